Source: an optimization exercise on an open RTL-to-GDS flow (aim: small area and a short achievable clock period). Production flows keep margins and buffers that such runs may drop. RTL that was checked went through simulation tests only; none was proved equivalent to the original. The runs stand in the order in which they began. Some may have run side by side, so a run need not build on the results above it, and the first need not be the original design. Some runs may be left out. An edit can pass the tests and still lose a function that they never use. No functional check of the RTL was part of runs 2 to 8, 10, 11 and 13 to 18.

## flow/run.sh

```bash
#!/bin/bash
# synth_recipe.tcl (not shown) runs the flow's synth.tcl, then flattens the netlist and writes it again
# the make line also repeats each setting of config.mk as NAME=value (left out here)
make -C /OpenROAD-flow-scripts/flow DESIGN_CONFIG=/design/flow/config.mk WORK_HOME=/design/flow/orfs CLKGATE_MAP_FILE= SYNTH_SCRIPT=/design/flow/synth_recipe.tcl finish
```

## flow/config.mk

```make
export PLATFORM = sky130hd
export DESIGN_NAME = top
export DESIGN_NICKNAME = top
export VERILOG_FILES = /design/flow/design.v
export SDC_FILE = /design/flow/constraint.sdc
export NUM_CORES = 4
export LEC_CHECK = 0
export CAP_MARGIN = 20
export CORE_MARGIN = 2
export CORE_UTILIZATION = 40
export SLEW_MARGIN = 20
```

## flow/constraint.sdc

```tcl
create_clock -name core_clock -period 3.1 [get_ports {clk}]
set_input_delay 0.6200 -clock core_clock [delete_from_list [all_inputs] [get_ports {clk}]]
set_output_delay 0.6200 -clock core_clock [all_outputs]
set_load 0.01 [all_outputs]
```

## flow/design.v

```verilog
module fifo
	#(
		parameter DATA_WIDTH = 64,  
		parameter ADDR_WIDTH = 5
	)
	(
		input logic								clk,
		input logic								rst,
		input logic		[DATA_WIDTH-1:0] 		data_input,
		input logic								read_enable_input,
		input logic								write_enable_input,
		output logic	[DATA_WIDTH-1:0]		data_output,
		output logic							empty,
		output logic							full
	);
	parameter FIFO_SIZE  = (1 << ADDR_WIDTH);
	reg [DATA_WIDTH-1:0] fifo_mem [0:FIFO_SIZE-1]; 
	reg	[ADDR_WIDTH-1:0] head_ptr;	 
	reg	[ADDR_WIDTH-1:0] tail_ptr;	 
	reg [ADDR_WIDTH:0]   fifo_cnt;	 
	wire read_enable, write_enable;
	assign read_enable = read_enable_input && !empty;
	assign write_enable = write_enable_input && !full;
	assign full = (fifo_cnt == (FIFO_SIZE));
	assign empty = (fifo_cnt == 0);
	always @(posedge clk, posedge rst)
	begin
		if (rst) begin
			fifo_cnt <= 0;
		end	else if (read_enable && !write_enable) begin
			fifo_cnt <= fifo_cnt - 1;
		end else if (!read_enable && write_enable) begin
			fifo_cnt <= fifo_cnt + 1;
		end else if (read_enable && write_enable) begin
			fifo_cnt <= fifo_cnt;
		end else begin
			fifo_cnt <= fifo_cnt;
		end 
	end
	always @(posedge clk, posedge rst) 
	begin
		if (rst) begin
			head_ptr <= 0;
		end else if (read_enable && !empty) begin
			head_ptr <= head_ptr + 1;
		end else begin
			head_ptr <= head_ptr;
		end  
	end
	always @(posedge clk, posedge rst) 
	begin
		if (rst) begin
			tail_ptr <= 0;
		end else if (write_enable && !full) begin
			tail_ptr <= tail_ptr + 1;
		end else begin
			tail_ptr <= tail_ptr;
		end  
	end
	always @(posedge clk) 
	begin
		if (!full && write_enable) begin
			fifo_mem[tail_ptr] <= data_input;
		end else begin
			fifo_mem[tail_ptr] <= fifo_mem[tail_ptr];
		end 
	end	
	always @(posedge clk) 
	begin
		if (!empty && read_enable) begin
			data_output <= fifo_mem[head_ptr];
		end else begin
			data_output <= data_output;
		end 
	end
endmodule  
module top(
	input clk,
	input rst,
	input [64-1:0] data_input,
	input read_enable,
	input write_enable,
	output [64-1:0] data_output,
	output empty,
	output full
);
fifo #(
	.DATA_WIDTH(64),  
	.ADDR_WIDTH(3))
	fifo(	clk,
			rst,
			data_input,
			read_enable,
			write_enable,
			data_output,
			empty,
			full
			);
endmodule
```

==> flow_summary.ini, run 1 <==
[job]
cap_violations = 0

[critical_path]
arrival_ns = 2.26
worstSetupPathType = reg2out
worstRegToRegCells = 6
cp_max_fo = 8
rr_startpoint = fifo.fifo_cnt[0]
end_kind = output port
worstPathRequired_ns = 2.48
rrSetupSlack_ns = 0.55
startpoint_type = flip-flop
startpoint = fifo.fifo_cnt[0]
endpoint = full
r2r_end = fifo.fifo_cnt[3]

[grt]
grt_max_degree = 66
grt_pass1_vias = 10200
grt_first_pass_wirelength_mm = 62.4
grt_antenna_before_repair = 6
grt_use_total = 0.148
grt_overflow = 0

[synth]
synth_top_area_share = 0.795
synth_edf_count = 576
async_flop_share = 0.0171
synthCells = 869
synth_warnings = 1
syn_nets = 942
synthFlopType = edfxtp_1
synth_cell_types = 33
syn-cell-area_mm2 = 0.0218
synth_common_cells = edfxtp_1, mux4_2, mux2_2
synth_area_leaders = edfxtp_1, mux4_2, mux2_2
synth-seq-area-share = 0.806
yosysTopAreaCell = edfxtp_1
ys_ff_latch = 586
synth.most_common_cell = edfxtp_1
syn_avg_cell_area_um2 = 25.0

[finish]
nFillCells = 4276
finalInstanceArea_mm2 = 0.0261
final_layout_size_suffix_gt1_frac = 0.291
n_antenna_cell = 0
finalNonFillerCells = 1792
syn_to_final_growth_pct = 19.9
nets = 1124

[timing]
slew_headroom = 0.316
period_share = 0.928
fmax_mhz = 348
hold_viol_final = 0
clock_skew_ns = 0.0202
worst_slew_pin_slew_ns = 1.03
period_needed_ns = 2.88
tns_ns = 0
timing.hold.ws_ns = 0.329
finalSetupViolCount = 0
grt_setup_unrepaired = false
maxSlewViolCount = 0

[placement]
dp_hpwl_mm = 22.5
gp_congestion = 0.694
placed_area_mm2 = 0.0243
portBuffers = 133
placed_cells_incl_taps = 1688

[clock_network]
cts_tree = done
cts-root-buf = clkbuf_16
numCtsBuffers = 57
htree_levels = 2
cts_num_sinks = 586
clk_path_buf_depth = 3
clock_latency_ns = 0.60
postCtsSetupBuffers = 0
cts_resized = 0
postCtsHoldBufs = 0
clk_pin_slew_ns = 0.06

[drt]
routedWlPerCell_um = 22.8
drt_pass1_iterations = 5
highest_layer = met5
drt-met1-wl_mm = 17.4
wl_mm = 40.8
met3_length_mm = 2.08
drtIter0Drc = 703
drc = 0
wl_met2_mm = 20.5
ant_nets = 0
vias = 9278
viasPerCell = 5.18

[floorplan]
core_mm2 = 0.0538
chipHeight_um = 237
die_w_um = 237
die_area_mm2 = 0.0563
rows = 85
start_util = 0.404
io_pins = 134

[worst_hold_path]
hold_path.class = in2async

[status]
status = timing/DRC/antenna clean
## critical path: stages, from the launching register on
cell	delay, ns
dfrtp_1	0.47
or4b_4	0.60
inv_1	0.07
clkdlybuf4s50_1	0.53
## state kept, by name (all words and copies together), names as in the netlist
register,flops
fifo.fifo_cnt,4
fifo.data_output,64
fifo.tail_ptr,3
fifo.fifo_mem,512
fifo.head_ptr,3
## cells in the final DEF (no fill, tap or decap), drive strengths merged, types with 4 or more instances in the layout
cell           synthesis  final
edfxtp               576    576
clkdlybuf4s50          0    133
mux4                 128    128
clkbuf                11     69
mux2                  66     66
buf                   27     28
clkinv                 0     26
dfrtp                 10     10
bufinv                 0      7
xnor2                  6      6
nand2                  6      6
inv                    5      6
ha                     5      5
nor3                   4      4
nor2                   4      4
## routing by layer
metal | up-vias | global-route usage
li1 | 4072 | -
met1 | 4922 | 0.190
met2 | 207 | 0.252
met3 | 65 | 0.0377
met4 | 12 | 0.0354
met5 | - | 0
## cell families after synthesis
kind of cell,after synthesis,synth area share
flip-flops,586,0.806
AO/OA/AOI/OAI,7,0.00253
buffers and inverters,43,0.0118
AND/OR/NAND/NOR,26,0.00684
XOR/XNOR,7,0.00282
adder cells (fa/ha/maj),5,0.00287
multiplexers,195,0.167
## worst min-delay path by stage
stage | startpoint | end | slack (ns) | cells past startpoint
after floorplan | rst | fifo.fifo_cnt[0] | 0.46 | 1
after global placement | fifo.fifo_cnt[2] | fifo.fifo_cnt[2] | 0.60 | 1
after detailed placement | fifo.fifo_cnt[2] | fifo.fifo_cnt[2] | 0.63 | 1
after CTS | rst | fifo.fifo_cnt[3] | 0.30 | 2
after global routing | rst | fifo.fifo_cnt[3] | 0.34 | 2
final | rst | fifo.fifo_cnt[3] | 0.33 | 2
## metrics by stage
step / util / worst slack [ns]
floorplan: - / -0.873
global placement: 0.451 / 0.333
detailed placement: 0.451 / 0.345
CTS: 0.485 / 0.176
global route: 0.485 / 0.137
finish: 0.485 / 0.223
## layout make-up
cell class | instances | area [um^2] | area share
clock buffers | 69 | 1490 | 0.0572
clock inverters | 35 | 354 | 0.0136
inverters | 5 | 21.3 | 0.000815
multi-input cells | 240 | 4050 | 0.155
flip-flops and latches | 586 | 17600 | 0.673
well taps | 696 | 871 | 0.0334
repair buffers | 161 | 1750 | 0.0672
Power of run 1 is not shown: the default activity estimate is doubtful for this run.
==> run 2: changes to the inputs <==
==> flow/design.v (replaced) <==
module fifo
	#(
		parameter DATA_WIDTH = 64,  
		parameter ADDR_WIDTH = 5
	)
	(
		input logic								clk,
		input logic								rst,
		input logic		[DATA_WIDTH-1:0] 		data_input,
		input logic								read_enable_input,
		input logic								write_enable_input,
		output logic	[DATA_WIDTH-1:0]		data_output,
		output logic							empty,
		output logic							full
	);
	localparam FIFO_SIZE = (1 << ADDR_WIDTH);
	reg [DATA_WIDTH-1:0] fifo_mem [0:FIFO_SIZE-1];
	reg [ADDR_WIDTH-1:0] head_ptr;	 
	reg [ADDR_WIDTH-1:0] tail_ptr;	 
	reg                  empty_r;
	reg                  full_r;
	wire read_enable  = read_enable_input  && !empty_r;
	wire write_enable = write_enable_input && !full_r;
	wire [ADDR_WIDTH-1:0] head_inc = head_ptr + 1'b1;
	wire [ADDR_WIDTH-1:0] tail_inc = tail_ptr + 1'b1;
	assign empty = empty_r;
	assign full  = full_r;
	always @(posedge clk, posedge rst) begin
		if (rst) begin
			head_ptr <= 0;
			tail_ptr <= 0;
			empty_r  <= 1'b1;
			full_r   <= 1'b0;
		end else begin
			if (read_enable)
				head_ptr <= head_inc;
			if (write_enable)
				tail_ptr <= tail_inc;
			if (read_enable && !write_enable) begin
				empty_r <= (head_inc == tail_ptr);
				full_r  <= 1'b0;
			end else if (write_enable && !read_enable) begin
				empty_r <= 1'b0;
				full_r  <= (tail_inc == head_ptr);
			end
		end
	end
	always @(posedge clk) begin
		if (write_enable)
			fifo_mem[tail_ptr] <= data_input;
	end
	always @(posedge clk) begin
		if (read_enable)
			data_output <= fifo_mem[head_ptr];
	end
endmodule  
module top(
	input clk,
	input rst,
	input [64-1:0] data_input,
	input read_enable,
	input write_enable,
	output [64-1:0] data_output,
	output empty,
	output full
);
fifo #(
	.DATA_WIDTH(64),  
	.ADDR_WIDTH(3))
	fifo(	clk,
			rst,
			data_input,
			read_enable,
			write_enable,
			data_output,
			empty,
			full
			);
endmodule
==> run 2 against run 1 <==
Still clean on timing, DRC and antenna. Global-route usage hardly changed. Sequential share of layout area up 0.41 points. Hold slack worse by 0.044 ns. Final cell count fell by 0.67%. Critical endpoint is now empty. Largest cell class unchanged.
==> flow_summary.ini, run 2 <==
[grt]
grt_antenna_before_repair = 5
grt_overflow = 0
grt_first_pass_wirelength_mm = 61.8
grt_pass1_vias = 9967
grt_max_degree = 65
grt_use_total = 0.148

[critical_path]
cpLargestDelayFamily = flip-flops
slowest_delay_ns = 0.57
cp_max_fo = 3
end_kind = output port
startpoint_type = flip-flop
arrival_ns = 1.70
cp_cell_sequence = clkdlybuf4s50_1
worstPathRequired_ns = 2.48
slowest_stage = dfstp_2
worstSetupPathType = reg2out
cp_num_buf_inv = 1

[drt]
ant_nets = 0
wl_mm = 40.7
vias = 9138
drc = 0
drt_pass1_iterations = 4
viasPerCell = 5.13
routedWlPerCell_um = 22.9
drtIter0Drc = 597

[clock_network]
postCtsSetupBuffers = 0
numCtsBuffers = 56
cts_num_sinks = 584
htree_levels = 2
clk_path_buf_depth = 3
postCtsHoldBufs = 0
cts_tree = done
cts-root-buf = clkbuf_16
cts_resized = 0
clock_latency_ns = 0.61
clk_pin_slew_ns = 0.06

[finish]
final_common_cell = edfxtp_1
reg_top3 = fifo.fifo_mem: 512 flops, fifo.data_output: 64 flops
finalNonFillerCells = 1780
final_layout_size_suffix_gt1_frac = 0.293
nets = 1105
finalInstanceArea_mm2 = 0.0259
top_register = fifo.fifo_mem
mostFrequentLayoutCells = edfxtp_1, clkdlybuf4s50_1, mux4_2
fin_util = 0.483
largest_register_ffs = 512
syn_to_final_growth_pct = 19.7

[floorplan]
core_mm2 = 0.0536
chipHeight_um = 236
rows = 85
die_w_um = 236
start_util = 0.403
die_area_mm2 = 0.0559
io_pins = 134

[placement]
placed_area_mm2 = 0.0241
portBuffers = 133
placed_cells_incl_taps = 1672
dp_hpwl_mm = 22.8
gp_congestion = 0.689

[synth]
ys_ff_latch = 584
synth_cell_types = 20
synthFlopType = edfxtp_1
synth_common_cells = edfxtp_1, mux4_2, mux2_2
synth-seq-area-share = 0.810
synth_warnings = 1
synth_area_leaders = edfxtp_1, mux4_2, mux2_2
syn-cell-area_mm2 = 0.0216
syn_avg_cell_area_um2 = 25.3
synth_edf_count = 576
synthAdderAreaFrac = 0.00174
synth_xor_area_frac = 0.00405
yosysTopAreaCell = edfxtp_1
synth_top_family_by_area = multiplexers
async_flop_share = 0.0137
synth_top_area_share = 0.800
synth.most_common_cell = edfxtp_1
syn_nets = 924
synth-compound-area-share = 0.000868
synthSimpleGateAreaFrac = 0.00434
synthCells = 853
synthMuxAreaShare = 0.168

[timing]
hold_viol_final = 0
fmax_mhz = 430
period_share = 0.749
worst_slew_pin_slew_ns = 0.556
clock_skew_ns = 0.0222
maxSlewViolCount = 0
period_needed_ns = 2.32
grt_setup_unrepaired = false
finalSetupViolCount = 0
timing.hold.ws_ns = 0.285
slew_headroom = 0.630

[status]
status = timing/DRC/antenna clean

[job]
cap_violations = 0

[worst_hold_path]
hold_path.class = in2async
-- run 2: final cells by class --
cell class                      instances  area, um^2
Multi-Input combinational cell        230        3940
Antenna cell                            2        5.00
Tap cell                              696         871
Clock buffer                           67        1440
Sequential cell                       584       17500
Fill cell                            4315       27700
Inverter                                2        7.51
Timing Repair Buffer                  160        1720
Clock inverter                         39         369
-- run 2: path summary, 6_finish.rpt --
kind | from | end | slack [ns] | cells after the start
max | fifo.empty_r | empty | 0.78 | 1
min | rst | fifo.full_r | 0.29 | 2
max reg2reg | fifo.head_ptr[1] | fifo.data_output[34] | 0.94 | 3
min reg2reg | fifo.empty_r | fifo.empty_r | 0.51 | 2
max in group asynchronous | rst | fifo.empty_r | 2.53 | 2
min in group core_clock | fifo.empty_r | fifo.empty_r | 0.51 | 2
-- run 2: metal layers --
layer	wire length, um	global-route usage
met1	17100	0.190
met3	1600	0.0290
met5	37	0
met4	790	0.0466
met2	21200	0.255
-- run 2: logic make-up after synthesis --
logic type / after synthesis
flip-flops: 584
AND/OR/NAND/NOR: 21
multiplexers: 194
AO/OA/AOI/OAI: 2
XOR/XNOR: 10
buffers and inverters: 39
adder cells (fa/ha/maj): 3
-- run 2: metrics by stage --
stage	TNS (ns)	worst slack (ns)
2_1_floorplan	-31.00	-0.0847
3_3_place_gp	0	0.378
3_5_place_dp	0	0.359
4_1_cts	0	0.739
5_1_grt	0	0.732
6_report	0	0.777
Power of run 2 is not shown: the default activity estimate is doubtful for this run.
==> run 3: changes to the inputs <==
--- a/flow/design.v
+++ b/flow/design.v
@@ -50,7 +50,13 @@
 			fifo_mem[tail_ptr] <= data_input;
 	end
+	reg [DATA_WIDTH-1:0] read_word;
+	integer i;
+	always @(*) begin
+		read_word = {DATA_WIDTH{!read_enable}} & data_output;
+		for (i = 0; i < FIFO_SIZE; i = i + 1)
+			read_word = read_word | ({DATA_WIDTH{read_enable && head_ptr == i}} & fifo_mem[i]);
+	end
 	always @(posedge clk) begin
-		if (read_enable)
-			data_output <= fifo_mem[head_ptr];
+		data_output <= read_word;
 	end
 endmodule  
==> run 3 against run 2 <==
Still clean on timing, DRC and antenna. Core utilization is 0.21 points higher. Design area shrank 1.5%. First-iteration DRC count up 75%. Flip-flop and latch count unchanged. Global-route usage up 2.0 points. Non-clock buffer count grew 4. Sequential share of layout area is 1.5 points lower. Count of clock-buffer cells in the layout rose by 16. Critical endpoint is now fifo.data_output[60].
==> flow_summary.ini, run 3 <==
[drt]
vias = 11000
drt_pass1_iterations = 5
drtIter0Drc = 1045
drc = 0
viasPerCell = 5.49
wl_mm = 46.0
ant_nets = 0
routedWlPerCell_um = 22.9

[grt]
grt_first_pass_wirelength_mm = 69.3
grt_use_total = 0.168
grt_max_degree = 100
grt_antenna_before_repair = 1
grt_pass1_vias = 11400
grt_overflow = 0

[job]
cap_violations = 0

[status]
status = timing/DRC/antenna clean

[clock_network]
htree_levels = 2
cts_resized = 0
clock_latency_ns = 0.62
postCtsSetupBuffers = 0
postCtsHoldBufs = 0
clk_path_buf_depth = 3
cts_num_sinks = 584
cts_tree = done
cts-root-buf = clkbuf_16
clk_pin_slew_ns = 0.06
numCtsBuffers = 57

[synth]
yosysTopAreaCell = edfxtp_1
async_flop_share = 0.0137
synthFlopType = edfxtp_1
syn-cell-area_mm2 = 0.0212
syn_nets = 1209
synth_area_leaders = edfxtp_1, dfxtp_1, mux2_4
synth-seq-area-share = 0.794
synth_warnings = 1
ys_ff_latch = 584
syn_avg_cell_area_um2 = 18.7
synth_cell_types = 35
synth_edf_count = 512
synth_top_area_share = 0.724
synth.most_common_cell = edfxtp_1
synthCells = 1133
synth_common_cells = edfxtp_1, nand2_1, dfxtp_1

[floorplan]
core_mm2 = 0.0526
start_util = 0.404
die_area_mm2 = 0.0549
die_w_um = 234
rows = 84
io_pins = 134
chipHeight_um = 234

[timing]
finalSetupViolCount = 0
period_needed_ns = 2.42
hold_viol_final = 0
fmax_mhz = 413
grt_setup_unrepaired = false
slew_headroom = 0.369
maxSlewViolCount = 0
period_share = 0.781
clock_skew_ns = 0.0271
worst_slew_pin_slew_ns = 0.947

[critical_path]
cp_max_fo = 48
end_kind = flip-flop
rrSetupSlack_ns = 0.68
worstRegToRegCells = 6
r2r_end = fifo.data_output[60]
arrival_ns = 2.92
startpoint_type = flip-flop
worstSetupPathType = reg2reg
rr_startpoint = fifo.head_ptr[0]
worstPathRequired_ns = 3.60

[placement]
gp_congestion = 0.745
portBuffers = 133
placed_area_mm2 = 0.0235
dp_hpwl_mm = 25.7

[finish]
top_register = fifo.fifo_mem
final_layout_size_suffix_gt1_frac = 0.144
largest_register_ffs = 512
reg_top3 = fifo.fifo_mem: 512 flops, fifo.data_output: 64 flops
syn_to_final_growth_pct = 20.0
final_common_cell = edfxtp_1
nets = 1353
finalInstanceArea_mm2 = 0.0255
mostFrequentLayoutCells = edfxtp_1, clkdlybuf4s50_1, nand2_1
n_antenna_cell = 0

[worst_hold_path]
hold_path.class = in2async
-- run 3: cell types whose count changed after synthesis, moves of 49 or more --
cell,delta
dfxtp_1,+64
edfxtp_1,-64
mux4_2,-128
mux2_2,-61
nand2_1,+65
a221o_1,+49
-- run 3: worst max path at each step --
stage                      from              endpoint  slack, ns  depth (start not counted)
2_1_floorplan      write_enable   fifo.fifo_mem[6][0]      -0.08                          3
3_3_place_gp        read_enable  fifo.data_output[31]       0.49                          6
3_5_place_dp        read_enable  fifo.data_output[19]       0.44                          6
4_1_cts        fifo.head_ptr[1]   fifo.data_output[5]       0.64                          6
5_1_grt        fifo.head_ptr[0]  fifo.data_output[43]       0.58                          7
6_report       fifo.head_ptr[0]  fifo.data_output[60]       0.68                          6
-- run 3: critical path: stages, from the launching register on --
cell and delay, ns:
dfrtp_1 0.44, ha_1 0.31, ha_4 0.39, buf_4 0.34
a222oi_1 0.37, o221ai_1 0.15, a221o_1 0.28
-- run 3: layout make-up --
| class | count | area [um^2] |
|---|---|---|
| clock buffers | 83 | 1650 |
| clock inverters | 24 | 251 |
| fillers | 4320 | 27100 |
| inverters | 6 | 22.5 |
| multi-input cells | 464 | 4070 |
| flip-flops and latches | 584 | 16900 |
| well taps | 688 | 861 |
| repair buffers | 164 | 1760 |
-- run 3: per-stage QoR --
step                setup WS (ns)  std cells  TNS (ns)  hold WS [ns]   util
finish                      0.680       2013         0         0.280  0.485
global route                0.578       2013         0         0.287  0.485
CTS                         0.644       2012         0         0.263  0.484
detailed placement          0.444       1905         0         0.455  0.448
global placement            0.489       1905         0         0.449  0.448
floorplan                 -0.0847       1133    -31.01         0.435      -
-- run 3: cell families after synthesis --
logic type	after synthesis	share of synthesized area
and+or+nand+nor	106	0.0212
adders and majority gates	8	0.00472
buffers and inverters	85	0.0198
DFF	584	0.794
xor gates and xnor gates	9	0.00371
AOI/OAI and AO/OA	242	0.0987
muxes	99	0.0578
-- run 3: per-layer routing --
metal / global-route usage / routed length [um] / vias up
met3: 0.0294 / 2680 / 53
li1: - / - / 5004
met5: 0 / 13 / -
met2: 0.277 / 22300 / 328
met1: 0.229 / 20300 / 5655
met4: 0.0470 / 755 / 2
Power of run 3 is not shown: the default activity estimate is doubtful for this run.
==> run 4: changes to the inputs <==
--- a/flow/design.v
+++ b/flow/design.v
@@ -50,13 +50,7 @@
 			fifo_mem[tail_ptr] <= data_input;
 	end
-	reg [DATA_WIDTH-1:0] read_word;
-	integer i;
-	always @(*) begin
-		read_word = {DATA_WIDTH{!read_enable}} & data_output;
-		for (i = 0; i < FIFO_SIZE; i = i + 1)
-			read_word = read_word | ({DATA_WIDTH{read_enable && head_ptr == i}} & fifo_mem[i]);
-	end
 	always @(posedge clk) begin
-		data_output <= read_word;
+		if (read_enable)
+			data_output <= fifo_mem[head_ptr];
 	end
 endmodule  
--- a/flow/config.mk
+++ b/flow/config.mk
@@ -9,3 +9,4 @@
 export CORE_MARGIN = 2
 export CORE_UTILIZATION = 40
+export SETUP_SLACK_MARGIN = 1.0
 export SLEW_MARGIN = 20
==> run 4 against run 3 <==
Still clean on timing, DRC and antenna. Count of clock-buffer cells in the layout decreased by 14. Sequential share of layout area is 1.2 points higher. Flip-flop and latch count unchanged. Routed wire length down 8.8%. Core utilization hardly changed. Area after synthesis is 1.8% higher. Fmax is 19% higher. Via count down 17%. Synthesized cell count shrank 25%. Critical endpoint is now empty. Highest routed layer unchanged.
==> flow_summary.ini, run 4 <==
[worst_hold_path]
hold_path.class = in2async

[floorplan]
io_pins = 134
start_util = 0.403
die_area_mm2 = 0.0559
chipHeight_um = 236
core_mm2 = 0.0536
die_w_um = 236
rows = 85

[timing]
period_share = 0.654
slew_headroom = 0.634
clock_skew_ns = 0.0172
period_needed_ns = 2.03
finalSetupViolCount = 0
worst_slew_pin_slew_ns = 0.549
hold_viol_final = 0
tns_ns = 0
maxSlewViolCount = 0
fmax_mhz = 493
grt_setup_unrepaired = false

[synth]
synth_edf_count = 576
synthAdderAreaFrac = 0.00174
synthSimpleGateAreaFrac = 0.00434
synth.most_common_cell = edfxtp_1
synth_common_cells = edfxtp_1, mux4_2, mux2_2
synth_cell_types = 20
synth_xor_area_frac = 0.00405
yosysTopAreaCell = edfxtp_1
async_flop_share = 0.0137
synthMuxAreaShare = 0.168
synth-seq-area-share = 0.810
synthCells = 853
synth_top_area_share = 0.800
syn_avg_cell_area_um2 = 25.3
synth_top_family_by_area = multiplexers
synth_area_leaders = edfxtp_1, mux4_2, mux2_2
ys_ff_latch = 584
synthFlopType = edfxtp_1
syn-cell-area_mm2 = 0.0216
synth-compound-area-share = 0.000868
syn_nets = 924
synth_warnings = 1

[clock_network]
cts-root-buf = clkbuf_16
numCtsBuffers = 56
htree_levels = 2
clock_latency_ns = 0.60
clk_path_buf_depth = 3
clk_pin_slew_ns = 0.06
cts_num_sinks = 584
cts_tree = done

[drt]
highest_layer = met5
drc = 0
ant_nets = 0
routedWlPerCell_um = 23.5
wl_mm = 42.0
vias = 9154
met3_length_mm = 2.18
drt-met1-wl_mm = 18.0
viasPerCell = 5.13
drtIter0Drc = 643
drt_pass1_iterations = 5
wl_met2_mm = 20.9

[grt]
grt_antenna_before_repair = 5
grt_overflow = 0
grt_pass1_vias = 9934
grt_max_degree = 65
grt_use_total = 0.153
grt_first_pass_wirelength_mm = 63.4

[critical_path]
cp_cell_sequence = clkdlybuf4s15_1
arrival_ns = 1.41
end_kind = output port
slowest_stage = dfstp_2
cpLargestDelayFamily = flip-flops
worstSetupPathType = reg2out
worstPathRequired_ns = 2.48
cp_num_buf_inv = 1
cp_max_fo = 3
startpoint_type = flip-flop
slowest_delay_ns = 0.57

[finish]
syn_to_final_growth_pct = 20.2
reg_top3 = fifo.fifo_mem: 512 flops, fifo.data_output: 64 flops
final_layout_size_suffix_gt1_frac = 0.297
top_register = fifo.fifo_mem
final_common_cell = edfxtp_1
fin_util = 0.485
largest_register_ffs = 512
nets = 1110
mostFrequentLayoutCells = edfxtp_1, mux4_2, clkdlybuf4s50_1

[job]
cap_violations = 0

[placement]
dp_hpwl_mm = 22.7
gp_congestion = 0.679
portBuffers = 133

[status]
status = timing/DRC/antenna clean
run 4: path summary, 6_finish.rpt:
path / startpoint / end / slack [ns] / cells after the start
worst max register to register: fifo.head_ptr[1] / fifo.data_output[31] / 1.10 / 3
worst min-delay path: rst / fifo.tail_ptr[1] / 0.42 / 2
max in group asynchronous: rst / fifo.head_ptr[1] / 2.36 / 2
min in group core_clock: fifo.empty_r / fifo.empty_r / 0.52 / 2
worst min register to register: fifo.empty_r / fifo.empty_r / 0.52 / 2
worst max-delay path: fifo.empty_r / empty / 1.07 / 1
run 4: what timing repair did:
item / in CTS / in global routing
gates resized for setup: 63 / 4
endpoints found under the hold margin: 0 / 0
hold buffers: 0 / 0
endpoints found under the setup margin: 120 / 9
setup buffers: 5 / 1
run 4: metal layers:
metal	up-vias	track usage
li1	4016	-
met1	4891	0.206
met2	182	0.253
met3	61	0.0317
met4	4	0.0435
met5	-	0
run 4: cell families (layout without fill, tap and decap cells):
group / count (synthesis) / after routing
buffers and inverters: 39 / 272
AOI/OAI and AO/OA: 2 / 2
other: 0 / 3
adders and majority gates: 3 / 3
xor gates and xnor gates: 10 / 10
DFF: 584 / 584
muxes: 194 / 194
and+or+nand+nor: 21 / 21
run 4: final cells by class:
class,count,area [um^2]
antenna,3,7.51
tap,696,871
clock buffer,69,1490
multi-input combinational,230,3990
inverter,2,7.51
sequential,584,17500
clock inverter,36,357
fill,4376,27600
timing repair buffer,165,1740
run 4: through the flow:
step	setup WS (ns)	cells	hold slack [ns]	area (um^2)
floorplan	0.0947	853	0.435	21700
CTS	0.994	1781	0.414	25900
finish	1.07	1785	0.418	26000
global placement	0.527	1671	0.512	24100
detailed placement	0.511	1671	0.511	24100
global route	1.02	1784	0.431	26000
Power of run 4 is not shown: the default activity estimate is doubtful for this run.
==> run 5: changes to the inputs <==
--- a/flow/design.v
+++ b/flow/design.v
@@ -15,5 +15,4 @@
 	);
 	localparam FIFO_SIZE = (1 << ADDR_WIDTH);
-	reg [DATA_WIDTH-1:0] fifo_mem [0:FIFO_SIZE-1];
 	reg [ADDR_WIDTH-1:0] head_ptr;	 
 	reg [ADDR_WIDTH-1:0] tail_ptr;	 
@@ -46,13 +45,77 @@
 		end
 	end
-	always @(posedge clk) begin
-		if (write_enable)
-			fifo_mem[tail_ptr] <= data_input;
-	end
-	always @(posedge clk) begin
-		if (read_enable)
-			data_output <= fifo_mem[head_ptr];
-	end
+	wire [FIFO_SIZE-1:0] wsel, wsel_n, rsel;
+	wire                 rhold = !read_enable;
+	genvar i;
+	generate
+		for (i = 0; i < FIFO_SIZE; i = i + 1) begin : dec
+			assign wsel[i]   = write_enable && (tail_ptr == i);
+			assign wsel_n[i] = !wsel[i];
+			assign rsel[i]   = read_enable && (head_ptr == i);
+		end
+	endgenerate
+	wire [DATA_WIDTH-1:0] mem_q [0:FIFO_SIZE-1];
+	generate
+		for (i = 0; i < FIFO_SIZE; i = i + 1) begin : entry
+			reg  [DATA_WIDTH-1:0] word;
+			wire [DATA_WIDTH-1:0] word_d;
+			fifo_ao22 #(.W(DATA_WIDTH)) hold_mux (
+				.a(data_input), .sa(wsel[i]),
+				.b(word),       .sb(wsel_n[i]),
+				.y(word_d));
+			always @(posedge clk)
+				word <= word_d;
+			assign mem_q[i] = word;
+		end
+	endgenerate
+	wire [DATA_WIDTH-1:0] rd_n0, rd_n1, rd_n2, rd_word;
+	fifo_aoi222 #(.W(DATA_WIDTH)) rd_g0 (
+		.a(mem_q[0]), .sa(rsel[0]),
+		.b(mem_q[1]), .sb(rsel[1]),
+		.c(mem_q[2]), .sc(rsel[2]),
+		.y(rd_n0));
+	fifo_aoi222 #(.W(DATA_WIDTH)) rd_g1 (
+		.a(mem_q[3]), .sa(rsel[3]),
+		.b(mem_q[4]), .sb(rsel[4]),
+		.c(mem_q[5]), .sc(rsel[5]),
+		.y(rd_n1));
+	fifo_aoi222 #(.W(DATA_WIDTH)) rd_g2 (
+		.a(mem_q[6]),    .sa(rsel[6]),
+		.b(mem_q[7]),    .sb(rsel[7]),
+		.c(data_output), .sc(rhold),
+		.y(rd_n2));
+	fifo_nand3 #(.W(DATA_WIDTH)) rd_g3 (
+		.a(rd_n0), .b(rd_n1), .c(rd_n2), .y(rd_word));
+	always @(posedge clk)
+		data_output <= rd_word;
 endmodule  
+module fifo_ao22 #(parameter W = 1) (
+	input  [W-1:0] a,
+	input          sa,
+	input  [W-1:0] b,
+	input          sb,
+	output [W-1:0] y
+);
+	assign y = ({W{sa}} & a) | ({W{sb}} & b);
+endmodule
+module fifo_aoi222 #(parameter W = 1) (
+	input  [W-1:0] a,
+	input          sa,
+	input  [W-1:0] b,
+	input          sb,
+	input  [W-1:0] c,
+	input          sc,
+	output [W-1:0] y
+);
+	assign y = ~(({W{sa}} & a) | ({W{sb}} & b) | ({W{sc}} & c));
+endmodule
+module fifo_nand3 #(parameter W = 1) (
+	input  [W-1:0] a,
+	input  [W-1:0] b,
+	input  [W-1:0] c,
+	output [W-1:0] y
+);
+	assign y = ~(a & b & c);
+endmodule
 module top(
 	input clk,
--- a/flow/config.mk
+++ b/flow/config.mk
@@ -9,4 +9,5 @@
 export CORE_MARGIN = 2
 export CORE_UTILIZATION = 40
-export SETUP_SLACK_MARGIN = 1.0
 export SLEW_MARGIN = 20
+export SYNTH_HIERARCHICAL = 1
+export SYNTH_MINIMUM_KEEP_SIZE = 0
==> run 5 against run 4 <==
Non-clock buffer count is 22 higher. Via count increased by 69%. Fmax shrank 17%. Hold slack worse by 0.17 ns. Critical path depth grew 5. Register-to-register slack worse by 0.44 ns. Largest cell class unchanged. Flip-flop and latch count did not move.
==> flow_summary.ini, run 5 <==
[synth]
async_flop_share = 0.0137
syn_nets = 1678
synth.most_common_cell = dfxtp_1
synth-compound-area-share = 0.310
syn_avg_cell_area_um2 = 13.0
yosysTopAreaCell = dfxtp_1
ys_ff_latch = 584
synth_edf_count = 0
synth_warnings = 7
synthSimpleGateAreaFrac = 0.0223
synth_area_leaders = dfxtp_1, a22o_1, a222oi_1
synthAdderAreaFrac = 0.00782
synth-seq-area-share = 0.564
synth_common_cells = dfxtp_1, a22o_1, a222oi_1
synthCells = 1597
synth_xor_area_frac = 0.00295
synth_top_family_by_area = compound AO/OA/AOI/OAI gates
synthFlopType = dfxtp_1
synth_top_area_share = 0.555
syn-cell-area_mm2 = 0.0208
synthMuxAreaShare = 0
synth_cell_types = 22

[drt]
wl_mm = 64.2
drtIter0Drc = 2186
viasPerCell = 6.46
ant_nets = 0
drt_pass1_iterations = 8
vias = 15500
drc = 0
routedWlPerCell_um = 26.8

[floorplan]
io_pins = 134
rows = 83
die_area_mm2 = 0.0538
die_w_um = 232
core_mm2 = 0.0513
chipHeight_um = 232
start_util = 0.405

[clock_network]
postCtsSetupBuffers = 0
numCtsBuffers = 58
clock_latency_ns = 0.62
cts_num_sinks = 584
clk_pin_slew_ns = 0.06
cts-root-buf = clkbuf_16
cts_resized = 0
htree_levels = 2
clk_path_buf_depth = 3
cts_tree = done
postCtsHoldBufs = 0

[finish]
final_layout_size_suffix_gt1_frac = 0.0976
syn_to_final_growth_pct = 13.9
nets = 1748
final_common_cell = dfxtp_1
top_register = fifo.entry.word
fin_util = 0.462
reg_top3 = fifo.entry.word: 512 flops, fifo.data_output: 64 flops
largest_register_ffs = 512
mostFrequentLayoutCells = dfxtp_1, a22o_1, a222oi_1

[grt]
grt_use_total = 0.230
grt_first_pass_wirelength_mm = 96.5
grt_pass1_vias = 15400
grt_antenna_before_repair = 4
grt_max_degree = 67
grt_overflow = 0

[timing]
hold_viol_final = 0
worst_slew_pin_slew_ns = 1.09
maxSlewViolCount = 0
tns_ns = 0
fmax_mhz = 409
grt_setup_unrepaired = false
period_needed_ns = 2.44
period_share = 0.788
fin_ws_ns = 0.656
finalSetupViolCount = 0
slew_headroom = 0.275
clock_skew_ns = 0.0214

[job]
cap_violations = 0

[critical_path]
worstPathRequired_ns = 3.56
worstSetupPathType = reg2reg
end_kind = flip-flop
rrSetupSlack_ns = 0.66
startpoint = fifo.empty_r
worstRegToRegCells = 6
cp_max_fo = 36
arrival_ns = 2.91
startpoint_type = flip-flop
rr_startpoint = fifo.empty_r

[status]
status = timing/DRC/antenna clean

[placement]
dp_hpwl_mm = 35.0
dp_slack_ns = 0.287
portBuffers = 133
gp_congestion = 0.773

[worst_hold_path]
hold_path.class = in2async
[run 5: critical path, cell delays in order (launching register included)]
cell      delay (ns)
dfstp_2         0.59
nand2b_4        0.17
inv_1           0.16
and3_2          0.42
buf_12          0.25
a222oi_1        0.54
nand3_1         0.13
[run 5: kinds of logic (layout without fill, tap and decap cells)]
| logic type | after synthesis | in the layout |
|---|---|---|
| AOI/OAI and AO/OA | 710 | 710 |
| DFF | 584 | 584 |
| buffers and inverters | 194 | 308 |
| and+or+nand+nor | 89 | 89 |
| adders and majority gates | 13 | 13 |
| xor gates and xnor gates | 7 | 7 |
| other | 0 | 2 |
[run 5: per-stage QoR]
| step | instance area [um^2] | hold slack (ns) | instances |
|---|---|---|---|
| 3_3_place_gp | 21800 | 0.451 | 2287 |
| 5_1_grt | 23700 | 0.275 | 2392 |
| 6_report | 23700 | 0.250 | 2393 |
| 3_5_place_dp | 21800 | 0.452 | 2287 |
| 4_1_cts | 23700 | 0.241 | 2391 |
| 2_1_floorplan | 20800 | 0.435 | 1597 |
[run 5: path summary, 6_finish.rpt]
kind	to
worst min-delay path	fifo.tail_ptr[0]
min in group core_clock	fifo.entry[2].word[11]
max in group asynchronous	fifo.empty_r
worst max-delay path	fifo.data_output[40]
worst max register to register	fifo.data_output[40]
worst min register to register	fifo.entry[2].word[11]
[run 5: metal layers]
| metal | up-vias | global-route usage | wire (um) |
|---|---|---|---|
| li1 | 6712 | - | - |
| met1 | 7849 | 0.316 | 28100 |
| met2 | 805 | 0.364 | 29000 |
| met3 | 100 | 0.0476 | 5700 |
| met4 | 4 | 0.0725 | 1370 |
| met5 | - | 0 | 29 |
[run 5: final cells by class]
type / instances / area, um^2
fillers: 4589 / 27600
flip-flops and latches: 584 / 11700
multi-input cells: 819 / 7160
repair buffers: 187 / 1990
clock buffers: 91 / 1760
well taps: 680 / 851
clock inverters: 13 / 125
inverters: 17 / 63.8
diodes: 2 / 5.00
Power of run 5 is not shown: the default activity estimate is doubtful for this run.
==> run 6: changes to the inputs <==
--- a/flow/config.mk
+++ b/flow/config.mk
@@ -9,4 +9,5 @@
 export CORE_MARGIN = 2
 export CORE_UTILIZATION = 40
+export SETUP_SLACK_MARGIN = 1.2
 export SLEW_MARGIN = 20
 export SYNTH_HIERARCHICAL = 1
==> run 6 against run 5 <==
Still clean. Global-route usage up 0.45 points. Core utilization up 0.90 points. Synthesized cell count unchanged. Largest cell class unchanged. Highest routed layer unchanged.
==> flow_summary.ini, run 6 <==
[clock_network]
clock_latency_ns = 0.62
postCtsHoldBufs = 0
clk_path_buf_depth = 3
clk_pin_slew_ns = 0.06
cts-root-buf = clkbuf_16
cts_num_sinks = 584
numCtsBuffers = 58
cts_tree = done
htree_levels = 2

[drt]
routedWlPerCell_um = 27.4
drtIter0Drc = 2345
drt_pass1_iterations = 9
vias = 15700
viasPerCell = 6.50
drc = 0
ant_nets = 0
wl_mm = 66.2

[finish]
final_layout_size_suffix_gt1_frac = 0.132
reg_top3 = fifo.entry.word: 512 flops, fifo.data_output: 64 flops
top_register = fifo.entry.word
finalNonFillerCells = 2414
mostFrequentLayoutCells = dfxtp_1, a22o_1, a222oi_1
nets = 1768
final_common_cell = dfxtp_1
largest_register_ffs = 512
syn_to_final_growth_pct = 16.2

[timing]
clock_skew_ns = 0.0233
period_needed_ns = 2.23
slew_headroom = 0.280
hold_viol_final = 0
fmax_mhz = 448
period_share = 0.720
worst_slew_pin_slew_ns = 1.08
tns_ns = 0
finalSetupViolCount = 0
grt_setup_unrepaired = true
maxSlewViolCount = 0

[status]
status = timing/DRC/antenna clean

[critical_path]
worstSetupPathType = reg2reg
worstPathRequired_ns = 3.56
rrSetupSlack_ns = 0.87
rr_startpoint = fifo.empty_r
slowest_stage = a222oi_1
startpoint_type = flip-flop
slowest_delay_ns = 0.60
r2r_end = fifo.data_output[37]
cp_cell_sequence = nand2b_4, clkinvlp_4, and3_4, buf_4, a222oi_1, nand3_1
arrival_ns = 2.69
end_kind = flip-flop
worstRegToRegCells = 6
cp_max_fo = 7

[floorplan]
die_area_mm2 = 0.0538
core_mm2 = 0.0513
die_w_um = 232
rows = 83
chipHeight_um = 232
start_util = 0.405
io_pins = 134

[grt]
grt_max_degree = 67
grt_use_total = 0.235
grt_overflow = 0
grt_first_pass_wirelength_mm = 97.9
grt_pass1_vias = 15500
grt_antenna_before_repair = 4

[synth]
synth_warnings = 7
synth_area_leaders = dfxtp_1, a22o_1, a222oi_1
synthCells = 1597
yosysTopAreaCell = dfxtp_1
synthFlopType = dfxtp_1
synth_edf_count = 0
async_flop_share = 0.0137
synth_cell_types = 22
synth_common_cells = dfxtp_1, a22o_1, a222oi_1
synth.most_common_cell = dfxtp_1
syn-cell-area_mm2 = 0.0208
ys_ff_latch = 584
synth_top_area_share = 0.555
syn_avg_cell_area_um2 = 13.0
syn_nets = 1678
synth-seq-area-share = 0.564

[placement]
dp_hpwl_mm = 35.0
gp_congestion = 0.773
portBuffers = 133
placed_cells_incl_taps = 2287

[job]
cap_violations = 0

[worst_hold_path]
hold_path.class = in2async
## run 6: cell counts after synthesis
Identical to the previous run, type by type.
## run 6: how the worst max path moves through the flow
stage	start	endpoint	cells past startpoint
after CTS	fifo.empty_r	fifo.data_output[40]	6
after global placement	read_enable	fifo.data_output[40]	7
after global routing	fifo.empty_r	fifo.data_output[40]	6
final	fifo.empty_r	fifo.data_output[37]	6
after detailed placement	read_enable	fifo.data_output[40]	7
after floorplan	fifo.empty_r	fifo.data_output[10]	8
## run 6: stage by stage
step	worst slack, ns	hold WS (ns)	area [um^2]	utilization
finish	0.869	0.252	24100	0.471
floorplan	1.29	0.435	20800	-
global placement	0.287	0.451	21800	0.425
global route	0.831	0.275	24100	0.471
detailed placement	0.287	0.452	21800	0.425
CTS	0.919	0.241	24000	0.468
## run 6: cell type report
| type | instances | area, um^2 |
|---|---|---|
| sequential | 584 | 11800 |
| inverter | 17 | 75.1 |
| clock inverter | 13 | 125 |
| multi-input combinational | 819 | 7200 |
| clock buffer | 91 | 1760 |
| fill | 4565 | 27200 |
| antenna | 3 | 7.51 |
| timing repair buffer | 207 | 2370 |
| tap | 680 | 851 |
## run 6: routing by layer
| layer | global-route usage | wire length (um) | vias to the layer above |
|---|---|---|---|
| li1 | - | - | 6760 |
| met1 | 0.321 | 28700 | 7966 |
| met2 | 0.367 | 29700 | 847 |
| met3 | 0.0516 | 6200 | 111 |
| met4 | 0.0795 | 1550 | 2 |
| met5 | 0 | 15 | - |
## run 6: what timing repair did
action                                  4_1_cts  5_1_grt
setup buffers                                10        3
resized for setup                           182       26
pin swaps                                    63       53
cloned                                        3        4
hold endpoints to repair                      0        0
endpoints found under the setup margin      272      168
## run 6: cell families (layout without fill, tap and decap cells)
family / count (synthesis) / count (layout) / share of synthesized area
adder cells (fa/ha/maj): 13 / 13 / 0.00782
buffers and inverters: 194 / 328 / 0.0926
AO/OA/AOI/OAI: 710 / 710 / 0.310
XOR/XNOR: 7 / 7 / 0.00295
other: 0 / 3 / 0
AND/OR/NAND/NOR: 89 / 89 / 0.0223
flip-flops: 584 / 584 / 0.564
## run 6: critical path: cells and delay by family (launching register included)
kind | cells | cell delay, ns
AO/OA/AOI/OAI | 1 | 0.60
buffers and inverters | 2 | 0.32
flip-flops | 1 | 0.59
AND/OR/NAND/NOR | 3 | 0.55
Power of run 6 is not shown: the default activity estimate is doubtful for this run.
==> run 7: changes to the inputs <==
--- a/flow/config.mk
+++ b/flow/config.mk
@@ -9,5 +9,5 @@
 export CORE_MARGIN = 2
 export CORE_UTILIZATION = 40
-export SETUP_SLACK_MARGIN = 1.2
+export CTS_BUF_LIST = sky130_fd_sc_hd__clkbuf_4 sky130_fd_sc_hd__clkbuf_8
 export SLEW_MARGIN = 20
 export SYNTH_HIERARCHICAL = 1
==> run 7 against run 6 <==
Still clean. Critical endpoint is now empty. Worst setup slack lost 0.21 ns. Register-to-register slack worse by 0.13 ns. Routed wire length fell by 2.3%. Flip-flop and latch count stayed put. Global-route usage fell by 0.17 points. Critical path depth shrank 5. Hold slack got worse by 0.046 ns.
==> flow_summary.ini, run 7 <==
[status]
status = timing/DRC/antenna clean

[timing]
fmax_mhz = 409
worst_slew_pin_slew_ns = 1.11
maxSlewViolCount = 0
slew_headroom = 0.261
finalSetupViolCount = 0
timing.hold.ws_ns = 0.206
period_needed_ns = 2.45
hold_viol_final = 0
tns_ns = 0
grt_setup_unrepaired = false
clock_skew_ns = 0.0173
period_share = 0.789

[drt]
highest_layer = met5
drc = 0
vias = 15600
met3_length_mm = 6.37
viasPerCell = 6.38
wl_met2_mm = 29.2
wl_mm = 64.7
drtIter0Drc = 2202
drt-met1-wl_mm = 27.9
drt_pass1_iterations = 9
routedWlPerCell_um = 26.4
ant_nets = 0

[clock_network]
cts_num_sinks = 584
cts-root-buf = clkbuf_8
clk_path_buf_depth = 3
cts_resized = 0
clk_pin_slew_ns = 0.06
postCtsHoldBufs = 0
cts_tree = done
numCtsBuffers = 92
postCtsSetupBuffers = 0
clock_latency_ns = 0.67
htree_levels = 3

[floorplan]
rows = 83
io_pins = 134
start_util = 0.405
core_mm2 = 0.0513
die_area_mm2 = 0.0538
chipHeight_um = 232
die_w_um = 232

[synth]
synth_xor_area_frac = 0.00295
synth_edf_count = 0
synth_cell_types = 22
synth.most_common_cell = dfxtp_1
synthFlopType = dfxtp_1
synth_area_leaders = dfxtp_1, a22o_1, a222oi_1
synth-seq-area-share = 0.564
synthMuxAreaShare = 0
synth_common_cells = dfxtp_1, a22o_1, a222oi_1
synth_top_family_by_area = compound AO/OA/AOI/OAI gates
syn_avg_cell_area_um2 = 13.0
synthSimpleGateAreaFrac = 0.0223
synthCells = 1597
syn-cell-area_mm2 = 0.0208
ys_ff_latch = 584
syn_nets = 1678
synthAdderAreaFrac = 0.00782
yosysTopAreaCell = dfxtp_1
synth_warnings = 7
synth_top_area_share = 0.555
async_flop_share = 0.0137
synth-compound-area-share = 0.310

[grt]
grt_first_pass_wirelength_mm = 97.4
grt_pass1_vias = 15700
grt_use_total = 0.233
grt_overflow = 0
grt_max_degree = 67
grt_antenna_before_repair = 4

[finish]
reg_top3 = fifo.entry.word: 512 flops, fifo.data_output: 64 flops
syn_to_final_growth_pct = 14.3
final_common_cell = dfxtp_1
final_layout_size_suffix_gt1_frac = 0.138
nets = 1782
largest_register_ffs = 512
top_register = fifo.entry.word
mostFrequentLayoutCells = dfxtp_1, a22o_1, a222oi_1

[critical_path]
cp_cell_sequence = clkdlybuf4s50_1
cp_max_fo = 3
cpLargestDelayFamily = flip-flops
slowest_delay_ns = 0.60
worstSetupPathType = reg2out
worstPathRequired_ns = 2.48
slowest_stage = dfstp_2
arrival_ns = 1.83
end_kind = output port
cp_num_buf_inv = 1
startpoint_type = flip-flop

[placement]
dp_hpwl_mm = 35.0
gp_congestion = 0.773
portBuffers = 133

[worst_hold_path]
hold_path.class = in2async

[job]
cap_violations = 0
run 7: cell counts after synthesis:
Identical to the previous run, type by type.
run 7: final timing paths:
path,start,to,slack (ns),depth (start not counted)
hold reg to reg,fifo.entry[5].word[57],fifo.entry[5].word[57],0.47,1
min in group core_clock,fifo.entry[5].word[57],fifo.entry[5].word[57],0.47,1
setup reg to reg,fifo.empty_r,fifo.data_output[9],0.74,6
setup / recovery,fifo.empty_r,empty,0.65,1
hold / removal,rst,fifo.tail_ptr[0],0.21,2
max in group asynchronous,rst,fifo.empty_r,2.60,2
run 7: final cells by class:
class	count	area (um^2)
fillers	4647	27600
multi-input cells	819	7160
inverters	17	63.8
diodes	2	5.00
clock buffers	143	1810
well taps	680	851
repair buffers	187	1990
flip-flops and latches	584	11700
clock inverters	20	144
run 7: metal layers:
layer	up-vias	global-route usage
met5	-	0
met4	4	0.0781
met3	93	0.0548
met2	847	0.366
met1	7895	0.315
li1	6802	-
run 7: kinds of logic (layout without fill, tap and decap cells):
group                    after synthesis  in the layout
buffers and inverters                194            367
XOR/XNOR                               7              7
other                                  0              2
flip-flops                           584            584
AO/OA/AOI/OAI                        710            710
AND/OR/NAND/NOR                       89             89
adder cells (fa/ha/maj)               13             13
run 7: through the flow:
stage | std cells | worst slack [ns] | utilization | cell area [um^2]
floorplan | 1597 | 1.29 | - | 20800
global placement | 2287 | 0.287 | 0.425 | 21800
detailed placement | 2287 | 0.287 | 0.425 | 21800
CTS | 2450 | 0.618 | 0.463 | 23700
global route | 2451 | 0.604 | 0.463 | 23700
finish | 2452 | 0.655 | 0.463 | 23800
Power of run 7 is not shown: the default activity estimate is doubtful for this run.
==> run 8: changes to the inputs <==
--- a/flow/design.v
+++ b/flow/design.v
@@ -17,11 +17,11 @@
 	reg [ADDR_WIDTH-1:0] head_ptr;	 
 	reg [ADDR_WIDTH-1:0] tail_ptr;	 
-	reg                  empty_r;
+	reg                  not_empty_r;	 
 	reg                  full_r;
-	wire read_enable  = read_enable_input  && !empty_r;
+	wire read_enable  = read_enable_input  && not_empty_r;
 	wire write_enable = write_enable_input && !full_r;
 	wire [ADDR_WIDTH-1:0] head_inc = head_ptr + 1'b1;
 	wire [ADDR_WIDTH-1:0] tail_inc = tail_ptr + 1'b1;
-	assign empty = empty_r;
+	assign empty = !not_empty_r;
 	assign full  = full_r;
 	always @(posedge clk, posedge rst) begin
@@ -29,5 +29,5 @@
 			head_ptr <= 0;
 			tail_ptr <= 0;
-			empty_r  <= 1'b1;
+			not_empty_r <= 1'b0;
 			full_r   <= 1'b0;
 		end else begin
@@ -37,14 +37,15 @@
 				tail_ptr <= tail_inc;
 			if (read_enable && !write_enable) begin
-				empty_r <= (head_inc == tail_ptr);
+				not_empty_r <= (head_inc != tail_ptr);
 				full_r  <= 1'b0;
 			end else if (write_enable && !read_enable) begin
-				empty_r <= 1'b0;
+				not_empty_r <= 1'b1;
 				full_r  <= (tail_inc == head_ptr);
 			end
 		end
 	end
-	wire [FIFO_SIZE-1:0] wsel, wsel_n, rsel;
-	wire                 rhold = !read_enable;
+	wire [FIFO_SIZE-1:0] wsel, wsel_n, hsel;
+	wire                 rd_take = read_enable;
+	wire                 rd_hold = !read_enable;
 	genvar i;
 	generate
@@ -52,5 +53,5 @@
 			assign wsel[i]   = write_enable && (tail_ptr == i);
 			assign wsel_n[i] = !wsel[i];
-			assign rsel[i]   = read_enable && (head_ptr == i);
+			assign hsel[i]   = (head_ptr == i);
 		end
 	endgenerate
@@ -69,22 +70,25 @@
 		end
 	endgenerate
-	wire [DATA_WIDTH-1:0] rd_n0, rd_n1, rd_n2, rd_word;
+	wire [DATA_WIDTH-1:0] rd_n0, rd_n1, rd_n2, head_word, rd_word;
 	fifo_aoi222 #(.W(DATA_WIDTH)) rd_g0 (
-		.a(mem_q[0]), .sa(rsel[0]),
-		.b(mem_q[1]), .sb(rsel[1]),
-		.c(mem_q[2]), .sc(rsel[2]),
+		.a(mem_q[0]), .sa(hsel[0]),
+		.b(mem_q[1]), .sb(hsel[1]),
+		.c(mem_q[2]), .sc(hsel[2]),
 		.y(rd_n0));
 	fifo_aoi222 #(.W(DATA_WIDTH)) rd_g1 (
-		.a(mem_q[3]), .sa(rsel[3]),
-		.b(mem_q[4]), .sb(rsel[4]),
-		.c(mem_q[5]), .sc(rsel[5]),
+		.a(mem_q[3]), .sa(hsel[3]),
+		.b(mem_q[4]), .sb(hsel[4]),
+		.c(mem_q[5]), .sc(hsel[5]),
 		.y(rd_n1));
-	fifo_aoi222 #(.W(DATA_WIDTH)) rd_g2 (
-		.a(mem_q[6]),    .sa(rsel[6]),
-		.b(mem_q[7]),    .sb(rsel[7]),
-		.c(data_output), .sc(rhold),
+	fifo_aoi22 #(.W(DATA_WIDTH)) rd_g2 (
+		.a(mem_q[6]), .sa(hsel[6]),
+		.b(mem_q[7]), .sb(hsel[7]),
 		.y(rd_n2));
 	fifo_nand3 #(.W(DATA_WIDTH)) rd_g3 (
-		.a(rd_n0), .b(rd_n1), .c(rd_n2), .y(rd_word));
+		.a(rd_n0), .b(rd_n1), .c(rd_n2), .y(head_word));
+	fifo_ao22 #(.W(DATA_WIDTH)) rd_g4 (
+		.a(head_word),   .sa(rd_take),
+		.b(data_output), .sb(rd_hold),
+		.y(rd_word));
 	always @(posedge clk)
 		data_output <= rd_word;
@@ -109,4 +113,13 @@
 );
 	assign y = ~(({W{sa}} & a) | ({W{sb}} & b) | ({W{sc}} & c));
+endmodule
+module fifo_aoi22 #(parameter W = 1) (
+	input  [W-1:0] a,
+	input          sa,
+	input  [W-1:0] b,
+	input          sb,
+	output [W-1:0] y
+);
+	assign y = ~(({W{sa}} & a) | ({W{sb}} & b));
 endmodule
 module fifo_nand3 #(parameter W = 1) (
==> flow/flow/run.sh (new file) <==
#!/bin/bash
# The standard layout, with the ports buffered by small plain buffers
# (buffer_ports would otherwise pick a slow delay cell); repair may upsize them.
set -euo pipefail
export BUFFER_PORTS_ARGS="-buffer_cell sky130_fd_sc_hd__buf_1"
bash standard.sh > standard.log 2>&1
==> flow/standard.sh (new file) <==
#!/bin/bash
# synth_recipe.tcl (not shown) runs the flow's synth.tcl, then flattens the netlist and writes it again
# the make line also repeats each setting of config.mk as NAME=value (left out here)
make -C /OpenROAD-flow-scripts/flow DESIGN_CONFIG=/design/flow/config.mk WORK_HOME=/design/flow/orfs CLKGATE_MAP_FILE= SYNTH_SCRIPT=/design/flow/synth_recipe.tcl "${@:-finish}"
--- a/flow/config.mk
+++ b/flow/config.mk
@@ -9,5 +9,5 @@
 export CORE_MARGIN = 2
 export CORE_UTILIZATION = 40
-export CTS_BUF_LIST = sky130_fd_sc_hd__clkbuf_4 sky130_fd_sc_hd__clkbuf_8
+export SETUP_SLACK_MARGIN = 1.2
 export SLEW_MARGIN = 20
 export SYNTH_HIERARCHICAL = 1
removed: flow/run.sh
==> run 8 against run 7 <==
Final cell count up 3.6%. First-iteration DRC count up 14%. Design area up 3.4%. Core utilization up 0.36 points. Register-to-register slack better by 0.22 ns. Global-route usage up 1.2 points. Clock skew down 0.0021 ns. Via count up 5.7%. Hold slack better by 0.13 ns. Fmax up 14%. Critical path depth up 7. Area after synthesis up 2.8%. Highest routed layer unchanged.
==> flow_summary.ini, run 8 <==
[status]
status = timing/DRC/antenna clean

[drt]
wl_mm = 72.8
viasPerCell = 6.51
drtIter0Drc = 2514
drt_pass1_iterations = 10
vias = 16500
ant_nets = 0
routedWlPerCell_um = 28.6
drc = 0

[floorplan]
chipHeight_um = 235
start_util = 0.406
rows = 84
die_w_um = 235
die_area_mm2 = 0.0553
io_pins = 134
core_mm2 = 0.0527

[synth]
synth_top_area_share = 0.539
synth_edf_count = 0
synthFlopType = dfxtp_1
syn_avg_cell_area_um2 = 12.8
synthCells = 1666
synth_warnings = 7
synth_area_leaders = dfxtp_1, a22o_1, buf_6
async_flop_share = 0.0137
syn_nets = 1747
ys_ff_latch = 584
synth_cell_types = 25
syn-cell-area_mm2 = 0.0214
yosysTopAreaCell = dfxtp_1
synth-seq-area-share = 0.549
synth_common_cells = a22o_1, dfxtp_1, buf_6

[timing]
finalSetupViolCount = 0
period_share = 0.690
period_needed_ns = 2.14
fmax_mhz = 468
hold_viol_final = 0
clock_skew_ns = 0.0153
slew_headroom = 0.331
maxSlewViolCount = 0
worst_slew_pin_slew_ns = 1.00
grt_setup_unrepaired = true
tns_ns = 0

[critical_path]
arrival_ns = 2.64
end_kind = flip-flop
worstSetupPathType = reg2reg
cp_max_fo = 7
startpoint_type = flip-flop
worstPathRequired_ns = 3.60

[clock_network]
clock_latency_ns = 0.62
clk_pin_slew_ns = 0.06
cts-root-buf = clkbuf_16
cts_tree = done
numCtsBuffers = 57
htree_levels = 2
cts_num_sinks = 584
clk_path_buf_depth = 3

[finish]
syn_to_final_growth_pct = 15.0
reg_top3 = fifo.entry.word: 512 flops, fifo.data_output: 64 flops
largest_register_ffs = 512
mostFrequentLayoutCells = a22o_1, dfxtp_1, buf_1
nets = 1888
final_layout_size_suffix_gt1_frac = 0.147
top_register = fifo.entry.word

[grt]
grt_overflow = 0
grt_use_total = 0.246
grt_max_degree = 68
grt_antenna_before_repair = 4
grt_pass1_vias = 16300
grt_first_pass_wirelength_mm = 106

[placement]
gp_congestion = 0.742
portBuffers = 133
dp_hpwl_mm = 35.5

[worst_hold_path]
hold_path.class = in2reg

[job]
cap_violations = 0
==> run 8: cell count changes in the layout (fill, tap and decap cells not counted), sizes merged, moves of 8 or more <==
| cell | change |
|---|---|
| a22oi | +64 |
| a22o | +64 |
| buf | +193 |
| clkbuf | -48 |
| and2b | +8 |
| a222oi | -64 |
| clkdlybuf4s50 | -133 |
==> run 8: area by class of cell <==
class / instances / area, um^2
Antenna cell: 1 / 2.50
Clock buffer: 88 / 1710
Clock inverter: 16 / 234
Fill cell: 4604 / 28100
Inverter: 18 / 80.1
Multi-Input combinational cell: 891 / 7820
Sequential cell: 584 / 11700
Tap cell: 688 / 861
Timing Repair Buffer: 255 / 2120
==> run 8: cells by family after synthesis <==
group | count (synthesis) | share of synthesized area
fa+ha+maj | 13 | 0.00761
xor+xnor | 7 | 0.00287
simple gates | 86 | 0.0216
buf+inv | 202 | 0.0960
flops | 584 | 0.549
compound gates | 774 | 0.323
==> run 8: path summary, 6_finish.rpt <==
path / start / endpoint / slack (ns) / depth (start not counted)
min reg2reg: fifo.entry[4].word[10] / fifo.entry[4].word[10] / 0.47 / 1
min in group asynchronous: rst / fifo.not_empty_r / 0.51 / 3
max: fifo.head_ptr[0] / fifo.data_output[37] / 0.96 / 8
max in group asynchronous: rst / fifo.head_ptr[2] / 2.31 / 3
max reg2reg: fifo.head_ptr[0] / fifo.data_output[37] / 0.96 / 8
min: read_enable / fifo.head_ptr[1] / 0.34 / 3
==> run 8: timing repair <==
action | CTS | global route
setup buffers | 41 | 16
setup endpoints to repair | 303 | 316
pin swaps | 118 | 65
gates resized for setup | 71 | 23
gates cloned | 19 | 8
hold buffers | 1 | 0
hold endpoints to repair | 8 | 0
==> run 8: worst max-delay path: stages, from the launching register on <==
cell and delay, ns:
dfrtp_2 0.48, inv_4 0.08, ha_4 0.17, and2b_4 0.23, buf_6 0.16, buf_16 0.15
a222oi_1 0.39, nand3_1 0.15, a22o_1 0.22
==> run 8: stage by stage <==
stage	worst slack (ns)	util	std cells	instance area [um^2]	hold slack, ns
after floorplan	1.25	-	1666	21400	0.436
after global placement	0.589	0.405	2351	21300	0.450
after detailed placement	0.503	0.405	2351	21300	0.452
after CTS	1.04	0.459	2516	24200	0.306
after global routing	0.873	0.467	2541	24600	0.325
final	0.961	0.467	2541	24600	0.336
==> run 8: routing by layer <==
layer | vias to the layer above | global-route usage | wire length (um)
li1 | 7080 | - | -
met1 | 8320 | 0.341 | 30500
met2 | 984 | 0.383 | 32900
met3 | 147 | 0.0551 | 7520
met4 | 6 | 0.0685 | 1820
met5 | - | 0 | 33
Power of run 8 is not shown: the default activity estimate is doubtful for this run.
==> run 9: changes to the inputs <==
--- a/flow/design.v
+++ b/flow/design.v
@@ -45,7 +45,6 @@
 		end
 	end
-	wire [FIFO_SIZE-1:0] wsel, wsel_n, hsel;
-	wire                 rd_take = read_enable;
-	wire                 rd_hold = !read_enable;
+	wire [FIFO_SIZE-1:0] wsel, wsel_n, rsel;
+	wire                 rhold = !read_enable;
 	genvar i;
 	generate
@@ -53,5 +52,5 @@
 			assign wsel[i]   = write_enable && (tail_ptr == i);
 			assign wsel_n[i] = !wsel[i];
-			assign hsel[i]   = (head_ptr == i);
+			assign rsel[i]   = read_enable && (head_ptr == i);
 		end
 	endgenerate
@@ -70,25 +69,22 @@
 		end
 	endgenerate
-	wire [DATA_WIDTH-1:0] rd_n0, rd_n1, rd_n2, head_word, rd_word;
+	wire [DATA_WIDTH-1:0] rd_n0, rd_n1, rd_n2, rd_word;
 	fifo_aoi222 #(.W(DATA_WIDTH)) rd_g0 (
-		.a(mem_q[0]), .sa(hsel[0]),
-		.b(mem_q[1]), .sb(hsel[1]),
-		.c(mem_q[2]), .sc(hsel[2]),
+		.a(mem_q[0]), .sa(rsel[0]),
+		.b(mem_q[1]), .sb(rsel[1]),
+		.c(mem_q[2]), .sc(rsel[2]),
 		.y(rd_n0));
 	fifo_aoi222 #(.W(DATA_WIDTH)) rd_g1 (
-		.a(mem_q[3]), .sa(hsel[3]),
-		.b(mem_q[4]), .sb(hsel[4]),
-		.c(mem_q[5]), .sc(hsel[5]),
+		.a(mem_q[3]), .sa(rsel[3]),
+		.b(mem_q[4]), .sb(rsel[4]),
+		.c(mem_q[5]), .sc(rsel[5]),
 		.y(rd_n1));
-	fifo_aoi22 #(.W(DATA_WIDTH)) rd_g2 (
-		.a(mem_q[6]), .sa(hsel[6]),
-		.b(mem_q[7]), .sb(hsel[7]),
+	fifo_aoi222 #(.W(DATA_WIDTH)) rd_g2 (
+		.a(mem_q[6]),    .sa(rsel[6]),
+		.b(mem_q[7]),    .sb(rsel[7]),
+		.c(data_output), .sc(rhold),
 		.y(rd_n2));
 	fifo_nand3 #(.W(DATA_WIDTH)) rd_g3 (
-		.a(rd_n0), .b(rd_n1), .c(rd_n2), .y(head_word));
-	fifo_ao22 #(.W(DATA_WIDTH)) rd_g4 (
-		.a(head_word),   .sa(rd_take),
-		.b(data_output), .sb(rd_hold),
-		.y(rd_word));
+		.a(rd_n0), .b(rd_n1), .c(rd_n2), .y(rd_word));
 	always @(posedge clk)
 		data_output <= rd_word;
@@ -113,13 +109,4 @@
 );
 	assign y = ~(({W{sa}} & a) | ({W{sb}} & b) | ({W{sc}} & c));
-endmodule
-module fifo_aoi22 #(parameter W = 1) (
-	input  [W-1:0] a,
-	input          sa,
-	input  [W-1:0] b,
-	input          sb,
-	output [W-1:0] y
-);
-	assign y = ~(({W{sa}} & a) | ({W{sb}} & b));
 endmodule
 module fifo_nand3 #(parameter W = 1) (
==> run 9 against run 8 <==
Design area shrank 4.5%. Fmax grew 12%. Clock skew is 0.0032 ns higher. Worst setup slack gained 0.23 ns. Count of clock-buffer cells in the layout increased by 1. Flip-flop and latch count stayed put. Global-route usage grew 0.48 points. Area after synthesis down 2.8%. Routed wire length is 4.6% lower. Non-clock buffer count shrank 55. Register-to-register slack better by 0.23 ns.
==> flow_summary.ini, run 9 <==
[status]
status = timing/DRC/antenna clean

[timing]
slew_headroom = 0.248
tns_ns = 0
timing.hold.ws_ns = 0.363
maxSlewViolCount = 0
period_needed_ns = 1.91
finalSetupViolCount = 0
hold_viol_final = 0
period_share = 0.615
worst_slew_pin_slew_ns = 1.13
grt_setup_unrepaired = true
clock_skew_ns = 0.0184
fmax_mhz = 524

[synth]
synthCells = 1596
yosysTopAreaCell = dfxtp_1
synthFlopType = dfxtp_1
synth_area_leaders = dfxtp_1, a22o_1, a222oi_1
syn_avg_cell_area_um2 = 13.0
synth_warnings = 7
synth_cell_types = 24
synth_top_area_share = 0.555
synth_edf_count = 0
synth.most_common_cell = dfxtp_1
synth-seq-area-share = 0.564
syn_nets = 1677
async_flop_share = 0.0137
syn-cell-area_mm2 = 0.0208
ys_ff_latch = 584
synth_common_cells = dfxtp_1, a22o_1, a222oi_1

[clock_network]
clock_latency_ns = 0.63
clk_pin_slew_ns = 0.06
numCtsBuffers = 59
cts_num_sinks = 584
cts-root-buf = clkbuf_16
htree_levels = 2
cts_tree = done
clk_path_buf_depth = 3

[critical_path]
arrival_ns = 2.38
end_kind = flip-flop
rrSetupSlack_ns = 1.19
rr_startpoint = fifo.head_ptr[0]
worstSetupPathType = reg2reg
worstPathRequired_ns = 3.58
startpoint_type = flip-flop
cp_max_fo = 8
worstRegToRegCells = 5
r2r_end = fifo.data_output[35]

[finish]
regArea_mm2 = 0.0117
largest_register_ffs = 512
mostFrequentLayoutCells = dfxtp_1, a22o_1, a222oi_1
multi_input_area_mm2 = 0.00735
reg_top3 = fifo.entry.word: 512 flops, fifo.data_output: 64 flops
fin_util = 0.457
nets = 1772
finalNonFillerCells = 2420
final_common_cell = dfxtp_1
final_layout_size_suffix_gt1_frac = 0.123
nFillCells = 4604
syn_to_final_growth_pct = 12.9
top_register = fifo.entry.word

[floorplan]
die_w_um = 232
io_pins = 134
chipHeight_um = 232
core_mm2 = 0.0513
start_util = 0.405
die_area_mm2 = 0.0538
rows = 83

[worst_hold_path]
hold_path.class = in2reg
hold_start = write_enable
hold_path_depth = 3
whs_endpoint = fifo.tail_ptr[0]

[drt]
wl_mm = 69.5
viasPerCell = 6.55
drc = 0
vias = 15900
drtIter0Drc = 2583
routedWlPerCell_um = 28.7
drt_pass1_iterations = 6
ant_nets = 0

[placement]
gp_congestion = 0.767
dp_hpwl_mm = 33.3
placed_cells_incl_taps = 2268
portBuffers = 133

[grt]
grt_pass1_vias = 15900
grt_use_total = 0.250
grt_first_pass_wirelength_mm = 103
grt_overflow = 0
grt_antenna_before_repair = 6
grt_max_degree = 67

[job]
cap_violations = 0
[run 9: changes by cell type in the layout (fill, tap and decap cells not counted), sizes merged, moves of 18 or more]
cell / change
a222oi: +64
a22o: -64
a22oi: -64
and3: +18
buf: -53
[run 9: area by class of cell]
cell class / instances / share of cell area
sequential: 584 / 0.500
multi-input combinational: 828 / 0.313
clock buffer: 89 / 0.0724
timing repair buffer: 200 / 0.0615
tap: 680 / 0.0363
clock inverter: 19 / 0.0124
inverter: 18 / 0.00363
antenna: 2 / 0.000213
[run 9: through the flow]
step	cell area (um^2)	worst slack (ns)
floorplan	20800	1.38
global placement	20800	0.636
detailed placement	20800	0.533
CTS	23200	1.16
global route	23500	1.14
finish	23500	1.19
[run 9: repair_timing]
| action | CTS | global route |
|---|---|---|
| hold endpoints to repair | 8 | 0 |
| cloned | 12 | 3 |
| gates resized for setup | 46 | 29 |
| buffers inserted | 16 | 10 |
| setup endpoints to repair | 398 | 299 |
| hold buffers | 1 | 0 |
| pin swaps | 40 | 58 |
[run 9: how the worst max path moves through the flow]
stage          cells after the start              from  slack (ns)                   end
2_1_floorplan                      7  fifo.head_ptr[0]        1.38  fifo.data_output[10]
3_3_place_gp                       7       read_enable        0.64  fifo.data_output[33]
3_5_place_dp                       7       read_enable        0.53  fifo.data_output[42]
4_1_cts                            6  fifo.head_ptr[0]        1.16  fifo.data_output[37]
5_1_grt                            6  fifo.head_ptr[0]        1.14  fifo.data_output[33]
6_report                           5  fifo.head_ptr[0]        1.19  fifo.data_output[35]
[run 9: logic make-up after synthesis]
kind of cell,after synthesis,synth area share
adders and majority gates,13,0.00783
AOI/OAI and AO/OA,710,0.310
DFF,584,0.564
xor gates and xnor gates,7,0.00295
buffers and inverters,194,0.0923
and+or+nand+nor,88,0.0225
[run 9: critical path: stages, from the launching register on]
cell and delay [ns]:
dfrtp_2 0.44, ha_2 0.23, ha_4 0.23, and3_4 0.24, a222oi_1 0.48, nand3_1 0.13
[run 9: per-layer routing]
| layer | GRT usage | wire length [um] | vias up |
|---|---|---|---|
| li1 | - | - | 6801 |
| met1 | 0.342 | 29100 | 7936 |
| met2 | 0.390 | 31300 | 982 |
| met3 | 0.0556 | 7310 | 130 |
| met4 | 0.0861 | 1800 | 6 |
| met5 | 0 | 31 | - |
Power of run 9 is not shown: the default activity estimate is doubtful for this run.
==> run 10: changes to the inputs <==
--- a/flow/design.v
+++ b/flow/design.v
@@ -15,44 +15,39 @@
 	);
 	localparam FIFO_SIZE = (1 << ADDR_WIDTH);
-	reg [ADDR_WIDTH-1:0] head_ptr;	 
-	reg [ADDR_WIDTH-1:0] tail_ptr;	 
-	reg                  not_empty_r;	 
-	reg                  full_r;
+	reg [FIFO_SIZE-1:0] head_oh;	 
+	reg [FIFO_SIZE-1:0] tail_oh;	 
+	reg                 not_empty_r;	 
+	reg                 full_r;
 	wire read_enable  = read_enable_input  && not_empty_r;
 	wire write_enable = write_enable_input && !full_r;
-	wire [ADDR_WIDTH-1:0] head_inc = head_ptr + 1'b1;
-	wire [ADDR_WIDTH-1:0] tail_inc = tail_ptr + 1'b1;
+	wire [FIFO_SIZE-1:0] head_inc = {head_oh[FIFO_SIZE-2:0], head_oh[FIFO_SIZE-1]};
+	wire [FIFO_SIZE-1:0] tail_inc = {tail_oh[FIFO_SIZE-2:0], tail_oh[FIFO_SIZE-1]};
 	assign empty = !not_empty_r;
 	assign full  = full_r;
 	always @(posedge clk, posedge rst) begin
 		if (rst) begin
-			head_ptr <= 0;
-			tail_ptr <= 0;
+			head_oh     <= 1;
+			tail_oh     <= 1;
 			not_empty_r <= 1'b0;
-			full_r   <= 1'b0;
+			full_r      <= 1'b0;
 		end else begin
 			if (read_enable)
-				head_ptr <= head_inc;
+				head_oh <= head_inc;
 			if (write_enable)
-				tail_ptr <= tail_inc;
+				tail_oh <= tail_inc;
 			if (read_enable && !write_enable) begin
-				not_empty_r <= (head_inc != tail_ptr);
-				full_r  <= 1'b0;
+				not_empty_r <= !(|(head_inc & tail_oh));
+				full_r      <= 1'b0;
 			end else if (write_enable && !read_enable) begin
 				not_empty_r <= 1'b1;
-				full_r  <= (tail_inc == head_ptr);
+				full_r      <= |(tail_inc & head_oh);
 			end
 		end
 	end
-	wire [FIFO_SIZE-1:0] wsel, wsel_n, rsel;
-	wire                 rhold = !read_enable;
+	wire [FIFO_SIZE-1:0] wsel   = {FIFO_SIZE{write_enable}} & tail_oh;
+	wire [FIFO_SIZE-1:0] wsel_n = ~wsel;
+	wire [FIFO_SIZE-1:0] rsel   = {FIFO_SIZE{read_enable}} & head_oh;
+	wire                 rhold  = !read_enable;
 	genvar i;
-	generate
-		for (i = 0; i < FIFO_SIZE; i = i + 1) begin : dec
-			assign wsel[i]   = write_enable && (tail_ptr == i);
-			assign wsel_n[i] = !wsel[i];
-			assign rsel[i]   = read_enable && (head_ptr == i);
-		end
-	endgenerate
 	wire [DATA_WIDTH-1:0] mem_q [0:FIFO_SIZE-1];
 	generate
--- a/flow/config.mk
+++ b/flow/config.mk
@@ -9,5 +9,5 @@
 export CORE_MARGIN = 2
 export CORE_UTILIZATION = 40
-export SETUP_SLACK_MARGIN = 1.2
+export SETUP_SLACK_MARGIN = 1.4
 export SLEW_MARGIN = 20
 export SYNTH_HIERARCHICAL = 1
==> run 10 against run 9 <==
Non-clock buffer count increased by 111. Clock skew barely moved. Sequential share of layout area shrank 5.0 points. Highest routed layer unchanged.
==> flow_summary.ini, run 10 <==
[placement]
dp_slack_ns = 0.430
placed_area_mm2 = 0.0210
dp_hpwl_mm = 35.3
portBuffers = 133
gp_congestion = 0.783
placed_cells_incl_taps = 2292

[critical_path]
startpoint_type = flip-flop
slowest_stage = dfrtp_2
slowest_delay_ns = 0.46
worstSetupPathType = reg2out
end_kind = output port
cp_max_fo = 4
worstPathRequired_ns = 2.48
arrival_ns = 1.27
cp_cell_sequence = inv_2, buf_6
rrSetupSlack_ns = 1.22

[clock_network]
cts-root-buf = clkbuf_16
clk_pin_slew_ns = 0.07
cts_tree = done
numCtsBuffers = 58
htree_levels = 2
clk_path_buf_depth = 3
cts_num_sinks = 594
clock_latency_ns = 0.62

[synth]
syn_avg_cell_area_um2 = 13.0
synthFlopType = dfxtp_1
ys_ff_latch = 594
synth_top_area_share = 0.551
synthAdderAreaFrac = 0.000598
synth_area_leaders = dfxtp_1, a22o_1, a222oi_1
synth.most_common_cell = dfxtp_1
synthMuxAreaShare = 0
syn_nets = 1676
synth-seq-area-share = 0.573
synthSimpleGateAreaFrac = 0.0234
synth-compound-area-share = 0.313
synth_edf_count = 0
synth_top_family_by_area = compound AO/OA/AOI/OAI gates
syn-cell-area_mm2 = 0.0209
synth_cell_types = 22
synth_warnings = 7
async_flop_share = 0.0303
synth_common_cells = dfxtp_1, a22o_1, a222oi_1
yosysTopAreaCell = dfxtp_1
synthCells = 1607
synth_xor_area_frac = 0

[job]
cap_violations = 0

[worst_hold_path]
hold_path.class = in2async

[floorplan]
chipHeight_um = 233
die_area_mm2 = 0.0542
die_w_um = 233
start_util = 0.406
core_mm2 = 0.0515
rows = 83
io_pins = 134

[finish]
nFillCells = 4255
top_register = fifo.entry.word
multi_input_area_mm2 = 0.00734
finalNonFillerCells = 2548
final_layout_size_suffix_gt1_frac = 0.247
mostFrequentLayoutCells = a22o_1, dfxtp_1, a222oi_1
reg_top3 = fifo.entry.word: 512 flops, fifo.data_output: 64 flops
finalInstanceArea_mm2 = 0.0269
largest_register_ffs = 512
final_common_cell = a22o_1
nets = 1885
syn_to_final_growth_pct = 28.4
regArea_mm2 = 0.0121

[grt]
grt_first_pass_wirelength_mm = 107
grt_antenna_before_repair = 8
grt_use_total = 0.262
grt_overflow = 0
grt_max_degree = 65
grt_pass1_vias = 16400

[drt]
viasPerCell = 6.93
drc = 0
drt_pass1_iterations = 8
ant_nets = 0
drtIter0Drc = 3384
wl_mm = 86.9
routedWlPerCell_um = 34.1
vias = 17700

[timing]
tns_ns = 0
fin_ws_ns = 1.21
finalSetupViolCount = 0
clock_skew_ns = 0.0181
maxSlewViolCount = 0
hold_viol_final = 0
period_needed_ns = 1.89
fmax_mhz = 528
grt_setup_unrepaired = true
period_share = 0.611
worst_slew_pin_slew_ns = 0.804
slew_headroom = 0.463

[status]
status = timing/DRC/antenna clean
[run 10: cell types whose count changed after synthesis, sizes merged, moves of 2 or more]
cell,delta
dfstp,+2
o21ai,-4
a21o,+8
a22oi,+6
nand2,+18
ha,-12
dfrtp,+8
xnor2,-2
nand3,-3
xor2,-5
and3,-2
inv,-7
[run 10: worst max-delay path, delay by kind of cell (launching register included)]
family   cells  cell delay, ns
flops        1            0.46
buf+inv      2            0.19
[run 10: final cells by class]
| class | instances | share of cell area |
|---|---|---|
| clock buffers | 79 | 0.0626 |
| inverters | 12 | 0.00591 |
| flip-flops and latches | 594 | 0.450 |
| repair inverters | 5 | 0.00247 |
| multi-input cells | 834 | 0.273 |
| well taps | 680 | 0.0317 |
| clock inverters | 30 | 0.0131 |
| repair buffers | 311 | 0.161 |
| diodes | 3 | 0.000279 |
[run 10: logic make-up (layout without fill, tap and decap cells)]
kind of cell | Yosys count | after routing
AOI/OAI and AO/OA | 722 | 722
adders and majority gates | 1 | 1
and+or+nand+nor | 101 | 111
DFF | 594 | 594
other | 0 | 3
buffers and inverters | 189 | 437
[run 10: metrics by stage]
step	hold WS, ns	utilization
5_1_grt	0.256	0.522
4_1_cts	0.150	0.486
6_report	0.184	0.522
2_1_floorplan	0.439	-
3_5_place_dp	0.453	0.407
3_3_place_gp	0.451	0.407
[run 10: what timing repair did]
action | 4_1_cts | 5_1_grt
setup buffers | 38 | 26
gates cloned | 26 | 54
gates resized for setup | 337 | 112
setup endpoints to repair | 650 | 438
pin swaps | 34 | 111
hold buffers | 0 | 0
[run 10: path summary, 6_finish.rpt]
check / cells after the start / start / endpoint
max: 2 / fifo.not_empty_r / empty
min reg2reg: 1 / fifo.entry[2].word[58] / fifo.entry[2].word[58]
min in group core_clock: 1 / fifo.entry[2].word[58] / fifo.entry[2].word[58]
max reg2reg: 7 / fifo.full_r / fifo.entry[3].word[24]
min: 2 / rst / fifo.full_r
max in group asynchronous: 2 / rst / fifo.not_empty_r
[run 10: layer usage]
metal  GRT usage  vias up  wire [um]
met1       0.349     8739      32500
met5           0        -         61
met3      0.0539      313      11200
met2       0.410     1477      37800
met4       0.116       10       5250
li1            -     7121          -
Power of run 10 is not shown: the default activity estimate is doubtful for this run.
==> run 11: changes to the inputs <==
--- a/flow/config.mk
+++ b/flow/config.mk
@@ -9,4 +9,6 @@
 export CORE_MARGIN = 2
 export CORE_UTILIZATION = 40
+export CTS_CLUSTER_DIAMETER = 120
+export CTS_CLUSTER_SIZE = 30
 export SETUP_SLACK_MARGIN = 1.4
 export SLEW_MARGIN = 20
==> run 11 against run 10 <==
Still clean on timing, DRC and antenna. Area after synthesis unchanged. Global-route usage down 1.4 points. Count of clock-buffer cells in the layout down 52. Via count is 2.0% lower. Final cell count down 3.3%. Flip-flop and latch count did not move. Critical path depth up 4. Worst setup slack gained 0.0066 ns. Sequential share of layout area increased by 3.1 points. Core utilization decreased by 3.4 points. Largest cell class unchanged. Highest routed layer unchanged.
==> flow_summary.ini, run 11 <==
[status]
status = timing/DRC/antenna clean

[drt]
viasPerCell = 7.02
drc = 0
ant_nets = 0
routedWlPerCell_um = 34.5
drtIter0Drc = 3437
wl_mm = 85.0
drt_pass1_iterations = 7
vias = 17300

[clock_network]
cts_tree = done
postCtsHoldBufs = 0
cts_num_sinks = 594
cts-root-buf = clkbuf_16
htree_levels = 1
clk_pin_slew_ns = 0.12
clock_latency_ns = 0.59
numCtsBuffers = 23
clk_path_buf_depth = 3

[grt]
grt_use_total = 0.247
grt_antenna_before_repair = 5
grt_pass1_vias = 15700
grt_max_degree = 65
grt_overflow = 0
grt_first_pass_wirelength_mm = 103

[synth]
synthMuxAreaShare = 0
synthCells = 1607
synthFlopType = dfxtp_1
synth.most_common_cell = dfxtp_1
syn_nets = 1676
synthAdderAreaFrac = 0.000598
synth_top_family_by_area = compound AO/OA/AOI/OAI gates
async_flop_share = 0.0303
synth_area_leaders = dfxtp_1, a22o_1, a222oi_1
synth_common_cells = dfxtp_1, a22o_1, a222oi_1
syn_avg_cell_area_um2 = 13.0
syn-cell-area_mm2 = 0.0209
synth_cell_types = 22
synth-seq-area-share = 0.573
synth_top_area_share = 0.551
synth-compound-area-share = 0.313
synth_warnings = 7
ys_ff_latch = 594
yosysTopAreaCell = dfxtp_1
synth_xor_area_frac = 0
synthSimpleGateAreaFrac = 0.0234
synth_edf_count = 0

[timing]
worst_slew_pin_slew_ns = 0.789
period_needed_ns = 1.89
grt_setup_unrepaired = true
slew_headroom = 0.473
period_share = 0.609
tns_ns = 0
maxSlewViolCount = 0
hold_viol_final = 0
finalSetupViolCount = 0
fmax_mhz = 530
clock_skew_ns = 0.0161

[floorplan]
start_util = 0.406
die_area_mm2 = 0.0542
core_mm2 = 0.0515
rows = 83
die_w_um = 233
io_pins = 134
chipHeight_um = 233

[critical_path]
end_kind = flip-flop
cp_cell_sequence = buf_4, and3_4, buf_4, buf_6, a222oi_1, nand3_1
worstPathRequired_ns = 3.56
startpoint_type = flip-flop
cpLargestDelayFamily = buffers and inverters
slowest_delay_ns = 0.47
arrival_ns = 2.34
cp_num_buf_inv = 3
cp_common_cell = buf_4
slowest_stage = dfrtp_2
cp_max_fo = 9
worstSetupPathType = reg2reg

[placement]
portBuffers = 133
placed_cells_incl_taps = 2292
dp_hpwl_mm = 35.3
gp_congestion = 0.783

[job]
cap_violations = 0

[worst_hold_path]
hold_path.class = in2async

[finish]
top_register = fifo.entry.word
syn_to_final_growth_pct = 20.2
reg_top3 = fifo.entry.word: 512 flops, fifo.data_output: 64 flops
final_layout_size_suffix_gt1_frac = 0.213
nets = 1848
mostFrequentLayoutCells = a22o_1, dfxtp_1, a222oi_1
largest_register_ffs = 512
finalNonFillerCells = 2465
==> run 11: cell counts after synthesis <==
Identical to the previous run, type by type.
==> run 11: kinds of logic after synthesis <==
| kind of cell | count (synthesis) |
|---|---|
| compound gates | 722 |
| simple gates | 101 |
| fa+ha+maj | 1 |
| buf+inv | 189 |
| flops | 594 |
==> run 11: final cells by class <==
cell class                      count  area (um^2)
Multi-Input combinational cell    836         7370
Fill cell                        4482        26400
Inverter                           12          165
Antenna cell                        3         7.51
Timing Repair inverter              5         51.3
Clock inverter                      1         30.0
Sequential cell                   594        12100
Tap cell                          680          851
Clock buffer                       27          601
Timing Repair Buffer              307         3970
==> run 11: timing repair <==
action                                  in CTS  in global routing
pin swaps                                   25                 85
gates cloned                                16                 70
setup buffers                               29                 27
endpoints found under the setup margin     650                556
resized for setup                          269                139
==> run 11: final timing paths <==
check / start / to / slack (ns) / depth (start not counted)
worst max register to register: fifo.not_empty_r / fifo.data_output[9] / 1.21 / 6
min in group core_clock: fifo.entry[1].word[7] / fifo.entry[1].word[7] / 0.48 / 1
worst max-delay path: fifo.not_empty_r / fifo.data_output[9] / 1.21 / 6
max in group asynchronous: rst / fifo.not_empty_r / 2.35 / 2
worst min-delay path: rst / fifo.tail_oh[1] / 0.21 / 2
worst min register to register: fifo.entry[1].word[7] / fifo.entry[1].word[7] / 0.48 / 1
==> run 11: routing by layer <==
metal,wire length [um],global-route usage,vias up
met3,11100,0.0426,255
li1,-,-,6998
met4,4140,0.0858,6
met5,37,0,-
met2,37400,0.396,1355
met1,32300,0.336,8684
==> run 11: through the flow <==
| step | hold WS [ns] | utilization | instance area, um^2 | setup slack, ns |
|---|---|---|---|---|
| after global placement | 0.451 | 0.407 | 21000 | 0.478 |
| after CTS | 0.178 | 0.445 | 22900 | 1.24 |
| after global routing | 0.239 | 0.488 | 25100 | 1.21 |
| after floorplan | 0.439 | - | 20900 | 1.42 |
| final | 0.211 | 0.488 | 25100 | 1.21 |
| after detailed placement | 0.453 | 0.407 | 21000 | 0.430 |
Power of run 11 is not shown: the default activity estimate is doubtful for this run.
==> run 12: changes to the inputs <==
--- a/flow/design.v
+++ b/flow/design.v
@@ -15,39 +15,44 @@
 	);
 	localparam FIFO_SIZE = (1 << ADDR_WIDTH);
-	reg [FIFO_SIZE-1:0] head_oh;	 
-	reg [FIFO_SIZE-1:0] tail_oh;	 
-	reg                 not_empty_r;	 
-	reg                 full_r;
+	reg [ADDR_WIDTH-1:0] head_ptr;	 
+	reg [ADDR_WIDTH-1:0] tail_ptr;	 
+	reg                  not_empty_r;	 
+	reg                  full_r;
 	wire read_enable  = read_enable_input  && not_empty_r;
 	wire write_enable = write_enable_input && !full_r;
-	wire [FIFO_SIZE-1:0] head_inc = {head_oh[FIFO_SIZE-2:0], head_oh[FIFO_SIZE-1]};
-	wire [FIFO_SIZE-1:0] tail_inc = {tail_oh[FIFO_SIZE-2:0], tail_oh[FIFO_SIZE-1]};
+	wire [ADDR_WIDTH-1:0] head_inc = head_ptr + 1'b1;
+	wire [ADDR_WIDTH-1:0] tail_inc = tail_ptr + 1'b1;
 	assign empty = !not_empty_r;
 	assign full  = full_r;
 	always @(posedge clk, posedge rst) begin
 		if (rst) begin
-			head_oh     <= 1;
-			tail_oh     <= 1;
+			head_ptr <= 0;
+			tail_ptr <= 0;
 			not_empty_r <= 1'b0;
-			full_r      <= 1'b0;
+			full_r   <= 1'b0;
 		end else begin
 			if (read_enable)
-				head_oh <= head_inc;
+				head_ptr <= head_inc;
 			if (write_enable)
-				tail_oh <= tail_inc;
+				tail_ptr <= tail_inc;
 			if (read_enable && !write_enable) begin
-				not_empty_r <= !(|(head_inc & tail_oh));
-				full_r      <= 1'b0;
+				not_empty_r <= (head_inc != tail_ptr);
+				full_r  <= 1'b0;
 			end else if (write_enable && !read_enable) begin
 				not_empty_r <= 1'b1;
-				full_r      <= |(tail_inc & head_oh);
+				full_r  <= (tail_inc == head_ptr);
 			end
 		end
 	end
-	wire [FIFO_SIZE-1:0] wsel   = {FIFO_SIZE{write_enable}} & tail_oh;
-	wire [FIFO_SIZE-1:0] wsel_n = ~wsel;
-	wire [FIFO_SIZE-1:0] rsel   = {FIFO_SIZE{read_enable}} & head_oh;
-	wire                 rhold  = !read_enable;
+	wire [FIFO_SIZE-1:0] wsel, wsel_n, rsel;
+	wire                 rhold = !read_enable;
 	genvar i;
+	generate
+		for (i = 0; i < FIFO_SIZE; i = i + 1) begin : dec
+			assign wsel[i]   = write_enable && (tail_ptr == i);
+			assign wsel_n[i] = !wsel[i];
+			assign rsel[i]   = read_enable && (head_ptr == i);
+		end
+	endgenerate
 	wire [DATA_WIDTH-1:0] mem_q [0:FIFO_SIZE-1];
 	generate
--- a/flow/config.mk
+++ b/flow/config.mk
@@ -11,5 +11,5 @@
 export CTS_CLUSTER_DIAMETER = 120
 export CTS_CLUSTER_SIZE = 30
-export SETUP_SLACK_MARGIN = 1.4
+export SETUP_SLACK_MARGIN = 1.2
 export SLEW_MARGIN = 20
 export SYNTH_HIERARCHICAL = 1
==> run 12 against run 11 <==
Via count is 8.2% lower. Count of clock-buffer cells in the layout is 1 lower. Still clean. Global-route usage hardly changed. Final cell count is 4.3% lower. Largest cell class unchanged. Clock skew is 0.019 ns higher. Critical path depth is 3 higher.
==> flow_summary.ini, run 12 <==
[timing]
finalSetupViolCount = 0
period_needed_ns = 2.01
tns_ns = 0
worst_slew_pin_slew_ns = 1.07
fmax_mhz = 497
timing.hold.ws_ns = 0.378
hold_viol_final = 0
slew_headroom = 0.287
period_share = 0.649
grt_setup_unrepaired = true
clock_skew_ns = 0.0352
maxSlewViolCount = 0

[critical_path]
cp_max_fo = 4
r2r_end = fifo.data_output[17]
rrSetupSlack_ns = 1.09
startpoint_type = flip-flop
arrival_ns = 2.45
end_kind = flip-flop
worstRegToRegCells = 9
worstPathRequired_ns = 3.54
worstSetupPathType = reg2reg
rr_startpoint = fifo.head_ptr[0]

[synth]
syn-cell-area_mm2 = 0.0208
synth_warnings = 7
yosysTopAreaCell = dfxtp_1
synth_common_cells = dfxtp_1, a22o_1, a222oi_1
synth_top_area_share = 0.555
synthFlopType = dfxtp_1
synth-seq-area-share = 0.564
synth.most_common_cell = dfxtp_1
synth_cell_types = 24
syn_avg_cell_area_um2 = 13.0
ys_ff_latch = 584
syn_nets = 1677
synth_edf_count = 0
async_flop_share = 0.0137
synth_area_leaders = dfxtp_1, a22o_1, a222oi_1
synthCells = 1596

[finish]
finalInstanceArea_mm2 = 0.0226
reg_top3 = fifo.entry.word: 512 flops, fifo.data_output: 64 flops
largest_register_ffs = 512
top_register = fifo.entry.word
mostFrequentLayoutCells = dfxtp_1, a22o_1, a222oi_1
nets = 1754
syn_to_final_growth_pct = 8.64
final_layout_size_suffix_gt1_frac = 0.100
nFillCells = 4649
final_common_cell = dfxtp_1

[grt]
grt_overflow = 0
grt_antenna_before_repair = 4
grt_max_degree = 67
grt_pass1_vias = 15600
grt_use_total = 0.248
grt_first_pass_wirelength_mm = 102

[drt]
drtIter0Drc = 2577
vias = 15900
ant_nets = 0
viasPerCell = 6.74
drt_pass1_iterations = 9
routedWlPerCell_um = 30.4
wl_mm = 71.7
drc = 0

[floorplan]
die_area_mm2 = 0.0538
die_w_um = 232
core_mm2 = 0.0513
start_util = 0.405
chipHeight_um = 232
io_pins = 134
rows = 83

[placement]
gp_congestion = 0.767
portBuffers = 133
placed_area_mm2 = 0.0208
dp_hpwl_mm = 33.3

[job]
cap_violations = 0

[worst_hold_path]
whs_endpoint = fifo.tail_ptr[0]
hold_path_depth = 3
hold_path.class = in2reg
hold_start = write_enable

[clock_network]
htree_levels = 1
clock_latency_ns = 0.60
clk_pin_slew_ns = 0.12
cts_num_sinks = 584
numCtsBuffers = 23
cts-root-buf = clkbuf_16
clk_path_buf_depth = 3
cts_tree = done

[status]
status = timing/DRC/antenna clean
run 12: worst max path at each step:
stage	to	startpoint	slack, ns
floorplan	fifo.data_output[10]	fifo.head_ptr[0]	1.38
global placement	fifo.data_output[33]	read_enable	0.64
detailed placement	fifo.data_output[42]	read_enable	0.53
CTS	fifo.data_output[23]	fifo.head_ptr[0]	1.15
global route	fifo.data_output[24]	fifo.head_ptr[0]	1.03
finish	fifo.data_output[17]	fifo.head_ptr[0]	1.09
run 12: layer usage:
| layer | global-route usage | wire [um] | up-vias |
|---|---|---|---|
| li1 | - | - | 6725 |
| met1 | 0.345 | 29600 | 8006 |
| met2 | 0.387 | 32200 | 1007 |
| met3 | 0.0449 | 7730 | 143 |
| met4 | 0.0805 | 2140 | 4 |
| met5 | 0 | 16 | - |
run 12: worst max-delay path: stages (launching register included):
cell and delay, ns:
dfrtp_2 0.44, buf_6 0.13, inv_6 0.04, ha_4 0.15, and3_4 0.20, buf_16 0.16
buf_12 0.12, buf_4 0.13, a222oi_1 0.35, nand3_1 0.13
run 12: area by class of cell:
| type | count | area [um^2] | share of cell area |
|---|---|---|---|
| multi-input combinational | 830 | 7400 | 0.328 |
| antenna | 1 | 2.50 | 0.000111 |
| clock inverter | 3 | 26.3 | 0.00116 |
| sequential | 584 | 11700 | 0.520 |
| tap | 680 | 851 | 0.0377 |
| inverter | 18 | 97.6 | 0.00432 |
| clock buffer | 26 | 597 | 0.0264 |
| timing repair inverter | 1 | 8.76 | 0.000388 |
| timing repair buffer | 215 | 1860 | 0.0822 |
run 12: kinds of logic after synthesis:
| group | after synthesis | synth area share |
|---|---|---|
| buffers and inverters | 194 | 0.0923 |
| flip-flops | 584 | 0.564 |
| XOR/XNOR | 7 | 0.00295 |
| AND/OR/NAND/NOR | 88 | 0.0225 |
| adder cells (fa/ha/maj) | 13 | 0.00783 |
| AO/OA/AOI/OAI | 710 | 0.310 |
run 12: stage by stage:
stage / setup WS, ns / utilization / instances
floorplan: 1.38 / - / 1596
global placement: 0.636 / 0.405 / 2268
detailed placement: 0.533 / 0.405 / 2268
CTS: 1.15 / 0.431 / 2336
global route: 1.03 / 0.440 / 2357
finish: 1.09 / 0.440 / 2358
run 12: what timing repair did:
item / CTS / global route
resized for setup: 65 / 38
setup endpoints to repair: 421 / 337
hold buffers: 1 / 0
setup buffers: 21 / 8
gates cloned: 17 / 13
pin swaps: 45 / 52
hold endpoints to repair: 8 / 0
Power of run 12 is not shown: the default activity estimate is doubtful for this run.
==> run 13: changes to the inputs <==
--- a/flow/design.v
+++ b/flow/design.v
@@ -15,44 +15,39 @@
 	);
 	localparam FIFO_SIZE = (1 << ADDR_WIDTH);
-	reg [ADDR_WIDTH-1:0] head_ptr;	 
-	reg [ADDR_WIDTH-1:0] tail_ptr;	 
-	reg                  not_empty_r;	 
-	reg                  full_r;
+	reg [FIFO_SIZE-1:0] head_oh;	 
+	reg [FIFO_SIZE-1:0] tail_oh;	 
+	reg                 not_empty_r;	 
+	reg                 full_r;
 	wire read_enable  = read_enable_input  && not_empty_r;
 	wire write_enable = write_enable_input && !full_r;
-	wire [ADDR_WIDTH-1:0] head_inc = head_ptr + 1'b1;
-	wire [ADDR_WIDTH-1:0] tail_inc = tail_ptr + 1'b1;
+	wire [FIFO_SIZE-1:0] head_inc = {head_oh[FIFO_SIZE-2:0], head_oh[FIFO_SIZE-1]};
+	wire [FIFO_SIZE-1:0] tail_inc = {tail_oh[FIFO_SIZE-2:0], tail_oh[FIFO_SIZE-1]};
 	assign empty = !not_empty_r;
 	assign full  = full_r;
 	always @(posedge clk, posedge rst) begin
 		if (rst) begin
-			head_ptr <= 0;
-			tail_ptr <= 0;
+			head_oh     <= 1;
+			tail_oh     <= 1;
 			not_empty_r <= 1'b0;
-			full_r   <= 1'b0;
+			full_r      <= 1'b0;
 		end else begin
 			if (read_enable)
-				head_ptr <= head_inc;
+				head_oh <= head_inc;
 			if (write_enable)
-				tail_ptr <= tail_inc;
+				tail_oh <= tail_inc;
 			if (read_enable && !write_enable) begin
-				not_empty_r <= (head_inc != tail_ptr);
-				full_r  <= 1'b0;
+				not_empty_r <= !(|(head_inc & tail_oh));
+				full_r      <= 1'b0;
 			end else if (write_enable && !read_enable) begin
 				not_empty_r <= 1'b1;
-				full_r  <= (tail_inc == head_ptr);
+				full_r      <= |(tail_inc & head_oh);
 			end
 		end
 	end
-	wire [FIFO_SIZE-1:0] wsel, wsel_n, rsel;
-	wire                 rhold = !read_enable;
+	wire [FIFO_SIZE-1:0] wsel   = {FIFO_SIZE{write_enable}} & tail_oh;
+	wire [FIFO_SIZE-1:0] wsel_n = ~wsel;
+	wire [FIFO_SIZE-1:0] rsel   = {FIFO_SIZE{read_enable}} & head_oh;
+	wire                 rhold  = !read_enable;
 	genvar i;
-	generate
-		for (i = 0; i < FIFO_SIZE; i = i + 1) begin : dec
-			assign wsel[i]   = write_enable && (tail_ptr == i);
-			assign wsel_n[i] = !wsel[i];
-			assign rsel[i]   = read_enable && (head_ptr == i);
-		end
-	endgenerate
 	wire [DATA_WIDTH-1:0] mem_q [0:FIFO_SIZE-1];
 	generate
--- a/flow/config.mk
+++ b/flow/config.mk
@@ -9,6 +9,4 @@
 export CORE_MARGIN = 2
 export CORE_UTILIZATION = 40
-export CTS_CLUSTER_DIAMETER = 120
-export CTS_CLUSTER_SIZE = 30
 export SETUP_SLACK_MARGIN = 1.2
 export SLEW_MARGIN = 20
==> run 13 against run 12 <==
Worst setup slack improved by 0.073 ns. Non-clock buffer count decreased by 31. Final cell count is 1.9% higher. Design area increased by 2.0%. Via count decreased by 1.3%. Clock skew shrank 0.0047 ns. Synthesized cell count is 0.69% higher. Hold slack got worse by 0.26 ns. Sequential share of layout area is 0.070 points higher. First-iteration DRC count decreased by 16%. Still clean.
==> flow_summary.ini, run 13 <==
[clock_network]
htree_levels = 2
clk_path_buf_depth = 3
cts-root-buf = clkbuf_16
clock_latency_ns = 0.62
postCtsHoldBufs = 0
clk_pin_slew_ns = 0.07
cts_num_sinks = 594
numCtsBuffers = 56
cts_tree = done

[synth]
yosysTopAreaCell = dfxtp_1
synth.most_common_cell = dfxtp_1
synthCells = 1607
synthFlopType = dfxtp_1
syn-cell-area_mm2 = 0.0209
synth_area_leaders = dfxtp_1, a22o_1, a222oi_1
synth-seq-area-share = 0.573
synth_common_cells = dfxtp_1, a22o_1, a222oi_1
ys_ff_latch = 594
syn_nets = 1676
synth_warnings = 7
synth_top_area_share = 0.551
synth_cell_types = 22
syn_avg_cell_area_um2 = 13.0
async_flop_share = 0.0303
synth_edf_count = 0

[critical_path]
arrival_ns = 2.40
worstPathRequired_ns = 3.56
end_kind = flip-flop
slowest_stage = a222oi_1
cp_max_fo = 39
worstRegToRegCells = 5
slowest_delay_ns = 0.55
worstSetupPathType = reg2reg
cp_cell_sequence = buf_2, and3_2, buf_8, a222oi_1, nand3_1
startpoint_type = flip-flop

[grt]
grt_max_degree = 66
grt_use_total = 0.226
grt_overflow = 0
grt_pass1_vias = 15600
grt_first_pass_wirelength_mm = 95.9
grt_antenna_before_repair = 2

[drt]
wl_mm = 63.1
routedWlPerCell_um = 26.3
drc = 0
drtIter0Drc = 2155
vias = 15700
viasPerCell = 6.53
ant_nets = 0
drt_pass1_iterations = 6

[worst_hold_path]
hold_path.class = in2async

[floorplan]
core_mm2 = 0.0515
die_w_um = 233
chipHeight_um = 233
rows = 83
start_util = 0.406
die_area_mm2 = 0.0542
io_pins = 134

[timing]
grt_setup_unrepaired = true
clock_skew_ns = 0.0305
period_needed_ns = 1.94
finalSetupViolCount = 0
hold_viol_final = 0
worst_slew_pin_slew_ns = 0.912
fmax_mhz = 515
period_share = 0.626
fin_ws_ns = 1.16
maxSlewViolCount = 0
tns_ns = 0
slew_headroom = 0.392

[placement]
gp_congestion = 0.767
dp_hpwl_mm = 35.2
portBuffers = 133
dp_slack_ns = 0.688

[finish]
syn_to_final_growth_pct = 10.0
final_layout_size_suffix_gt1_frac = 0.0970
nets = 1742
largest_register_ffs = 512
final_common_cell = dfxtp_1
reg_top3 = fifo.entry.word: 512 flops, fifo.data_output: 64 flops
top_register = fifo.entry.word
mostFrequentLayoutCells = dfxtp_1, a22o_1, a222oi_1

[job]
cap_violations = 0

[status]
status = timing/DRC/antenna clean
==> run 13: cell count changes after synthesis, moves of 4 or more <==
cell / previous run / this run
inv_2: 4 / 0
a22oi_1: 0 / 6
xor2_1: 5 / 0
nand2_1: 6 / 24
dfrtp_1: 8 / 16
ha_1: 13 / 1
a21o_1: 0 / 8
==> run 13: final timing paths <==
check,from,endpoint,slack (ns)
setup / recovery,fifo.not_empty_r,fifo.data_output[17],1.16
hold / removal,rst,fifo.head_oh[3],0.12
setup reg to reg,fifo.not_empty_r,fifo.data_output[17],1.16
hold reg to reg,fifo.entry[2].word[37],fifo.entry[2].word[37],0.47
max in group asynchronous,rst,fifo.not_empty_r,2.44
min in group core_clock,fifo.entry[2].word[37],fifo.entry[2].word[37],0.47
==> run 13: cells by family after synthesis <==
group                      share of synthesized area
AOI/OAI and AO/OA                              0.313
DFF                                            0.573
adders and majority gates                   0.000598
buffers and inverters                         0.0906
and+or+nand+nor                               0.0234
==> run 13: layer usage <==
layer / wire, um / vias up / GRT usage
met2: 28500 / 817 / 0.357
li1: - / 6761 / -
met4: 1510 / 2 / 0.0748
met5: 10 / - / 0
met1: 27600 / 7988 / 0.309
met3: 5440 / 115 / 0.0458
==> run 13: cell type report <==
| cell class | instances | area, um^2 |
|---|---|---|
| Timing Repair Buffer | 184 | 1080 |
| Sequential cell | 594 | 12000 |
| Fill cell | 4770 | 28500 |
| Multi-Input combinational cell | 825 | 7120 |
| Inverter | 12 | 50.0 |
| Clock inverter | 14 | 213 |
| Antenna cell | 1 | 2.50 |
| Clock buffer | 92 | 1720 |
| Tap cell | 680 | 851 |
==> run 13: worst max-delay path: cells and delay by family, from the launching register on <==
kind | cells | cell delay [ns]
buffers and inverters | 2 | 0.42
AOI/OAI and AO/OA | 1 | 0.55
and+or+nand+nor | 2 | 0.36
DFF | 1 | 0.46
==> run 13: what timing repair did <==
item,4_1_cts,5_1_grt
gates cloned,0,1
setup endpoints to repair,152,247
pin swaps,0,13
gates resized for setup,11,22
setup buffers,0,4
==> run 13: through the flow <==
step,util,hold slack [ns],cells,instance area [um^2]
finish,0.447,0.117,2402,23000
global route,0.447,0.154,2402,23000
CTS,0.445,0.120,2396,22900
detailed placement,0.407,0.452,2290,20900
global placement,0.407,0.451,2290,20900
floorplan,-,0.439,1607,20900
Power of run 13 is not shown: the default activity estimate is doubtful for this run.
==> run 14: changes to the inputs <==
--- a/flow/design.v
+++ b/flow/design.v
@@ -15,37 +15,47 @@
 	);
 	localparam FIFO_SIZE = (1 << ADDR_WIDTH);
-	reg [FIFO_SIZE-1:0] head_oh;	 
-	reg [FIFO_SIZE-1:0] tail_oh;	 
+	reg [FIFO_SIZE-1:0] rd_ok;
+	reg [FIFO_SIZE-1:0] wr_ok;
 	reg                 not_empty_r;	 
 	reg                 full_r;
 	wire read_enable  = read_enable_input  && not_empty_r;
 	wire write_enable = write_enable_input && !full_r;
-	wire [FIFO_SIZE-1:0] head_inc = {head_oh[FIFO_SIZE-2:0], head_oh[FIFO_SIZE-1]};
-	wire [FIFO_SIZE-1:0] tail_inc = {tail_oh[FIFO_SIZE-2:0], tail_oh[FIFO_SIZE-1]};
+	wire [FIFO_SIZE-1:0] head_pos = not_empty_r ? rd_ok : wr_ok;
+	wire [FIFO_SIZE-1:0] tail_pos = full_r      ? rd_ok : wr_ok;
+	wire [FIFO_SIZE-1:0] head_inc = {head_pos[FIFO_SIZE-2:0], head_pos[FIFO_SIZE-1]};
+	wire [FIFO_SIZE-1:0] tail_inc = {tail_pos[FIFO_SIZE-2:0], tail_pos[FIFO_SIZE-1]};
+	reg [FIFO_SIZE-1:0] head_next, tail_next;
+	reg                 not_empty_next, full_next;
+	always @(*) begin
+		head_next      = read_enable  ? head_inc : head_pos;
+		tail_next      = write_enable ? tail_inc : tail_pos;
+		not_empty_next = not_empty_r;
+		full_next      = full_r;
+		if (read_enable && !write_enable) begin
+			not_empty_next = !(|(head_inc & tail_pos));
+			full_next      = 1'b0;
+		end else if (write_enable && !read_enable) begin
+			not_empty_next = 1'b1;
+			full_next      = |(tail_inc & head_pos);
+		end
+	end
 	assign empty = !not_empty_r;
 	assign full  = full_r;
 	always @(posedge clk, posedge rst) begin
 		if (rst) begin
-			head_oh     <= 1;
-			tail_oh     <= 1;
+			rd_ok       <= 0;
+			wr_ok       <= 1;
 			not_empty_r <= 1'b0;
 			full_r      <= 1'b0;
 		end else begin
-			if (read_enable)
-				head_oh <= head_inc;
-			if (write_enable)
-				tail_oh <= tail_inc;
-			if (read_enable && !write_enable) begin
-				not_empty_r <= !(|(head_inc & tail_oh));
-				full_r      <= 1'b0;
-			end else if (write_enable && !read_enable) begin
-				not_empty_r <= 1'b1;
-				full_r      <= |(tail_inc & head_oh);
-			end
+			rd_ok       <= not_empty_next ? head_next : {FIFO_SIZE{1'b0}};
+			wr_ok       <= full_next      ? {FIFO_SIZE{1'b0}} : tail_next;
+			not_empty_r <= not_empty_next;
+			full_r      <= full_next;
 		end
 	end
-	wire [FIFO_SIZE-1:0] wsel   = {FIFO_SIZE{write_enable}} & tail_oh;
+	wire [FIFO_SIZE-1:0] wsel   = {FIFO_SIZE{write_enable_input}} & wr_ok;
 	wire [FIFO_SIZE-1:0] wsel_n = ~wsel;
-	wire [FIFO_SIZE-1:0] rsel   = {FIFO_SIZE{read_enable}} & head_oh;
+	wire [FIFO_SIZE-1:0] rsel   = {FIFO_SIZE{read_enable_input}} & rd_ok;
 	wire                 rhold  = !read_enable;
 	genvar i;
==> run 14 against run 13 <==
Die area is 2.1% higher. Via count is 3.0% higher. Routed wire length is 4.1% higher. Sequential share of layout area is 1.5 points lower. Critical path depth is 1 higher. Worst setup slack better by 0.070 ns. Register-to-register slack better by 0.07 ns. Highest routed layer unchanged. Final cell count is 3.6% higher. Area after synthesis is 2.1% higher.
==> flow_summary.ini, run 14 <==
[status]
status = timing/DRC/antenna clean

[placement]
portBuffers = 133
dp_hpwl_mm = 37.1
gp_congestion = 0.802
dp_slack_ns = 0.631

[finish]
final_layout_size_suffix_gt1_frac = 0.119
final_common_cell = dfxtp_1
mostFrequentLayoutCells = dfxtp_1, a22o_1, a222oi_1
n_antenna_cell = 0
reg_top3 = fifo.entry.word: 512 flops, fifo.data_output: 64 flops
syn_to_final_growth_pct = 11.1
nFillCells = 4779
nets = 1822
largest_register_ffs = 512
top_register = fifo.entry.word

[critical_path]
cp_max_fo = 8
worstPathRequired_ns = 3.64
r2r_end = fifo.wr_ok[7]
arrival_ns = 2.41
end_kind = flip-flop
startpoint_type = flip-flop
rrSetupSlack_ns = 1.23
worstSetupPathType = reg2reg
worstRegToRegCells = 6
rr_startpoint = fifo.not_empty_r

[clock_network]
clk_path_buf_depth = 3
cts_tree = done
clk_pin_slew_ns = 0.07
htree_levels = 2
cts-root-buf = clkbuf_16
clock_latency_ns = 0.61
postCtsHoldBufs = 0
cts_num_sinks = 594
numCtsBuffers = 58

[synth]
yosysTopAreaCell = dfxtp_1
synth_edf_count = 0
synth.most_common_cell = dfxtp_1
async_flop_share = 0.0303
syn_nets = 1738
synth_common_cells = dfxtp_1, a22o_1, a222oi_1
synth-compound-area-share = 0.313
synth_top_area_share = 0.540
syn-cell-area_mm2 = 0.0214
synthCells = 1670
syn_avg_cell_area_um2 = 12.8
synth_area_leaders = dfxtp_1, a22o_1, a222oi_1
synth_xor_area_frac = 0
synth_warnings = 7
synthMuxAreaShare = 0.0112
synthFlopType = dfxtp_1
ys_ff_latch = 594
synthAdderAreaFrac = 0
synth_cell_types = 25
synth-seq-area-share = 0.561
synthSimpleGateAreaFrac = 0.0241
synth_top_family_by_area = compound AO/OA/AOI/OAI gates

[grt]
grt_first_pass_wirelength_mm = 99.9
grt_antenna_before_repair = 5
grt_pass1_vias = 16300
grt_max_degree = 66
grt_overflow = 0
grt_use_total = 0.226

[worst_hold_path]
hold_path.class = in2async

[job]
cap_violations = 0

[floorplan]
die_area_mm2 = 0.0553
start_util = 0.406
core_mm2 = 0.0527
io_pins = 134
die_w_um = 235
rows = 84
chipHeight_um = 235

[drt]
drc = 0
vias = 16200
routedWlPerCell_um = 26.4
drtIter0Drc = 2086
viasPerCell = 6.49
drt_pass1_iterations = 9
wl_mm = 65.7
ant_nets = 0

[timing]
tns_ns = 0
period_needed_ns = 1.87
period_share = 0.603
grt_setup_unrepaired = true
fin_ws_ns = 1.23
hold_viol_final = 0
maxSlewViolCount = 0
clock_skew_ns = 0.0146
worst_slew_pin_slew_ns = 0.748
finalSetupViolCount = 0
slew_headroom = 0.501
fmax_mhz = 535
## run 14: changes by cell type after synthesis, sizes merged, moves of 4 or more
cell / change
a21oi: +39
mux2i: +24
nand2: -16
and2: +9
nand2b: +9
a21o: -8
and3: -8
nor2: +8
o22ai: +8
a22oi: -5
buf: +4
clkbuf: +4
## run 14: timing repair
| item | in CTS | in global routing |
|---|---|---|
| setup endpoints to repair | 83 | 57 |
| buffers inserted | 8 | 2 |
| pin swaps | 3 | 4 |
| cloned | 0 | 2 |
| resized for setup | 13 | 22 |
## run 14: how the worst max path moves through the flow
stage | cells after the start | from | end
floorplan | 7 | read_enable | fifo.data_output[10]
global placement | 6 | read_enable | fifo.data_output[6]
detailed placement | 6 | read_enable | fifo.data_output[50]
CTS | 4 | fifo.not_empty_r | fifo.data_output[6]
global route | 5 | fifo.not_empty_r | fifo.data_output[6]
finish | 6 | fifo.not_empty_r | fifo.wr_ok[7]
## run 14: worst max-delay path, stage by stage (launching register included)
cell	delay, ns
dfrtp_2	0.44
buf_12	0.17
mux2i_4	0.24
o22ai_1	0.11
o41a_1	0.52
buf_4	0.19
a21oi_1	0.13
## run 14: kinds of logic after synthesis
kind of cell	count (synthesis)
DFF	594
muxes	24
AOI/OAI and AO/OA	755
and+or+nand+nor	102
buffers and inverters	195
## run 14: cell type report
type | instances | area [um^2] | share of cell area
Sequential cell | 594 | 12000 | 0.505
Multi-Input combinational cell | 883 | 7570 | 0.319
Clock buffer | 92 | 1840 | 0.0777
Timing Repair Buffer | 207 | 1270 | 0.0536
Tap cell | 688 | 861 | 0.0363
Clock inverter | 15 | 159 | 0.00669
Inverter | 10 | 40.0 | 0.00169
## run 14: stage by stage
stage | cell area, um^2 | utilization | hold slack [ns] | instances
after floorplan | 21400 | - | 0.439 | 1670
after global placement | 21500 | 0.409 | 0.451 | 2370
after detailed placement | 21500 | 0.409 | 0.452 | 2370
after CTS | 23600 | 0.449 | 0.104 | 2485
after global routing | 23700 | 0.451 | 0.157 | 2489
final | 23700 | 0.451 | 0.103 | 2489
## run 14: per-layer routing
metal | track usage | part of all wire
met1 | 0.316 | 0.44
met2 | 0.357 | 0.45
met3 | 0.0378 | 0.085
met4 | 0.0735 | 0.027
met5 | 0 | 0.00076
Power of run 14 is not shown: the default activity estimate is doubtful for this run.
==> run 15: changes to the inputs <==
--- a/flow/config.mk
+++ b/flow/config.mk
@@ -9,4 +9,6 @@
 export CORE_MARGIN = 2
 export CORE_UTILIZATION = 40
+export CTS_CLUSTER_DIAMETER = 80
+export CTS_CLUSTER_SIZE = 20
 export SETUP_SLACK_MARGIN = 1.2
 export SLEW_MARGIN = 20
==> run 15 against run 14 <==
Design area down 4.0%. Sequential share of layout area is 2.1 points higher. Core utilization is 1.8 points lower. Critical path type unchanged. Flip-flop and latch count is the same. Routed wire length is 1.1% lower. Via count shrank 0.72%. Synthesized cell count is the same. Critical path depth is the same. Worst setup slack worse by 0.042 ns. Critical endpoint is now fifo.wr_ok[0].
==> flow_summary.ini, run 15 <==
[finish]
finalInstanceArea_mm2 = 0.0228
n_antenna_cell = 0
nFillCells = 4866
largest_register_ffs = 512
nets = 1802
final_layout_size_suffix_gt1_frac = 0.0977
mostFrequentLayoutCells = dfxtp_1, a22o_1, a222oi_1
syn_to_final_growth_pct = 6.69
final_common_cell = dfxtp_1
top_register = fifo.entry.word
reg_top3 = fifo.entry.word: 512 flops, fifo.data_output: 64 flops

[floorplan]
core_mm2 = 0.0527
io_pins = 134
die_w_um = 235
start_util = 0.406
chipHeight_um = 235
rows = 84
die_area_mm2 = 0.0553

[timing]
period_share = 0.617
fmax_mhz = 523
worst_slew_pin_slew_ns = 0.752
period_needed_ns = 1.91
grt_setup_unrepaired = true
maxSlewViolCount = 0
clock_skew_ns = 0.0140
finalSetupViolCount = 0
tns_ns = 0
slew_headroom = 0.499
hold_viol_final = 0

[drt]
vias = 16000
drt_pass1_iterations = 7
drc = 0
routedWlPerCell_um = 26.7
viasPerCell = 6.60
wl_mm = 64.9
ant_nets = 0
drtIter0Drc = 2216

[job]
cap_violations = 0

[critical_path]
worstSetupPathType = reg2reg
worstPathRequired_ns = 3.58
cp_max_fo = 8
end_kind = flip-flop
startpoint_type = flip-flop
arrival_ns = 2.40

[synth]
syn_nets = 1738
syn_avg_cell_area_um2 = 12.8
synth_warnings = 7
synth_area_leaders = dfxtp_1, a22o_1, a222oi_1
synth_cell_types = 25
ys_ff_latch = 594
synth-seq-area-share = 0.561
synth_edf_count = 0
synthFlopType = dfxtp_1
synth_top_area_share = 0.540
synth.most_common_cell = dfxtp_1
syn-cell-area_mm2 = 0.0214
async_flop_share = 0.0303
synth_common_cells = dfxtp_1, a22o_1, a222oi_1
synthCells = 1670
yosysTopAreaCell = dfxtp_1

[grt]
grt_pass1_vias = 16100
grt_use_total = 0.224
grt_max_degree = 66
grt_first_pass_wirelength_mm = 98.7
grt_antenna_before_repair = 4
grt_overflow = 0

[placement]
placed_area_mm2 = 0.0215
gp_congestion = 0.802
dp_hpwl_mm = 37.1
portBuffers = 133

[status]
status = timing/DRC/antenna clean

[clock_network]
cts-root-buf = clkbuf_16
htree_levels = 2
cts_tree = done
clk_pin_slew_ns = 0.08
cts_num_sinks = 594
postCtsHoldBufs = 0
clk_path_buf_depth = 3
numCtsBuffers = 37
clock_latency_ns = 0.56

[worst_hold_path]
hold_path.class = in2async
run 15: area by class of cell:
class                           instances  area (um^2)  share of cell area
Inverter                               10         45.0             0.00198
Timing Repair Buffer                  207         1280              0.0562
Multi-Input combinational cell        884         7610               0.334
Clock inverter                          7         81.3             0.00357
Sequential cell                       594        12000               0.526
Clock buffer                           38          930              0.0408
Tap cell                              688          861              0.0378
run 15: critical path: stages (launching register included):
cell and delay (ns):
dfrtp_4 0.54, buf_12 0.17, mux2i_2 0.19, o22ai_1 0.11, o41a_1 0.51, buf_4 0.19
a21oi_1 0.13
run 15: what timing repair did:
| item | 4_1_cts | 5_1_grt |
|---|---|---|
| endpoints found under the setup margin | 82 | 77 |
| pin swaps | 3 | 9 |
| gates cloned | 0 | 3 |
| gates resized for setup | 17 | 28 |
| setup buffers | 9 | 1 |
run 15: logic make-up after synthesis:
group,synth area share
AO/OA/AOI/OAI,0.313
flip-flops,0.561
multiplexers,0.0112
AND/OR/NAND/NOR,0.0241
buffers and inverters,0.0905
run 15: path summary, 6_finish.rpt:
| path | from | endpoint | slack [ns] | cells past startpoint |
|---|---|---|---|---|
| setup / recovery | fifo.not_empty_r | fifo.wr_ok[0] | 1.19 | 6 |
| hold / removal | rst | fifo.wr_ok[2] | 0.15 | 2 |
| setup reg to reg | fifo.not_empty_r | fifo.wr_ok[0] | 1.19 | 6 |
| hold reg to reg | fifo.entry[6].word[10] | fifo.entry[6].word[10] | 0.47 | 1 |
| max in group asynchronous | rst | fifo.not_empty_r | 2.41 | 2 |
| min in group core_clock | fifo.entry[6].word[10] | fifo.entry[6].word[10] | 0.47 | 1 |
run 15: per-stage QoR:
stage / worst slack [ns] / cells / util / hold slack, ns
global route: 1.13 / 2428 / 0.433 / 0.215
global placement: 0.610 / 2370 / 0.409 / 0.451
detailed placement: 0.631 / 2370 / 0.409 / 0.452
finish: 1.19 / 2428 / 0.433 / 0.149
floorplan: 1.21 / 1670 / - / 0.439
CTS: 1.20 / 2424 / 0.430 / 0.154
run 15: per-layer routing:
metal	vias up	routed length, um	GRT usage	part of all wire
met3	121	5170	0.0359	0.080
met1	8166	28700	0.312	0.44
li1	6969	-	-	-
met4	8	1760	0.0719	0.027
met2	772	29300	0.354	0.45
met5	-	55	0	0.00085
Power of run 15 is not shown: the default activity estimate is doubtful for this run.
==> run 16: changes to the inputs <==
--- a/flow/config.mk
+++ b/flow/config.mk
@@ -11,5 +11,5 @@
 export CTS_CLUSTER_DIAMETER = 80
 export CTS_CLUSTER_SIZE = 20
-export SETUP_SLACK_MARGIN = 1.2
+export SETUP_SLACK_MARGIN = 1.0
 export SLEW_MARGIN = 20
 export SYNTH_HIERARCHICAL = 1
==> run 16 against run 15 <==
Hold slack worse by 0.035 ns. Largest cell class unchanged. Clock skew rose by 0.015 ns. Final cell count decreased by 0.86%. Routed wire length decreased by 3.0%. Critical endpoint is now empty. Flip-flop and latch count unchanged.
==> flow_summary.ini, run 16 <==
[status]
status = timing/DRC/antenna clean

[clock_network]
clk_pin_slew_ns = 0.09
cts_tree = done
postCtsHoldBufs = 0
numCtsBuffers = 36
clk_path_buf_depth = 3
clock_latency_ns = 0.58
htree_levels = 2
cts-root-buf = clkbuf_16
cts_num_sinks = 594

[grt]
grt_max_degree = 66
grt_overflow = 0
grt_first_pass_wirelength_mm = 96.7
grt_pass1_vias = 15800
grt_use_total = 0.218
grt_antenna_before_repair = 4

[synth]
syn-cell-area_mm2 = 0.0214
synth_warnings = 7
synth_edf_count = 0
async_flop_share = 0.0303
synth_xor_area_frac = 0
synth-compound-area-share = 0.313
synth_cell_types = 25
synth_top_family_by_area = compound AO/OA/AOI/OAI gates
synth_top_area_share = 0.540
synthSimpleGateAreaFrac = 0.0241
synth_common_cells = dfxtp_1, a22o_1, a222oi_1
syn_nets = 1738
synthAdderAreaFrac = 0
synthCells = 1670
yosysTopAreaCell = dfxtp_1
synthMuxAreaShare = 0.0112
ys_ff_latch = 594
synth.most_common_cell = dfxtp_1
synth-seq-area-share = 0.561
synth_area_leaders = dfxtp_1, a22o_1, a222oi_1
syn_avg_cell_area_um2 = 12.8
synthFlopType = dfxtp_1

[finish]
largest_register_ffs = 512
finalNonFillerCells = 2407
syn_to_final_growth_pct = 5.02
top_register = fifo.entry.word
finalInstanceArea_mm2 = 0.0224
nets = 1780
final_common_cell = dfxtp_1
reg_top3 = fifo.entry.word: 512 flops, fifo.data_output: 64 flops
final_layout_size_suffix_gt1_frac = 0.0757
mostFrequentLayoutCells = dfxtp_1, a22o_1, a222oi_1

[placement]
placed_area_mm2 = 0.0214
placed_cells_incl_taps = 2359
gp_congestion = 0.819
portBuffers = 133
dp_hpwl_mm = 36.7

[drt]
wl_mm = 63.0
routedWlPerCell_um = 26.2
drt_pass1_iterations = 9
drtIter0Drc = 2124
ant_nets = 0
viasPerCell = 6.56
drc = 0
vias = 15800

[timing]
grt_setup_unrepaired = true
period_needed_ns = 2.08
tns_ns = 0
hold_viol_final = 0
finalSetupViolCount = 0
maxSlewViolCount = 0
clock_skew_ns = 0.0287
period_share = 0.670
fmax_mhz = 481
slew_headroom = 0.414
worst_slew_pin_slew_ns = 0.879

[worst_hold_path]
hold_path.class = in2async

[job]
cap_violations = 0

[floorplan]
chipHeight_um = 235
die_area_mm2 = 0.0553
io_pins = 134
rows = 84
start_util = 0.406
die_w_um = 235
core_mm2 = 0.0527

[critical_path]
cp_max_fo = 10
startpoint = fifo.not_empty_r
arrival_ns = 1.46
worstSetupPathType = reg2out
rr_startpoint = fifo.rd_ok[3]
startpoint_type = flip-flop
end_kind = output port
worstPathRequired_ns = 2.48
slowest_stage = dfrtp_4
slowest_delay_ns = 0.56
cp_cell_sequence = inv_4, clkbuf_2
-- run 16: cell counts after synthesis --
No cell type changed its count.
-- run 16: cells by family after synthesis --
| group | count (synthesis) |
|---|---|
| and+or+nand+nor | 102 |
| muxes | 24 |
| buffers and inverters | 195 |
| DFF | 594 |
| AOI/OAI and AO/OA | 755 |
-- run 16: through the flow --
stage	setup slack, ns	hold slack (ns)	utilization
6_report	1.02	0.114	0.426
5_1_grt	0.974	0.179	0.426
4_1_cts	0.898	0.114	0.425
3_5_place_dp	0.651	0.452	0.406
3_3_place_gp	0.621	0.451	0.406
2_1_floorplan	1.07	0.439	-
-- run 16: critical path: cells and delay by family (launching register included) --
family	cells	cell delay [ns]
DFF	1	0.56
buffers and inverters	2	0.31
-- run 16: timing repair --
| item | in CTS | in global routing |
|---|---|---|
| setup endpoints to repair | 21 | 12 |
| gates resized for setup | 3 | 5 |
| pin swaps | 0 | 1 |
| buffers inserted | 0 | 3 |
-- run 16: per-layer routing --
metal	vias up	part of all wire	global-route usage
met5	-	0.00075	0
met4	8	0.028	0.0806
met1	8021	0.43	0.299
met2	745	0.46	0.345
li1	6916	-	-
met3	105	0.081	0.0383
-- run 16: cell type report --
class	count	area (um^2)
multi-input combinational	881	7490
fill	4785	30200
antenna	1	2.50
tap	688	861
clock inverter	4	67.6
timing repair buffer	189	1030
inverter	10	40.0
clock buffer	40	958
sequential	594	12000
-- run 16: worst paths after layout --
check	end	slack, ns	depth (start not counted)
max	empty	1.02	2
min	fifo.not_empty_r	0.11	2
max reg2reg	fifo.data_output[46]	1.04	4
min reg2reg	fifo.entry[4].word[11]	0.47	1
max in group asynchronous	fifo.full_r	2.42	2
min in group core_clock	fifo.not_empty_r	0.46	3
Power of run 16 is not shown: the default activity estimate is doubtful for this run.
==> run 17: changes to the inputs <==
--- a/flow/config.mk
+++ b/flow/config.mk
@@ -11,6 +11,7 @@
 export CTS_CLUSTER_DIAMETER = 80
 export CTS_CLUSTER_SIZE = 20
-export SETUP_SLACK_MARGIN = 1.0
+export SETUP_SLACK_MARGIN = 1.3
 export SLEW_MARGIN = 20
 export SYNTH_HIERARCHICAL = 1
 export SYNTH_MINIMUM_KEEP_SIZE = 0
+export TNS_END_PERCENT = 5
==> run 17 against run 16 <==
Flip-flop and latch count unchanged. Largest cell class unchanged. Non-clock buffer count increased by 7. Global-route usage increased by 1.7 points. Area after synthesis unchanged. Still clean on timing, DRC and antenna.
==> flow_summary.ini, run 17 <==
[status]
status = timing/DRC/antenna clean

[finish]
nets = 1790
final_layout_size_suffix_gt1_frac = 0.0921
regArea_mm2 = 0.0120
finalInstanceArea_mm2 = 0.0228
reg_top3 = fifo.entry.word: 512 flops, fifo.data_output: 64 flops
largest_register_ffs = 512
multi_input_area_mm2 = 0.00765
top_register = fifo.entry.word
mostFrequentLayoutCells = dfxtp_1, a22o_1, a222oi_1
nFillCells = 4752
syn_to_final_growth_pct = 6.73
final_common_cell = dfxtp_1

[critical_path]
arrival_ns = 2.48
end_kind = flip-flop
slowest_delay_ns = 0.69
startpoint_type = input pin
startpoint = read_enable
cp_cell_sequence = buf_1, and2_2, buf_12, a222oi_1, nand3_1
worstPathRequired_ns = 3.60
endpoint = fifo.data_output[62]
rr_startpoint = fifo.not_empty_r
rrSetupSlack_ns = 1.16
cp_max_fo = 20
cp_num_buf_inv = 2
slowest_stage = and2_2
cp.depth = 5
worstRegToRegCells = 6
r2r_end = fifo.rd_ok[5]
cpLargestDelayFamily = buffers and inverters
worstSetupPathType = in2reg

[drt]
drt_pass1_iterations = 8
routedWlPerCell_um = 28.4
wl_mm = 68.7
drc = 0
ant_nets = 0
drtIter0Drc = 2518
viasPerCell = 6.70
vias = 16200

[clock_network]
clk_path_buf_depth = 3
cts-root-buf = clkbuf_16
clk_pin_slew_ns = 0.08
htree_levels = 2
cts_num_sinks = 594
cts_tree = done
numCtsBuffers = 37
clock_latency_ns = 0.57
postCtsHoldBufs = 0

[floorplan]
start_util = 0.406
die_area_mm2 = 0.0553
rows = 84
die_w_um = 235
io_pins = 134
core_mm2 = 0.0527
chipHeight_um = 235

[synth]
synth.most_common_cell = dfxtp_1
async_flop_share = 0.0303
synth_common_cells = dfxtp_1, a22o_1, a222oi_1
synth_top_area_share = 0.540
synth_cell_types = 25
synthCells = 1670
yosysTopAreaCell = dfxtp_1
synth-seq-area-share = 0.561
synth_area_leaders = dfxtp_1, a22o_1, a222oi_1
syn-cell-area_mm2 = 0.0214
synth_warnings = 7
synth_edf_count = 0
synthFlopType = dfxtp_1
syn_nets = 1738
ys_ff_latch = 594
syn_avg_cell_area_um2 = 12.8

[grt]
grt_antenna_before_repair = 5
grt_pass1_vias = 16200
grt_max_degree = 66
grt_first_pass_wirelength_mm = 102
grt_use_total = 0.236
grt_overflow = 0

[placement]
gp_congestion = 0.784
placed_area_mm2 = 0.0215
dp_hpwl_mm = 35.7
dp_slack_ns = 0.551
portBuffers = 133

[timing]
tns_ns = 0
hold_viol_final = 0
period_share = 0.638
period_needed_ns = 1.98
maxSlewViolCount = 0
slew_headroom = 0.482
clock_skew_ns = 0.0135
finalSetupViolCount = 0
fin_ws_ns = 1.12
fmax_mhz = 506
worst_slew_pin_slew_ns = 0.776
grt_setup_unrepaired = true

[job]
cap_violations = 0

[worst_hold_path]
hold_path.class = in2async
[run 17: kinds of logic after synthesis]
family | after synthesis | share of synthesized area
AOI/OAI and AO/OA | 755 | 0.313
DFF | 594 | 0.561
muxes | 24 | 0.0112
buffers and inverters | 195 | 0.0905
and+or+nand+nor | 102 | 0.0241
[run 17: per-layer routing]
layer / wire length [um] / share of wire / global-route usage / up-vias
li1: - / - / - / 6936
met1: 29500 / 0.43 / 0.328 / 8240
met2: 31500 / 0.46 / 0.372 / 868
met3: 6190 / 0.090 / 0.0435 / 119
met4: 1400 / 0.020 / 0.0675 / 8
met5: 52 / 0.00076 / 0 / -
[run 17: repair_timing]
item	4_1_cts	5_1_grt
cloned	1	2
resized for setup	13	30
endpoints found under the setup margin	268	381
pin swaps	1	3
setup buffers	8	1
[run 17: layout make-up]
class / count / share of cell area
Sequential cell: 594 / 0.526
Timing Repair Buffer: 196 / 0.0549
Inverter: 10 / 0.00187
Clock buffer: 39 / 0.0418
Antenna cell: 1 / 0.000110
Tap cell: 688 / 0.0377
Clock inverter: 4 / 0.00236
Multi-Input combinational cell: 883 / 0.336
[run 17: metrics by stage]
stage,hold slack (ns),cells,utilization
floorplan,0.438,1670,-
finish,0.148,2415,0.433
global placement,0.451,2359,0.409
global route,0.182,2414,0.433
CTS,0.135,2411,0.430
detailed placement,0.452,2359,0.409
[run 17: worst min path at each step]
stage,start,end,slack [ns],depth (start not counted)
after global routing,rst,fifo.wr_ok[6],0.18,2
after floorplan,fifo.entry[0].word[54],fifo.entry[0].word[54],0.44,1
final,rst,fifo.wr_ok[6],0.15,2
after CTS,rst,fifo.wr_ok[6],0.13,2
after global placement,fifo.entry[1].word[12],fifo.entry[1].word[12],0.45,1
after detailed placement,fifo.entry[1].word[40],fifo.entry[1].word[40],0.45,1
[run 17: worst reg2reg max path: cells and delay by family (launching register included)]
family                 cells  cell delay (ns)
flip-flops                 1             0.45
AND/OR/NAND/NOR            1             0.59
buffers and inverters      2             0.29
multiplexers               1             0.24
AO/OA/AOI/OAI              2             0.29
Power of run 17 is not shown: the default activity estimate is doubtful for this run.
==> run 18: changes to the inputs <==
--- a/flow/config.mk
+++ b/flow/config.mk
@@ -8,10 +8,9 @@
 export CAP_MARGIN = 20
 export CORE_MARGIN = 2
-export CORE_UTILIZATION = 40
+export CORE_UTILIZATION = 55
 export CTS_CLUSTER_DIAMETER = 80
 export CTS_CLUSTER_SIZE = 20
-export SETUP_SLACK_MARGIN = 1.3
+export SETUP_SLACK_MARGIN = 1.2
 export SLEW_MARGIN = 20
 export SYNTH_HIERARCHICAL = 1
 export SYNTH_MINIMUM_KEEP_SIZE = 0
-export TNS_END_PERCENT = 5
==> run 18 against run 17 <==
Fmax up 2.3%. Synthesized cell count unchanged. First-iteration DRC count down 15%. Clock skew up 0.0010 ns. Via count down 1.1%. Count of clock-buffer cells in the layout up 2. Die area down 27%. Routed wire length down 6.7%. Worst setup slack better by 0.045 ns. Sequential share of layout area up 0.75 points. Non-clock buffer count down 4. Final cell count down 7.2%. Critical path type is now reg2reg. Critical endpoint is now fifo.not_empty_r. Largest cell class unchanged.
==> flow_summary.ini, run 18 <==
[synth]
synth_cell_types = 25
syn-cell-area_mm2 = 0.0214
syn_avg_cell_area_um2 = 12.8
synth.most_common_cell = dfxtp_1
synth_top_area_share = 0.540
async_flop_share = 0.0303
synth_warnings = 7
synth_area_leaders = dfxtp_1, a22o_1, a222oi_1
yosysTopAreaCell = dfxtp_1
synthFlopType = dfxtp_1
syn_nets = 1738
synth_edf_count = 0
synth-seq-area-share = 0.561
ys_ff_latch = 594
synthCells = 1670
synth_common_cells = dfxtp_1, a22o_1, a222oi_1

[finish]
final_layout_size_suffix_gt1_frac = 0.0866
final_common_cell = dfxtp_1
nets = 1783
top_register = fifo.entry.word
syn_to_final_growth_pct = 5.25
mostFrequentLayoutCells = dfxtp_1, a22o_1, a222oi_1
reg_top3 = fifo.entry.word: 512 flops, fifo.data_output: 64 flops
largest_register_ffs = 512

[timing]
maxSlewViolCount = 0
period_needed_ns = 1.93
tns_ns = 0
clock_skew_ns = 0.0146
finalSetupViolCount = 0
slew_headroom = 0.291
fmax_mhz = 518
worst_slew_pin_slew_ns = 1.06
hold_viol_final = 0
grt_setup_unrepaired = true
period_share = 0.623

[floorplan]
chipHeight_um = 201
core_mm2 = 0.0385
die_area_mm2 = 0.0404
io_pins = 134
rows = 72
die_w_um = 201
start_util = 0.555

[clock_network]
clock_latency_ns = 0.57
clk_path_buf_depth = 3
numCtsBuffers = 35
cts-root-buf = clkbuf_16
cts_num_sinks = 594
clk_pin_slew_ns = 0.08
postCtsHoldBufs = 0
htree_levels = 2
cts_tree = done

[grt]
grt_use_total = 0.310
grt_pass1_vias = 15800
grt_antenna_before_repair = 5
grt_overflow = 0
grt_max_degree = 74
grt_first_pass_wirelength_mm = 98.0

[status]
status = timing/DRC/antenna clean

[drt]
drt_pass1_iterations = 9
drtIter0Drc = 2134
ant_nets = 0
wl_mm = 64.1
vias = 16000
routedWlPerCell_um = 28.6
drc = 0
viasPerCell = 7.13

[critical_path]
startpoint_type = flip-flop
arrival_ns = 2.42
rr_startpoint = fifo.full_r
slowest_stage = or4_4
worstSetupPathType = reg2reg
cp_max_fo = 9
cp_cell_sequence = buf_12, mux2i_1, o22ai_1, or4_4, a22oi_4
end_kind = flip-flop
worstPathRequired_ns = 3.59
startpoint = fifo.full_r
slowest_delay_ns = 0.63

[worst_hold_path]
hold_path.class = in2async

[placement]
dp_hpwl_mm = 32.8
portBuffers = 133
gp_congestion = 0.866

[job]
cap_violations = 0
run 18: cell count changes in the layout (fill, tap and decap cells not counted), sizes merged:
| cell | before | now |
|---|---|---|
| inv | 12 | 10 |
| clkinv | 2 | 1 |
| clkbuf | 40 | 41 |
| buf | 195 | 192 |
| or4 | 2 | 1 |
| diode | 1 | 3 |
run 18: logic make-up (layout without fill, tap and decap cells):
family	count (synthesis)	after routing	share of synthesized area
AO/OA/AOI/OAI	755	756	0.313
buffers and inverters	195	244	0.0905
flip-flops	594	594	0.561
multiplexers	24	24	0.0112
other	0	3	0
AND/OR/NAND/NOR	102	102	0.0241
run 18: cell type report:
cell class / instances / area (um^2)
diodes: 3 / 7.51
clock inverters: 1 / 5.00
flip-flops and latches: 594 / 12000
multi-input cells: 882 / 7670
inverters: 10 / 45.0
fillers: 3224 / 16000
clock buffers: 41 / 951
well taps: 518 / 648
repair buffers: 192 / 1170
run 18: metal layers:
metal,vias to the layer above,wire length [um],GRT usage
met5,-,35,0
met1,8104,28100,0.445
met2,855,28800,0.476
met4,6,1330,0.0907
met3,104,5880,0.0603
li1,6918,-,-
run 18: repair_timing:
action / CTS / global route
gates resized for setup: 13 / 24
setup endpoints to repair: 20 / 20
setup buffers: 6 / 5
cloned: 1 / 0
pin swaps: 1 / 10
run 18: path summary, 6_finish.rpt:
path	endpoint	slack, ns	depth (start not counted)
hold / removal	fifo.wr_ok[7]	0.14	2
hold reg to reg	fifo.entry[7].word[30]	0.47	1
min in group core_clock	fifo.entry[7].word[30]	0.47	1
setup reg to reg	fifo.not_empty_r	1.17	5
max in group asynchronous	fifo.not_empty_r	2.41	2
setup / recovery	fifo.not_empty_r	1.17	5
run 18: per-stage QoR:
step | hold WS [ns] | utilization | setup slack [ns] | cells | area [um^2]
2_1_floorplan | 0.439 | - | 1.21 | 1670 | 21400
3_3_place_gp | 0.451 | 0.552 | 0.795 | 2184 | 21200
3_5_place_dp | 0.452 | 0.552 | 0.799 | 2184 | 21200
4_1_cts | 0.136 | 0.580 | 1.09 | 2233 | 22300
5_1_grt | 0.189 | 0.585 | 1.09 | 2240 | 22500
6_report | 0.143 | 0.585 | 1.17 | 2241 | 22500
run 18: worst max-delay path: cells and delay by family, from the launching register on:
family,cells,cell delay (ns)
flops,1,0.51
mux,1,0.25
simple gates,1,0.63
buf+inv,1,0.16
compound gates,2,0.30
Power of run 18 is not shown: the default activity estimate is doubtful for this run.
==> run 19: changes to the inputs <==
--- a/flow/design.v
+++ b/flow/design.v
@@ -17,26 +17,38 @@
 	reg [FIFO_SIZE-1:0] rd_ok;
 	reg [FIFO_SIZE-1:0] wr_ok;
+	reg [FIFO_SIZE-1:1] count_is;
 	reg                 not_empty_r;	 
 	reg                 full_r;
 	wire read_enable  = read_enable_input  && not_empty_r;
 	wire write_enable = write_enable_input && !full_r;
-	wire [FIFO_SIZE-1:0] head_pos = not_empty_r ? rd_ok : wr_ok;
-	wire [FIFO_SIZE-1:0] tail_pos = full_r      ? rd_ok : wr_ok;
-	wire [FIFO_SIZE-1:0] head_inc = {head_pos[FIFO_SIZE-2:0], head_pos[FIFO_SIZE-1]};
-	wire [FIFO_SIZE-1:0] tail_inc = {tail_pos[FIFO_SIZE-2:0], tail_pos[FIFO_SIZE-1]};
-	reg [FIFO_SIZE-1:0] head_next, tail_next;
+	wire count_up     = write_enable && !read_enable;
+	wire count_down   = read_enable  && !write_enable;
+	wire [FIFO_SIZE-1:0] rd_rot = {rd_ok[FIFO_SIZE-2:0], rd_ok[FIFO_SIZE-1]};
+	wire [FIFO_SIZE-1:0] wr_rot = {wr_ok[FIFO_SIZE-2:0], wr_ok[FIFO_SIZE-1]};
+	wire [FIFO_SIZE:0] count_ext = {full_r, count_is, !not_empty_r};
+	reg [FIFO_SIZE-1:0] rd_ok_next, wr_ok_next;
+	reg [FIFO_SIZE-1:1] count_is_next;
 	reg                 not_empty_next, full_next;
+	integer k;
 	always @(*) begin
-		head_next      = read_enable  ? head_inc : head_pos;
-		tail_next      = write_enable ? tail_inc : tail_pos;
-		not_empty_next = not_empty_r;
-		full_next      = full_r;
-		if (read_enable && !write_enable) begin
-			not_empty_next = !(|(head_inc & tail_pos));
-			full_next      = 1'b0;
-		end else if (write_enable && !read_enable) begin
-			not_empty_next = 1'b1;
-			full_next      = |(tail_inc & head_pos);
-		end
+		if (read_enable)
+			rd_ok_next = (count_down && count_is[1]) ? {FIFO_SIZE{1'b0}} : rd_rot;
+		else if (write_enable && !not_empty_r)
+			rd_ok_next = wr_ok;
+		else
+			rd_ok_next = rd_ok;
+		if (write_enable)
+			wr_ok_next = (count_up && count_is[FIFO_SIZE-1]) ? {FIFO_SIZE{1'b0}} : wr_rot;
+		else if (read_enable && full_r)
+			wr_ok_next = rd_ok;
+		else
+			wr_ok_next = wr_ok;
+		for (k = 1; k < FIFO_SIZE; k = k + 1)
+			count_is_next[k] = count_up   ? count_ext[k-1] :
+			                   count_down ? count_ext[k+1] : count_ext[k];
+		not_empty_next = count_up   ? 1'b1 :
+		                 count_down ? !count_is[1] : not_empty_r;
+		full_next      = count_up   ? count_is[FIFO_SIZE-1] :
+		                 count_down ? 1'b0 : full_r;
 	end
 	assign empty = !not_empty_r;
@@ -46,9 +58,11 @@
 			rd_ok       <= 0;
 			wr_ok       <= 1;
+			count_is    <= 0;
 			not_empty_r <= 1'b0;
 			full_r      <= 1'b0;
 		end else begin
-			rd_ok       <= not_empty_next ? head_next : {FIFO_SIZE{1'b0}};
-			wr_ok       <= full_next      ? {FIFO_SIZE{1'b0}} : tail_next;
+			rd_ok       <= rd_ok_next;
+			wr_ok       <= wr_ok_next;
+			count_is    <= count_is_next;
 			not_empty_r <= not_empty_next;
 			full_r      <= full_next;
--- a/flow/config.mk
+++ b/flow/config.mk
@@ -8,5 +8,5 @@
 export CAP_MARGIN = 20
 export CORE_MARGIN = 2
-export CORE_UTILIZATION = 55
+export CORE_UTILIZATION = 40
 export CTS_CLUSTER_DIAMETER = 80
 export CTS_CLUSTER_SIZE = 20
==> run 19 against run 18 <==
First-iteration DRC count grew 13%. Synthesized cell count is 1.4% lower. Critical path type is now reg2out. Register-to-register slack improved by 0.11 ns. Hold slack better by 0.33 ns. Critical path depth decreased by 4. Still clean. Largest cell class unchanged. Critical endpoint is now data_output[1]. Non-clock buffer count is 6 lower. Core utilization decreased by 15 points. Highest routed layer unchanged. Fmax up 3.8%. Via count down 0.60%.
==> flow_summary.ini, run 19 <==
[drt]
drt-met1-wl_mm = 28.5
drtIter0Drc = 2416
wl_met2_mm = 29.6
ant_nets = 0
drc = 0
viasPerCell = 6.64
met3_length_mm = 7.08
drt_pass1_iterations = 7
vias = 15900
wl_mm = 66.9
routedWlPerCell_um = 28.0
highest_layer = met5

[critical_path]
cp_num_buf_inv = 1
cp_max_fo = 2
cpLargestDelayFamily = flip-flops
worstPathRequired_ns = 2.48
arrival_ns = 1.24
worstSetupPathType = reg2out
end_kind = output port
startpoint_type = flip-flop
slowest_stage = dfxtp_1
cp_cell_sequence = buf_1
slowest_delay_ns = 0.48

[timing]
finalSetupViolCount = 0
maxSlewViolCount = 0
timing.hold.ws_ns = 0.474
hold_viol_final = 0
slew_headroom = 0.331
period_share = 0.600
grt_setup_unrepaired = true
worst_slew_pin_slew_ns = 1.00
clock_skew_ns = 0.0224
tns_ns = 0
period_needed_ns = 1.86
fmax_mhz = 537

[floorplan]
io_pins = 134
start_util = 0.406
die_w_um = 235
chipHeight_um = 235
die_area_mm2 = 0.0553
rows = 84
core_mm2 = 0.0527

[synth]
synth_warnings = 7
synth_area_leaders = dfxtp_1, a22o_1, a222oi_1
synthCells = 1646
yosysTopAreaCell = dfxtp_1
async_flop_share = 0.0416
synth_cell_types = 29
synthFlopType = dfxtp_1
syn_nets = 1714
ys_ff_latch = 601
syn_avg_cell_area_um2 = 13.0
synth_edf_count = 0
synth_top_area_share = 0.540
synth_common_cells = dfxtp_1, a22o_1, a222oi_1
synth.most_common_cell = dfxtp_1
syn-cell-area_mm2 = 0.0214
synth-seq-area-share = 0.569

[placement]
placed_area_mm2 = 0.0215
dp_hpwl_mm = 35.5
portBuffers = 133
gp_congestion = 0.775
placed_cells_incl_taps = 2336

[finish]
finalNonFillerCells = 2392
multi_input_area_mm2 = 0.00730
nFillCells = 4773
mostFrequentLayoutCells = dfxtp_1, a22o_1, a222oi_1
finalInstanceArea_mm2 = 0.0227
largest_register_ffs = 512
final_layout_size_suffix_gt1_frac = 0.0787
nets = 1757
top_register = fifo.entry.word
syn_to_final_growth_pct = 6.34
final_common_cell = dfxtp_1
reg_top3 = fifo.entry.word: 512 flops, fifo.data_output: 64 flops
regArea_mm2 = 0.0122

[clock_network]
cts-root-buf = clkbuf_16
numCtsBuffers = 37
htree_levels = 2
clock_latency_ns = 0.58
clk_pin_slew_ns = 0.09
cts_tree = done
cts_num_sinks = 601
clk_path_buf_depth = 3
postCtsSetupBuffers = 0

[status]
status = timing/DRC/antenna clean

[grt]
grt_use_total = 0.232
grt_overflow = 0
grt_antenna_before_repair = 3
grt_pass1_vias = 15700
grt_first_pass_wirelength_mm = 100
grt_max_degree = 65

[job]
cap_violations = 0

[worst_hold_path]
hold_path.class = reg2reg
[run 19: worst paths after layout]
check	slack [ns]	end	from	cells after the start
worst max-delay path	1.24	data_output[1]	fifo.data_output[1]	1
worst min-delay path	0.47	fifo.entry[4].word[15]	fifo.entry[4].word[15]	1
worst max register to register	1.28	fifo.data_output[8]	fifo.rd_ok[4]	4
worst min register to register	0.47	fifo.entry[4].word[15]	fifo.entry[4].word[15]	1
max in group asynchronous	2.14	fifo.wr_ok[0]	rst	4
min in group asynchronous	0.49	fifo.count_is[6]	rst	3
[run 19: metal layers]
metal  global-route usage  up-vias
met4               0.0809        6
met5                    0        -
met3               0.0529      134
met1                0.327     7984
li1                     -     6857
met2                0.348      910
[run 19: per-stage QoR]
step	utilization	setup WS, ns
finish	0.432	1.24
global route	0.431	1.19
CTS	0.431	1.20
detailed placement	0.409	0.506
global placement	0.409	0.592
floorplan	-	1.27
[run 19: kinds of logic (layout without fill, tap and decap cells)]
group / Yosys count / after routing / share of synthesized area
AOI/OAI and AO/OA: 730 / 730 / 0.311
xor gates and xnor gates: 1 / 1 / 0.000410
buffers and inverters: 198 / 255 / 0.0908
DFF: 601 / 601 / 0.569
muxes: 1 / 1 / 0.000702
other: 0 / 1 / 0
and+or+nand+nor: 115 / 115 / 0.0280
[run 19: area by class of cell]
type,instances,share of cell area
Inverter,16,0.00286
Clock inverter,5,0.00446
Clock buffer,48,0.0453
Timing Repair Buffer,186,0.0528
Multi-Input combinational cell,847,0.321
Tap cell,688,0.0379
Antenna cell,1,0.000110
Sequential cell,601,0.535
[run 19: repair_timing]
item | CTS | global route
resized for setup | 4 | 4
endpoints found under the setup margin | 52 | 6
hold endpoints to repair | 0 | 7
hold buffers | 0 | 1
Power of run 19 is not shown: the default activity estimate is doubtful for this run.
==> run 20: changes to the inputs <==
--- a/flow/config.mk
+++ b/flow/config.mk
@@ -11,5 +11,5 @@
 export CTS_CLUSTER_DIAMETER = 80
 export CTS_CLUSTER_SIZE = 20
-export SETUP_SLACK_MARGIN = 1.2
+export SETUP_SLACK_MARGIN = 1.6
 export SLEW_MARGIN = 20
 export SYNTH_HIERARCHICAL = 1
==> run 20 against run 19 <==
Highest routed layer unchanged. Sequential share of layout area is 2.9 points lower. Non-clock buffer count increased by 43. Synthesized cell count stayed put. Area after synthesis is the same. Still clean on timing, DRC and antenna. Routed wire length grew 9.0%. Count of clock-buffer cells in the layout shrank 9. Via count rose by 3.1%. Clock skew fell by 0.0061 ns. Die area unchanged.
==> flow_summary.ini, run 20 <==
[clock_network]
cts_num_sinks = 601
postCtsHoldBufs = 0
clk_path_buf_depth = 3
numCtsBuffers = 36
clk_pin_slew_ns = 0.08
cts_tree = done
cts-root-buf = clkbuf_16
htree_levels = 2
clock_latency_ns = 0.58

[synth]
synth_common_cells = dfxtp_1, a22o_1, a222oi_1
ys_ff_latch = 601
syn_nets = 1714
synth_area_leaders = dfxtp_1, a22o_1, a222oi_1
yosysTopAreaCell = dfxtp_1
synth_top_area_share = 0.540
synth_warnings = 7
async_flop_share = 0.0416
synth_cell_types = 29
synthFlopType = dfxtp_1
synth.most_common_cell = dfxtp_1
syn-cell-area_mm2 = 0.0214
synth-seq-area-share = 0.569
synth_edf_count = 0
synthCells = 1646
syn_avg_cell_area_um2 = 13.0

[grt]
grt_antenna_before_repair = 8
grt_overflow = 0
grt_first_pass_wirelength_mm = 107
grt_max_degree = 65
grt_pass1_vias = 16200
grt_use_total = 0.252

[timing]
grt_setup_unrepaired = true
tns_ns = 0
maxSlewViolCount = 0
slew_headroom = 0.375
hold_viol_final = 0
clock_skew_ns = 0.0164
worst_slew_pin_slew_ns = 0.932
fmax_mhz = 541
period_share = 0.597
finalSetupViolCount = 0
period_needed_ns = 1.85

[floorplan]
start_util = 0.406
io_pins = 134
chipHeight_um = 235
core_mm2 = 0.0527
rows = 84
die_w_um = 235
die_area_mm2 = 0.0553

[critical_path]
slowest_delay_ns = 0.40
worstSetupPathType = reg2reg
arrival_ns = 2.28
cp_max_fo = 8
slowest_stage = dfrtp_2
startpoint_type = flip-flop
worstPathRequired_ns = 3.53
cp_cell_sequence = buf_6, buf_6, and2_4, buf_12, buf_16, buf_12, inv_16, a222oi_1, nand3_1
worstRegToRegCells = 9
end_kind = flip-flop

[drt]
drtIter0Drc = 2482
drt_pass1_iterations = 9
routedWlPerCell_um = 29.9
viasPerCell = 6.73
ant_nets = 0
vias = 16400
drc = 0
wl_mm = 72.9

[placement]
portBuffers = 133
dp_hpwl_mm = 33.7
placed_cells_incl_taps = 2330
gp_congestion = 0.731

[worst_hold_path]
hold_path.class = in2async

[finish]
regArea_mm2 = 0.0123
multi_input_area_mm2 = 0.00744
mostFrequentLayoutCells = a22o_1, dfxtp_1, a222oi_1
syn_to_final_growth_pct = 13.3
finalNonFillerCells = 2437
nets = 1810
top_register = fifo.entry.word
final_layout_size_suffix_gt1_frac = 0.188
largest_register_ffs = 512
reg_top3 = fifo.entry.word: 512 flops, fifo.data_output: 64 flops
nFillCells = 4589

[job]
cap_violations = 0

[status]
status = timing/DRC/antenna clean
==> run 20: cell count changes in the layout (fill, tap and decap cells not counted), sizes merged <==
cell	previous run	this run
dlygate4sd3	1	0
clkbuf	51	39
inv	16	27
bufbuf	0	7
diode	1	3
bufinv	2	0
buf	182	222
==> run 20: what timing repair did <==
item                                    4_1_cts  5_1_grt
hold endpoints to repair                      0        0
gates resized for setup                     276       21
endpoints found under the setup margin      217      153
gates cloned                                 21        1
pin swaps                                    34       28
setup buffers                                29       11
==> run 20: cells by family (layout without fill, tap and decap cells) <==
family	Yosys count	after routing	share of synthesized area
flops	601	601	0.569
simple gates	115	115	0.0280
buf+inv	198	298	0.0908
mux	1	1	0.000702
other cells	0	3	0
compound gates	730	730	0.311
xor+xnor	1	1	0.000410
==> run 20: through the flow <==
step / hold slack, ns / setup WS (ns) / util / cell area, um^2
after floorplan: 0.439 / 1.37 / - / 21400
after global placement: 0.451 / 0.602 / 0.408 / 21500
after detailed placement: 0.452 / 0.604 / 0.408 / 21500
after CTS: 0.277 / 1.30 / 0.455 / 24000
after global routing: 0.157 / 1.20 / 0.460 / 24200
final: 0.113 / 1.25 / 0.460 / 24200
==> run 20: cell type report <==
| class | instances | share of cell area |
|---|---|---|
| sequential | 601 | 0.506 |
| multi-input combinational | 847 | 0.307 |
| timing repair buffer | 229 | 0.101 |
| clock buffer | 39 | 0.0385 |
| tap | 688 | 0.0355 |
| timing repair inverter | 11 | 0.00770 |
| inverter | 16 | 0.00315 |
| clock inverter | 3 | 0.000981 |
| antenna | 3 | 0.000310 |
==> run 20: routing by layer <==
metal,wire length (um),part of all wire,global-route usage,up-vias
li1,-,-,-,6965
met1,30100,0.41,0.340,8333
met2,32600,0.45,0.392,936
met3,7820,0.11,0.0626,145
met4,2380,0.033,0.0907,10
met5,69,0.00095,0,-
==> run 20: final timing paths <==
path	start	endpoint	slack (ns)
max	fifo.not_empty_r	fifo.data_output[56]	1.25
min	rst	fifo.full_r	0.11
max reg2reg	fifo.not_empty_r	fifo.data_output[56]	1.25
min reg2reg	fifo.entry[0].word[51]	fifo.entry[0].word[51]	0.47
max in group asynchronous	rst	fifo.not_empty_r	2.52
min in group core_clock	read_enable	fifo.not_empty_r	0.46
==> run 20: worst max-delay path, delay by kind of cell, from the launching register on <==
family	cells	cell delay, ns
buf+inv	6	0.70
flops	1	0.40
simple gates	2	0.30
compound gates	1	0.29
Power of run 20 is not shown: the default activity estimate is doubtful for this run.
==> run 21: changes to the inputs <==
--- a/flow/config.mk
+++ b/flow/config.mk
@@ -11,5 +11,5 @@
 export CTS_CLUSTER_DIAMETER = 80
 export CTS_CLUSTER_SIZE = 20
-export SETUP_SLACK_MARGIN = 1.6
+export SETUP_SLACK_MARGIN = 1.4
 export SLEW_MARGIN = 20
 export SYNTH_HIERARCHICAL = 1
==> run 21 against run 20 <==
Still clean. Via count is 2.9% lower. Final cell count fell by 1.7%. Count of clock-buffer cells in the layout rose by 2.
==> flow_summary.ini, run 21 <==
[grt]
grt_overflow = 0
grt_first_pass_wirelength_mm = 98.9
grt_pass1_vias = 15800
grt_use_total = 0.227
grt_max_degree = 65
grt_antenna_before_repair = 5

[synth]
synth_area_leaders = dfxtp_1, a22o_1, a222oi_1
synth-compound-area-share = 0.311
synth_edf_count = 0
syn-cell-area_mm2 = 0.0214
synth_xor_area_frac = 0.000410
synth_top_family_by_area = compound AO/OA/AOI/OAI gates
syn_avg_cell_area_um2 = 13.0
synth_cell_types = 29
synthSimpleGateAreaFrac = 0.0280
synthAdderAreaFrac = 0
ys_ff_latch = 601
yosysTopAreaCell = dfxtp_1
synth_warnings = 7
synth-seq-area-share = 0.569
synthCells = 1646
synth_common_cells = dfxtp_1, a22o_1, a222oi_1
synthMuxAreaShare = 0.000703
synth_top_area_share = 0.540
synthFlopType = dfxtp_1
async_flop_share = 0.0416
synth.most_common_cell = dfxtp_1
syn_nets = 1714

[drt]
drtIter0Drc = 2240
viasPerCell = 6.64
drt_pass1_iterations = 8
wl_mm = 67.0
drc = 0
vias = 15900
routedWlPerCell_um = 28.0
ant_nets = 0

[timing]
slew_headroom = 0.300
tns_ns = 0
fmax_mhz = 575
hold_viol_final = 0
maxSlewViolCount = 0
clock_skew_ns = 0.0202
grt_setup_unrepaired = true
period_share = 0.561
period_needed_ns = 1.74
worst_slew_pin_slew_ns = 1.05
timing.hold.ws_ns = 0.473
finalSetupViolCount = 0

[clock_network]
cts-root-buf = clkbuf_16
cts_num_sinks = 601
cts_tree = done
numCtsBuffers = 37
htree_levels = 2
clock_latency_ns = 0.58
clk_path_buf_depth = 3
clk_pin_slew_ns = 0.08

[critical_path]
worstPathRequired_ns = 2.48
rr_startpoint = fifo.not_empty_r
slowest_stage = dfrtp_1
cpLargestDelayFamily = flip-flops
arrival_ns = 1.12
cp_num_buf_inv = 2
worstSetupPathType = reg2out
startpoint = fifo.not_empty_r
cp_max_fo = 2
end_kind = output port
startpoint_type = flip-flop
slowest_delay_ns = 0.38
cp_cell_sequence = inv_1, buf_2

[finish]
nFillCells = 4720
finalNonFillerCells = 2396
mostFrequentLayoutCells = dfxtp_1, a22o_1, a222oi_1
final_layout_size_suffix_gt1_frac = 0.157
reg_top3 = fifo.entry.word: 512 flops, fifo.data_output: 64 flops
final_common_cell = dfxtp_1
nets = 1768
largest_register_ffs = 512
top_register = fifo.entry.word
syn_to_final_growth_pct = 8.38

[floorplan]
die_w_um = 235
core_mm2 = 0.0527
io_pins = 134
start_util = 0.406
rows = 84
die_area_mm2 = 0.0553
chipHeight_um = 235

[placement]
dp_hpwl_mm = 34.5
placed_cells_incl_taps = 2330
portBuffers = 133
gp_congestion = 0.745

[job]
cap_violations = 0

[worst_hold_path]
hold_start = fifo.entry[2].word[1]
hold_path.class = reg2reg

[status]
status = timing/DRC/antenna clean
## run 21: cell counts after synthesis
Identical to the previous run, type by type.
## run 21: cell families (layout without fill, tap and decap cells)
family,Yosys count,after routing
compound gates,730,730
flops,601,601
mux,1,1
buf+inv,198,257
other cells,0,2
xor+xnor,1,1
simple gates,115,116
## run 21: cell type report
type / count / area (um^2) / area share
Antenna cell: 2 / 5.00 / 0.000216
Clock buffer: 41 / 983 / 0.0425
Clock inverter: 4 / 52.6 / 0.00227
Inverter: 16 / 86.3 / 0.00373
Multi-Input combinational cell: 848 / 7330 / 0.317
Sequential cell: 601 / 12300 / 0.529
Tap cell: 688 / 861 / 0.0372
Timing Repair Buffer: 192 / 1530 / 0.0662
Timing Repair inverter: 4 / 45.0 / 0.00194
## run 21: timing repair
action,CTS,global route
cloned,1,6
hold endpoints to repair,0,6
hold buffers,0,1
setup buffers,3,7
setup endpoints to repair,122,80
resized for setup,152,52
pin swaps,2,5
## run 21: layer usage
layer,track usage,share of wire,vias to the layer above
met5,0,0.00067,-
li1,-,-,6880
met4,0.0669,0.017,8
met3,0.0570,0.11,100
met2,0.347,0.45,866
met1,0.315,0.42,8061
## run 21: worst paths after layout
| kind | to | slack, ns | cells past startpoint |
|---|---|---|---|
| setup / recovery | empty | 1.36 | 2 |
| hold / removal | fifo.entry[2].word[1] | 0.47 | 1 |
| setup reg to reg | fifo.data_output[43] | 1.44 | 6 |
| hold reg to reg | fifo.entry[2].word[1] | 0.47 | 1 |
| max in group asynchronous | fifo.wr_ok[0] | 2.11 | 4 |
| min in group asynchronous | fifo.count_is[2] | 0.50 | 3 |
## run 21: per-stage QoR
stage	utilization	area (um^2)	setup slack, ns
final	0.440	23200	1.36
after detailed placement	0.407	21500	0.592
after global placement	0.407	21500	0.649
after floorplan	-	21400	1.37
after CTS	0.434	22800	1.34
after global routing	0.440	23200	1.29
Power of run 21 is not shown: the default activity estimate is doubtful for this run.
==> run 22: changes to the inputs <==
--- a/flow/config.mk
+++ b/flow/config.mk
@@ -9,7 +9,8 @@
 export CORE_MARGIN = 2
 export CORE_UTILIZATION = 40
-export CTS_CLUSTER_DIAMETER = 80
-export CTS_CLUSTER_SIZE = 20
-export SETUP_SLACK_MARGIN = 1.4
+export CTS_BUF_LIST = sky130_fd_sc_hd__clkbuf_8
+export CTS_CLUSTER_DIAMETER = 60
+export CTS_CLUSTER_SIZE = 14
+export SETUP_SLACK_MARGIN = 1.2
 export SLEW_MARGIN = 20
 export SYNTH_HIERARCHICAL = 1
==> run 22 against run 21 <==
Still clean. Clock skew up 0.033 ns. Hold slack worse by 0.068 ns. Routed wire length up 0.14%. Worst setup slack worse by 0.16 ns. Register-to-register slack worse by 0.16 ns. Non-clock buffer count down 4.
==> flow_summary.ini, run 22 <==
[clock_network]
clock_latency_ns = 0.68
cts_tree = done
htree_levels = 2
cts-root-buf = clkbuf_8
cts_num_sinks = 601
clk_path_buf_depth = 3
numCtsBuffers = 50
clk_pin_slew_ns = 0.09

[finish]
fin_util = 0.426
final_layout_size_suffix_gt1_frac = 0.0962
reg_top3 = fifo.entry.word: 512 flops, fifo.data_output: 64 flops
final_common_cell = dfxtp_1
nets = 1772
top_register = fifo.entry.word
syn_to_final_growth_pct = 4.89
nFillCells = 4812
finalInstanceArea_mm2 = 0.0224
mostFrequentLayoutCells = dfxtp_1, a22o_1, a222oi_1
finalNonFillerCells = 2408
largest_register_ffs = 512

[timing]
worst_slew_pin_slew_ns = 0.999
slew_headroom = 0.334
period_needed_ns = 1.90
tns_ns = 0
finalSetupViolCount = 0
grt_setup_unrepaired = true
period_share = 0.612
clock_skew_ns = 0.0534
maxSlewViolCount = 0
fmax_mhz = 527
hold_viol_final = 0

[floorplan]
core_mm2 = 0.0527
start_util = 0.406
die_w_um = 235
chipHeight_um = 235
rows = 84
die_area_mm2 = 0.0553
io_pins = 134

[critical_path]
worstPathRequired_ns = 2.48
cp_max_fo = 4
rr_startpoint = fifo.not_empty_r
end_kind = output port
rrSetupSlack_ns = 1.28
arrival_ns = 1.28
worstSetupPathType = reg2out
startpoint_type = flip-flop
worstRegToRegCells = 5
r2r_end = fifo.rd_ok[1]

[worst_hold_path]
hold_path.class = in2async

[grt]
grt.met3_usage = 0.0559
grt_use_met1 = 0.325
grt_antenna_before_repair = 6
grt_pass1_vias = 15800
grt_use_total = 0.232
grt-busiest-layer = met2
grt_max_degree = 65
grt_overflow = 0
grt_first_pass_wirelength_mm = 100
met2_usage = 0.349

[synth]
synth_cell_types = 29
syn-cell-area_mm2 = 0.0214
synth_area_leaders = dfxtp_1, a22o_1, a222oi_1
synth_warnings = 7
syn_nets = 1714
synth_top_area_share = 0.540
syn_avg_cell_area_um2 = 13.0
synthFlopType = dfxtp_1
synthCells = 1646
yosysTopAreaCell = dfxtp_1
synth_common_cells = dfxtp_1, a22o_1, a222oi_1
synth_edf_count = 0
ys_ff_latch = 601
async_flop_share = 0.0416
synth.most_common_cell = dfxtp_1
synth-seq-area-share = 0.569

[placement]
gp_congestion = 0.775
dp_hpwl_mm = 35.5
placed_area_mm2 = 0.0215
portBuffers = 133
placed_cells_incl_taps = 2336

[drt]
routedWlPerCell_um = 27.9
drt_pass1_iterations = 9
wl_mm = 67.1
ant_nets = 0
vias = 16200
drtIter0Drc = 2519
viasPerCell = 6.72
drc = 0

[status]
status = timing/DRC/antenna clean

[job]
cap_violations = 0
-- run 22: cell types whose count changed in the layout (fill, tap and decap cells not counted), moves of 7 or more --
cell       before  now
clkbuf_16      41    0
dfxtp_1       514  568
buf_2          33    8
buf_1          65  121
and2_4          8    1
buf_6          33    1
clkbuf_8        0   50
dfxtp_4        10    1
dfxtp_2        52    7
-- run 22: what timing repair did --
item / CTS / global route
hold buffers: 0 / 1
buffers inserted: 2 / 0
gates cloned: 0 / 0
endpoints found under the hold margin: 0 / 7
endpoints found under the setup margin: 67 / 39
resized for setup: 21 / 7
-- run 22: cell families (layout without fill, tap and decap cells) --
| logic type | after synthesis | after routing | synth area share |
|---|---|---|---|
| AOI/OAI and AO/OA | 730 | 730 | 0.311 |
| xor gates and xnor gates | 1 | 1 | 0.000410 |
| buffers and inverters | 198 | 268 | 0.0908 |
| DFF | 601 | 601 | 0.569 |
| muxes | 1 | 1 | 0.000702 |
| other | 0 | 4 | 0 |
| and+or+nand+nor | 115 | 115 | 0.0280 |
-- run 22: critical path, cell delays in order, from the launching register on --
cell,delay (ns)
dfrtp_2,0.45
inv_2,0.06
buf_6,0.09
-- run 22: metrics by stage --
stage	hold slack [ns]	worst slack (ns)
after floorplan	0.439	1.27
after global placement	0.451	0.592
after detailed placement	0.452	0.506
after CTS	0.144	1.15
after global routing	0.402	1.16
final	0.405	1.20
-- run 22: worst max path at each step --
stage                           from                   end  depth (start not counted)
global route        fifo.not_empty_r                 empty                          2
finish              fifo.not_empty_r                 empty                          2
global placement         read_enable  fifo.data_output[62]                          6
detailed placement       read_enable         fifo.rd_ok[2]                          6
CTS                 fifo.not_empty_r                 empty                          2
floorplan                read_enable  fifo.data_output[10]                          8
-- run 22: layout make-up --
cell class / count / area (um^2) / share of cell area
Multi-Input combinational cell: 847 / 7300 / 0.326
Timing Repair Buffer: 188 / 1230 / 0.0549
Inverter: 16 / 65.1 / 0.00290
Antenna cell: 4 / 10.0 / 0.000447
Clock buffer: 50 / 688 / 0.0307
Tap cell: 688 / 861 / 0.0384
Sequential cell: 601 / 12200 / 0.543
Clock inverter: 14 / 82.6 / 0.00368
-- run 22: metal layers --
layer	wire length, um	vias to the layer above
met4	1790	6
met3	6730	162
met5	40	-
met1	29100	8208
li1	-	6890
met2	29500	913
Power of run 22 is not shown: the default activity estimate is doubtful for this run.
==> run 23: changes to the inputs <==
--- a/flow/config.mk
+++ b/flow/config.mk
@@ -9,8 +9,7 @@
 export CORE_MARGIN = 2
 export CORE_UTILIZATION = 40
-export CTS_BUF_LIST = sky130_fd_sc_hd__clkbuf_8
-export CTS_CLUSTER_DIAMETER = 60
-export CTS_CLUSTER_SIZE = 14
-export SETUP_SLACK_MARGIN = 1.2
+export CTS_CLUSTER_DIAMETER = 80
+export CTS_CLUSTER_SIZE = 20
+export SETUP_SLACK_MARGIN = 1.5
 export SLEW_MARGIN = 20
 export SYNTH_HIERARCHICAL = 1
==> run 23 against run 22 <==
Still clean. Core utilization up 2.9 points. Register-to-register slack better by 0.08 ns. Synthesized cell count unchanged. Via count up 0.25%. Non-clock buffer count up 46. Routed wire length up 6.1%. Critical path depth unchanged. Die area unchanged. Clock skew down 0.037 ns.
==> flow_summary.ini, run 23 <==
[finish]
largest_register_ffs = 512
syn_to_final_growth_pct = 12.0
final_layout_size_suffix_gt1_frac = 0.186
top_register = fifo.entry.word
reg_top3 = fifo.entry.word: 512 flops, fifo.data_output: 64 flops
nets = 1808
nFillCells = 4698
mostFrequentLayoutCells = a22o_1, dfxtp_1, a222oi_1
finalInstanceArea_mm2 = 0.0239

[synth]
yosysTopAreaCell = dfxtp_1
synth.most_common_cell = dfxtp_1
synth_warnings = 7
synth_top_area_share = 0.540
async_flop_share = 0.0416
ys_ff_latch = 601
synth_common_cells = dfxtp_1, a22o_1, a222oi_1
synthCells = 1646
synthFlopType = dfxtp_1
synth_cell_types = 29
synth-seq-area-share = 0.569
synth_area_leaders = dfxtp_1, a22o_1, a222oi_1
syn_nets = 1714
synth_edf_count = 0
syn-cell-area_mm2 = 0.0214
syn_avg_cell_area_um2 = 13.0

[critical_path]
worstPathRequired_ns = 2.48
cp_max_fo = 2
arrival_ns = 1.14
worstSetupPathType = reg2out
startpoint_type = flip-flop
end_kind = output port

[drt]
vias = 16200
routedWlPerCell_um = 29.2
drc = 0
drt_pass1_iterations = 6
ant_nets = 0
drtIter0Drc = 2695
wl_mm = 71.2
viasPerCell = 6.66

[timing]
fmax_mhz = 569
timing.hold.ws_ns = 0.125
hold_viol_final = 0
finalSetupViolCount = 0
maxSlewViolCount = 0
period_needed_ns = 1.76
tns_ns = 0
worst_slew_pin_slew_ns = 0.960
grt_setup_unrepaired = true
clock_skew_ns = 0.0164
period_share = 0.567
slew_headroom = 0.356

[floorplan]
core_mm2 = 0.0527
io_pins = 134
die_area_mm2 = 0.0553
rows = 84
die_w_um = 235
start_util = 0.406
chipHeight_um = 235

[placement]
dp_hpwl_mm = 35.8
portBuffers = 133
placed_area_mm2 = 0.0215
gp_congestion = 0.791

[grt]
grt_max_degree = 65
grt_overflow = 0
grt_antenna_before_repair = 6
grt_pass1_vias = 16400
grt_first_pass_wirelength_mm = 102
grt_use_total = 0.233

[clock_network]
cts_tree = done
htree_levels = 2
numCtsBuffers = 36
clock_latency_ns = 0.56
cts-root-buf = clkbuf_16
clk_path_buf_depth = 3
cts_num_sinks = 601
clk_pin_slew_ns = 0.09

[status]
status = timing/DRC/antenna clean

[worst_hold_path]
hold_path.class = in2async

[job]
cap_violations = 0
==> run 23: cell type report <==
type / instances / area (um^2) / share of cell area
clock buffers: 41 / 951 / 0.0397
diodes: 2 / 5.00 / 0.000209
repair inverters: 3 / 36.3 / 0.00152
repair buffers: 234 / 2250 / 0.0940
flip-flops and latches: 601 / 12300 / 0.513
well taps: 688 / 861 / 0.0360
inverters: 16 / 76.3 / 0.00319
multi-input cells: 848 / 7420 / 0.310
clock inverters: 2 / 46.3 / 0.00194
==> run 23: final timing paths <==
| check | startpoint | endpoint | slack [ns] | depth (start not counted) |
|---|---|---|---|---|
| max | fifo.not_empty_r | empty | 1.34 | 2 |
| min | rst | fifo.count_is[5] | 0.13 | 2 |
| max reg2reg | fifo.not_empty_r | fifo.data_output[6] | 1.36 | 7 |
| min reg2reg | fifo.entry[1].word[55] | fifo.entry[1].word[55] | 0.48 | 1 |
| max in group asynchronous | rst | fifo.rd_ok[0] | 2.49 | 2 |
| min in group core_clock | fifo.entry[1].word[55] | fifo.entry[1].word[55] | 0.48 | 1 |
==> run 23: what timing repair did <==
action	4_1_cts	5_1_grt
pin swaps	0	30
resized for setup	235	47
endpoints found under the setup margin	150	226
gates cloned	3	15
setup buffers	23	11
hold buffers	0	0
==> run 23: kinds of logic after synthesis <==
kind of cell    after synthesis  share of synthesized area
flops                       601                      0.569
buf+inv                     198                     0.0908
xor+xnor                      1                   0.000410
mux                           1                   0.000702
compound gates              730                      0.311
simple gates                115                     0.0280
==> run 23: worst max-delay path: stages, from the launching register on <==
cell     delay, ns
dfrtp_2       0.43
inv_2         0.06
buf_6         0.09
==> run 23: layer usage <==
metal | GRT usage | wire length (um)
met5 | 0 | 57
met4 | 0.0802 | 2260
met3 | 0.0503 | 7360
met2 | 0.372 | 32000
met1 | 0.314 | 29500
==> run 23: metrics by stage <==
| stage | std cells | setup WS (ns) | utilization |
|---|---|---|---|
| final | 2435 | 1.34 | 0.454 |
| after global routing | 2434 | 1.30 | 0.454 |
| after CTS | 2407 | 1.31 | 0.443 |
| after detailed placement | 2338 | 0.578 | 0.408 |
| after global placement | 2338 | 0.736 | 0.408 |
| after floorplan | 1646 | 1.37 | - |
Power of run 23 is not shown: the default activity estimate is doubtful for this run.
==> run 24: changes to the inputs <==
--- a/flow/config.mk
+++ b/flow/config.mk
@@ -9,7 +9,8 @@
 export CORE_MARGIN = 2
 export CORE_UTILIZATION = 40
-export CTS_CLUSTER_DIAMETER = 80
-export CTS_CLUSTER_SIZE = 20
-export SETUP_SLACK_MARGIN = 1.5
+export CTS_BUF_LIST = sky130_fd_sc_hd__clkbuf_8
+export CTS_CLUSTER_DIAMETER = 60
+export CTS_CLUSTER_SIZE = 14
+export SETUP_SLACK_MARGIN = 1.4
 export SLEW_MARGIN = 20
 export SYNTH_HIERARCHICAL = 1
==> run 24 against run 23 <==
Still clean. Routed wire length fell by 6.5%. Final cell count fell by 0.78%. Clock skew rose by 0.015 ns. Die area did not move. Hold slack improved by 0.28 ns. Via count fell by 1.6%. Largest cell class unchanged.
==> flow_summary.ini, run 24 <==
[drt]
drt_pass1_iterations = 7
routedWlPerCell_um = 27.5
drc = 0
vias = 16000
wl_mm = 66.5
ant_nets = 0
drtIter0Drc = 2206
viasPerCell = 6.60

[floorplan]
rows = 84
chipHeight_um = 235
die_area_mm2 = 0.0553
start_util = 0.406
die_w_um = 235
io_pins = 134
core_mm2 = 0.0527

[finish]
finalInstanceArea_mm2 = 0.0232
fin_util = 0.440
nets = 1786
final_layout_size_suffix_gt1_frac = 0.170
largest_register_ffs = 512
reg_top3 = fifo.entry.word: 512 flops, fifo.data_output: 64 flops
syn_to_final_growth_pct = 8.53
top_register = fifo.entry.word
mostFrequentLayoutCells = a22o_1, dfxtp_1, a222oi_1

[timing]
finalSetupViolCount = 0
worst_slew_pin_slew_ns = 0.947
tns_ns = 0
period_needed_ns = 1.84
hold_viol_final = 0
period_share = 0.594
clock_skew_ns = 0.0311
grt_setup_unrepaired = true
slew_headroom = 0.368
fmax_mhz = 543
maxSlewViolCount = 0

[synth]
synth-seq-area-share = 0.569
synth_common_cells = dfxtp_1, a22o_1, a222oi_1
syn_nets = 1714
async_flop_share = 0.0416
synthCells = 1646
ys_ff_latch = 601
synth_edf_count = 0
synth_warnings = 7
syn-cell-area_mm2 = 0.0214
synth_top_area_share = 0.540
syn_avg_cell_area_um2 = 13.0
synth_cell_types = 29
synth_area_leaders = dfxtp_1, a22o_1, a222oi_1
yosysTopAreaCell = dfxtp_1
synth.most_common_cell = dfxtp_1
synthFlopType = dfxtp_1

[clock_network]
cts_num_sinks = 601
clock_latency_ns = 0.67
cts-root-buf = clkbuf_8
cts_tree = done
clk_pin_slew_ns = 0.09
htree_levels = 2
clk_path_buf_depth = 3
numCtsBuffers = 52

[grt]
grt_use_total = 0.228
grt_max_degree = 65
grt_antenna_before_repair = 5
grt_pass1_vias = 16000
grt_overflow = 0
grt_first_pass_wirelength_mm = 99.8

[critical_path]
end_kind = output port
cpLargestDelayFamily = flip-flops
worstSetupPathType = reg2out
worstPathRequired_ns = 2.48
slowest_delay_ns = 0.39
cp_num_buf_inv = 2
cp_max_fo = 2
arrival_ns = 1.22
startpoint_type = flip-flop
cp_cell_sequence = inv_1, buf_2
slowest_stage = dfrtp_1

[placement]
gp_congestion = 0.745
placed_area_mm2 = 0.0215
dp_hpwl_mm = 34.5
portBuffers = 133

[worst_hold_path]
hold_path.class = in2async

[job]
cap_violations = 0

[status]
status = timing/DRC/antenna clean
[run 24: worst min-delay path, delay by kind of cell]
family,cells,cell delay (ns)
buffers and inverters,3,0.85
[run 24: timing repair]
item,CTS,global route
setup buffers,9,8
endpoints found under the hold margin,0,6
gates resized for setup,226,18
hold buffers,0,1
pin swaps,2,8
gates cloned,1,2
setup endpoints to repair,124,116
[run 24: area by class of cell]
cell class	count	area (um^2)
fillers	4724	29500
multi-input cells	847	7330
inverters	16	86.3
well taps	688	861
flip-flops and latches	601	12300
diodes	1	2.50
clock buffers	55	757
clock inverters	8	76.3
repair buffers	199	1790
repair inverters	1	20.0
[run 24: cell families after synthesis]
logic type      after synthesis  synth area share
compound gates              730             0.311
xor+xnor                      1          0.000410
buf+inv                     198            0.0908
flops                       601             0.569
mux                           1          0.000702
simple gates                115            0.0280
[run 24: layer usage]
layer / wire length [um] / GRT usage / part of all wire
met1: 28700 / 0.318 / 0.43
met3: 6460 / 0.0521 / 0.097
met4: 1460 / 0.0727 / 0.022
met2: 29900 / 0.351 / 0.45
met5: 46 / 0 / 0.00069
[run 24: path summary, 6_finish.rpt]
check | end | from | depth (start not counted) | slack, ns
worst max-delay path | empty | fifo.not_empty_r | 2 | 1.26
worst min-delay path | fifo.count_is[7] | rst | 3 | 0.40
worst min register to register | fifo.entry[7].word[56] | fifo.entry[7].word[56] | 1 | 0.48
min in group core_clock | fifo.not_empty_r | read_enable | 4 | 0.41
worst max register to register | fifo.data_output[63] | fifo.rd_ok[1] | 4 | 1.42
max in group asynchronous | fifo.wr_ok[0] | rst | 4 | 2.20
[run 24: metrics by stage]
| step | hold slack, ns | worst slack (ns) | cells |
|---|---|---|---|
| after global placement | 0.451 | 0.649 | 2330 |
| after global routing | 0.412 | 1.19 | 2416 |
| final | 0.402 | 1.26 | 2416 |
| after floorplan | 0.439 | 1.37 | 1646 |
| after CTS | 0.129 | 1.21 | 2403 |
| after detailed placement | 0.452 | 0.592 | 2330 |
Power of run 24 is not shown: the default activity estimate is doubtful for this run.
==> run 25: changes to the inputs <==
--- a/flow/config.mk
+++ b/flow/config.mk
@@ -9,7 +9,7 @@
 export CORE_MARGIN = 2
 export CORE_UTILIZATION = 40
-export CTS_BUF_LIST = sky130_fd_sc_hd__clkbuf_8
-export CTS_CLUSTER_DIAMETER = 60
-export CTS_CLUSTER_SIZE = 14
+export CTS_CLUSTER_DIAMETER = 80
+export CTS_CLUSTER_SIZE = 20
+export PLACE_DENSITY = 0.75
 export SETUP_SLACK_MARGIN = 1.4
 export SLEW_MARGIN = 20
==> run 25 against run 24 <==
Still clean. Sequential share of layout area increased by 0.60 points. Synthesized cell count unchanged. Die area unchanged. Fmax increased by 4.6%. First-iteration DRC count increased by 14%. Critical endpoint unchanged.
==> flow_summary.ini, run 25 <==
[synth]
synthCells = 1646
synth_area_leaders = dfxtp_1, a22o_1, a222oi_1
synth_common_cells = dfxtp_1, a22o_1, a222oi_1
ys_ff_latch = 601
syn_avg_cell_area_um2 = 13.0
synth_top_area_share = 0.540
synth_warnings = 7
syn-cell-area_mm2 = 0.0214
syn_nets = 1714
synthFlopType = dfxtp_1
synth_cell_types = 29
synth_edf_count = 0
yosysTopAreaCell = dfxtp_1
synth-seq-area-share = 0.569
async_flop_share = 0.0416
synth.most_common_cell = dfxtp_1

[finish]
nets = 1765
regArea_mm2 = 0.0122
reg_top3 = fifo.entry.word: 512 flops, fifo.data_output: 64 flops
largest_register_ffs = 512
final_common_cell = dfxtp_1
mostFrequentLayoutCells = dfxtp_1, a22o_1, a222oi_1
multi_input_area_mm2 = 0.00733
top_register = fifo.entry.word
nFillCells = 4709
syn_to_final_growth_pct = 6.65
final_layout_size_suffix_gt1_frac = 0.126

[drt]
ant_nets = 0
viasPerCell = 6.73
vias = 16100
drc = 0
drtIter0Drc = 2516
wl_mm = 62.9
routedWlPerCell_um = 26.3
drt_pass1_iterations = 9

[clock_network]
htree_levels = 2
clk_pin_slew_ns = 0.08
clock_latency_ns = 0.55
cts-root-buf = clkbuf_16
cts_num_sinks = 601
numCtsBuffers = 36
clk_path_buf_depth = 3
cts_tree = done

[timing]
maxSlewViolCount = 0
hold_viol_final = 0
period_share = 0.568
fmax_mhz = 568
tns_ns = 0
clock_skew_ns = 0.0264
finalSetupViolCount = 0
grt_setup_unrepaired = true
worst_slew_pin_slew_ns = 0.860
period_needed_ns = 1.76
slew_headroom = 0.427

[worst_hold_path]
hold_path.class = reg2reg

[critical_path]
rrSetupSlack_ns = 1.35
cp_max_fo = 3
arrival_ns = 1.14
worstSetupPathType = reg2out
worstPathRequired_ns = 2.48
startpoint_type = flip-flop
end_kind = output port

[floorplan]
rows = 84
die_area_mm2 = 0.0553
die_w_um = 235
core_mm2 = 0.0527
start_util = 0.406
io_pins = 134
chipHeight_um = 235

[placement]
gp_congestion = 0.793
portBuffers = 133
dp_hpwl_mm = 35.1

[grt]
grt_max_degree = 65
grt_pass1_vias = 15900
grt_first_pass_wirelength_mm = 95.6
grt_antenna_before_repair = 9
grt_overflow = 0
grt_use_total = 0.214

[status]
status = timing/DRC/antenna clean

[job]
cap_violations = 0
## run 25: per-layer routing
metal	wire, um	GRT usage
met2	28300	0.334
met5	84	0
met1	25600	0.287
met3	6930	0.0460
met4	2010	0.0875
## run 25: what timing repair did
| item | in CTS | in global routing |
|---|---|---|
| setup buffers | 4 | 6 |
| gates resized for setup | 81 | 35 |
| hold buffers | 0 | 1 |
| setup endpoints to repair | 92 | 59 |
| hold endpoints to repair | 0 | 5 |
| pin swaps | 1 | 6 |
| gates cloned | 1 | 2 |
## run 25: path summary, 6_finish.rpt
kind / from / to / cells past startpoint
worst min register to register: fifo.entry[1].word[13] / fifo.entry[1].word[13] / 1
worst max-delay path: fifo.not_empty_r / empty / 2
worst max register to register: fifo.rd_ok[2] / fifo.data_output[26] / 4
min in group asynchronous: rst / fifo.count_is[2] / 3
max in group asynchronous: rst / fifo.wr_ok[0] / 4
worst min-delay path: fifo.entry[1].word[13] / fifo.entry[1].word[13] / 1
## run 25: layout make-up
| class | count | area share |
|---|---|---|
| well taps | 688 | 0.0378 |
| inverters | 16 | 0.00318 |
| clock buffers | 39 | 0.0410 |
| flip-flops and latches | 601 | 0.535 |
| multi-input cells | 849 | 0.322 |
| clock inverters | 2 | 0.000933 |
| repair buffers | 193 | 0.0600 |
| diodes | 3 | 0.000329 |
## run 25: per-stage QoR
step | instance area, um^2 | hold slack, ns | std cells | setup WS [ns] | utilization
finish | 22800 | 0.474 | 2391 | 1.34 | 0.433
global route | 22800 | 0.484 | 2390 | 1.28 | 0.433
CTS | 22600 | 0.288 | 2378 | 1.30 | 0.429
detailed placement | 21500 | 0.452 | 2332 | 0.719 | 0.408
global placement | 21500 | 0.451 | 2332 | 0.744 | 0.408
floorplan | 21400 | 0.439 | 1646 | 1.37 | -
## run 25: cell families (layout without fill, tap and decap cells)
| logic type | count (synthesis) | after routing | synth area share |
|---|---|---|---|
| flip-flops | 601 | 601 | 0.569 |
| multiplexers | 1 | 1 | 0.000702 |
| AO/OA/AOI/OAI | 730 | 730 | 0.311 |
| other | 0 | 3 | 0 |
| AND/OR/NAND/NOR | 115 | 117 | 0.0280 |
| XOR/XNOR | 1 | 1 | 0.000410 |
| buffers and inverters | 198 | 250 | 0.0908 |
## run 25: worst max-delay path, stage by stage (launching register included)
cell	delay, ns
dfrtp_2	0.44
inv_2	0.06
buf_6	0.09
Power of run 25 is not shown: the default activity estimate is doubtful for this run.
==> run 26: changes to the inputs <==
--- a/flow/config.mk
+++ b/flow/config.mk
@@ -11,6 +11,5 @@
 export CTS_CLUSTER_DIAMETER = 80
 export CTS_CLUSTER_SIZE = 20
-export PLACE_DENSITY = 0.75
-export SETUP_SLACK_MARGIN = 1.4
+export SETUP_SLACK_MARGIN = 1.3
 export SLEW_MARGIN = 20
 export SYNTH_HIERARCHICAL = 1
==> run 26 against run 25 <==
Critical endpoint is now data_output[19]. Via count is 1.1% lower. Final cell count hardly changed. Area after synthesis stayed put. Fmax is 0.86% lower. Register-to-register slack hardly changed. Critical path type unchanged. Non-clock buffer count is 9 lower. Clock skew is 0.0032 ns lower.
==> flow_summary.ini, run 26 <==
[synth]
synth_common_cells = dfxtp_1, a22o_1, a222oi_1
syn_avg_cell_area_um2 = 13.0
synth-seq-area-share = 0.569
synth_top_area_share = 0.540
synthFlopType = dfxtp_1
synthCells = 1646
synth_cell_types = 29
synth_area_leaders = dfxtp_1, a22o_1, a222oi_1
synth_warnings = 7
syn_nets = 1714
async_flop_share = 0.0416
yosysTopAreaCell = dfxtp_1
synth.most_common_cell = dfxtp_1
ys_ff_latch = 601
syn-cell-area_mm2 = 0.0214
synth_edf_count = 0

[finish]
nets = 1755
final_common_cell = dfxtp_1
multi_input_area_mm2 = 0.00731
syn_to_final_growth_pct = 5.98
finalInstanceArea_mm2 = 0.0226
top_register = fifo.entry.word
regArea_mm2 = 0.0122
largest_register_ffs = 512
mostFrequentLayoutCells = dfxtp_1, a22o_1, a222oi_1
nFillCells = 4772
final_layout_size_suffix_gt1_frac = 0.0937
reg_top3 = fifo.entry.word: 512 flops, fifo.data_output: 64 flops

[drt]
routedWlPerCell_um = 27.7
drtIter0Drc = 2423
wl_mm = 66.1
vias = 15900
viasPerCell = 6.66
drt_pass1_iterations = 9
drc = 0
ant_nets = 0

[critical_path]
arrival_ns = 1.16
cp.depth = 1
slowest_delay_ns = 0.41
cp_num_buf_inv = 1
cpLargestDelayFamily = flip-flops
worstRegToRegCells = 4
worstSetupPathType = reg2out
end_kind = output port
rrSetupSlack_ns = 1.36
rr_startpoint = fifo.full_r
worstPathRequired_ns = 2.48
r2r_end = fifo.rd_ok[7]
slowest_stage = dfxtp_1
cp_max_fo = 2
startpoint_type = flip-flop
cp_cell_sequence = buf_1

[timing]
fmax_mhz = 563
period_share = 0.573
maxSlewViolCount = 0
slew_headroom = 0.527
worst_slew_pin_slew_ns = 0.710
hold_viol_final = 0
period_needed_ns = 1.78
grt_setup_unrepaired = true
tns_ns = 0
finalSetupViolCount = 0
clock_skew_ns = 0.0233

[clock_network]
cts_tree = done
numCtsBuffers = 37
htree_levels = 2
cts-root-buf = clkbuf_16
cts_num_sinks = 601
postCtsHoldBufs = 0
clk_pin_slew_ns = 0.09
clock_latency_ns = 0.58
clk_path_buf_depth = 3

[grt]
grt_first_pass_wirelength_mm = 101
grt_use_total = 0.230
grt_max_degree = 65
grt_antenna_before_repair = 5
grt_overflow = 0
grt_pass1_vias = 16100

[status]
status = timing/DRC/antenna clean

[floorplan]
die_w_um = 235
chipHeight_um = 235
die_area_mm2 = 0.0553
core_mm2 = 0.0527
rows = 84
start_util = 0.406
io_pins = 134

[placement]
portBuffers = 133
gp_congestion = 0.771
placed_area_mm2 = 0.0215
dp_hpwl_mm = 34.7

[worst_hold_path]
hold_path.class = in2async

[job]
cap_violations = 0
## run 26: kinds of logic (layout without fill, tap and decap cells)
logic type	Yosys count	count (layout)	synth area share
other	0	4	0
DFF	601	601	0.569
muxes	1	1	0.000702
AOI/OAI and AO/OA	730	730	0.311
xor gates and xnor gates	1	1	0.000410
and+or+nand+nor	115	115	0.0280
buffers and inverters	198	249	0.0908
## run 26: worst max path at each step
| stage | start | end | slack, ns |
|---|---|---|---|
| after CTS | fifo.not_empty_r | empty | 1.28 |
| after floorplan | read_enable | fifo.data_output[10] | 1.33 |
| final | fifo.data_output[19] | data_output[19] | 1.32 |
| after global placement | read_enable | fifo.data_output[7] | 0.79 |
| after detailed placement | read_enable | fifo.data_output[6] | 0.78 |
| after global routing | fifo.not_empty_r | empty | 1.28 |
## run 26: area by class of cell
class                           count  area share
Tap cell                          688      0.0380
Clock buffer                       43      0.0438
Sequential cell                   601       0.538
Clock inverter                      6     0.00265
Multi-Input combinational cell    847       0.323
Antenna cell                        4    0.000442
Inverter                           16     0.00298
Timing Repair Buffer              184      0.0517
## run 26: metal layers
layer	global-route usage	share of wire
met1	0.319	0.43
met2	0.357	0.45
met3	0.0512	0.093
met4	0.0723	0.026
met5	0	0.00033
## run 26: per-stage QoR
stage / utilization / setup slack, ns / hold slack [ns] / std cells
final: 0.430 / 1.32 / 0.0515 / 2389
after global routing: 0.430 / 1.28 / 0.0895 / 2386
after CTS: 0.429 / 1.28 / 0.246 / 2384
after detailed placement: 0.408 / 0.777 / 0.453 / 2333
after global placement: 0.408 / 0.787 / 0.451 / 2333
after floorplan: - / 1.33 / 0.439 / 1646
## run 26: what timing repair did
item,CTS,global route
gates resized for setup,23,20
endpoints found under the setup margin,83,31
pin swaps,0,0
hold endpoints to repair,0,0
setup buffers,2,0
Power of run 26 is not shown: the default activity estimate is doubtful for this run.
==> run 27: changes to the inputs <==
--- a/flow/config.mk
+++ b/flow/config.mk
@@ -11,4 +11,5 @@
 export CTS_CLUSTER_DIAMETER = 80
 export CTS_CLUSTER_SIZE = 20
+export PLACE_DENSITY = 0.7
 export SETUP_SLACK_MARGIN = 1.3
 export SLEW_MARGIN = 20
==> run 27 against run 26 <==
Design area shrank 0.12%. Hold slack better by 0.062 ns. Sequential share of layout area barely moved. Register-to-register slack about the same. First-iteration DRC count increased by 4.4%. Global-route usage is 0.81 points lower. Core utilization down 0.052 points. Synthesized cell count is the same. Critical path type unchanged. Clock skew is 0.0087 ns lower. Worst setup slack gained 0.0011 ns. Highest routed layer unchanged. Count of clock-buffer cells in the layout down 1. Still clean. Non-clock buffer count down 5.
==> flow_summary.ini, run 27 <==
[status]
status = timing/DRC/antenna clean

[timing]
grt_setup_unrepaired = true
worst_slew_pin_slew_ns = 1.01
clock_skew_ns = 0.0146
slew_headroom = 0.326
period_share = 0.573
finalSetupViolCount = 0
fmax_mhz = 563
tns_ns = 0
hold_viol_final = 0
period_needed_ns = 1.78
maxSlewViolCount = 0

[grt]
grt_overflow = 0
grt_first_pass_wirelength_mm = 98.6
grt_use_total = 0.222
grt_pass1_vias = 16400
grt_antenna_before_repair = 11
grt_max_degree = 65

[synth]
syn-cell-area_mm2 = 0.0214
syn_avg_cell_area_um2 = 13.0
synthSimpleGateAreaFrac = 0.0280
synth_xor_area_frac = 0.000410
synth-compound-area-share = 0.311
synth_top_area_share = 0.540
synth_area_leaders = dfxtp_1, a22o_1, a222oi_1
synth_common_cells = dfxtp_1, a22o_1, a222oi_1
ys_ff_latch = 601
synth_edf_count = 0
synth_warnings = 7
yosysTopAreaCell = dfxtp_1
synthCells = 1646
synth_top_family_by_area = compound AO/OA/AOI/OAI gates
synth.most_common_cell = dfxtp_1
synthAdderAreaFrac = 0
synthFlopType = dfxtp_1
synthMuxAreaShare = 0.000703
async_flop_share = 0.0416
syn_nets = 1714
synth_cell_types = 29
synth-seq-area-share = 0.569

[drt]
drc = 0
met3_length_mm = 5.93
vias = 15900
wl_met2_mm = 29.5
highest_layer = met5
viasPerCell = 6.67
drt-met1-wl_mm = 27.2
wl_mm = 64.1
drt_pass1_iterations = 7
ant_nets = 0
routedWlPerCell_um = 26.9
drtIter0Drc = 2530

[placement]
portBuffers = 133
dp_hpwl_mm = 35.0
placed_cells_incl_taps = 2328
gp_congestion = 0.788

[floorplan]
io_pins = 134
chipHeight_um = 235
rows = 84
core_mm2 = 0.0527
die_w_um = 235
die_area_mm2 = 0.0553
start_util = 0.406

[job]
cap_violations = 0

[critical_path]
end_kind = output port
worstSetupPathType = reg2out
cpLargestDelayFamily = flip-flops
arrival_ns = 1.16
slowest_delay_ns = 0.42
worstPathRequired_ns = 2.48
slowest_stage = dfxtp_1
cp_max_fo = 2
cp_num_buf_inv = 1
startpoint_type = flip-flop
cp_cell_sequence = buf_1

[finish]
regArea_mm2 = 0.0122
finalNonFillerCells = 2384
top_register = fifo.entry.word
syn_to_final_growth_pct = 5.85
mostFrequentLayoutCells = dfxtp_1, a22o_1, a222oi_1
final_layout_size_suffix_gt1_frac = 0.0857
multi_input_area_mm2 = 0.00731
nets = 1750
fin_util = 0.430
largest_register_ffs = 512
nFillCells = 4769
reg_top3 = fifo.entry.word: 512 flops, fifo.data_output: 64 flops
final_common_cell = dfxtp_1

[clock_network]
clock_latency_ns = 0.57
cts-root-buf = clkbuf_16
cts_num_sinks = 601
clk_pin_slew_ns = 0.08
htree_levels = 2
numCtsBuffers = 37
cts_tree = done
clk_path_buf_depth = 3

[worst_hold_path]
hold_path.class = in2async
[run 27: cell counts after synthesis]
No cell type changed its count.
[run 27: area by class of cell]
| type | instances | area share |
|---|---|---|
| well taps | 688 | 0.0381 |
| flip-flops and latches | 601 | 0.538 |
| inverters | 16 | 0.00288 |
| multi-input cells | 847 | 0.323 |
| clock inverters | 6 | 0.00315 |
| clock buffers | 42 | 0.0427 |
| repair buffers | 179 | 0.0515 |
| diodes | 5 | 0.000553 |
[run 27: worst paths after layout]
| check | start | end | slack, ns | cells after the start |
|---|---|---|---|---|
| setup / recovery | fifo.data_output[13] | data_output[13] | 1.32 | 1 |
| hold / removal | rst | fifo.wr_ok[3] | 0.11 | 2 |
| setup reg to reg | fifo.rd_ok[5] | fifo.data_output[17] | 1.36 | 4 |
| hold reg to reg | fifo.entry[6].word[22] | fifo.entry[6].word[22] | 0.47 | 1 |
| max in group asynchronous | rst | fifo.full_r | 2.51 | 2 |
| min in group core_clock | read_enable | fifo.not_empty_r | 0.45 | 4 |
[run 27: per-stage QoR]
| stage | cell area, um^2 | hold slack (ns) | setup slack [ns] |
|---|---|---|---|
| finish | 22600 | 0.114 | 1.32 |
| detailed placement | 21500 | 0.452 | 0.547 |
| CTS | 22600 | 0.262 | 1.30 |
| floorplan | 21400 | 0.439 | 1.33 |
| global route | 22600 | 0.160 | 1.30 |
| global placement | 21500 | 0.451 | 0.620 |
[run 27: logic make-up after synthesis]
group	after synthesis
buffers and inverters	198
and+or+nand+nor	115
xor gates and xnor gates	1
AOI/OAI and AO/OA	730
muxes	1
DFF	601
[run 27: timing repair]
item / 4_1_cts / 5_1_grt
setup endpoints to repair: 73 / 195
gates resized for setup: 14 / 14
hold buffers: 0 / 0
setup buffers: 3 / 0
[run 27: routing by layer]
| layer | up-vias | global-route usage |
|---|---|---|
| met5 | - | 0 |
| met2 | 846 | 0.360 |
| met4 | 12 | 0.0708 |
| met3 | 117 | 0.0478 |
| met1 | 8090 | 0.295 |
| li1 | 6841 | - |
Power of run 27 is not shown: the default activity estimate is doubtful for this run.

==> what the ideal ports hide <==
How much do the figures lean on ideal ports? The routed layouts below were timed once more, with nothing changed but the port constraints.
Step 1: set_driving_cell puts a clkbuf_16 on clk and a buf_2 on each other input, an assumption about the parent block.
Step 2 times the ports against the registers' clock, not the clock port: input delays grow and output delays shrink by t, the midpoint of the rising clock arrivals with the driver on.
Slacks: ideal / step 1 / step 2; pairs: ideal / step 1.
run	t (ns)	setup slack, ns	worst data-port slew with drivers (ns)
run 1	0.648	0.223 / 0.167 / 0.314	0.10
run 2	0.655	0.777 / 0.721 / 0.414	0.10
run 3	0.663	0.680 / 0.680 / 0.443	0.10
run 4	0.647	1.071 / 1.018 / 0.517	0.10
run 5	0.671	0.656 / 0.647 / 0.234	0.10
run 6	0.671	0.869 / 0.869 / 0.437	0.11
run 7	0.719	0.655 / 0.602 / 0.293	0.11
run 8	0.671	0.961 / 0.961 / 0.961	0.11
run 9	0.685	1.193 / 1.183 / 0.736	0.11
run 10	0.671	1.206 / 1.149 / 0.838	0.11
run 11	0.645	1.212 / 1.162 / 0.820	0.12
run 12	0.644	1.087 / 1.087 / 0.666	0.11
run 13	0.661	1.160 / 1.132 / 0.625	0.08
run 14	0.658	1.230 / 1.182 / 0.714	0.12
run 15	0.609	1.188 / 1.173 / 0.740	0.10
run 16	0.625	1.022 / 0.967 / 0.648	0.12
run 17	0.621	1.123 / 1.148 / 0.527	0.10
run 18	0.625	1.168 / 1.115 / 0.753	0.09
run 19	0.629	1.239 / 1.183 / 0.703	0.14
run 20	0.629	1.250 / 1.246 / 0.915	0.12
run 21	0.631	1.361 / 1.295 / 0.988	0.11
run 22	0.707	1.204 / 1.152 / 0.643	0.14
run 23	0.619	1.341 / 1.279 / 0.888	0.11
run 24	0.712	1.257 / 1.199 / 0.956	0.11
run 25	0.593	1.338 / 1.280 / 0.853	0.11
run 26	0.625	1.323 / 1.268 / 0.860	0.11
run 27	0.615	1.324 / 1.268 / 0.796	0.09
After both steps setup and hold are still met in every run listed. The setup slack of run 17, which loses most, moves by +0.025 ns with the drivers and by -0.596 ns with both steps.
